This design comes from an exercise in tuning for small area on the open sky130 flow, not from production work. RTL that was checked went through simulation tests only; none was proved equivalent to the original. Runs are listed by start time; runs that overlapped did not see each other's results, and the first one shown may already differ from the original design. The series may have gaps, and a smaller design here may also do less where the tests do not look. Function not checked in run 1: the RTL went through the layout flow alone. The flow treats the clock pin as an ideal source. Dropping or thinning the clock tree relies on that and would not hold on a real chip. Power figures rest on the tool's default switching activity, not on a simulated workload.

File: flow/config.mk
export PLATFORM = sky130hd
export DESIGN_NAME = DE1_SoC
export DESIGN_NICKNAME = DE1_SoC
export VERILOG_FILES = /design/flow/design.v
export SDC_FILE = /design/flow/constraint.sdc
export NUM_CORES = 4
export LEC_CHECK = 0
export CAP_MARGIN = 20
export CORE_MARGIN = 2
export CORE_UTILIZATION = 40
export PLACE_DENSITY = 0.6
export SLEW_MARGIN = 20
File: flow/constraint.sdc
create_clock -name core_clock -period 8.0 [get_ports {CLOCK_50}]
set_input_delay 1.6000 -clock core_clock [delete_from_list [all_inputs] [get_ports {CLOCK_50}]]
set_output_delay 1.6000 -clock core_clock [all_outputs]
set_load 0.01 [all_outputs]
File: flow/design.v
module seg7 (bcd, pattern);
	input logic [3:0] bcd;
	logic [6:0] leds;
	output logic [6:0] pattern;
	always_comb begin
		case (bcd)
			3'b000: leds = 7'b0111111;  
			3'b010: leds = 7'b0000110;  
			3'b100: leds = 7'b1011011;  
			3'b110: leds = 7'b1001111;  
			default: leds = 7'b0000000;
		endcase
	end
	assign pattern= ~leds;
endmodule
module User_Input(out, clk, reset, button);
	input logic button;
	logic button0, buttonF;
	input logic clk, reset;
	output logic out;
	enum{off, on} ps,ns;
		always_comb begin
			case(ps)
				on : if(buttonF)
					ns = on;
				 else
					ns = off;
				off: if (buttonF)
						ns = on;
					 else
						ns = off;
				default: ns = off;
			endcase
		end
		always_ff @(posedge clk) begin  
		 if (reset)  
			  ps <= off;  
		 else  
			  ps <= ns;  
	end
	always_ff @(posedge clk) begin 
		if(reset) begin
			buttonF<=0;
			button0<=0;
		end else begin
			buttonF<=button0;
			button0<=button;
			end
	end
	assign out = (ps==on & ns==off); 
endmodule
module CarController(clk, reset, difficulty, lane1, lane2, lane3, lane4, lane5, lane6, lane7, lane10, lane11, lane12, lane13, lane14, lane15);
	input  logic clk;
	input  logic reset;
	input  logic [1:0]  difficulty;
	output logic [15:0] lane1, lane2, lane3, lane4, lane5;
	output logic [15:0] lane6, lane7, lane10, lane11, lane12;
	output logic [15:0] lane13, lane14, lane15;
    logic [15:0] lane1_reg,  lane2_reg,  lane3_reg,  lane4_reg;
    logic [15:0] lane5_reg,  lane6_reg,  lane7_reg;
    logic [15:0] lane10_reg, lane11_reg, lane12_reg, lane13_reg, lane14_reg, lane15_reg;
	 logic [15:0] slowCount;
    logic [15:0] SHIFT_INTERVAL;
	 always_comb begin
         case (difficulty)
            2'b00: SHIFT_INTERVAL = 16'd1000;  
            2'b01: SHIFT_INTERVAL = 16'd500;   
            2'b10: SHIFT_INTERVAL = 16'd200;   
            2'b11: SHIFT_INTERVAL = 16'd100;
        endcase
    end
    always_ff @(posedge clk) begin
        if (reset) begin
            lane1_reg  <= 16'b0000_0000_0000_1000;
            lane2_reg  <= 16'b0000_0000_1000_0000;
            lane3_reg  <= 16'b1000_0000_0000_0000;
            lane4_reg  <= 16'b0000_0000_0000_0000;
            lane5_reg  <= 16'b0000_1000_0000_0000;
            lane6_reg  <= 16'b0001_0000_0001_0001;
            lane7_reg  <= 16'b1000_0000_0000_0001;
            lane10_reg <= 16'b0000_0000_0000_0000;
            lane11_reg <= 16'b0000_0000_0000_0001;
            lane12_reg <= 16'b1000_0000_0000_0001;
            lane13_reg <= 16'b1000_0000_0000_0001;
            lane14_reg <= 16'b1000_0000_0000_0001;
            lane15_reg <= 16'b0000_0000_0000_0000;
				slowCount <= 16'd0;
        end
        else begin
				slowCount <= slowCount + 1'b1;
				if (slowCount >= SHIFT_INTERVAL) begin
					slowCount <= 16'd0;
						lane1_reg  <= {lane1_reg [14:0],  lane1_reg [15]};
						lane2_reg  <= {lane2_reg [14:0],  lane2_reg [15]};
						lane3_reg  <= {lane3_reg [14:0],  lane3_reg [15]};
						lane4_reg  <= {lane4_reg [14:0],  lane4_reg [15]};
						lane5_reg  <= {lane5_reg [14:0],  lane5_reg [15]};
						lane6_reg  <= {lane6_reg [14:0],  lane6_reg [15]};
						lane7_reg  <= {lane7_reg [14:0],  lane7_reg [15]};
						lane10_reg <= {lane10_reg[14:0], lane10_reg[15]};
						lane11_reg <= {lane11_reg[14:0], lane11_reg[15]};
						lane12_reg <= {lane12_reg[14:0], lane12_reg[15]};
						lane13_reg <= {lane13_reg[14:0], lane13_reg[15]};
						lane14_reg <= {lane14_reg[14:0], lane14_reg[15]};
						lane15_reg <= {lane15_reg[14:0], lane15_reg[15]};
				end
        end
    end
    assign lane1  = lane1_reg;
    assign lane2  = lane2_reg;
    assign lane3  = lane3_reg;
    assign lane4  = lane4_reg;
    assign lane5  = lane5_reg;
    assign lane6  = lane6_reg;
    assign lane7  = lane7_reg;
    assign lane10 = lane10_reg;
    assign lane11 = lane11_reg;
    assign lane12 = lane12_reg;
    assign lane13 = lane13_reg;
    assign lane14 = lane14_reg;
    assign lane15 = lane15_reg;
endmodule
module VictoryCounter(clk, reset, frogAtBottom, Midreset, scoreSeg);
	input  logic clk;
	input  logic reset;
	input  logic frogAtBottom;
	output logic Midreset;
	output logic [6:0] scoreSeg;
   enum { ST_OFF, ST_WIN } ps, ns;
    logic [3:0] score;
    seg7 winR(.bcd(score), .pattern(scoreSeg));
    always_comb begin
        ns = ps;
        case (ps)
            ST_OFF: begin
                if (frogAtBottom)
                    ns = ST_WIN;
            end
            ST_WIN: begin
                ns = ST_OFF;
            end
        endcase
    end
    always_ff @(posedge clk) begin
        if (reset) begin
            ps <= ST_OFF;
            score <= 3'd0;
            Midreset <= 1'b0;
        end
        else if (Midreset) begin
            ps <= ST_OFF;
            Midreset <= 1'b0;
				score <= score;
        end
        else begin
            ps <= ns;
        end
        if (ps == ST_OFF && ns == ST_WIN) begin
            score <= score + 1;
        end
        if (ps == ST_WIN)
            Midreset <= 1'b1;
        else
            Midreset <= 1'b0;
    end
endmodule
module FroggerGame (clk, reset, moveUp, moveDown, moveLeft, moveRight, difficulty, RedPixels, GrnPixels, HEX0);	 
	 input  logic clk;
    input  logic reset;
    input  logic moveUp;
    input  logic moveDown;
    input  logic moveLeft;
    input  logic moveRight;
	 input  logic [1:0] difficulty;
    output logic [15:0][15:0] RedPixels;
    output logic [15:0][15:0] GrnPixels;
	 output logic [6:0] HEX0;
    logic [15:0] lane1, lane2, lane3, lane4;
    logic [15:0] lane5, lane6, lane7;
    logic [15:0] lane10, lane11, lane12, lane13, lane14, lane15_reg;
    CarController carGen(
        .clk     (clk),
        .reset   (reset),
		  .difficulty (difficulty),
        .lane1   (lane1),
        .lane2   (lane2),
        .lane3   (lane3),
        .lane4   (lane4),
        .lane5   (lane5),
        .lane6   (lane6),
        .lane7   (lane7),
        .lane10  (lane10),
        .lane11  (lane11),
        .lane12  (lane12),
        .lane13  (lane13),
        .lane14  (lane14),
        .lane15  (lane15_reg)
    );
    logic Midreset;
    logic frogAtBottom;
    VictoryCounter vmod (.clk , .reset, .frogAtBottom, .Midreset, .scoreSeg (HEX0));
    logic [3:0] frogRow, frogCol;
    always_ff @(posedge clk) begin
        if (reset) begin
            frogRow <= 4'd0;
            frogCol <= 4'd7;  
        end
        else if (Midreset) begin
            frogRow <= 4'd0;
            frogCol <= 4'd7;
        end
        else begin
            if (moveUp    && frogRow > 4'd0)   frogRow <= frogRow - 4'd1;
            if (moveDown  && frogRow < 4'd15)  frogRow <= frogRow + 4'd1;
            if (moveLeft  && frogCol > 4'd0)   frogCol <= frogCol - 4'd1;
            if (moveRight && frogCol < 4'd15)  frogCol <= frogCol + 4'd1;
            case (frogRow)
                4'd1 :  if (lane1[frogCol])  begin frogRow<=4'd0; frogCol<=4'd7; end
                4'd2 :  if (lane2[frogCol])  begin frogRow<=4'd0; frogCol<=4'd7; end
                4'd3 :  if (lane3[frogCol])  begin frogRow<=4'd0; frogCol<=4'd7; end
                4'd4 :  if (lane4[frogCol])  begin frogRow<=4'd0; frogCol<=4'd7; end
                4'd5 :  if (lane5[frogCol])  begin frogRow<=4'd0; frogCol<=4'd7; end
                4'd6 :  if (lane6[frogCol])  begin frogRow<=4'd0; frogCol<=4'd7; end
                4'd7 :  if (lane7[frogCol])  begin frogRow<=4'd0; frogCol<=4'd7; end
                4'd10: if (lane10[frogCol]) begin frogRow<=4'd0; frogCol<=4'd7; end
                4'd11: if (lane11[frogCol]) begin frogRow<=4'd0; frogCol<=4'd7; end
                4'd12: if (lane12[frogCol]) begin frogRow<=4'd0; frogCol<=4'd7; end
                4'd13: if (lane13[frogCol]) begin frogRow<=4'd0; frogCol<=4'd7; end
                4'd14: if (lane14[frogCol]) begin frogRow<=4'd0; frogCol<=4'd7; end
                4'd15: if (lane15_reg[frogCol]) begin frogRow<=4'd0; frogCol<=4'd7; end
            endcase
        end
    end
    assign frogAtBottom = (frogRow == 4'd15);
    always_comb begin
        RedPixels = '0;
        GrnPixels = '0;
        RedPixels[1]  = lane1;
        RedPixels[2]  = lane2;
        RedPixels[3]  = lane3;
        RedPixels[4]  = lane4;
        RedPixels[5]  = lane5;
        RedPixels[6]  = lane6;
        RedPixels[7]  = lane7;
        RedPixels[10] = lane10;
        RedPixels[11] = lane11;
        RedPixels[12] = lane12;
        RedPixels[13] = lane13;
        RedPixels[14] = lane14;
        RedPixels[15] = lane15_reg;
        GrnPixels[frogRow][frogCol] = 1'b1;
    end
endmodule
module LEDDriver #(parameter FREQDIV = 0) (GPIO_1, RedPixels, GrnPixels, EnableCount, CLK, RST);
    output logic [35:0] GPIO_1;
    input logic [15:0][15:0] RedPixels ;
    input logic [15:0][15:0] GrnPixels ;
    input logic EnableCount, CLK, RST;
    reg [(FREQDIV + 3):0] Counter;
    logic [3:0] RowSelect;
    assign RowSelect = Counter[(FREQDIV + 3):FREQDIV];
    always_ff @(posedge CLK)
    begin
        if(RST) Counter <= 'b0;
        else if(EnableCount) Counter <= Counter + 1'b1;
    end
    assign GPIO_1[35:32] = RowSelect;
    assign GPIO_1[31:16] = { GrnPixels[RowSelect][0], GrnPixels[RowSelect][1], GrnPixels[RowSelect][2], GrnPixels[RowSelect][3], GrnPixels[RowSelect][4], GrnPixels[RowSelect][5], GrnPixels[RowSelect][6], GrnPixels[RowSelect][7], GrnPixels[RowSelect][8], GrnPixels[RowSelect][9], GrnPixels[RowSelect][10], GrnPixels[RowSelect][11], GrnPixels[RowSelect][12], GrnPixels[RowSelect][13], GrnPixels[RowSelect][14], GrnPixels[RowSelect][15] };
    assign GPIO_1[15:0] = { RedPixels[RowSelect][0], RedPixels[RowSelect][1], RedPixels[RowSelect][2], RedPixels[RowSelect][3], RedPixels[RowSelect][4], RedPixels[RowSelect][5], RedPixels[RowSelect][6], RedPixels[RowSelect][7], RedPixels[RowSelect][8], RedPixels[RowSelect][9], RedPixels[RowSelect][10], RedPixels[RowSelect][11], RedPixels[RowSelect][12], RedPixels[RowSelect][13], RedPixels[RowSelect][14], RedPixels[RowSelect][15] };
endmodule
module DE1_SoC (CLOCK_50, reset, HEX0, KEY, SW, GPIO_1); 
	input logic CLOCK_50;
	input logic reset;
	output logic [6:0] HEX0;
	input logic [3:0] KEY;
	input logic [1:0] SW;
	output logic [35:0] GPIO_1;
    logic system_clk;
    assign system_clk = CLOCK_50;
	 logic [1:0] difficulty;
    assign difficulty = SW[1:0];
	 logic upPulse, downPulse, leftPulse, rightPulse;
    User_Input up_in (.clk(system_clk), .reset(reset), .button(~KEY[1]), .out(upPulse));
    User_Input down_in (.clk(system_clk), .reset(reset), .button(~KEY[2]), .out(downPulse));
    User_Input left_in (.clk(system_clk), .reset(reset), .button(~KEY[0]), .out(leftPulse));
    User_Input right_in (.clk(system_clk), .reset(reset), .button(~KEY[3]), .out(rightPulse));
    logic [15:0][15:0] RedPixels, GrnPixels;
    FroggerGame game_inst (
        .clk         (system_clk),
        .reset       (reset),
        .moveUp      (upPulse),
        .moveDown    (downPulse),
        .moveLeft    (leftPulse),
        .moveRight   (rightPulse),
		  .difficulty  (difficulty),
        .RedPixels   (RedPixels),
        .GrnPixels   (GrnPixels),
        .HEX0        (HEX0)
    );
	 LEDDriver #(.FREQDIV(0)) driver_inst (
        .CLK         (system_clk),
        .RST         (reset),
        .EnableCount (1'b1),
        .RedPixels   (RedPixels),
        .GrnPixels   (GrnPixels),
        .GPIO_1      (GPIO_1)
    );
endmodule
File: flow/run.sh
#!/bin/bash
# synth_recipe.tcl (not shown) runs the flow's synth.tcl, then flattens the netlist and writes it again
# the make line also repeats each setting of config.mk as NAME=value (left out here)
make -C /OpenROAD-flow-scripts/flow DESIGN_CONFIG=/design/flow/config.mk WORK_HOME=/design/flow/orfs CLKGATE_MAP_FILE= SYNTH_SCRIPT=/design/flow/synth_recipe.tcl finish
==> flow_metrics.py, run 1 <==
metrics = {
    "placement": {
        "finalWeightedCongestion": 0.870,
        "dpl.hpwl_mm": 26.7,
        "pre_cts_ws_ps": 2690,
        "port_buf_inserts": 50,
        "dp.cells": 2101,
        "placedInstanceArea_um2": 15400,
    },
    "clock_tree": {
        "cts_max_level": 2,
        "cts_max_path_buffers": 3,
        "cts.root.buffer_cell": "sky130_fd_sc_hd__clkbuf_16",
        "cts-buffers-inserted": 34,
        "clkLatencyLatePin_ps": 520,
        "clk_pin_slew_ps": 60,
        "post_cts_buffers": 0,
        "tritoncts": "done",
        "clock_sink_count": 285,
        "cts_resized": 0,
        "postCtsHoldBufs": 0,
    },
    "finish": {
        "fin_nets": 1698,
        "multi_input_comb_area_um2": 8340,
        "mostFrequentLayoutCells": "sky130_fd_sc_hd__nand2_1, sky130_fd_sc_hd__dfxtp_1, sky130_fd_sc_hd__a21oi_1, sky130_fd_sc_hd__nor2_1, sky130_fd_sc_hd__mux4_2",
        "final_layout_size_suffix_gt1_share_pct": 12.2,
        "final_common_cell": "sky130_fd_sc_hd__nand2_1",
        "postLayoutCellArea_um2": 16600,
        "area_growth_pct": 12.4,
        "stdcell_count": 2160,
        "fillerInstances": 3468,
        "diode_insertion_count_for_antenna_repair": 0,
        "reg_area_um2": 5760,
        "largest-register": "game_inst.vmod.ps",
        "largest_register_ffs": 32,
    },
    "floorplan": {
        "floorplan.die_area_um2": 38300,
        "rows": 70,
        "die_w_um": 196,
        "core-area_um2": 36400,
        "die_h_um": 196,
        "io_pins": 51,
        "initial_utilization_pct": 40.4,
    },
    "timing": {
        "timing.final.max_slew_violations": 0,
        "final.setup_skew_ps": 19.7,
        "timing.slew.headroom_pct": 33.0,
        "fmax_ghz": 0.170,
        "fin_crit_ps": 5890,
        "hold_violations": 0,
        "finalSetupViolCount": 0,
        "unrepaired_setup_endpoints_after_global_routing": "no",
        "timing.setup.tns_ps": 0,
        "final_critical_path_setup_slack_ps": 2110,
        "finalCritPeriodShare_pct": 73.6,
        "worst-slew-pin-transition_ps": 1010,
    },
    "routing": {
        "drcViolationCount": 0,
        "drt_iter0_drc": 1245,
        "detail-route-antenna-nets": 0,
        "route.detailed.wl_per_inst_um": 19.0,
        "mean_number_of_vias_per_cell": 5.67,
        "detailroute.via_count": 12300,
        "wirelength_mm": 41.0,
        "drtPass1Iterations": 5,
    },
    "power": {
        "ir_drop_mv": 0.123,
        "leakage_nw": 5.89,
        "cellPowerDensity_nw_per_um2": 207,
    },
    "worst_setup_path": {
        "startpoint_kind_of_the_worst_setup_timing_path": "register",
        "critical_path.reg2reg.startpoint": "game_inst.frogCol[1]$_SDFF_PP1_",
        "worst_ep_required_time_ps": 6400,
        "endpoint_kind": "output port",
        "arrival_time_at_the_worst_endpoint_ps": 4290,
        "cp-startpoint": "game_inst.frogCol[0]$_SDFF_PP1_",
        "worstSetupPathType": "register to output port",
        "critical_path.cell_chain": "buf_4, or4_4, nor2_4, nand2_1, nor2_1, ha_1, xor2_1, inv_1, a2111oi_0, nand4b_1, or3_1, nor2_1, clkdlybuf4s50_1",
        "crit_top_cell": "sky130_fd_sc_hd__nor2_1",
        "regToRegSetupSlack_ps": 4310,
        "timing.critical_path.fanout_max": 33,
        "rr_worst_depth": 8,
        "timing.critical_path.slowest_cell_delay_ps": 600,
        "worst_path_max_delay_cell": "sky130_fd_sc_hd__or4_4",
        "r2r-end": "game_inst.frogCol[1]$_SDFF_PP1_",
    },
    "global_routing": {
        "antenna_found_initial": 0,
        "global_route_wire_length_before_repair_mm": 65.0,
        "pin_count_of_the_biggest_net_entering_global_routing": 210,
        "grt_pass1_vias": 11400,
        "grt-ovfl-total": 0,
        "grt_usage_pct": 21.0,
    },
    "synthesis": {
        "syn_avg_cell_area_um2": 8.68,
        "synthesis.area_um2": 14700,
        "synth_edf_count": 4,
        "primary_ff_master_synth": "sky130_fd_sc_hd__dfxtp_1",
        "synthesis.instances": 1695,
        "postSynth.asyncResetShare_pct": 0,
        "synth.distinct_cells": 75,
        "yosys_warnings": 6,
        "sequential_share_of_the_synthesized_area_pct": 39.0,
        "ys_seq_elements": 285,
    },
    "min_path": {
        "hold_path.startpoint": "right_in.button0$_SDFF_PP0_",
        "hold_path_class": "register to register",
        "whs_path_depth": 1,
        "whs_endpoint": "right_in.buttonF$_SDFF_PP0_",
    },
    "job": {
        "maxCapViolations": 0,
    },
    "status": {
        "run_status": "finished clean",
    },
}
## worst max-delay path: cells and delay by family, from the launching register on
kind	cells	cell delay, ps
flip-flops	1	310
buffers and inverters	3	880
AND/OR/NAND/NOR	7	1690
AO/OA/AOI/OAI	1	380
XOR/XNOR	1	220
adder cells (fa/ha/maj)	1	300
## metal layers
metal / track usage [%] / share of wire (%)
met5: 0 / 0
met1: 30.6 / 46
met4: 6.00 / 2.5
met3: 2.51 / 6.0
met2: 32.9 / 46
## kinds of logic after synthesis
group,count (synthesis),synth area share [%]
XOR/XNOR,27,1.70
flip-flops,285,39.0
AO/OA/AOI/OAI,312,12.7
AND/OR/NAND/NOR,736,22.0
multiplexers,162,18.1
other,1,0.0255
adder cells (fa/ha/maj),21,1.79
buffers and inverters,151,4.59
## worst max-delay path by stage
stage                 end  slack [ps]
2_1_floorplan  GPIO_1[16]        3560
3_3_place_gp   GPIO_1[19]        2730
3_5_place_dp   GPIO_1[27]        2690
4_1_cts        GPIO_1[27]        2120
5_1_grt        GPIO_1[27]        1780
6_report       GPIO_1[27]        2110
## cells in the mapped netlist, types with 12 or more instances
cell type | count | area, um2
sky130_fd_sc_hd__a21oi_1 | 212 | 1060
sky130_fd_sc_hd__nor2_1 | 76 | 285
sky130_fd_sc_hd__nor4_1 | 12 | 75.1
sky130_fd_sc_hd__and2_1 | 41 | 257
sky130_fd_sc_hd__mux4_1 | 14 | 368
sky130_fd_sc_hd__mux2i_1 | 33 | 330
sky130_fd_sc_hd__o311ai_0 | 16 | 140
sky130_fd_sc_hd__nand3b_1 | 17 | 128
sky130_fd_sc_hd__buf_2 | 28 | 140
sky130_fd_sc_hd__mux4_2 | 60 | 1350
sky130_fd_sc_hd__nor3_1 | 15 | 75.1
sky130_fd_sc_hd__clkbuf_1 | 89 | 334
sky130_fd_sc_hd__nand3_1 | 16 | 80.1
sky130_fd_sc_hd__a22oi_1 | 27 | 203
sky130_fd_sc_hd__mux2_2 | 54 | 608
sky130_fd_sc_hd__dfxtp_1 | 281 | 5630
sky130_fd_sc_hd__inv_1 | 20 | 75.1
sky130_fd_sc_hd__ha_1 | 21 | 263
sky130_fd_sc_hd__nor2b_1 | 14 | 87.6
sky130_fd_sc_hd__xnor2_1 | 15 | 131
sky130_fd_sc_hd__nand2_1 | 488 | 1830
sky130_fd_sc_hd__nand2b_1 | 12 | 75.1
## metrics by stage
stage          utilization [%]  power (mW)  hold WS (ps)
2_1_floorplan                -        1.77           414
3_3_place_gp              42.3        1.85           434
3_5_place_dp              42.3        1.85           431
4_1_cts                   45.4        3.44           441
5_1_grt                   45.4        3.53           469
6_report                  45.4        3.42           438
## report_power, final
group / switching, mW / total, mW / internal, mW
registers: 0.0446 / 1.49 / 1.45
logic: 0.192 / 0.334 / 0.142
clock network: 0.611 / 1.59 / 0.980
## final cells by class
cell class / instances / share of cell area, %
repair buffers: 65 / 3.86
flip-flops and latches: 285 / 34.8
multi-input cells: 1263 / 50.4
clock inverters: 11 / 0.839
well taps: 468 / 3.54
inverters: 20 / 0.454
clock buffers: 48 / 6.13
==> inputs of run 2 (changes only) <==
==> flow/design.v (replaced) <==
module DE1_SoC (CLOCK_50, reset, HEX0, KEY, SW, GPIO_1);
	input  logic CLOCK_50;
	input  logic reset;
	output logic [6:0] HEX0;
	input  logic [3:0] KEY;
	input  logic [1:0] SW;
	output logic [35:0] GPIO_1;
	function automatic logic [3:0] lane_a(input logic [3:0] r);
		logic r6;
		r6 = (r == 4'd6);
		lane_a = {r6, 1'b0, r6, r6 | (r == 4'd7) | (r == 4'd11) | (r == 4'd12) | (r == 4'd13) | (r == 4'd14)};
	endfunction
	function automatic logic [3:0] lane_b(input logic [3:0] r);
		lane_b = {(r == 4'd3) | (r == 4'd7) | (r == 4'd12) | (r == 4'd13) | (r == 4'd14),
		          r == 4'd5, r == 4'd2, r == 4'd1};
	endfunction
	logic [3:0] b0, bF, bP;
	always_ff @(posedge CLOCK_50) begin
		if (reset) begin
			b0 <= 4'b0; bF <= 4'b0; bP <= 4'b0;
		end else begin
			b0 <= ~KEY; bF <= b0; bP <= bF;
		end
	end
	logic [3:0] pulse;
	assign pulse = bP & ~bF;    
	logic [9:0] cnt;
	logic [3:0] rot;
	logic shift;
	always_comb begin
		case (SW)
			2'd0: shift = &cnt[9:5] & cnt[3];                  
			2'd1: shift = cnt >= 10'd500;
			2'd2: shift = cnt >= 10'd200;
			default: shift = cnt >= 10'd100;
		endcase
	end
	always_ff @(posedge CLOCK_50) begin
		if (reset) begin
			cnt <= 10'd0; rot <= 4'd0;
		end else if (shift) begin
			cnt <= 10'd0; rot <= rot + 4'd1;
		end else begin
			cnt <= cnt + 10'd1;
		end
	end
	logic [3:0] frogRow, frogCol;
	logic hit, mid, vps;
	logic [3:0] fA, fB;
	logic [1:0] ra, rb, ra2;
	assign ra = rot[3:2];
	assign rb = rot[1:0];
	assign ra2 = ra + {1'b0, |rb};    
	assign fA = lane_a(frogRow);
	assign fB = lane_b(frogRow);
	assign hit = ((frogCol[1:0] == rb) & fA[frogCol[3:2] - ra])
	           | ((frogCol[1:0] + 2'd1 == rb) & fB[frogCol[3:2] - ra2]);
	always_ff @(posedge CLOCK_50) begin
		if (reset | mid | hit) begin
			frogRow <= 4'd0; frogCol <= 4'd7;
		end else begin
			if (pulse[2] && frogRow != 4'd15)      frogRow <= frogRow + 4'd1;
			else if (pulse[1] && frogRow != 4'd0)  frogRow <= frogRow - 4'd1;
			if (pulse[3] && frogCol != 4'd15)      frogCol <= frogCol + 4'd1;
			else if (pulse[0] && frogCol != 4'd0)  frogCol <= frogCol - 4'd1;
		end
	end
	logic atBottom, inc;
	logic [3:0] score;
	assign atBottom = (frogRow == 4'd15);
	assign inc = ~vps & atBottom;
	always_ff @(posedge CLOCK_50) begin
		mid <= vps;
		vps <= ~(reset | mid) & inc;
		if (inc) score <= score + 4'd1;
		else if (reset) score <= 4'd0;
	end
	always_comb begin
		case (score)
			4'd0: HEX0 = 7'b1000000;
			4'd2: HEX0 = 7'b1111001;
			4'd4: HEX0 = 7'b0100100;
			4'd6: HEX0 = 7'b0110000;
			default: HEX0 = 7'b1111111;
		endcase
	end
	logic [3:0] rs;
	always_ff @(posedge CLOCK_50) begin
		if (reset) rs <= 4'd0;
		else rs <= rs + 4'd1;
	end
	logic [15:0] red;
	logic [3:0] sA, sB, Ar, Br;
	assign sA = lane_a(rs);
	assign sB = lane_b(rs);
	always_comb begin
		for (int p = 0; p < 4; p++) begin
			Ar[p] = sA[2'(p - ra)];
			Br[p] = sB[2'(p - ra2)];
		end
		for (int p = 0; p < 4; p++)
			for (int q = 0; q < 4; q++)
				red[4*p+q] = ((2'(q) == rb) & Ar[p]) | ((2'(q+1) == rb) & Br[p]);
	end
	always_comb begin
		GPIO_1[35:32] = rs;
		for (int i = 0; i < 16; i++) begin
			GPIO_1[31-i] = (frogRow == rs) && (frogCol == i[3:0]);
			GPIO_1[15-i] = red[i];
		end
	end
endmodule
==> flow_metrics.py, run 2 <==
metrics = {
    "timing": {
        "hold_violations": 0,
        "finalCritPeriodShare_pct": 62.1,
        "worst-slew-pin-transition_ps": 870,
        "final.setup_skew_ps": 2.99,
        "fin_crit_ps": 4960,
        "timing.setup.tns_ps": 0,
        "unrepaired_setup_endpoints_after_global_routing": "no",
        "final_critical_path_setup_slack_ps": 3040,
        "timing.final.max_slew_violations": 0,
        "finalSetupViolCount": 0,
        "fmax_ghz": 0.201,
        "timing.slew.headroom_pct": 41.5,
    },
    "power": {
        "ir_drop_mv": 0.113,
        "leakage_nw": 1.38,
        "final_total_power_uw": 468,
        "cellPowerDensity_nw_per_um2": 132,
    },
    "placement": {
        "dpl.hpwl_mm": 4.48,
        "dp.cells": 483,
        "port_buf_inserts": 50,
        "finalWeightedCongestion": 0.817,
        "pre_cts_ws_ps": 3360,
    },
    "worst_setup_path": {
        "worst_ep_required_time_ps": 6400,
        "rr_worst_depth": 10,
        "critical_path.reg2reg.startpoint": "rot[0]$_SDFFE_PP0P_",
        "endpoint_kind": "output port",
        "r2r-end": "frogCol[0]$_SDFFE_PP1P_",
        "timing.critical_path.fanout_max": 10,
        "startpoint_kind_of_the_worst_setup_timing_path": "register",
        "cp-startpoint": "rot[0]$_SDFFE_PP0P_",
        "regToRegSetupSlack_ps": 4960,
        "arrival_time_at_the_worst_endpoint_ps": 3360,
        "worstSetupPathType": "register to output port",
    },
    "routing": {
        "detail-route-antenna-nets": 0,
        "wirelength_mm": 5.96,
        "drtPass1Iterations": 5,
        "drcViolationCount": 0,
        "mean_number_of_vias_per_cell": 4.96,
        "drt_iter0_drc": 102,
        "detailroute.via_count": 2435,
        "route.detailed.wl_per_inst_um": 12.1,
    },
    "clock_tree": {
        "clock_sink_count": 44,
        "post_cts_buffers": 0,
        "cts_resized": 0,
        "cts_max_path_buffers": 2,
        "cts.root.buffer_cell": "sky130_fd_sc_hd__clkbuf_8",
        "clk_pin_slew_ps": 80,
        "cts-buffers-inserted": 5,
        "postCtsHoldBufs": 0,
        "clkLatencyLatePin_ps": 290,
        "cts_max_level": 2,
        "tritoncts": "done",
    },
    "synthesis": {
        "syn_avg_cell_area_um2": 8.19,
        "synthesis.instances": 353,
        "yosys.area.top_type_share_pct": 27.7,
        "primary_ff_master_synth": "sky130_fd_sc_hd__dfxtp_1",
        "post_synth_main_area_contributors": "sky130_fd_sc_hd__dfxtp_1, sky130_fd_sc_hd__ha_1, sky130_fd_sc_hd__nor2_1, sky130_fd_sc_hd__xnor2_1, sky130_fd_sc_hd__a22o_1",
        "postSynth.asyncResetShare_pct": 0,
        "synth_xor_xnor_area_share_pct": 10.0,
        "ys_seq_elements": 44,
        "yosys.area_share.adder_pct": 10.8,
        "yosys_warnings": 1,
        "yosys-mux-area-fraction_pct": 1.38,
        "synth.distinct_cells": 51,
        "post-synth-top-area-cell": "sky130_fd_sc_hd__dfxtp_1",
        "netlist_top_cells_count": "sky130_fd_sc_hd__nor2_1, sky130_fd_sc_hd__dfxtp_1, sky130_fd_sc_hd__ha_1",
        "synthesis.area_um2": 2890,
        "synth_edf_count": 4,
        "synth_top_family_by_area": "simple AND/OR/NAND/NOR gates",
        "synth-compound-area-share_pct": 13.5,
        "synth_most_common_cell": "sky130_fd_sc_hd__nor2_1",
        "sequential_share_of_the_synthesized_area_pct": 31.8,
        "synth-simple-area-share_pct": 26.6,
    },
    "floorplan": {
        "core-area_um2": 7140,
        "die_h_um": 89.0,
        "rows": 31,
        "floorplan.die_area_um2": 7930,
        "io_pins": 51,
        "initial_utilization_pct": 40.5,
        "die_w_um": 89.0,
    },
    "min_path": {
        "hold_path.startpoint": "vps$_DFF_P_",
        "whs_endpoint": "mid$_DFF_P_",
        "hold_path_class": "register to register",
        "whs_path_depth": 0,
    },
    "global_routing": {
        "grt-ovfl-total": 0,
        "global_route_wire_length_before_repair_mm": 9.70,
        "antenna_found_initial": 0,
        "grt_usage_pct": 15.2,
        "grt_pass1_vias": 2109,
        "pin_count_of_the_biggest_net_entering_global_routing": 25,
    },
    "finish": {
        "largest_register_ffs": 10,
        "stdcell_count": 491,
        "final_layout_size_suffix_gt1_share_pct": 3.83,
        "postLayoutCoreUtil_pct": 49.6,
        "largest-register": "cnt",
        "mostFrequentLayoutCells": "sky130_fd_sc_hd__nor2_1, sky130_fd_sc_hd__clkdlybuf4s50_1, sky130_fd_sc_hd__dfxtp_1, sky130_fd_sc_hd__ha_1, sky130_fd_sc_hd__inv_1",
        "final_common_cell": "sky130_fd_sc_hd__nor2_1",
        "fin_nets": 424,
        "diode_insertion_count_for_antenna_repair": 0,
        "area_growth_pct": 22.3,
    },
    "status": {
        "run_status": "finished clean",
    },
    "job": {
        "maxCapViolations": 0,
    },
}
==> run 2: how the worst max path moves through the flow <==
stage | endpoint | slack, ps
global route | GPIO_1[7] | 2820
detailed placement | GPIO_1[13] | 3360
global placement | GPIO_1[15] | 3460
CTS | GPIO_1[13] | 3020
finish | GPIO_1[15] | 3040
floorplan | GPIO_1[4] | 3960
==> run 2: layer usage <==
metal	wire (um)	global-route usage, %	share of wire, %
met3	163	3.05	2.7
met1	2910	19.8	49
met5	0	0	0
met4	32	3.93	0.54
met2	2850	26.0	48
==> run 2: report_power, final <==
part	switching [mW]	internal (mW)	total [mW]
clock	0.0716	0.0926	0.164
combinational	0.0331	0.0325	0.0656
sequential	0.00906	0.229	0.238
==> run 2: stage by stage <==
step	instance area [um2]	hold slack [ps]
final	3540	352
after global routing	3540	369
after CTS	3540	353
after detailed placement	3430	339
after global placement	3430	330
after floorplan	2890	324
==> run 2: kinds of logic (layout without fill, tap and decap cells) <==
group,Yosys count,after routing
AOI/OAI and AO/OA,53,53
xor gates and xnor gates,31,31
adders and majority gates,25,25
buffers and inverters,41,80
DFF,44,44
muxes,4,4
and+or+nand+nor,155,155
==> run 2: cell type report <==
type                            instances  area [um2]
Multi-Input combinational cell        268        1800
Inverter                               22        82.6
Clock buffer                            6        72.6
Sequential cell                        44         921
Clock inverter                          2        35.0
Tap cell                               99         124
Timing Repair Buffer                   50         500
Fill cell                             698        3600
==> run 2: worst max-delay path, cell delays in order (launching register included) <==
cell and delay [ps]:
sky130_fd_sc_hd__dfxtp_1 360, sky130_fd_sc_hd__inv_1 130, sky130_fd_sc_hd__ha_1 380, sky130_fd_sc_hd__inv_1 80
sky130_fd_sc_hd__ha_1 410, sky130_fd_sc_hd__or3b_2 470, sky130_fd_sc_hd__a21oi_1 190, sky130_fd_sc_hd__nor3_1 80
sky130_fd_sc_hd__nor2_1 250, sky130_fd_sc_hd__a22o_1 200, sky130_fd_sc_hd__clkdlybuf4s50_1 530
==> inputs of run 3 (changes only) <==
--- a/flow/config.mk
+++ b/flow/config.mk
@@ -6,4 +6,5 @@
 export NUM_CORES = 4
 export LEC_CHECK = 0
+export ABC_AREA = 1
 export CAP_MARGIN = 20
 export CORE_MARGIN = 2
==> flow_metrics.py, run 3 <==
metrics = {
    "status": {
        "run_status": "finished clean",
    },
    "finish": {
        "area_growth_pct": 21.2,
        "final_layout_size_suffix_gt1_share_pct": 3.59,
        "mostFrequentLayoutCells": "sky130_fd_sc_hd__nand2_1, sky130_fd_sc_hd__nor2_1, sky130_fd_sc_hd__inv_1, sky130_fd_sc_hd__clkdlybuf4s50_1, sky130_fd_sc_hd__nand3_1",
        "postLayoutCoreUtil_pct": 50.6,
        "fin_nets": 533,
        "diode_insertion_count_for_antenna_repair": 0,
        "largest-register": "cnt",
        "final_common_cell": "sky130_fd_sc_hd__nand2_1",
        "largest_register_ffs": 10,
        "stdcell_count": 600,
        "postLayoutCellArea_um2": 3710,
    },
    "clock_tree": {
        "cts_max_level": 2,
        "cts_max_path_buffers": 2,
        "cts_resized": 0,
        "cts.root.buffer_cell": "sky130_fd_sc_hd__clkbuf_8",
        "clkLatencyLatePin_ps": 290,
        "clk_pin_slew_ps": 80,
        "postCtsHoldBufs": 0,
        "clock_sink_count": 44,
        "tritoncts": "done",
        "post_cts_buffers": 0,
        "cts-buffers-inserted": 5,
    },
    "min_path": {
        "hold_path_class": "register to register",
        "hold_path.startpoint": "vps$_DFF_P_",
    },
    "floorplan": {
        "core-area_um2": 7330,
        "die_h_um": 91.4,
        "io_pins": 51,
        "floorplan.die_area_um2": 8360,
        "rows": 31,
        "die_w_um": 91.4,
        "initial_utilization_pct": 41.7,
    },
    "placement": {
        "port_buf_inserts": 50,
        "finalWeightedCongestion": 0.870,
        "dpl.hpwl_mm": 5.33,
        "dp.cells": 592,
        "placedInstanceArea_um2": 3620,
        "pre_cts_ws_ps": 3800,
    },
    "routing": {
        "detailroute.via_count": 2815,
        "drtPass1Iterations": 4,
        "drcViolationCount": 0,
        "mean_number_of_vias_per_cell": 4.69,
        "drt_iter0_drc": 94,
        "wirelength_mm": 6.75,
        "route.detailed.wl_per_inst_um": 11.3,
        "detail-route-antenna-nets": 0,
    },
    "timing": {
        "timing.slew.headroom_pct": 44.8,
        "timing.final.max_slew_violations": 0,
        "hold_violations": 0,
        "unrepaired_setup_endpoints_after_global_routing": "no",
        "final.setup_skew_ps": 3.94,
        "fmax_ghz": 0.221,
        "finalSetupViolCount": 0,
        "final_critical_path_setup_slack_ps": 3480,
        "timing.setup.tns_ps": 0,
        "finalCritPeriodShare_pct": 56.5,
        "fin_crit_ps": 4520,
        "worst-slew-pin-transition_ps": 826,
    },
    "global_routing": {
        "grt_pass1_vias": 2640,
        "pin_count_of_the_biggest_net_entering_global_routing": 23,
        "grt_usage_pct": 17.0,
        "antenna_found_initial": 0,
        "global_route_wire_length_before_repair_mm": 11.8,
        "grt-ovfl-total": 0,
    },
    "power": {
        "leakage_nw": 1.69,
        "ir_drop_mv": 0.0816,
        "cellPowerDensity_nw_per_um2": 125,
    },
    "worst_setup_path": {
        "worstSetupPathType": "register to output port",
        "critical_path.reg2reg.startpoint": "rot[0]$_SDFFE_PP0P_",
        "startpoint_kind_of_the_worst_setup_timing_path": "register",
        "worst_ep_required_time_ps": 6400,
        "timing.critical_path.fanout_max": 9,
        "endpoint_kind": "output port",
        "cp-startpoint": "rot[0]$_SDFFE_PP0P_",
        "arrival_time_at_the_worst_endpoint_ps": 2920,
    },
    "synthesis": {
        "ys_seq_elements": 44,
        "synthesis.area_um2": 3060,
        "synthesis.instances": 456,
        "primary_ff_master_synth": "sky130_fd_sc_hd__dfxtp_1",
        "synth_most_common_cell": "sky130_fd_sc_hd__nand2_1",
        "post-synth-top-area-cell": "sky130_fd_sc_hd__dfxtp_1",
        "yosys.area.top_type_share_pct": 26.2,
        "synth_edf_count": 4,
        "synth.distinct_cells": 31,
        "netlist_top_cells_count": "sky130_fd_sc_hd__nand2_1, sky130_fd_sc_hd__nor2_1, sky130_fd_sc_hd__inv_1",
        "sequential_share_of_the_synthesized_area_pct": 30.1,
        "post_synth_main_area_contributors": "sky130_fd_sc_hd__dfxtp_1, sky130_fd_sc_hd__nand2_1, sky130_fd_sc_hd__ha_1, sky130_fd_sc_hd__nor2_1, sky130_fd_sc_hd__nand3_1",
        "postSynth.asyncResetShare_pct": 0,
        "yosys_warnings": 1,
        "syn_avg_cell_area_um2": 6.71,
    },
    "job": {
        "maxCapViolations": 0,
    },
}
-- run 3: logic make-up after synthesis --
group	count (synthesis)	synth area share (%)
and+or+nand+nor	246	34.6
AOI/OAI and AO/OA	45	8.47
adders and majority gates	25	10.2
xor gates and xnor gates	26	7.45
DFF	44	30.1
buffers and inverters	70	9.17
-- run 3: worst paths after layout --
kind,to,slack [ps],cells after the start
setup reg to reg,frogRow[2]$_SDFFE_PP0P_,5530,12
setup / recovery,GPIO_1[13],3480,10
hold reg to reg,mid$_DFF_P_,350,0
hold / removal,mid$_DFF_P_,350,0
-- run 3: critical path, stage by stage, from the launching register on --
cell and delay [ps]:
sky130_fd_sc_hd__dfxtp_1 380, sky130_fd_sc_hd__inv_1 130, sky130_fd_sc_hd__ha_1 360, sky130_fd_sc_hd__inv_1 80, sky130_fd_sc_hd__ha_1 420, sky130_fd_sc_hd__inv_1 150, sky130_fd_sc_hd__xor2_1 200, sky130_fd_sc_hd__o211ai_1 180
sky130_fd_sc_hd__nand3_1 110, sky130_fd_sc_hd__nand2_1 90, sky130_fd_sc_hd__clkdlybuf4s50_1 530
-- run 3: final cells by class --
class | instances | area, um2
clock buffer | 8 | 90.1
fill | 737 | 3620
inverter | 57 | 214
multi-input combinational | 342 | 1860
sequential | 44 | 921
tap | 99 | 124
timing repair buffer | 50 | 500
-- run 3: through the flow --
step | total power, mW | hold WS [ps]
detailed placement | 0.327 | 336
CTS | 0.472 | 354
global placement | 0.326 | 330
finish | 0.463 | 352
floorplan | 0.297 | 323
global route | 0.492 | 362
-- run 3: routing by layer --
layer | global-route usage, % | part of all wire (%) | routed length, um | vias up
li1 | - | - | - | 1526
met1 | 21.9 | 49 | 3340 | 1224
met2 | 28.9 | 46 | 3080 | 58
met3 | 3.07 | 4.0 | 271 | 7
met4 | 4.67 | 0.98 | 66 | 0
met5 | 0 | 0 | 0 | -
-- run 3: report_power, final --
group,total (mW),internal (mW),switching [mW]
combinational,0.0823,0.0363,0.0460
clock,0.142,0.0705,0.0712
sequential,0.239,0.230,0.00954
total,0.463,0.337,0.127
==> inputs of run 4 (changes only) <==
--- a/flow/design.v
+++ b/flow/design.v
@@ -15,14 +15,14 @@
 		          r == 4'd5, r == 4'd2, r == 4'd1};
 	endfunction
-	logic [3:0] b0, bF, bP;
+	logic [3:0] b0, b1n, b2;
+	logic [3:0] nrst;
+	assign nrst = {4{~reset}};
 	always_ff @(posedge CLOCK_50) begin
-		if (reset) begin
-			b0 <= 4'b0; bF <= 4'b0; bP <= 4'b0;
-		end else begin
-			b0 <= ~KEY; bF <= b0; bP <= bF;
-		end
+		b0  <= ~KEY & nrst;
+		b1n <= ~(b0 & nrst);
+		b2  <= ~b1n & nrst;
 	end
 	logic [3:0] pulse;
-	assign pulse = bP & ~bF;    
+	assign pulse = b2 & b1n;    
 	logic [9:0] cnt;
 	logic [3:0] rot;
@@ -37,11 +37,7 @@
 	end
 	always_ff @(posedge CLOCK_50) begin
-		if (reset) begin
-			cnt <= 10'd0; rot <= 4'd0;
-		end else if (shift) begin
-			cnt <= 10'd0; rot <= rot + 4'd1;
-		end else begin
-			cnt <= cnt + 10'd1;
-		end
+		if (reset | shift) cnt <= 10'd0;
+		else cnt <= cnt + 10'd1;
+		rot <= (rot + {3'b0, shift}) & {4{~reset}};
 	end
 	logic [3:0] frogRow, frogCol;
@@ -56,12 +52,24 @@
 	assign hit = ((frogCol[1:0] == rb) & fA[frogCol[3:2] - ra])
 	           | ((frogCol[1:0] + 2'd1 == rb) & fB[frogCol[3:2] - ra2]);
+	logic rInc, rDec, cInc, cDec;
+	logic [3:0] rt, ct;
+	assign rInc = pulse[2] & ~&frogRow;
+	assign rDec = pulse[1] & |frogRow & ~rInc;
+	assign cInc = pulse[3] & ~&frogCol;
+	assign cDec = pulse[0] & |frogCol & ~cInc;
+	always_comb begin
+		rt[0] = rInc | rDec;
+		ct[0] = cInc | cDec;
+		for (int i = 1; i < 4; i++) begin
+			rt[i] = rt[i-1] & (frogRow[i-1] ^ rDec);
+			ct[i] = ct[i-1] & (frogCol[i-1] ^ cDec);
+		end
+	end
 	always_ff @(posedge CLOCK_50) begin
 		if (reset | mid | hit) begin
 			frogRow <= 4'd0; frogCol <= 4'd7;
 		end else begin
-			if (pulse[2] && frogRow != 4'd15)      frogRow <= frogRow + 4'd1;
-			else if (pulse[1] && frogRow != 4'd0)  frogRow <= frogRow - 4'd1;
-			if (pulse[3] && frogCol != 4'd15)      frogCol <= frogCol + 4'd1;
-			else if (pulse[0] && frogCol != 4'd0)  frogCol <= frogCol - 4'd1;
+			frogRow <= frogRow ^ rt;
+			frogCol <= frogCol ^ ct;
 		end
 	end
@@ -73,6 +81,5 @@
 		mid <= vps;
 		vps <= ~(reset | mid) & inc;
-		if (inc) score <= score + 4'd1;
-		else if (reset) score <= 4'd0;
+		score <= (score + {3'b0, inc}) & {4{inc | ~reset}};
 	end
 	always_comb begin
--- a/flow/config.mk
+++ b/flow/config.mk
@@ -6,5 +6,4 @@
 export NUM_CORES = 4
 export LEC_CHECK = 0
-export ABC_AREA = 1
 export CAP_MARGIN = 20
 export CORE_MARGIN = 2
==> flow_metrics.py, run 4 <==
metrics = {
    "clock_tree": {
        "clock_sink_count": 44,
        "clk_pin_slew_ps": 90,
        "cts_resized": 0,
        "tritoncts": "done",
        "cts_max_path_buffers": 2,
        "cts-buffers-inserted": 5,
        "cts_max_level": 2,
        "clkLatencyLatePin_ps": 300,
        "postCtsHoldBufs": 0,
        "cts.root.buffer_cell": "sky130_fd_sc_hd__clkbuf_8",
        "post_cts_buffers": 0,
    },
    "placement": {
        "port_buf_inserts": 50,
        "placedInstanceArea_um2": 3430,
        "finalWeightedCongestion": 0.790,
        "dp.cells": 480,
        "dpl.hpwl_mm": 4.49,
    },
    "job": {
        "maxCapViolations": 0,
    },
    "synthesis": {
        "synth.distinct_cells": 63,
        "syn_avg_cell_area_um2": 8.39,
        "primary_ff_master_synth": "sky130_fd_sc_hd__dfxtp_1",
        "post_synth_main_area_contributors": "sky130_fd_sc_hd__dfxtp_1, sky130_fd_sc_hd__ha_1, sky130_fd_sc_hd__nor2_1, sky130_fd_sc_hd__nor3_2, sky130_fd_sc_hd__xor2_1",
        "post-synth-top-area-cell": "sky130_fd_sc_hd__dfxtp_1",
        "synth_edf_count": 0,
        "postSynth.asyncResetShare_pct": 0,
        "synthesis.instances": 354,
        "netlist_top_cells_count": "sky130_fd_sc_hd__nor2_1, sky130_fd_sc_hd__dfxtp_1, sky130_fd_sc_hd__nand2_1",
        "sequential_share_of_the_synthesized_area_pct": 29.6,
        "synthesis.area_um2": 2970,
        "yosys_warnings": 1,
        "ys_seq_elements": 44,
        "synth_most_common_cell": "sky130_fd_sc_hd__nor2_1",
        "yosys.area.top_type_share_pct": 29.6,
    },
    "routing": {
        "wirelength_mm": 6.10,
        "route.detailed.wl_per_inst_um": 12.5,
        "drtPass1Iterations": 4,
        "detailroute.via_count": 2548,
        "mean_number_of_vias_per_cell": 5.22,
        "drt_iter0_drc": 122,
        "detail-route-antenna-nets": 0,
        "drcViolationCount": 0,
    },
    "power": {
        "ir_drop_mv": 0.100,
        "cellPowerDensity_nw_per_um2": 131,
        "leakage_nw": 1.33,
        "final_total_power_uw": 465,
    },
    "global_routing": {
        "global_route_wire_length_before_repair_mm": 10.6,
        "antenna_found_initial": 0,
        "pin_count_of_the_biggest_net_entering_global_routing": 35,
        "grt_usage_pct": 15.2,
        "grt_pass1_vias": 2339,
        "grt-ovfl-total": 0,
    },
    "timing": {
        "unrepaired_setup_endpoints_after_global_routing": "no",
        "final.setup_skew_ps": 10.1,
        "finalCritPeriodShare_pct": 59.6,
        "timing.final.max_slew_violations": 0,
        "finalSetupViolCount": 0,
        "hold_slack_ps": 353,
        "timing.setup.tns_ps": 0,
        "fin_crit_ps": 4770,
        "fmax_ghz": 0.210,
        "timing.slew.headroom_pct": 43.0,
        "worst-slew-pin-transition_ps": 855,
        "hold_violations": 0,
    },
    "floorplan": {
        "initial_utilization_pct": 41.2,
        "rows": 31,
        "io_pins": 51,
        "core-area_um2": 7210,
        "floorplan.die_area_um2": 8130,
        "die_h_um": 90.2,
        "die_w_um": 90.2,
    },
    "finish": {
        "area_growth_pct": 19.2,
        "stdcell_count": 488,
        "fillerInstances": 712,
        "reg_area_um2": 881,
        "final_common_cell": "sky130_fd_sc_hd__clkdlybuf4s50_1",
        "diode_insertion_count_for_antenna_repair": 0,
        "final_layout_size_suffix_gt1_share_pct": 9.25,
        "largest-register": "cnt",
        "multi_input_comb_area_um2": 1870,
        "postLayoutCellArea_um2": 3540,
        "largest_register_ffs": 10,
        "fin_nets": 413,
        "mostFrequentLayoutCells": "sky130_fd_sc_hd__clkdlybuf4s50_1, sky130_fd_sc_hd__nor2_1, sky130_fd_sc_hd__dfxtp_1, sky130_fd_sc_hd__nand2_1, sky130_fd_sc_hd__ha_1",
    },
    "worst_setup_path": {
        "worstSetupPathType": "register to output port",
        "startpoint_kind_of_the_worst_setup_timing_path": "register",
        "worst_ep_required_time_ps": 6400,
        "critical_path.n_buffers_inverters": 1,
        "arrival_time_at_the_worst_endpoint_ps": 3170,
        "cp-startpoint": "rot[1]$_DFF_P_",
        "worst_path_max_delay_cell": "sky130_fd_sc_hd__ha_1",
        "endpoint_kind": "output port",
        "crit_top_cell": "sky130_fd_sc_hd__a21oi_1",
        "critical_path.cell_chain": "or2_2, ha_1, mux2_2, a21oi_1, a21oi_1, a21oi_2, o22ai_1, clkdlybuf4s50_1",
        "timing.critical_path.fanout_max": 12,
        "critical_path.reg2reg.startpoint": "rot[1]$_DFF_P_",
        "largest_delay_contributor_family_on_the_critical_path": "compound AO/OA/AOI/OAI gates",
        "timing.critical_path.slowest_cell_delay_ps": 500,
    },
    "status": {
        "run_status": "finished clean",
    },
    "min_path": {
        "hold_path.startpoint": "vps$_DFF_P_",
        "hold_path_class": "register to register",
    },
}
## run 4: cell types whose count changed after synthesis, moves of 10 or more
cell / before / now
sky130_fd_sc_hd__nor3_2: 0 / 14
sky130_fd_sc_hd__o211ai_1: 10 / 0
sky130_fd_sc_hd__nand2_1: 109 / 24
sky130_fd_sc_hd__nand3_1: 47 / 9
sky130_fd_sc_hd__nor2_1: 65 / 47
sky130_fd_sc_hd__inv_1: 55 / 13
sky130_fd_sc_hd__nand2b_1: 0 / 12
## run 4: per-stage QoR
| step | setup WS [ps] | utilization (%) |
|---|---|---|
| 2_1_floorplan | 4090 | - |
| 4_1_cts | 3240 | 49.1 |
| 6_report | 3230 | 49.1 |
| 3_3_place_gp | 3660 | 47.5 |
| 3_5_place_dp | 3590 | 47.5 |
| 5_1_grt | 3020 | 49.1 |
## run 4: area by class of cell
class,count,area share (%)
Inverter,13,1.38
Sequential cell,44,24.9
Multi-Input combinational cell,273,52.7
Clock buffer,5,1.94
Timing Repair Buffer,51,14.3
Clock inverter,3,1.31
Tap cell,99,3.50
## run 4: path summary, 6_finish.rpt
check                               end  depth (start not counted)  slack, ps
setup / recovery              GPIO_1[5]                          8       3230
hold / removal              mid$_DFF_P_                          0        350
setup reg to reg  frogRow[0]$_SDFF_PP0_                          8       5230
hold reg to reg             mid$_DFF_P_                          0        350
## run 4: worst register-to-register path: stages (launching register included)
cell and delay [ps]:
sky130_fd_sc_hd__dfxtp_1 430, sky130_fd_sc_hd__or2_2 410, sky130_fd_sc_hd__ha_1 500, sky130_fd_sc_hd__ha_1 370, sky130_fd_sc_hd__nor4bb_1 290, sky130_fd_sc_hd__a31oi_1 80
sky130_fd_sc_hd__a211o_1 350, sky130_fd_sc_hd__nand4b_4 160, sky130_fd_sc_hd__nor3_2 60
## run 4: per-layer routing
layer | vias to the layer above | GRT usage, % | share of wire [%]
li1 | 1307 | - | -
met1 | 1175 | 19.5 | 48
met2 | 55 | 25.9 | 46
met3 | 11 | 2.43 | 4.0
met4 | 0 | 5.51 | 1.7
met5 | - | 0 | 0
## run 4: cell families (layout without fill, tap and decap cells)
family / Yosys count / after routing / synth area share (%)
buffers and inverters: 37 / 72 / 7.58
multiplexers: 3 / 3 / 1.05
flip-flops: 44 / 44 / 29.6
adder cells (fa/ha/maj): 17 / 17 / 7.16
XOR/XNOR: 30 / 30 / 9.10
AND/OR/NAND/NOR: 158 / 158 / 30.3
AO/OA/AOI/OAI: 65 / 65 / 15.2
## run 4: report_power, final
part	total [mW]	internal (mW)	leakage, nW	switching [mW]
sequential	0.233	0.225	0.358	0.00794
combinational	0.0562	0.0274	0.920	0.0288
clock	0.176	0.0941	0.0548	0.0818
==> inputs of run 5 (changes only) <==
--- a/flow/config.mk
+++ b/flow/config.mk
@@ -9,4 +9,6 @@
 export CORE_MARGIN = 2
 export CORE_UTILIZATION = 40
+export CTS_CLUSTER_DIAMETER = 300
+export CTS_CLUSTER_SIZE = 50
 export PLACE_DENSITY = 0.6
 export SLEW_MARGIN = 20
==> flow_metrics.py, run 5 <==
metrics = {
    "status": {
        "run_status": "finished clean",
    },
    "power": {
        "pwr-share-clk_pct": 37.9,
        "net-switching-power_uw": 119,
        "final_total_power_uw": 465,
        "ir_drop_mv": 0.100,
        "cellPowerDensity_nw_per_um2": 131,
        "p_comb_share_pct": 12.1,
        "p_int_uw": 346,
        "leakage_nw": 1.33,
        "seq_power_share_pct": 50.1,
        "switching_share_pct": 25.5,
    },
    "worst_setup_path": {
        "worst_ep_required_time_ps": 6400,
        "worstSetupPathType": "register to output port",
        "endpoint_kind": "output port",
        "startpoint_kind_of_the_worst_setup_timing_path": "register",
        "arrival_time_at_the_worst_endpoint_ps": 3170,
        "timing.critical_path.fanout_max": 12,
        "critical_path.reg2reg.startpoint": "rot[1]$_DFF_P_",
        "regToRegSetupSlack_ps": 5230,
        "r2r-end": "frogRow[0]$_SDFF_PP0_",
        "rr_worst_depth": 8,
    },
    "timing": {
        "finalSetupViolCount": 0,
        "fin_crit_ps": 4770,
        "hold_slack_ps": 353,
        "timing.slew.headroom_pct": 43.0,
        "fmax_ghz": 0.210,
        "hold_violations": 0,
        "timing.setup.tns_ps": 0,
        "worst-slew-pin-transition_ps": 855,
        "unrepaired_setup_endpoints_after_global_routing": "no",
        "finalCritPeriodShare_pct": 59.6,
        "timing.final.max_slew_violations": 0,
        "final.setup_skew_ps": 10.1,
    },
    "floorplan": {
        "floorplan.die_area_um2": 8130,
        "die_w_um": 90.2,
        "rows": 31,
        "die_h_um": 90.2,
        "initial_utilization_pct": 41.2,
        "io_pins": 51,
        "core-area_um2": 7210,
    },
    "placement": {
        "port_buf_inserts": 50,
        "dpl.hpwl_mm": 4.49,
        "finalWeightedCongestion": 0.790,
        "dp.cells": 480,
    },
    "finish": {
        "final_layout_size_suffix_gt1_share_pct": 9.25,
        "area_growth_pct": 19.2,
        "fillerInstances": 712,
        "diode_insertion_count_for_antenna_repair": 0,
        "stdcell_count": 488,
        "fin_nets": 413,
        "postLayoutCoreUtil_pct": 49.1,
        "largest_register_ffs": 10,
        "mostFrequentLayoutCells": "sky130_fd_sc_hd__clkdlybuf4s50_1, sky130_fd_sc_hd__nor2_1, sky130_fd_sc_hd__dfxtp_1, sky130_fd_sc_hd__nand2_1, sky130_fd_sc_hd__ha_1",
        "largest-register": "cnt",
        "final_common_cell": "sky130_fd_sc_hd__clkdlybuf4s50_1",
    },
    "routing": {
        "wirelength_mm": 6.10,
        "met2WireLength_mm": 2.82,
        "drcViolationCount": 0,
        "mean_number_of_vias_per_cell": 5.22,
        "drtPass1Iterations": 4,
        "detail-route-antenna-nets": 0,
        "top_layer": "met4",
        "met3WireLength_um": 244,
        "drt_iter0_drc": 122,
        "route.detailed.wl_per_inst_um": 12.5,
        "detailroute.via_count": 2548,
        "wl_met1_mm": 2.93,
    },
    "clock_tree": {
        "cts.root.buffer_cell": "sky130_fd_sc_hd__clkbuf_8",
        "cts_max_path_buffers": 2,
        "clk_pin_slew_ps": 90,
        "clkLatencyLatePin_ps": 300,
        "cts_resized": 0,
        "post_cts_buffers": 0,
        "cts_max_level": 2,
        "postCtsHoldBufs": 0,
        "clock_sink_count": 44,
        "tritoncts": "done",
        "cts-buffers-inserted": 5,
    },
    "synthesis": {
        "yosys_warnings": 1,
        "syn_avg_cell_area_um2": 8.39,
        "netlist_top_cells_count": "sky130_fd_sc_hd__nor2_1, sky130_fd_sc_hd__dfxtp_1, sky130_fd_sc_hd__nand2_1",
        "synth_edf_count": 0,
        "post-synth-top-area-cell": "sky130_fd_sc_hd__dfxtp_1",
        "synth_most_common_cell": "sky130_fd_sc_hd__nor2_1",
        "ys_seq_elements": 44,
        "primary_ff_master_synth": "sky130_fd_sc_hd__dfxtp_1",
        "yosys.area.top_type_share_pct": 29.6,
        "sequential_share_of_the_synthesized_area_pct": 29.6,
        "postSynth.asyncResetShare_pct": 0,
        "synth.distinct_cells": 63,
        "post_synth_main_area_contributors": "sky130_fd_sc_hd__dfxtp_1, sky130_fd_sc_hd__ha_1, sky130_fd_sc_hd__nor2_1, sky130_fd_sc_hd__nor3_2, sky130_fd_sc_hd__xor2_1",
        "synthesis.area_um2": 2970,
        "synthesis.instances": 354,
    },
    "min_path": {
        "whs_endpoint": "mid$_DFF_P_",
        "hold_path_class": "register to register",
        "hold_path.startpoint": "vps$_DFF_P_",
        "whs_path_depth": 0,
    },
    "global_routing": {
        "grt_usage_pct": 15.2,
        "antenna_found_initial": 0,
        "grt-ovfl-total": 0,
        "grt_pass1_vias": 2339,
        "global_route_wire_length_before_repair_mm": 10.6,
        "pin_count_of_the_biggest_net_entering_global_routing": 35,
    },
    "job": {
        "maxCapViolations": 0,
    },
}
==> run 5: cell counts in the layout (fill, tap and decap cells not counted) <==
Identical to the previous run, type by type.
==> run 5: per-stage QoR <==
step	instance area, um2	setup WS (ps)
floorplan	2970	4090
global placement	3430	3660
detailed placement	3430	3590
CTS	3540	3240
global route	3540	3020
finish	3540	3230
==> run 5: layer usage <==
metal | vias to the layer above | global-route usage (%)
met3 | 11 | 2.43
met2 | 55 | 25.9
met5 | - | 0
li1 | 1307 | -
met1 | 1175 | 19.5
met4 | 0 | 5.51
==> run 5: worst max path at each step <==
stage                              start          to  slack, ps
final                     rot[1]$_DFF_P_   GPIO_1[5]       3230
after global routing      rot[1]$_DFF_P_  GPIO_1[12]       3020
after CTS                 rot[1]$_DFF_P_   GPIO_1[5]       3240
after detailed placement  rot[1]$_DFF_P_   GPIO_1[5]       3590
after global placement    rot[1]$_DFF_P_  GPIO_1[12]       3660
after floorplan           rot[1]$_DFF_P_  GPIO_1[12]       4090
==> run 5: cells by family after synthesis <==
kind of cell | after synthesis | share of synthesized area, %
AND/OR/NAND/NOR | 158 | 30.3
AO/OA/AOI/OAI | 65 | 15.2
flip-flops | 44 | 29.6
buffers and inverters | 37 | 7.58
XOR/XNOR | 30 | 9.10
adder cells (fa/ha/maj) | 17 | 7.16
multiplexers | 3 | 1.05
==> run 5: final cells by class <==
| type | count | area (um2) | area share (%) |
|---|---|---|---|
| Clock inverter | 3 | 46.3 | 1.31 |
| Clock buffer | 5 | 68.8 | 1.94 |
| Inverter | 13 | 48.8 | 1.38 |
| Multi-Input combinational cell | 273 | 1870 | 52.7 |
| Timing Repair Buffer | 51 | 508 | 14.3 |
| Sequential cell | 44 | 881 | 24.9 |
| Tap cell | 99 | 124 | 3.50 |
==> run 5: power groups by stage <==
stage / registers (mW) / logic, mW / clock network [mW]
finish: 0.233 / 0.0562 / 0.176
global route: 0.234 / 0.0629 / 0.191
CTS: 0.233 / 0.0568 / 0.182
detailed placement: 0.238 / 0.0565 / 0
global placement: 0.238 / 0.0558 / 0
floorplan: 0.235 / 0.0387 / 0
==> run 5: worst max-delay path, cell delays in order (launching register included) <==
cell	delay [ps]
sky130_fd_sc_hd__dfxtp_1	430
sky130_fd_sc_hd__or2_2	410
sky130_fd_sc_hd__ha_1	500
sky130_fd_sc_hd__mux2_2	390
sky130_fd_sc_hd__a21oi_1	190
sky130_fd_sc_hd__a21oi_1	80
sky130_fd_sc_hd__a21oi_2	240
sky130_fd_sc_hd__o22ai_1	120
sky130_fd_sc_hd__clkdlybuf4s50_1	500
==> inputs of run 6 (changes only) <==
==> flow/flow/run.sh (new file) <==
#!/bin/bash
# Layout flow: the standard ORFS flow (standard.sh) with three changes.
#  1. After the standard synthesis, the combinational logic is re-mapped for area with
#     ABC (flow/resyn.tcl); the registers are left as that synthesis made them. Several
#     ABC scripts are tried and the netlist with the smallest cell area is kept.
#  2. Port buffers use sky130_fd_sc_hd__buf_1 (every port still gets its buffer).
#  3. Clock tree synthesis inserts no dummy loads.
# Each tool's output goes to a log file of its own in the work folder.
set -euo pipefail
WORK=$PWD
export BUFFER_PORTS_ARGS="-buffer_cell sky130_fd_sc_hd__buf_1"
export CTS_ARGS="-sink_clustering_enable -repair_clock_nets -dont_use_dummy_load"

bash standard.sh synth > log_1_standard_synth.log 2>&1

RES=$WORK/orfs/results/$FLOW_PLATFORM/DE1_SoC/base
YOSYS=$FLOW_HOME/../tools/install/yosys/bin/yosys
[[ -x $YOSYS ]] || YOSYS=yosys
export RESYN_LIB=$FLOW_HOME/platforms/$FLOW_PLATFORM/lib/sky130_fd_sc_hd__tt_025C_1v80.lib
export RESYN_DONTUSE="$(tr '\n' ' ' < $WORK/flow/dont_use.txt)"
cp $RES/1_2_yosys.v $WORK/std_1_2_yosys.v
export RESYN_IN=$WORK/std_1_2_yosys.v

mkdir -p $WORK/resyn
best=""; bestarea=""
pids=()
for s in $WORK/flow/abc_*.script; do
  n=$(basename $s .script)
  ( RESYN_SCRIPT=$s RESYN_OUT=$WORK/resyn/$n.v timeout 900 $YOSYS -c $WORK/flow/resyn.tcl > $WORK/log_2_resyn_$n.log 2>&1 || true ) &
  pids+=($!)
done
wait "${pids[@]}"
for s in $WORK/flow/abc_*.script; do
  n=$(basename $s .script)
  [[ -f $WORK/resyn/$n.v.stat ]] || continue
  a=$(sed -n "s/.*Chip area for top module.*: *//p" $WORK/resyn/$n.v.stat)
  [[ -n $a ]] || continue
  echo "$n $a" >> $WORK/resyn/areas.txt
  if [[ -z $bestarea ]] || awk "BEGIN{exit !($a < $bestarea)}"; then best=$n; bestarea=$a; fi
done
if [[ -n $best ]]; then
  echo "using $best ($bestarea)" >> $WORK/resyn/areas.txt
  cp $WORK/resyn/$best.v $RES/1_2_yosys.v
  rm -f $RES/1_synth.odb $RES/1_synth.sdc
fi

bash standard.sh > log_3_standard_layout.log 2>&1
==> flow/flow/abc_a.script (new file) <==
&get -n
&deepsyn -T 30
&put
strash
dch -f
amap
topo
==> flow/flow/abc_b.script (new file) <==
&get -n
&deepsyn -T 30
&put
strash
dch -f
map -a
topo
==> flow/flow/abc_c.script (new file) <==
strash
dch -f
amap
topo
==> flow/flow/abc_d.script (new file) <==
strash
dc2
dc2
dch -f
map -a
strash
dch -f
map -a
topo
==> flow/flow/dont_use.txt (new file) <==
sky130_fd_sc_hd__probe_p_8
sky130_fd_sc_hd__probec_p_8
sky130_fd_sc_hd__lpflow_bleeder_1
sky130_fd_sc_hd__lpflow_clkbufkapwr_1
sky130_fd_sc_hd__lpflow_clkbufkapwr_16
sky130_fd_sc_hd__lpflow_clkbufkapwr_2
sky130_fd_sc_hd__lpflow_clkbufkapwr_4
sky130_fd_sc_hd__lpflow_clkbufkapwr_8
sky130_fd_sc_hd__lpflow_clkinvkapwr_1
sky130_fd_sc_hd__lpflow_clkinvkapwr_16
sky130_fd_sc_hd__lpflow_clkinvkapwr_2
sky130_fd_sc_hd__lpflow_clkinvkapwr_4
sky130_fd_sc_hd__lpflow_clkinvkapwr_8
sky130_fd_sc_hd__lpflow_decapkapwr_12
sky130_fd_sc_hd__lpflow_decapkapwr_3
sky130_fd_sc_hd__lpflow_decapkapwr_4
sky130_fd_sc_hd__lpflow_decapkapwr_6
sky130_fd_sc_hd__lpflow_decapkapwr_8
sky130_fd_sc_hd__lpflow_inputiso0n_1
sky130_fd_sc_hd__lpflow_inputiso0p_1
sky130_fd_sc_hd__lpflow_inputiso1n_1
sky130_fd_sc_hd__lpflow_inputiso1p_1
sky130_fd_sc_hd__lpflow_inputisolatch_1
sky130_fd_sc_hd__lpflow_isobufsrc_1
sky130_fd_sc_hd__lpflow_isobufsrc_16
sky130_fd_sc_hd__lpflow_isobufsrc_2
sky130_fd_sc_hd__lpflow_isobufsrc_4
sky130_fd_sc_hd__lpflow_isobufsrc_8
sky130_fd_sc_hd__lpflow_isobufsrckapwr_16
sky130_fd_sc_hd__lpflow_lsbuf_lh_hl_isowell_tap_1
sky130_fd_sc_hd__lpflow_lsbuf_lh_hl_isowell_tap_2
sky130_fd_sc_hd__lpflow_lsbuf_lh_hl_isowell_tap_4
sky130_fd_sc_hd__lpflow_lsbuf_lh_isowell_4
sky130_fd_sc_hd__lpflow_lsbuf_lh_isowell_tap_1
sky130_fd_sc_hd__lpflow_lsbuf_lh_isowell_tap_2
sky130_fd_sc_hd__lpflow_lsbuf_lh_isowell_tap_4
==> flow/flow/resyn.tcl (new file) <==
# Re-map the combinational logic of the standard synthesis netlist for area.
# Registers stay as they are: same instances, names and cell types.
# env: RESYN_IN, RESYN_OUT, RESYN_SCRIPT, RESYN_LIB, RESYN_DONTUSE
yosys -import
read_liberty -ignore_miss_func $::env(RESYN_LIB)
foreach m [list sky130_fd_sc_hd__dfxtp_1 sky130_fd_sc_hd__conb_1] {
  setattr -mod -set keep_hierarchy 1 $m
}
read_verilog $::env(RESYN_IN)
hierarchy -top $::env(FLOW_TOP)
flatten
opt_clean -purge
set du {}
foreach c $::env(RESYN_DONTUSE) { lappend du -dont_use $c }
abc -script $::env(RESYN_SCRIPT) -liberty $::env(RESYN_LIB) {*}$du
splitnets
opt_clean -purge
hilomap -singleton -hicell sky130_fd_sc_hd__conb_1 HI -locell sky130_fd_sc_hd__conb_1 LO
insbuf -buf sky130_fd_sc_hd__buf_1 A X
opt_clean -purge
check
tee -o $::env(RESYN_OUT).stat stat -liberty $::env(RESYN_LIB)
blackbox sky130_fd_sc_hd__dfxtp_1 sky130_fd_sc_hd__conb_1
write_verilog -noattr -nohex -nodec $::env(RESYN_OUT)
==> flow/standard.sh (new file) <==
#!/bin/bash
# synth_recipe.tcl (not shown) runs the flow's synth.tcl, then flattens the netlist and writes it again
# the make line also repeats each setting of config.mk as NAME=value (left out here)
make -C /OpenROAD-flow-scripts/flow DESIGN_CONFIG=/design/flow/config.mk WORK_HOME=/design/flow/orfs CLKGATE_MAP_FILE= SYNTH_SCRIPT=/design/flow/synth_recipe.tcl "${@:-finish}"
--- a/flow/config.mk
+++ b/flow/config.mk
@@ -9,6 +9,4 @@
 export CORE_MARGIN = 2
 export CORE_UTILIZATION = 40
-export CTS_CLUSTER_DIAMETER = 300
-export CTS_CLUSTER_SIZE = 50
 export PLACE_DENSITY = 0.6
 export SLEW_MARGIN = 20
removed: flow/run.sh
==> flow_metrics.py, run 6 <==
metrics = {
    "routing": {
        "drtPass1Iterations": 4,
        "wl_met1_mm": 2.53,
        "wirelength_mm": 5.13,
        "detailroute.via_count": 2328,
        "met2WireLength_mm": 2.27,
        "top_layer": "met4",
        "detail-route-antenna-nets": 0,
        "mean_number_of_vias_per_cell": 5.17,
        "drt_iter0_drc": 94,
        "met3WireLength_um": 251,
        "route.detailed.wl_per_inst_um": 11.4,
        "drcViolationCount": 0,
    },
    "power": {
        "leakage_nw": 0.858,
        "cellPowerDensity_nw_per_um2": 157,
        "ir_drop_mv": 0.103,
        "final_total_power_uw": 405,
    },
    "clock_tree": {
        "tritoncts": "done",
        "cts_max_level": 2,
        "clk_pin_slew_ps": 80,
        "clock_sink_count": 44,
        "cts_max_path_buffers": 2,
        "cts-buffers-inserted": 5,
        "postCtsHoldBufs": 0,
        "clkLatencyLatePin_ps": 290,
        "cts.root.buffer_cell": "sky130_fd_sc_hd__clkbuf_8",
        "cts_resized": 0,
        "post_cts_buffers": 0,
    },
    "timing": {
        "finalCritPeriodShare_pct": 51.9,
        "timing.setup.tns_ps": 0,
        "finalSetupViolCount": 0,
        "hold_slack_ps": 373,
        "hold_violations": 0,
        "fmax_ghz": 0.241,
        "final.setup_skew_ps": 9.01,
        "timing.final.max_slew_violations": 0,
        "worst-slew-pin-transition_ps": 623,
        "fin_crit_ps": 4150,
        "unrepaired_setup_endpoints_after_global_routing": "no",
        "timing.slew.headroom_pct": 58.1,
    },
    "worst_setup_path": {
        "critical_path.cell_chain": "nor2_1, clkinv_1, o32ai_1, nor2_1, a21oi_1, clkinv_1, or2_0, o22a_1, nor2_1, buf_1",
        "rr_worst_depth": 10,
        "arrival_time_at_the_worst_endpoint_ps": 2550,
        "regToRegSetupSlack_ps": 5170,
        "worst_path_max_delay_cell": "sky130_fd_sc_hd__dfxtp_1",
        "startpoint_kind_of_the_worst_setup_timing_path": "register",
        "timing.critical_path.fanout_max": 14,
        "endpoint_kind": "output port",
        "crit_top_cell": "sky130_fd_sc_hd__nor2_1",
        "worst_ep_required_time_ps": 6400,
        "timing.critical_path.slowest_cell_delay_ps": 450,
        "largest_delay_contributor_family_on_the_critical_path": "compound AO/OA/AOI/OAI gates",
        "cp-startpoint": "rot[0]$_DFF_P_",
        "r2r-end": "frogCol[3]$_SDFF_PP0_",
        "critical_path.n_buffers_inverters": 3,
        "critical_path.reg2reg.startpoint": "frogRow[0]$_SDFF_PP0_",
        "worstSetupPathType": "register to output port",
    },
    "finish": {
        "stdcell_count": 450,
        "area_growth_pct": 15.0,
        "final_common_cell": "sky130_fd_sc_hd__nor2_1",
        "diode_insertion_count_for_antenna_repair": 0,
        "multi_input_comb_area_um2": 1190,
        "fillerInstances": 601,
        "final_layout_size_suffix_gt1_share_pct": 1.59,
        "largest-register": "cnt",
        "reg_area_um2": 881,
        "fin_nets": 388,
        "largest_register_ffs": 10,
        "mostFrequentLayoutCells": "sky130_fd_sc_hd__nor2_1, sky130_fd_sc_hd__buf_1, sky130_fd_sc_hd__dfxtp_1, sky130_fd_sc_hd__clkinv_1, sky130_fd_sc_hd__nand2_1",
    },
    "placement": {
        "dp.cells": 445,
        "dpl.hpwl_mm": 4.00,
        "finalWeightedCongestion": 0.816,
        "port_buf_inserts": 50,
    },
    "floorplan": {
        "floorplan.die_area_um2": 6210,
        "core-area_um2": 5440,
        "io_pins": 51,
        "die_h_um": 78.8,
        "rows": 27,
        "die_w_um": 78.8,
        "initial_utilization_pct": 41.2,
    },
    "global_routing": {
        "grt_usage_pct": 17.3,
        "global_route_wire_length_before_repair_mm": 8.73,
        "antenna_found_initial": 0,
        "grt_pass1_vias": 1953,
        "grt-ovfl-total": 0,
        "pin_count_of_the_biggest_net_entering_global_routing": 19,
    },
    "synthesis": {
        "yosys_warnings": 1,
        "syn_avg_cell_area_um2": 6.85,
        "synthesis.area_um2": 2240,
        "synthesis.instances": 327,
    },
    "min_path": {
        "whs_path_depth": 1,
        "whs_endpoint": "b1n[0]$_DFF_P_",
        "hold_path_class": "register to register",
        "hold_path.startpoint": "b0[0]$_DFF_P_",
    },
    "status": {
        "run_status": "finished clean",
    },
    "job": {
        "maxCapViolations": 0,
    },
}
## run 6: area by class of cell
| type | instances | area share, % |
|---|---|---|
| Inverter | 39 | 5.69 |
| Multi-Input combinational cell | 239 | 46.3 |
| Timing Repair Buffer | 51 | 7.58 |
| Sequential cell | 44 | 34.2 |
| Clock buffer | 5 | 2.67 |
| Tap cell | 72 | 3.50 |
## run 6: stage by stage
step           util (%)  worst slack, ps  cell area [um2]
6_report           47.3             3850             2570
5_1_grt            47.3             3510             2570
4_1_cts            47.3             3840             2570
3_5_place_dp       46.1             4200             2500
3_3_place_gp       46.1             4180             2500
2_1_floorplan         -             4540             2240
## run 6: worst max-delay path by stage
stage | end | slack, ps | depth (start not counted)
finish | GPIO_1[13] | 3850 | 10
detailed placement | GPIO_1[13] | 4200 | 10
global route | GPIO_1[15] | 3510 | 10
global placement | GPIO_1[13] | 4180 | 10
floorplan | GPIO_1[13] | 4540 | 9
CTS | GPIO_1[13] | 3840 | 10
## run 6: power breakdown
group          internal [mW]  switching [mW]  total [mW]  leakage, nW
logic                 0.0190          0.0339      0.0529        0.464
registers              0.225         0.00509       0.230        0.359
clock network         0.0563          0.0657       0.122       0.0359
total                  0.301           0.105       0.405        0.858
## run 6: layer usage
layer	up-vias	GRT usage [%]
li1	1238	-
met5	-	0
met4	0	7.54
met2	51	27.7
met1	1033	23.0
met3	6	3.07
==> inputs of run 7 (changes only) <==
--- a/flow/flow/run.sh
+++ b/flow/flow/run.sh
@@ -10,5 +10,5 @@
 WORK=$PWD
 export BUFFER_PORTS_ARGS="-buffer_cell sky130_fd_sc_hd__buf_1"
-export CTS_ARGS="-sink_clustering_enable -repair_clock_nets -dont_use_dummy_load"
+export CTS_ARGS="-sink_clustering_enable -repair_clock_nets -dont_use_dummy_load -buf_list {sky130_fd_sc_hd__clkbuf_2 sky130_fd_sc_hd__clkbuf_4}"
 
 bash standard.sh synth > log_1_standard_synth.log 2>&1
==> flow_metrics.py, run 7 <==
metrics = {
    "power": {
        "net-switching-power_uw": 102,
        "cellPowerDensity_nw_per_um2": 148,
        "switching_share_pct": 27.1,
        "p_int_uw": 274,
        "seq_power_share_pct": 61.3,
        "ir_drop_mv": 0.0939,
        "pwr-share-clk_pct": 24.6,
        "leakage_nw": 0.845,
        "p_comb_share_pct": 14.1,
    },
    "routing": {
        "drt_iter0_drc": 85,
        "detailroute.via_count": 2336,
        "wirelength_mm": 5.12,
        "drtPass1Iterations": 4,
        "detail-route-antenna-nets": 0,
        "drcViolationCount": 0,
        "route.detailed.wl_per_inst_um": 11.4,
        "mean_number_of_vias_per_cell": 5.19,
    },
    "finish": {
        "area_growth_pct": 13.6,
        "largest-register": "cnt",
        "final_layout_size_suffix_gt1_share_pct": 1.59,
        "largest_register_ffs": 10,
        "diode_insertion_count_for_antenna_repair": 0,
        "final_common_cell": "sky130_fd_sc_hd__nor2_1",
        "fin_nets": 388,
        "mostFrequentLayoutCells": "sky130_fd_sc_hd__nor2_1, sky130_fd_sc_hd__buf_1, sky130_fd_sc_hd__dfxtp_1, sky130_fd_sc_hd__clkinv_1, sky130_fd_sc_hd__nand2_1",
        "postLayoutCellArea_um2": 2540,
    },
    "clock_tree": {
        "post_cts_buffers": 0,
        "clkLatencyLatePin_ps": 340,
        "cts_resized": 0,
        "cts_max_path_buffers": 2,
        "postCtsHoldBufs": 0,
        "cts_max_level": 2,
        "tritoncts": "done",
        "cts.root.buffer_cell": "sky130_fd_sc_hd__clkbuf_4",
        "cts-buffers-inserted": 5,
        "clk_pin_slew_ps": 110,
        "clock_sink_count": 44,
    },
    "global_routing": {
        "pin_count_of_the_biggest_net_entering_global_routing": 19,
        "grt_pass1_vias": 1953,
        "grt-ovfl-total": 0,
        "global_route_wire_length_before_repair_mm": 8.76,
        "antenna_found_initial": 0,
        "grt_usage_pct": 17.3,
    },
    "timing": {
        "final.setup_skew_ps": 12.1,
        "hold_violations": 0,
        "worst-slew-pin-transition_ps": 622,
        "timing.final.max_slew_violations": 0,
        "finalSetupViolCount": 0,
        "fmax_ghz": 0.236,
        "finalCritPeriodShare_pct": 52.9,
        "timing.slew.headroom_pct": 58.2,
        "fin_crit_ps": 4230,
        "unrepaired_setup_endpoints_after_global_routing": "no",
        "timing.setup.tns_ps": 0,
    },
    "floorplan": {
        "core-area_um2": 5440,
        "die_h_um": 78.8,
        "rows": 27,
        "initial_utilization_pct": 41.2,
        "die_w_um": 78.8,
        "floorplan.die_area_um2": 6210,
        "io_pins": 51,
    },
    "worst_setup_path": {
        "startpoint_kind_of_the_worst_setup_timing_path": "register",
        "critical_path.reg2reg.startpoint": "frogRow[0]$_SDFF_PP0_",
        "timing.critical_path.fanout_max": 14,
        "r2r-end": "frogCol[3]$_SDFF_PP0_",
        "regToRegSetupSlack_ps": 5180,
        "worstSetupPathType": "register to output port",
        "worst_ep_required_time_ps": 6400,
        "endpoint_kind": "output port",
        "rr_worst_depth": 10,
        "arrival_time_at_the_worst_endpoint_ps": 2630,
    },
    "placement": {
        "dpl.hpwl_mm": 4.00,
        "placedInstanceArea_um2": 2500,
        "port_buf_inserts": 50,
        "finalWeightedCongestion": 0.816,
    },
    "synthesis": {
        "syn_avg_cell_area_um2": 6.85,
        "synthesis.instances": 327,
        "yosys_warnings": 1,
        "synthesis.area_um2": 2240,
    },
    "min_path": {
        "hold_path_class": "register to register",
        "hold_path.startpoint": "b0[2]$_DFF_P_",
        "whs_path_depth": 1,
        "whs_endpoint": "b1n[2]$_DFF_P_",
    },
    "job": {
        "maxCapViolations": 0,
    },
    "status": {
        "run_status": "finished clean",
    },
}
## run 7: stage by stage
stage / setup WS, ps / cells / power (mW) / utilization [%] / hold WS (ps)
after floorplan: 4540 / 327 / 0.272 / - / 351
after global placement: 4180 / 445 / 0.288 / 46.1 / 354
after detailed placement: 4200 / 445 / 0.288 / 46.1 / 355
after CTS: 3770 / 450 / 0.381 / 46.7 / 380
after global routing: 3420 / 450 / 0.396 / 46.7 / 396
final: 3770 / 450 / 0.376 / 46.7 / 383
## run 7: critical path, stage by stage, from the launching register on
cell,delay (ps)
sky130_fd_sc_hd__dfxtp_1,460
sky130_fd_sc_hd__nor2_1,240
sky130_fd_sc_hd__clkinv_1,160
sky130_fd_sc_hd__o32ai_1,310
sky130_fd_sc_hd__nor2_1,70
sky130_fd_sc_hd__a21oi_1,250
sky130_fd_sc_hd__clkinv_1,130
sky130_fd_sc_hd__or2_0,240
sky130_fd_sc_hd__o22a_1,190
sky130_fd_sc_hd__nor2_1,90
sky130_fd_sc_hd__buf_1,160
## run 7: final cells by class
cell class / count / area [um2]
Multi-Input combinational cell: 239 / 1190
Tap cell: 72 / 90.1
Inverter: 39 / 146
Timing Repair Buffer: 51 / 195
Clock buffer: 5 / 37.5
Fill cell: 602 / 2900
Sequential cell: 44 / 881
## run 7: power by group through the flow
stage | clock network [mW] | registers, mW | logic (mW)
6_report | 0.0924 | 0.230 | 0.0529
5_1_grt | 0.104 | 0.232 | 0.0600
4_1_cts | 0.0974 | 0.230 | 0.0532
3_5_place_dp | 0 | 0.236 | 0.0529
3_3_place_gp | 0 | 0.235 | 0.0527
2_1_floorplan | 0 | 0.234 | 0.0380
## run 7: how the worst max path moves through the flow
stage            endpoint            from  cells past startpoint
6_report       GPIO_1[13]  rot[0]$_DFF_P_                     10
5_1_grt        GPIO_1[15]  rot[0]$_DFF_P_                     10
3_5_place_dp   GPIO_1[13]  rot[0]$_DFF_P_                     10
2_1_floorplan  GPIO_1[13]  rot[0]$_DFF_P_                      9
3_3_place_gp   GPIO_1[13]  rot[0]$_DFF_P_                     10
4_1_cts        GPIO_1[13]  rot[0]$_DFF_P_                     10
## run 7: metal layers
metal	global-route usage [%]	up-vias	routed length (um)
met5	0	-	0
met4	7.02	0	70
met3	3.41	6	271
met2	27.9	60	2260
met1	22.8	1024	2520
li1	-	1246	-
==> inputs of run 8 (changes only) <==
--- a/flow/flow/run.sh
+++ b/flow/flow/run.sh
@@ -10,5 +10,5 @@
 WORK=$PWD
 export BUFFER_PORTS_ARGS="-buffer_cell sky130_fd_sc_hd__buf_1"
-export CTS_ARGS="-sink_clustering_enable -repair_clock_nets -dont_use_dummy_load -buf_list {sky130_fd_sc_hd__clkbuf_2 sky130_fd_sc_hd__clkbuf_4}"
+export CTS_ARGS="-sink_clustering_enable -repair_clock_nets -dont_use_dummy_load -sink_clustering_size 50 -sink_clustering_max_diameter 500"
 
 bash standard.sh synth > log_1_standard_synth.log 2>&1
==> flow_metrics.py, run 8 <==
metrics = {
    "finish": {
        "area_growth_pct": 15.0,
        "final_layout_size_suffix_gt1_share_pct": 1.59,
        "fillerInstances": 601,
        "largest-register": "cnt",
        "mostFrequentLayoutCells": "sky130_fd_sc_hd__nor2_1, sky130_fd_sc_hd__buf_1, sky130_fd_sc_hd__dfxtp_1, sky130_fd_sc_hd__clkinv_1, sky130_fd_sc_hd__nand2_1",
        "diode_insertion_count_for_antenna_repair": 0,
        "fin_nets": 388,
        "final_common_cell": "sky130_fd_sc_hd__nor2_1",
        "largest_register_ffs": 10,
    },
    "global_routing": {
        "global_route_wire_length_before_repair_mm": 8.73,
        "pin_count_of_the_biggest_net_entering_global_routing": 19,
        "grt-ovfl-total": 0,
        "grt_usage_pct": 17.3,
        "antenna_found_initial": 0,
        "grt_pass1_vias": 1953,
    },
    "clock_tree": {
        "cts.root.buffer_cell": "sky130_fd_sc_hd__clkbuf_8",
        "clk_pin_slew_ps": 80,
        "tritoncts": "done",
        "cts_max_path_buffers": 2,
        "cts-buffers-inserted": 5,
        "postCtsHoldBufs": 0,
        "cts_max_level": 2,
        "clock_sink_count": 44,
        "clkLatencyLatePin_ps": 290,
        "post_cts_buffers": 0,
        "cts_resized": 0,
    },
    "routing": {
        "route.detailed.wl_per_inst_um": 11.4,
        "drt_iter0_drc": 94,
        "mean_number_of_vias_per_cell": 5.17,
        "drtPass1Iterations": 4,
        "detail-route-antenna-nets": 0,
        "wirelength_mm": 5.13,
        "drcViolationCount": 0,
        "detailroute.via_count": 2328,
    },
    "min_path": {
        "hold_path_class": "register to register",
    },
    "worst_setup_path": {
        "timing.critical_path.slowest_cell_delay_ps": 450,
        "arrival_time_at_the_worst_endpoint_ps": 2550,
        "critical_path.endpoint": "GPIO_1[13]",
        "critical_path.cell_chain": "nor2_1, clkinv_1, o32ai_1, nor2_1, a21oi_1, clkinv_1, or2_0, o22a_1, nor2_1, buf_1",
        "cp-startpoint": "rot[0]$_DFF_P_",
        "regToRegSetupSlack_ps": 5170,
        "worst_path_max_delay_cell": "sky130_fd_sc_hd__dfxtp_1",
        "startpoint_kind_of_the_worst_setup_timing_path": "register",
        "cp.depth": 10,
        "timing.critical_path.fanout_max": 14,
        "largest_delay_contributor_family_on_the_critical_path": "compound AO/OA/AOI/OAI gates",
        "critical_path.n_buffers_inverters": 3,
        "endpoint_kind": "output port",
        "r2r-end": "frogCol[3]$_SDFF_PP0_",
        "worst_ep_required_time_ps": 6400,
        "worstSetupPathType": "register to output port",
        "rr_worst_depth": 10,
        "crit_top_cell": "sky130_fd_sc_hd__nor2_1",
        "critical_path.reg2reg.startpoint": "frogRow[0]$_SDFF_PP0_",
    },
    "floorplan": {
        "core-area_um2": 5440,
        "initial_utilization_pct": 41.2,
        "floorplan.die_area_um2": 6210,
        "rows": 27,
        "die_w_um": 78.8,
        "die_h_um": 78.8,
        "io_pins": 51,
    },
    "timing": {
        "worst-slew-pin-transition_ps": 623,
        "hold_violations": 0,
        "finalSetupViolCount": 0,
        "fmax_ghz": 0.241,
        "final.setup_skew_ps": 9.01,
        "finalCritPeriodShare_pct": 51.9,
        "timing.final.max_slew_violations": 0,
        "timing.slew.headroom_pct": 58.1,
        "timing.setup.tns_ps": 0,
        "hold_slack_ps": 373,
        "unrepaired_setup_endpoints_after_global_routing": "no",
        "fin_crit_ps": 4150,
    },
    "job": {
        "maxCapViolations": 0,
    },
    "synthesis": {
        "yosys_warnings": 1,
        "synthesis.instances": 327,
        "syn_avg_cell_area_um2": 6.85,
        "synthesis.area_um2": 2240,
    },
    "power": {
        "final_total_power_uw": 405,
        "ir_drop_mv": 0.103,
        "switching_share_pct": 25.8,
        "net-switching-power_uw": 105,
        "p_comb_share_pct": 13.1,
        "cellPowerDensity_nw_per_um2": 157,
        "seq_power_share_pct": 56.8,
        "pwr-share-clk_pct": 30.1,
        "leakage_nw": 0.858,
        "p_int_uw": 301,
    },
    "placement": {
        "dpl.hpwl_mm": 4.00,
        "port_buf_inserts": 50,
        "finalWeightedCongestion": 0.816,
    },
    "status": {
        "run_status": "finished clean",
    },
}
-- run 8: changes by cell type in the layout (fill, tap and decap cells not counted) --
cell                       before  now
sky130_fd_sc_hd__clkbuf_4       5    0
sky130_fd_sc_hd__clkbuf_8       0    5
-- run 8: area by class of cell --
cell class / count / area (um2) / share of cell area, %
Timing Repair Buffer: 51 / 195 / 7.58
Sequential cell: 44 / 881 / 34.2
Multi-Input combinational cell: 239 / 1190 / 46.3
Inverter: 39 / 146 / 5.69
Clock buffer: 5 / 68.8 / 2.67
Tap cell: 72 / 90.1 / 3.50
-- run 8: routing by layer --
layer | wire, um | up-vias | GRT usage [%]
met5 | 0 | - | 0
li1 | - | 1238 | -
met3 | 251 | 6 | 3.07
met2 | 2270 | 51 | 27.7
met4 | 76 | 0 | 7.54
met1 | 2530 | 1033 | 23.0
-- run 8: how the worst min path moves through the flow --
stage             startpoint        endpoint  slack (ps)  depth (start not counted)
6_report       b0[0]$_DFF_P_  b1n[0]$_DFF_P_         370                          1
3_3_place_gp   b0[1]$_DFF_P_  b1n[1]$_DFF_P_         350                          1
4_1_cts        b0[2]$_DFF_P_  b1n[2]$_DFF_P_         370                          1
2_1_floorplan    vps$_DFF_P_     mid$_DFF_P_         350                          0
5_1_grt        b0[2]$_DFF_P_  b1n[2]$_DFF_P_         390                          1
3_5_place_dp   b0[0]$_DFF_P_  b1n[0]$_DFF_P_         350                          1
-- run 8: power groups by stage --
stage | clock (mW) | combinational, mW | sequential, mW
2_1_floorplan | 0 | 0.0380 | 0.234
3_3_place_gp | 0 | 0.0527 | 0.235
3_5_place_dp | 0 | 0.0529 | 0.236
4_1_cts | 0.128 | 0.0532 | 0.230
5_1_grt | 0.134 | 0.0600 | 0.231
6_report | 0.122 | 0.0529 | 0.230
-- run 8: per-stage QoR --
stage	setup slack (ps)	instance area (um2)	instances	utilization, %
final	3850	2570	450	47.3
after global routing	3510	2570	450	47.3
after CTS	3840	2570	450	47.3
after detailed placement	4200	2500	445	46.1
after global placement	4180	2500	445	46.1
after floorplan	4540	2240	327	-
==> inputs of run 9 (changes only) <==
--- a/flow/flow/run.sh
+++ b/flow/flow/run.sh
@@ -10,5 +10,5 @@
 WORK=$PWD
 export BUFFER_PORTS_ARGS="-buffer_cell sky130_fd_sc_hd__buf_1"
-export CTS_ARGS="-sink_clustering_enable -repair_clock_nets -dont_use_dummy_load -sink_clustering_size 50 -sink_clustering_max_diameter 500"
+export CTS_ARGS="-sink_clustering_enable -repair_clock_nets -dont_use_dummy_load -buf_list sky130_fd_sc_hd__clkbuf_4 -root_buf sky130_fd_sc_hd__clkbuf_4"
 
 bash standard.sh synth > log_1_standard_synth.log 2>&1
==> flow_metrics.py, run 9 <==
metrics = {
    "power": {
        "ir_drop_mv": 0.0939,
        "final_total_power_uw": 376,
        "cellPowerDensity_nw_per_um2": 148,
        "leakage_nw": 0.845,
    },
    "floorplan": {
        "rows": 27,
        "die_h_um": 78.8,
        "initial_utilization_pct": 41.2,
        "io_pins": 51,
        "core-area_um2": 5440,
        "die_w_um": 78.8,
        "floorplan.die_area_um2": 6210,
    },
    "timing": {
        "timing.slew.headroom_pct": 58.2,
        "hold_slack_ps": 383,
        "fin_crit_ps": 4230,
        "unrepaired_setup_endpoints_after_global_routing": "no",
        "final.setup_skew_ps": 12.1,
        "finalCritPeriodShare_pct": 52.9,
        "fmax_ghz": 0.236,
        "hold_violations": 0,
        "timing.setup.tns_ps": 0,
        "finalSetupViolCount": 0,
        "timing.final.max_slew_violations": 0,
        "worst-slew-pin-transition_ps": 622,
    },
    "worst_setup_path": {
        "worstSetupPathType": "register to output port",
        "endpoint_kind": "output port",
        "arrival_time_at_the_worst_endpoint_ps": 2630,
        "timing.critical_path.fanout_max": 14,
        "startpoint_kind_of_the_worst_setup_timing_path": "register",
        "worst_ep_required_time_ps": 6400,
    },
    "placement": {
        "finalWeightedCongestion": 0.816,
        "dpl.hpwl_mm": 4.00,
        "port_buf_inserts": 50,
    },
    "routing": {
        "drtPass1Iterations": 4,
        "detailroute.via_count": 2336,
        "wirelength_mm": 5.12,
        "detail-route-antenna-nets": 0,
        "drt_iter0_drc": 85,
        "mean_number_of_vias_per_cell": 5.19,
        "drcViolationCount": 0,
        "route.detailed.wl_per_inst_um": 11.4,
    },
    "clock_tree": {
        "cts_max_level": 2,
        "cts_max_path_buffers": 2,
        "clock_sink_count": 44,
        "clkLatencyLatePin_ps": 340,
        "tritoncts": "done",
        "cts.root.buffer_cell": "sky130_fd_sc_hd__clkbuf_4",
        "post_cts_buffers": 0,
        "cts_resized": 0,
        "cts-buffers-inserted": 5,
        "clk_pin_slew_ps": 110,
        "postCtsHoldBufs": 0,
    },
    "synthesis": {
        "syn_avg_cell_area_um2": 6.85,
        "synthesis.instances": 327,
        "synthesis.area_um2": 2240,
        "yosys_warnings": 1,
    },
    "finish": {
        "largest_register_ffs": 10,
        "mostFrequentLayoutCells": "sky130_fd_sc_hd__nor2_1, sky130_fd_sc_hd__buf_1, sky130_fd_sc_hd__dfxtp_1, sky130_fd_sc_hd__clkinv_1, sky130_fd_sc_hd__nand2_1",
        "largest-register": "cnt",
        "area_growth_pct": 13.6,
        "final_common_cell": "sky130_fd_sc_hd__nor2_1",
        "diode_insertion_count_for_antenna_repair": 0,
        "final_layout_size_suffix_gt1_share_pct": 1.59,
        "fin_nets": 388,
    },
    "global_routing": {
        "global_route_wire_length_before_repair_mm": 8.76,
        "grt_pass1_vias": 1953,
        "antenna_found_initial": 0,
        "grt_usage_pct": 17.3,
        "pin_count_of_the_biggest_net_entering_global_routing": 19,
        "grt-ovfl-total": 0,
    },
    "job": {
        "maxCapViolations": 0,
    },
    "min_path": {
        "hold_path_class": "register to register",
    },
    "status": {
        "run_status": "finished clean",
    },
}
-- run 9: metal layers --
metal  global-route usage [%]  routed length (um)
met1                     22.8                2520
met2                     27.9                2260
met3                     3.41                 271
met4                     7.02                  70
met5                        0                   0
-- run 9: worst paths after layout --
| kind | from | to | slack, ps | depth (start not counted) |
|---|---|---|---|---|
| setup / recovery | rot[0]$_DFF_P_ | GPIO_1[13] | 3770 | 10 |
| hold / removal | b0[2]$_DFF_P_ | b1n[2]$_DFF_P_ | 380 | 1 |
| setup reg to reg | frogRow[0]$_SDFF_PP0_ | frogCol[3]$_SDFF_PP0_ | 5180 | 10 |
| hold reg to reg | b0[2]$_DFF_P_ | b1n[2]$_DFF_P_ | 380 | 1 |
-- run 9: per-stage QoR --
| step | instances | cell area, um2 | setup WS (ps) | utilization (%) |
|---|---|---|---|---|
| 2_1_floorplan | 327 | 2240 | 4540 | - |
| 3_3_place_gp | 445 | 2500 | 4180 | 46.1 |
| 3_5_place_dp | 445 | 2500 | 4200 | 46.1 |
| 4_1_cts | 450 | 2540 | 3770 | 46.7 |
| 5_1_grt | 450 | 2540 | 3420 | 46.7 |
| 6_report | 450 | 2540 | 3770 | 46.7 |
-- run 9: final cells by class --
type	count	area [um2]
multi-input combinational	239	1190
timing repair buffer	51	195
tap	72	90.1
inverter	39	146
clock buffer	5	37.5
sequential	44	881
fill	602	2900
-- run 9: critical path, stage by stage, from the launching register on --
cell                       delay, ps
sky130_fd_sc_hd__dfxtp_1         460
sky130_fd_sc_hd__nor2_1          240
sky130_fd_sc_hd__clkinv_1        160
sky130_fd_sc_hd__o32ai_1         310
sky130_fd_sc_hd__nor2_1           70
sky130_fd_sc_hd__a21oi_1         250
sky130_fd_sc_hd__clkinv_1        130
sky130_fd_sc_hd__or2_0           240
sky130_fd_sc_hd__o22a_1          190
sky130_fd_sc_hd__nor2_1           90
sky130_fd_sc_hd__buf_1           160
-- run 9: power by group --
part / switching, mW / leakage, nW / internal (mW)
Clock: 0.0629 / 0.0230 / 0.0295
Combinational: 0.0339 / 0.464 / 0.0190
Sequential: 0.00511 / 0.359 / 0.225
Total: 0.102 / 0.845 / 0.274
==> inputs of run 10 (changes only) <==
==> flow/flow/run.sh (replaced) <==
#!/bin/bash
# Layout flow: the standard ORFS flow (standard.sh) with three changes.
#  1. After the standard synthesis, the combinational logic is re-mapped for area with
#     ABC (flow/resyn.tcl, driven by flow/resyn_loop.sh); the registers are left as that
#     synthesis made them. Several ABC runs are tried and the smallest netlist is kept.
#  2. Port buffers use sky130_fd_sc_hd__buf_1 (every port still gets its buffer).
#  3. Clock tree synthesis is replaced by one clock buffer at the centre of the registers
#     (flow/pre_cts.tcl); every register's clock goes through it.
# Each tool's output goes to a log file of its own in the work folder.
set -euo pipefail
WORK=$PWD
export BUFFER_PORTS_ARGS="-buffer_cell sky130_fd_sc_hd__buf_1"
export PRE_CTS_TCL=$WORK/flow/pre_cts.tcl

bash standard.sh synth > log_1_standard_synth.log 2>&1

RES=$WORK/orfs/results/$FLOW_PLATFORM/DE1_SoC/base
export YOSYS=$FLOW_HOME/../tools/install/yosys/bin/yosys
[[ -x $YOSYS ]] || YOSYS=yosys
export RESYN_LIB=$FLOW_HOME/platforms/$FLOW_PLATFORM/lib/sky130_fd_sc_hd__tt_025C_1v80.lib
export RESYN_DONTUSE="$(tr '\n' ' ' < $WORK/flow/dont_use.txt)"
cp $RES/1_2_yosys.v $WORK/std_1_2_yosys.v
bash $WORK/flow/resyn_loop.sh $WORK/std_1_2_yosys.v $WORK/resyn_1_2_yosys.v $WORK/resyn 2 ${NUM_CORES:-4} 30 > log_2_resyn.log 2>&1
if [[ -s $WORK/resyn_1_2_yosys.v ]] && grep -q "^final [0-9]" $WORK/resyn/areas.txt; then
  cp $WORK/resyn_1_2_yosys.v $RES/1_2_yosys.v
  rm -f $RES/1_synth.odb $RES/1_synth.sdc
fi

bash standard.sh > log_3_standard_layout.log 2>&1
==> flow/flow/pre_cts.tcl (new file) <==
# Runs before clock tree synthesis (PRE_CTS_TCL). The design has few registers, so one
# clock buffer at the centre of the registers drives them all, in place of a clock tree:
# every register's clock arrives through the same buffer. clock_tree_synthesis is then
# skipped; the rest of the CTS step (placement legalisation, timing repair) runs as usual.
set block [ord::get_db_block]
set dbu [$block getDbUnitsPerMicron]
set sx 0.0; set sy 0.0; set n 0
foreach inst [$block getInsts] {
  if {[[$inst getMaster] isSequential]} {
    set bb [$inst getBBox]
    set sx [expr {$sx + ([$bb xMin] + [$bb xMax]) / 2.0}]
    set sy [expr {$sy + ([$bb yMin] + [$bb yMax]) / 2.0}]
    incr n
  }
}
set x [expr {$sx / $n / $dbu}]
set y [expr {$sy / $n / $dbu}]
puts "pre_cts: $n registers, clock buffer at $x $y"
insert_buffer -buffer_cell sky130_fd_sc_hd__clkbuf_8 -net CLOCK_50 -location [list $x $y] \
  -buffer_name clkbuf_root -net_name clknet_root
[$block findNet clknet_root] setSigType CLOCK
[$block findNet CLOCK_50] setSigType CLOCK
set_propagated_clock [all_clocks]
proc clock_tree_synthesis {args} { puts "clock_tree_synthesis skipped: one clock buffer drives all registers" }
--- a/flow/flow/resyn.tcl
+++ b/flow/flow/resyn.tcl
@@ -10,4 +10,5 @@
 hierarchy -top $::env(FLOW_TOP)
 flatten
+yosys rename -hide w:*.*
 opt_clean -purge
 set du {}
==> flow/flow/resyn_loop.sh (new file) <==
#!/bin/bash
# resyn_loop.sh IN OUT WORKDIR ROUNDS JOBS SECONDS
# Iterated area re-mapping: each round runs JOBS ABC jobs (different seeds of &deepsyn,
# SECONDS each) on the best netlist so far, and keeps the smallest result.
set -u
IN=$1; OUT=$2; D=$3; ROUNDS=$4; JOBS=$5; SECS=$6
HERE=$(cd "$(dirname "$0")" && pwd)
mkdir -p $D
cp $IN $D/best.v
best=1000000000
seed=1
for r in $(seq 1 $ROUNDS); do
  pids=()
  for j in $(seq 1 $JOBS); do
    n=r${r}_j${j}
    if [[ $r -eq 1 && $j -eq 1 ]]; then
      printf 'strash\ndch -f\nmap -a\namap\ntopo\n' > $D/$n.script
    else
      printf '&get -n\n&deepsyn -T %s -S %s\n&put\nstrash\ndch -f\nmap -a\namap\ntopo\n' $SECS $seed > $D/$n.script
    fi
    seed=$((seed+1))
    ( RESYN_IN=$D/best.v RESYN_SCRIPT=$D/$n.script RESYN_OUT=$D/$n.v timeout $((SECS*4+300)) ${YOSYS:-yosys} -c $HERE/resyn.tcl > $D/$n.log 2>&1 ) &
    pids+=($!)
  done
  wait "${pids[@]}"
  for j in $(seq 1 $JOBS); do
    n=r${r}_j${j}
    a=$(sed -n 's/.*Chip area for top module.*: *//p' $D/$n.v.stat 2>/dev/null)
    [[ -n $a ]] || continue
    echo "$n $a" >> $D/areas.txt
    if awk "BEGIN{exit !($a < $best)}"; then best=$a; cp $D/$n.v $D/best.v; echo "best $n $a" >> $D/areas.txt; fi
  done
done
cp $D/best.v $OUT
echo "final $best" >> $D/areas.txt
removed: flow/flow/abc_a.script
removed: flow/flow/abc_b.script
removed: flow/flow/abc_c.script
removed: flow/flow/abc_d.script
==> flow_metrics.py, run 10 <==
metrics = {
    "status": {
        "run_status": "did not finish",
        "haltStage": "clock tree synthesis",
        "first-error": "Error: cts.tcl, 6 invalid command name \"NULL\"",
    },
    "placement": {
        "placedInstanceArea_um2": 2450,
        "port_buf_inserts": 50,
        "dp.cells": 424,
        "dpl.hpwl_mm": 3.91,
        "finalWeightedCongestion": 0.862,
        "pre_cts_ws_ps": 4330,
    },
    "floorplan": {
        "io_pins": 51,
        "initial_utilization_pct": 42.2,
        "die_h_um": 77.9,
        "rows": 26,
        "die_w_um": 77.9,
    },
    "synthesis": {
        "synthesis.area_um2": 2180,
        "synthesis.instances": 306,
        "yosys_warnings": 1,
        "syn_avg_cell_area_um2": 7.13,
    },
}
## run 10: worst max path at each step
stage / from / slack (ps) / end / cells after the start
after floorplan: rs[0]$_SDFF_PP0_ / 4520 / GPIO_1[13] / 9
after global placement: rs[0]$_SDFF_PP0_ / 4410 / GPIO_1[15] / 10
after detailed placement: rs[0]$_SDFF_PP0_ / 4330 / GPIO_1[15] / 10
## run 10: stage by stage
| step | power, mW | utilization [%] | hold WS, ps |
|---|---|---|---|
| floorplan | 0.264 | - | 351 |
| global placement | 0.278 | 47.4 | 355 |
| detailed placement | 0.279 | 47.4 | 358 |
## run 10: power groups by stage
stage               logic, mW  registers, mW  clock network [mW]
detailed placement     0.0434          0.236                   0
floorplan              0.0296          0.235                   0
global placement       0.0431          0.235                   0
==> inputs of run 11 (changes only) <==
--- a/flow/flow/run.sh
+++ b/flow/flow/run.sh
@@ -5,11 +5,11 @@
 #     synthesis made them. Several ABC runs are tried and the smallest netlist is kept.
 #  2. Port buffers use sky130_fd_sc_hd__buf_1 (every port still gets its buffer).
-#  3. Clock tree synthesis is replaced by one clock buffer at the centre of the registers
-#     (flow/pre_cts.tcl); every register's clock goes through it.
+#  3. Clock tree synthesis builds its tree from sky130_fd_sc_hd__clkbuf_4 and inserts no
+#     dummy loads.
 # Each tool's output goes to a log file of its own in the work folder.
 set -euo pipefail
 WORK=$PWD
 export BUFFER_PORTS_ARGS="-buffer_cell sky130_fd_sc_hd__buf_1"
-export PRE_CTS_TCL=$WORK/flow/pre_cts.tcl
+export CTS_ARGS="-sink_clustering_enable -repair_clock_nets -dont_use_dummy_load -buf_list sky130_fd_sc_hd__clkbuf_4 -root_buf sky130_fd_sc_hd__clkbuf_4"
 
 bash standard.sh synth > log_1_standard_synth.log 2>&1
removed: flow/flow/pre_cts.tcl
==> flow_metrics.py, run 11 <==
metrics = {
    "status": {
        "run_status": "finished clean",
    },
    "worst_setup_path": {
        "timing.critical_path.slowest_cell_delay_ps": 470,
        "worstSetupPathType": "register to output port",
        "largest_delay_contributor_family_on_the_critical_path": "compound AO/OA/AOI/OAI gates",
        "critical_path.endpoint": "GPIO_1[13]",
        "critical_path.cell_chain": "clkinv_1, nor2_1, clkinv_1, nor2_1, a21oi_1, o22ai_1, nor2_1, o21ai_0, o22ai_1, buf_1",
        "critical_path.n_buffers_inverters": 3,
        "r2r-end": "frogRow[1]$_SDFF_PP0_",
        "regToRegSetupSlack_ps": 5140,
        "cp.depth": 10,
        "crit_top_cell": "sky130_fd_sc_hd__nor2_1",
        "critical_path.reg2reg.startpoint": "rot[2]$_DFF_P_",
        "arrival_time_at_the_worst_endpoint_ps": 2550,
        "startpoint_kind_of_the_worst_setup_timing_path": "register",
        "rr_worst_depth": 11,
        "endpoint_kind": "output port",
        "timing.critical_path.fanout_max": 7,
        "worst_path_max_delay_cell": "sky130_fd_sc_hd__dfxtp_1",
        "cp-startpoint": "rs[0]$_SDFF_PP0_",
        "worst_ep_required_time_ps": 6400,
    },
    "power": {
        "net-switching-power_uw": 107,
        "seq_power_share_pct": 61.0,
        "ir_drop_mv": 0.118,
        "switching_share_pct": 28.1,
        "leakage_nw": 0.813,
        "pwr-share-clk_pct": 24.7,
        "cellPowerDensity_nw_per_um2": 153,
        "p_comb_share_pct": 14.3,
        "final_total_power_uw": 381,
        "p_int_uw": 274,
    },
    "routing": {
        "route.detailed.wl_per_inst_um": 12.5,
        "detail-route-antenna-nets": 0,
        "wirelength_mm": 5.39,
        "drcViolationCount": 0,
        "drtPass1Iterations": 4,
        "mean_number_of_vias_per_cell": 5.36,
        "drt_iter0_drc": 120,
        "detailroute.via_count": 2312,
    },
    "clock_tree": {
        "clock_sink_count": 44,
        "clk_pin_slew_ps": 120,
        "cts_max_level": 2,
        "post_cts_buffers": 0,
        "clkLatencyLatePin_ps": 350,
        "cts.root.buffer_cell": "sky130_fd_sc_hd__clkbuf_4",
        "cts_resized": 0,
        "tritoncts": "done",
        "cts-buffers-inserted": 5,
        "cts_max_path_buffers": 2,
        "postCtsHoldBufs": 0,
    },
    "floorplan": {
        "rows": 26,
        "die_w_um": 78.0,
        "io_pins": 51,
        "core-area_um2": 5200,
        "floorplan.die_area_um2": 6080,
        "die_h_um": 78.0,
        "initial_utilization_pct": 42.1,
    },
    "synthesis": {
        "syn_avg_cell_area_um2": 7.09,
        "yosys_warnings": 1,
        "synthesis.instances": 309,
        "synthesis.area_um2": 2190,
    },
    "global_routing": {
        "global_route_wire_length_before_repair_mm": 8.98,
        "antenna_found_initial": 0,
        "grt_pass1_vias": 1989,
        "grt_usage_pct": 18.2,
        "grt-ovfl-total": 0,
        "pin_count_of_the_biggest_net_entering_global_routing": 19,
    },
    "finish": {
        "largest_register_ffs": 10,
        "fin_nets": 371,
        "area_growth_pct": 13.8,
        "mostFrequentLayoutCells": "sky130_fd_sc_hd__nor2_1, sky130_fd_sc_hd__buf_1, sky130_fd_sc_hd__clkinv_1, sky130_fd_sc_hd__dfxtp_1, sky130_fd_sc_hd__o22ai_1",
        "diode_insertion_count_for_antenna_repair": 0,
        "largest-register": "cnt",
        "final_layout_size_suffix_gt1_share_pct": 1.39,
        "final_common_cell": "sky130_fd_sc_hd__nor2_1",
    },
    "min_path": {
        "hold_path_class": "register to register",
        "whs_path_depth": 1,
    },
    "timing": {
        "finalCritPeriodShare_pct": 51.9,
        "fmax_ghz": 0.241,
        "final.setup_skew_ps": 19.2,
        "hold_violations": 0,
        "timing.final.max_slew_violations": 0,
        "timing.setup.tns_ps": 0,
        "hold_slack_ps": 377,
        "worst-slew-pin-transition_ps": 896,
        "timing.slew.headroom_pct": 40.3,
        "finalSetupViolCount": 0,
        "fin_crit_ps": 4150,
        "unrepaired_setup_endpoints_after_global_routing": "no",
    },
    "placement": {
        "port_buf_inserts": 50,
        "dpl.hpwl_mm": 4.08,
        "finalWeightedCongestion": 0.863,
    },
    "job": {
        "maxCapViolations": 0,
    },
}
## run 11: cell type report
type | instances | area (um2)
multi-input combinational | 217 | 1130
sequential | 44 | 881
fill | 557 | 2710
clock buffer | 5 | 37.5
inverter | 45 | 169
tap | 70 | 87.6
timing repair buffer | 50 | 188
## run 11: power groups by stage
stage	clock, mW	sequential [mW]	combinational (mW)
2_1_floorplan	0	0.236	0.0381
3_3_place_gp	0	0.237	0.0540
3_5_place_dp	0	0.237	0.0543
4_1_cts	0.0972	0.232	0.0546
5_1_grt	0.107	0.234	0.0618
6_report	0.0940	0.232	0.0544
## run 11: metrics by stage
stage	cell area, um2	utilization (%)	worst slack (ps)	instances
floorplan	2190	-	4600	309
global placement	2450	47.2	4390	426
detailed placement	2450	47.2	4300	426
CTS	2490	47.9	3890	431
global route	2490	47.9	3490	431
finish	2490	47.9	3850	431
## run 11: metal layers
metal | GRT usage, % | vias up | routed length [um]
li1 | - | 1199 | -
met1 | 23.4 | 1026 | 2690
met2 | 30.3 | 76 | 2310
met3 | 3.60 | 11 | 287
met4 | 6.67 | 0 | 101
met5 | 0 | - | 0
## run 11: worst min-delay path by stage
| stage | from | end | slack, ps |
|---|---|---|---|
| after floorplan | b0[0]$_DFF_P_ | b1n[0]$_DFF_P_ | 340 |
| after global placement | b0[1]$_DFF_P_ | b1n[1]$_DFF_P_ | 350 |
| after detailed placement | b0[2]$_DFF_P_ | b1n[2]$_DFF_P_ | 350 |
| after CTS | vps$_DFF_P_ | mid$_DFF_P_ | 380 |
| after global routing | vps$_DFF_P_ | mid$_DFF_P_ | 390 |
| final | b0[2]$_DFF_P_ | b1n[2]$_DFF_P_ | 380 |
## run 11: worst reg2reg max path, stage by stage (launching register included)
cell                       delay, ps
sky130_fd_sc_hd__dfxtp_1         490
sky130_fd_sc_hd__clkinv_1        300
sky130_fd_sc_hd__o22ai_1         360
sky130_fd_sc_hd__clkinv_1        140
sky130_fd_sc_hd__o22ai_1         250
sky130_fd_sc_hd__o21a_1          170
sky130_fd_sc_hd__nor2_1           40
sky130_fd_sc_hd__a21oi_1         120
sky130_fd_sc_hd__o32ai_1          90
sky130_fd_sc_hd__a31oi_1         340
sky130_fd_sc_hd__clkinv_1        280
sky130_fd_sc_hd__a211oi_1        220
==> inputs of run 12 (changes only) <==
--- a/flow/design.v
+++ b/flow/design.v
@@ -15,14 +15,10 @@
 		          r == 4'd5, r == 4'd2, r == 4'd1};
 	endfunction
-	logic [3:0] b0, b1n, b2;
-	logic [3:0] nrst;
-	assign nrst = {4{~reset}};
+	logic [3:0] b0, b1n, pulse;
 	always_ff @(posedge CLOCK_50) begin
-		b0  <= ~KEY & nrst;
-		b1n <= ~(b0 & nrst);
-		b2  <= ~b1n & nrst;
+		b0    <= ~KEY & {4{~reset}};
+		b1n   <= ~(b0 & {4{~reset}});
+		pulse <= ~b1n & ~b0 & {4{~reset}};
 	end
-	logic [3:0] pulse;
-	assign pulse = b2 & b1n;    
 	logic [9:0] cnt;
 	logic [3:0] rot;
@@ -43,13 +39,22 @@
 	logic [3:0] frogRow, frogCol;
 	logic hit, mid, vps;
-	logic [3:0] fA, fB;
 	logic [1:0] ra, rb, ra2;
 	assign ra = rot[3:2];
 	assign rb = rot[1:0];
 	assign ra2 = ra + {1'b0, |rb};    
-	assign fA = lane_a(frogRow);
-	assign fB = lane_b(frogRow);
-	assign hit = ((frogCol[1:0] == rb) & fA[frogCol[3:2] - ra])
-	           | ((frogCol[1:0] + 2'd1 == rb) & fB[frogCol[3:2] - ra2]);
+	logic [3:0] d;
+	assign d = frogCol - rot;
+	always_comb begin
+		case (frogRow)
+			4'd1: hit = d == 4'd3;
+			4'd2: hit = d == 4'd7;
+			4'd3: hit = d == 4'd15;
+			4'd5: hit = d == 4'd11;
+			4'd6: hit = d == 4'd0 || d == 4'd4 || d == 4'd12;
+			4'd7, 4'd12, 4'd13, 4'd14: hit = d == 4'd0 || d == 4'd15;
+			4'd11: hit = d == 4'd0;
+			default: hit = 1'b0;
+		endcase
+	end
 	logic rInc, rDec, cInc, cDec;
 	logic [3:0] rt, ct;
==> flow/flow/run.sh (replaced) <==
#!/bin/bash
set -euo pipefail
WORK=$PWD
export BUFFER_PORTS_ARGS="-buffer_cell sky130_fd_sc_hd__buf_1"
export CTS_ARGS="-sink_clustering_enable -repair_clock_nets -dont_use_dummy_load -buf_list sky130_fd_sc_hd__clkbuf_4 -root_buf sky130_fd_sc_hd__clkbuf_4"
export POST_CTS_TCL=$WORK/flow/post_cts.tcl
RES=$WORK/orfs/results/$FLOW_PLATFORM/DE1_SoC/base

# S: the standard synthesis.
bash standard.sh synth > log_1_standard_synth.log 2>&1
cp $RES/1_2_yosys.v $WORK/synth_S.v

# A: the same synthesis with an area ABC script, in a work folder of its own.
ALT=$WORK/orfs_alt
rm -rf $WORK/alt_scripts
cp -r $FLOW_HOME/scripts $WORK/alt_scripts
cp $WORK/flow/abc_area_map.script $WORK/alt_scripts/abc_speed.script
cp $WORK/flow/abc_area_map.script $WORK/alt_scripts/abc_area.script
if bash standard.sh WORK_HOME=$ALT SCRIPTS_DIR=$WORK/alt_scripts ADDER_MAP_FILE= \
     $ALT/results/$FLOW_PLATFORM/DE1_SoC/base/1_2_yosys.v > log_1_alt_synth.log 2>&1; then
  cp $ALT/results/$FLOW_PLATFORM/DE1_SoC/base/1_2_yosys.v $WORK/synth_A.v
fi

# Re-map each for area; keep the smallest.
export YOSYS=$FLOW_HOME/../tools/install/yosys/bin/yosys
[[ -x $YOSYS ]] || YOSYS=yosys
export RESYN_LIB=$FLOW_HOME/platforms/$FLOW_PLATFORM/lib/sky130_fd_sc_hd__tt_025C_1v80.lib
export RESYN_DONTUSE="$(tr '\n' ' ' < $WORK/flow/dont_use.txt)"
best=""; bestarea=1000000000
for s in S A; do
  [[ -s $WORK/synth_$s.v ]] || continue
  bash $WORK/flow/resyn_loop.sh $WORK/synth_$s.v $WORK/resyn_$s.v $WORK/resyn_$s 2 ${NUM_CORES:-4} 30 > log_2_resyn_$s.log 2>&1 || true
  a=$(sed -n 's/^final //p' $WORK/resyn_$s/areas.txt 2>/dev/null || true)
  echo "$s ${a:-none}" >> $WORK/resyn_choice.txt
  if [[ -n $a && -s $WORK/resyn_$s.v ]] && awk "BEGIN{exit !($a < $bestarea)}"; then best=$s; bestarea=$a; fi
done
if [[ -n $best ]]; then
  echo "using $best ($bestarea)" >> $WORK/resyn_choice.txt
  cp $WORK/resyn_$best.v $RES/1_2_yosys.v
  rm -f $RES/1_synth.odb $RES/1_synth.sdc
fi
rm -rf $WORK/alt_scripts

bash standard.sh > log_3_standard_layout.log 2>&1
==> flow/flow/abc_area_map.script (new file) <==
strash
dc2
dch -f
map -a
amap
topo
==> flow/flow/post_cts.tcl (new file) <==
set block [ord::get_db_block]
set root [$block findInst clkbuf_0_CLOCK_50]
if {$root ne "NULL"} {
  set out [$root findITerm X]
  set loads [expr {[llength [[$out getNet] getITerms]] - 1}]
  set port_loads [expr {[llength [[$block findNet CLOCK_50] getITerms]]}]
  if {$loads <= 4 && $port_loads == 1} {
    remove_buffers [list clkbuf_0_CLOCK_50]
    puts "post_cts: removed root clock buffer; the clock port drives $loads leaf buffers"
  }
}
--- a/flow/config.mk
+++ b/flow/config.mk
@@ -9,4 +9,5 @@
 export CORE_MARGIN = 2
 export CORE_UTILIZATION = 40
+export GPL_TIMING_DRIVEN = 0
 export PLACE_DENSITY = 0.6
 export SLEW_MARGIN = 20
==> flow_metrics.py, run 12 <==
metrics = {
    "status": {
        "run_status": "finished clean",
    },
    "floorplan": {
        "core-area_um2": 5170,
        "rows": 26,
        "initial_utilization_pct": 42.2,
        "floorplan.die_area_um2": 6070,
        "die_w_um": 77.9,
        "io_pins": 51,
        "die_h_um": 77.9,
    },
    "routing": {
        "drtPass1Iterations": 5,
        "mean_number_of_vias_per_cell": 5.30,
        "detailroute.via_count": 2320,
        "drt_iter0_drc": 136,
        "wirelength_mm": 5.09,
        "detail-route-antenna-nets": 0,
        "drcViolationCount": 0,
        "route.detailed.wl_per_inst_um": 11.6,
    },
    "timing": {
        "timing.final.max_slew_violations": 0,
        "final.setup_skew_ps": 18.3,
        "hold_slack_ps": 379,
        "fmax_ghz": 0.239,
        "timing.setup.tns_ps": 0,
        "worst-slew-pin-transition_ps": 821,
        "timing.slew.headroom_pct": 45.3,
        "finalCritPeriodShare_pct": 52.4,
        "unrepaired_setup_endpoints_after_global_routing": "no",
        "finalSetupViolCount": 0,
        "hold_violations": 0,
        "fin_crit_ps": 4190,
    },
    "global_routing": {
        "grt_usage_pct": 17.9,
        "global_route_wire_length_before_repair_mm": 9.11,
        "antenna_found_initial": 0,
        "pin_count_of_the_biggest_net_entering_global_routing": 19,
        "grt_pass1_vias": 2049,
        "grt-ovfl-total": 0,
    },
    "finish": {
        "largest-register": "cnt",
        "mostFrequentLayoutCells": "sky130_fd_sc_hd__nor2_1, sky130_fd_sc_hd__buf_1, sky130_fd_sc_hd__clkinv_1, sky130_fd_sc_hd__dfxtp_1, sky130_fd_sc_hd__nand2_1",
        "multi_input_comb_area_um2": 1110,
        "area_growth_pct": 14.0,
        "reg_area_um2": 881,
        "fin_nets": 378,
        "final_layout_size_suffix_gt1_share_pct": 1.09,
        "diode_insertion_count_for_antenna_repair": 0,
        "stdcell_count": 438,
        "largest_register_ffs": 10,
        "fillerInstances": 560,
        "final_common_cell": "sky130_fd_sc_hd__nor2_1",
    },
    "worst_setup_path": {
        "endpoint_kind": "output port",
        "startpoint_kind_of_the_worst_setup_timing_path": "register",
        "timing.critical_path.fanout_max": 5,
        "worst_ep_required_time_ps": 6400,
        "arrival_time_at_the_worst_endpoint_ps": 2590,
        "worstSetupPathType": "register to output port",
    },
    "power": {
        "p_comb_share_pct": 16.6,
        "pwr-share-clk_pct": 20.3,
        "net-switching-power_uw": 98.9,
        "leakage_nw": 0.825,
        "seq_power_share_pct": 63.1,
        "final_total_power_uw": 370,
        "cellPowerDensity_nw_per_um2": 149,
        "ir_drop_mv": 0.120,
        "p_int_uw": 271,
        "switching_share_pct": 26.7,
    },
    "synthesis": {
        "synthesis.area_um2": 2180,
        "yosys_warnings": 1,
        "syn_avg_cell_area_um2": 6.95,
        "synthesis.instances": 314,
    },
    "clock_tree": {
        "clk_pin_slew_ps": 120,
        "clkLatencyLatePin_ps": 180,
        "clock_sink_count": 44,
    },
    "placement": {
        "port_buf_inserts": 50,
        "finalWeightedCongestion": 0.848,
        "dpl.hpwl_mm": 4.01,
        "dp.cells": 434,
    },
    "min_path": {
        "hold_path_class": "register to register",
    },
    "job": {
        "maxCapViolations": 0,
    },
}
-- run 12: per-stage QoR --
| step | setup WS [ps] | instance area, um2 | utilization, % |
|---|---|---|---|
| 2_1_floorplan | 4410 | 2180 | - |
| 3_3_place_gp | 4100 | 2460 | 47.5 |
| 3_5_place_dp | 4080 | 2460 | 47.5 |
| 5_1_grt | 3470 | 2490 | 48.1 |
| 6_report | 3810 | 2490 | 48.1 |
-- run 12: final cells by class --
class                           instances  share of cell area [%]
Clock buffer                            4                    1.21
Sequential cell                        44                    35.4
Buffer                                  1                   0.151
Tap cell                               70                    3.52
Inverter                               49                    7.39
Multi-Input combinational cell        220                    44.8
Timing Repair Buffer                   50                    7.54
-- run 12: metal layers --
layer  part of all wire (%)  up-vias  track usage [%]  routed length (um)
li1                       -     1222                -                   -
met1                     51     1032             25.0                2600
met2                     43       62             29.1                2160
met3                    5.5        4             2.91                 278
met4                   0.87        0             3.75                  44
met5                      0        -                0                   0
-- run 12: final timing paths --
kind	from	to	slack, ps	cells after the start
worst max-delay path	rs[0]$_SDFF_PP0_	GPIO_1[12]	3810	13
worst min-delay path	vps$_DFF_P_	mid$_DFF_P_	380	0
worst max register to register	rot[2]$_DFF_P_	frogRow[2]$_SDFF_PP0_	5200	11
worst min register to register	vps$_DFF_P_	mid$_DFF_P_	380	0
-- run 12: power by group through the flow --
stage / clock network (mW) / logic, mW / registers [mW]
floorplan: 0 / 0.0433 / 0.237
finish: 0.0752 / 0.0614 / 0.233
global route: 0.0892 / 0.0706 / 0.235
detailed placement: 0 / 0.0609 / 0.238
global placement: 0 / 0.0603 / 0.238
-- run 12: worst max-delay path: stages, from the launching register on --
cell,delay [ps]
sky130_fd_sc_hd__dfxtp_1,440
sky130_fd_sc_hd__clkinv_1,140
sky130_fd_sc_hd__nor2_1,160
sky130_fd_sc_hd__clkinv_1,130
sky130_fd_sc_hd__nor2_1,180
sky130_fd_sc_hd__nor2_1,60
sky130_fd_sc_hd__a21oi_1,150
sky130_fd_sc_hd__nor2_1,50
sky130_fd_sc_hd__a21oi_1,230
sky130_fd_sc_hd__nand2_1,100
sky130_fd_sc_hd__o21ai_0,270
sky130_fd_sc_hd__clkinv_1,140
sky130_fd_sc_hd__o22ai_1,170
sky130_fd_sc_hd__buf_1,180
==> inputs of run 13 (changes only) <==
==> flow/flow/run.sh (replaced) <==
#!/bin/bash
set -euo pipefail
WORK=$PWD
export BUFFER_PORTS_ARGS="-buffer_cell sky130_fd_sc_hd__buf_1"
export CTS_ARGS="-sink_clustering_enable -repair_clock_nets -dont_use_dummy_load -buf_list sky130_fd_sc_hd__clkbuf_4 -root_buf sky130_fd_sc_hd__clkbuf_4"
export POST_CTS_TCL=$WORK/flow/post_cts.tcl
RES=$WORK/orfs/results/$FLOW_PLATFORM/DE1_SoC/base
JOBS=${NUM_CORES:-4}

# S: the standard synthesis.
bash standard.sh synth > log_1_standard_synth.log 2>&1
cp $RES/1_2_yosys.v $WORK/synth_S.v

export YOSYS=$FLOW_HOME/../tools/install/yosys/bin/yosys
[[ -x $YOSYS ]] || YOSYS=yosys
export RESYN_LIB=$FLOW_HOME/platforms/$FLOW_PLATFORM/lib/sky130_fd_sc_hd__tt_025C_1v80.lib
export RESYN_DONTUSE="$(tr '\n' ' ' < $WORK/flow/dont_use.txt)"
CAND=$WORK/candidates
mkdir -p $CAND

# S, re-mapped.
bash $WORK/flow/resyn_loop.sh $WORK/synth_S.v $CAND/S.v $WORK/resyn_S 1 $JOBS 30 > log_2_resyn_S.log 2>&1 || true
a=$(sed -n 's/^final //p' $WORK/resyn_S/areas.txt 2>/dev/null || true)
[[ -n $a && -s $CAND/S.v ]] && echo "S $a" >> $CAND/areas.txt

# P, one run per seed.
seed=1
for round in 1 2 3; do
  pids=()
  for j in $(seq 1 $JOBS); do
    n=P$seed
    printf '&get -n\n&deepsyn -T 30 -S %s\n&put\nstrash\ndch -f\nmap -a\namap\ntopo\n' $seed > $CAND/$n.script
    ( P_DESIGN=$FLOW_DESIGN P_SCRIPT=$CAND/$n.script P_OUT=$CAND/$n.raw.v timeout 600 $YOSYS -c $WORK/flow/synth_p.tcl > log_2_synth_$n.log 2>&1 \
      && python3 $WORK/flow/rename_regs.py $WORK/synth_S.v $CAND/$n.raw.v $CAND/$n.v >> log_2_synth_$n.log 2>&1 \
      && echo "$n $(sed -n 's/.*Chip area for module.*: *//p' $CAND/$n.raw.v.stat | tail -1)" >> $CAND/areas.txt ) &
    pids+=($!)
    seed=$((seed+1))
  done
  wait "${pids[@]}" || true
done

best=$(sort -k2 -g $CAND/areas.txt 2>/dev/null | head -1 | cut -d' ' -f1 || true)
if [[ -n $best && -s $CAND/$best.v ]]; then
  echo "using $best" >> $CAND/areas.txt
  cp $CAND/$best.v $RES/1_2_yosys.v
  rm -f $RES/1_synth.odb $RES/1_synth.sdc
fi

bash standard.sh > log_3_standard_layout.log 2>&1
==> flow/flow/rename_regs.py (new file) <==
# rename_regs.py STD.v IN.v OUT.v : give IN's flip-flops the instance names that STD's
# flip-flops driving the same net have. Fails unless every flip-flop pairs up, same cell type.
import re, sys
cell_re = re.compile(r'^\s*(sky130_fd_sc_hd__\w+)\s+(\\\S+|\S+)\s*\((.*?)\);', re.M | re.S)
def norm(n):
    n = n.strip()
    if n.startswith('\\'): n = n[1:]
    return n.replace(' ', '')
def flops(text):
    d = {}
    for m in cell_re.finditer(text):
        t, inst, body = m.group(1), m.group(2), m.group(3)
        if not re.search(r'__(df|ed|sdf)', t): continue
        q = re.search(r'\.Q\(\s*(.*?)\s*\)\s*(,|$)', body, re.S)
        d[norm(q.group(1))] = (t, inst, m.start(2), m.end(2))
    return d
std = open(sys.argv[1]).read(); txt = open(sys.argv[2]).read()
ports = lambda t: sorted(l.strip() for l in t.splitlines() if re.match(r'\s*(input|output|inout)\b', l))
if ports(std) != ports(txt) or not ports(std):
    sys.exit('ports differ')
fs, fi = flops(std), flops(txt)
if set(fs) != set(fi) or len(fs) == 0:
    sys.exit('register nets differ: %s' % sorted(set(fs) ^ set(fi))[:10])
for q in fs:
    if fs[q][0] != fi[q][0]: sys.exit('cell type differs for %s' % q)
out = txt
for q, (t, inst, a, b) in sorted(fi.items(), key=lambda x: -x[1][2]):
    out = out[:a] + fs[q][1] + out[b:]
open(sys.argv[3], 'w').write(out)
print('renamed %d registers' % len(fs))
==> flow/flow/synth_p.tcl (new file) <==
# Plain Yosys synthesis of the design, flattened, registers mapped to the library's flops,
# logic mapped for area by ABC. Registers are renamed afterwards to the standard names.
yosys -import
read_verilog -sv $::env(P_DESIGN)
synth -top $::env(FLOW_TOP) -flatten -nofsm -noshare
set du {}
foreach c $::env(RESYN_DONTUSE) { lappend du -dont_use $c }
dfflibmap -liberty $::env(RESYN_LIB) {*}$du
opt
abc -script $::env(P_SCRIPT) -liberty $::env(RESYN_LIB) {*}$du
splitnets
opt_clean -purge
hilomap -singleton -hicell sky130_fd_sc_hd__conb_1 HI -locell sky130_fd_sc_hd__conb_1 LO
insbuf -buf sky130_fd_sc_hd__buf_1 A X
opt_clean -purge
tee -o $::env(P_OUT).stat stat -liberty $::env(RESYN_LIB)
write_verilog -noattr -nohex -nodec $::env(P_OUT)
removed: flow/flow/abc_area_map.script
==> flow_metrics.py, run 13 <==
metrics = {
    "status": {
        "run_status": "finished clean",
    },
    "finish": {
        "final_layout_size_suffix_gt1_share_pct": 1.43,
        "mostFrequentLayoutCells": "sky130_fd_sc_hd__nor2_1, sky130_fd_sc_hd__buf_1, sky130_fd_sc_hd__dfxtp_1, sky130_fd_sc_hd__clkinv_1, sky130_fd_sc_hd__o22ai_1",
        "stdcell_count": 420,
        "area_growth_pct": 14.2,
        "diode_insertion_count_for_antenna_repair": 0,
        "postLayoutCoreUtil_pct": 47.9,
        "fillerInstances": 538,
        "largest_register_ffs": 10,
        "reg_area_um2": 881,
        "final_common_cell": "sky130_fd_sc_hd__nor2_1",
        "multi_input_comb_area_um2": 1120,
        "postLayoutCellArea_um2": 2460,
        "largest-register": "cnt",
        "fin_nets": 360,
    },
    "floorplan": {
        "io_pins": 51,
        "initial_utilization_pct": 42.0,
        "die_w_um": 77.4,
        "die_h_um": 77.4,
        "rows": 26,
        "core-area_um2": 5140,
        "floorplan.die_area_um2": 6000,
    },
    "timing": {
        "timing.setup.tns_ps": 0,
        "finalCritPeriodShare_pct": 48.5,
        "final_critical_path_setup_slack_ps": 4120,
        "finalSetupViolCount": 0,
        "worst-slew-pin-transition_ps": 737,
        "timing.final.max_slew_violations": 0,
        "hold_violations": 0,
        "final.setup_skew_ps": 26.1,
        "unrepaired_setup_endpoints_after_global_routing": "no",
        "timing.slew.headroom_pct": 50.5,
        "hold_slack_ps": 378,
        "fin_crit_ps": 3880,
        "fmax_ghz": 0.258,
    },
    "synthesis": {
        "yosys_warnings": 1,
        "synthesis.instances": 296,
        "synthesis.area_um2": 2160,
        "syn_avg_cell_area_um2": 7.29,
    },
    "global_routing": {
        "global_route_wire_length_before_repair_mm": 8.67,
        "antenna_found_initial": 0,
        "grt-ovfl-total": 0,
        "grt_pass1_vias": 1993,
        "pin_count_of_the_biggest_net_entering_global_routing": 29,
        "grt_usage_pct": 17.1,
    },
    "routing": {
        "route.detailed.wl_per_inst_um": 11.6,
        "drt_iter0_drc": 84,
        "drcViolationCount": 0,
        "wirelength_mm": 4.89,
        "drtPass1Iterations": 4,
        "mean_number_of_vias_per_cell": 5.31,
        "detailroute.via_count": 2231,
        "detail-route-antenna-nets": 0,
    },
    "worst_setup_path": {
        "critical_path.cell_chain": "clkinv_1, nor2_1, clkinv_1, a21oi_1, a22o_1, nor2_1, o22ai_1, o22ai_1, buf_1",
        "worst_ep_required_time_ps": 6400,
        "worstSetupPathType": "register to output port",
        "startpoint_kind_of_the_worst_setup_timing_path": "register",
        "timing.critical_path.fanout_max": 8,
        "worst_path_max_delay_cell": "sky130_fd_sc_hd__dfxtp_1",
        "timing.critical_path.slowest_cell_delay_ps": 510,
        "critical_path.n_buffers_inverters": 3,
        "endpoint_kind": "output port",
        "arrival_time_at_the_worst_endpoint_ps": 2280,
        "largest_delay_contributor_family_on_the_critical_path": "compound AO/OA/AOI/OAI gates",
    },
    "placement": {
        "placedInstanceArea_um2": 2430,
        "dp.cells": 416,
        "dpl.hpwl_mm": 3.68,
        "pre_cts_ws_ps": 4210,
        "finalWeightedCongestion": 0.850,
        "port_buf_inserts": 50,
    },
    "power": {
        "cellPowerDensity_nw_per_um2": 141,
        "ir_drop_mv": 0.0906,
        "leakage_nw": 0.755,
        "final_total_power_uw": 349,
    },
    "job": {
        "maxCapViolations": 0,
    },
    "min_path": {
        "hold_path_class": "register to register",
    },
    "clock_tree": {
        "clkLatencyLatePin_ps": 180,
        "clk_pin_slew_ps": 120,
        "clock_sink_count": 44,
    },
}
-- run 13: path summary, 6_finish.rpt --
check,start,to,slack (ps),cells after the start
worst min register to register,b1n[1]$_DFF_P_,pulse[1]$_DFF_P_,380,1
worst max-delay path,rs[0]$_SDFF_PP0_,GPIO_1[12],4120,9
worst min-delay path,b1n[1]$_DFF_P_,pulse[1]$_DFF_P_,380,1
worst max register to register,frogRow[1]$_SDFF_PP0_,frogRow[0]$_SDFF_PP0_,5380,8
-- run 13: worst reg2reg max path: stages, from the launching register on --
cell	delay, ps
sky130_fd_sc_hd__dfxtp_1	440
sky130_fd_sc_hd__clkinv_1	180
sky130_fd_sc_hd__nor2_1	280
sky130_fd_sc_hd__o22ai_1	130
sky130_fd_sc_hd__or2_0	290
sky130_fd_sc_hd__a311o_1	300
sky130_fd_sc_hd__a31oi_1	320
sky130_fd_sc_hd__clkinv_1	260
sky130_fd_sc_hd__a2111oi_0	300
-- run 13: metal layers --
metal / share of wire (%) / vias up / track usage, %
li1: - / 1191 / -
met1: 49 / 990 / 21.6
met2: 46 / 46 / 30.2
met3: 4.3 / 4 / 3.02
met4: 0.90 / 0 / 4.11
met5: 0 / - / 0
-- run 13: where the power goes --
part           switching, mW  total [mW]  internal (mW)
registers            0.00552       0.231          0.225
clock network         0.0541      0.0781         0.0241
logic                 0.0260      0.0399         0.0140
-- run 13: layout make-up --
cell class | count | share of cell area (%)
timing repair buffer | 50 | 7.67
sequential | 44 | 35.8
tap | 70 | 3.56
multi-input combinational | 211 | 45.6
buffer | 1 | 0.152
clock buffer | 4 | 1.22
inverter | 40 | 6.09
==> inputs of run 14 (changes only) <==
--- a/flow/config.mk
+++ b/flow/config.mk
@@ -8,6 +8,6 @@
 export CAP_MARGIN = 20
 export CORE_MARGIN = 2
-export CORE_UTILIZATION = 40
+export CORE_UTILIZATION = 60
 export GPL_TIMING_DRIVEN = 0
-export PLACE_DENSITY = 0.6
+export PLACE_DENSITY = 0.8
 export SLEW_MARGIN = 20
==> flow_metrics.py, run 14 <==
metrics = {
    "status": {
        "run_status": "finished clean",
    },
    "floorplan": {
        "initial_utilization_pct": 63.6,
        "rows": 21,
        "die_h_um": 64.0,
        "die_w_um": 64.0,
        "floorplan.die_area_um2": 4090,
        "io_pins": 51,
        "core-area_um2": 3390,
    },
    "clock_tree": {
        "clkLatencyLatePin_ps": 180,
        "clock_sink_count": 44,
        "clk_pin_slew_ps": 120,
    },
    "global_routing": {
        "global_route_wire_length_before_repair_mm": 8.24,
        "grt_usage_pct": 24.4,
        "grt_use_met3_pct": 3.87,
        "antenna_found_initial": 0,
        "pin_count_of_the_biggest_net_entering_global_routing": 19,
        "grt-ovfl-total": 0,
        "grt_pass1_vias": 1941,
        "grt.busiest_layer": "met2",
        "grt.met1_usage_pct": 32.0,
        "met2_usage_pct": 41.8,
    },
    "timing": {
        "timing.final.max_slew_violations": 0,
        "worst-slew-pin-transition_ps": 764,
        "fmax_ghz": 0.255,
        "timing.setup.tns_ps": 0,
        "unrepaired_setup_endpoints_after_global_routing": "no",
        "finalSetupViolCount": 0,
        "finalCritPeriodShare_pct": 49.0,
        "hold_slack_ps": 375,
        "fin_crit_ps": 3920,
        "timing.slew.headroom_pct": 48.7,
        "hold_violations": 0,
        "final.setup_skew_ps": 21.5,
    },
    "routing": {
        "mean_number_of_vias_per_cell": 5.72,
        "drcViolationCount": 0,
        "detailroute.via_count": 2269,
        "drtPass1Iterations": 4,
        "drt_iter0_drc": 109,
        "wirelength_mm": 4.61,
        "route.detailed.wl_per_inst_um": 11.6,
        "detail-route-antenna-nets": 0,
    },
    "finish": {
        "stdcell_count": 397,
        "fin_nets": 361,
        "diode_insertion_count_for_antenna_repair": 0,
        "postLayoutCellArea_um2": 2450,
        "largest-register": "cnt",
        "area_growth_pct": 13.5,
        "largest_register_ffs": 10,
        "final_common_cell": "sky130_fd_sc_hd__nor2_1",
        "mostFrequentLayoutCells": "sky130_fd_sc_hd__nor2_1, sky130_fd_sc_hd__buf_1, sky130_fd_sc_hd__dfxtp_1, sky130_fd_sc_hd__clkinv_1, sky130_fd_sc_hd__o22ai_1",
        "fillerInstances": 298,
        "final_layout_size_suffix_gt1_share_pct": 1.42,
    },
    "placement": {
        "dpl.hpwl_mm": 3.46,
        "finalWeightedCongestion": 0.816,
        "port_buf_inserts": 50,
        "placedInstanceArea_um2": 2420,
        "dp.cells": 393,
    },
    "synthesis": {
        "syn_avg_cell_area_um2": 7.29,
        "synthesis.instances": 296,
        "yosys_warnings": 1,
        "synthesis.area_um2": 2160,
    },
    "worst_setup_path": {
        "worstSetupPathType": "register to output port",
        "startpoint_kind_of_the_worst_setup_timing_path": "register",
        "arrival_time_at_the_worst_endpoint_ps": 2320,
        "endpoint_kind": "output port",
        "worst_ep_required_time_ps": 6400,
        "timing.critical_path.fanout_max": 8,
    },
    "job": {
        "maxCapViolations": 0,
    },
    "power": {
        "leakage_nw": 0.760,
        "ir_drop_mv": 0.135,
        "cellPowerDensity_nw_per_um2": 142,
        "final_total_power_uw": 347,
    },
    "min_path": {
        "hold_path_class": "register to register",
    },
}
## run 14: through the flow
stage	util [%]	setup WS (ps)
2_1_floorplan	-	4650
3_3_place_gp	70.9	4020
3_5_place_dp	71.3	3970
5_1_grt	72.2	3750
6_report	72.2	4080
## run 14: power by group
group,switching [mW],internal (mW)
sequential,0.00573,0.225
combinational,0.0260,0.0146
clock,0.0521,0.0240
## run 14: area by class of cell
class / instances / area [um2] / area share [%]
plain buffers: 1 / 3.75 / 0.153
clock buffers: 4 / 30.0 / 1.23
inverters: 40 / 150 / 6.13
multi-input cells: 211 / 1120 / 45.9
flip-flops and latches: 44 / 881 / 36.0
well taps: 46 / 57.6 / 2.35
repair buffers: 51 / 203 / 8.28
## run 14: final timing paths
path	from	end	slack, ps	cells past startpoint
max reg2reg	frogRow[1]$_SDFF_PP0_	frogRow[0]$_SDFF_PP0_	5430	8
min reg2reg	vps$_DFF_P_	mid$_DFF_P_	380	0
min	vps$_DFF_P_	mid$_DFF_P_	380	0
max	rs[0]$_SDFF_PP0_	GPIO_1[0]	4080	7
## run 14: routing by layer
| metal | share of wire [%] | routed length, um |
|---|---|---|
| met1 | 48 | 2220 |
| met5 | 0 | 0 |
| met2 | 45 | 2050 |
| met4 | 0.93 | 43 |
| met3 | 6.3 | 289 |
## run 14: worst max-delay path, stage by stage (launching register included)
cell	delay, ps
sky130_fd_sc_hd__dfxtp_1	510
sky130_fd_sc_hd__clkinv_1	180
sky130_fd_sc_hd__nor2_1	260
sky130_fd_sc_hd__a21oi_1	140
sky130_fd_sc_hd__o21ai_0	420
sky130_fd_sc_hd__a31oi_1	260
sky130_fd_sc_hd__o22ai_1	230
sky130_fd_sc_hd__buf_1	170
==> inputs of run 15 (changes only) <==
--- a/flow/flow/run.sh
+++ b/flow/flow/run.sh
@@ -24,19 +24,19 @@
 [[ -n $a && -s $CAND/S.v ]] && echo "S $a" >> $CAND/areas.txt
 
-# P, one run per seed.
-seed=1
-for round in 1 2 3; do
-  pids=()
-  for j in $(seq 1 $JOBS); do
-    n=P$seed
-    printf '&get -n\n&deepsyn -T 30 -S %s\n&put\nstrash\ndch -f\nmap -a\namap\ntopo\n' $seed > $CAND/$n.script
-    ( P_DESIGN=$FLOW_DESIGN P_SCRIPT=$CAND/$n.script P_OUT=$CAND/$n.raw.v timeout 600 $YOSYS -c $WORK/flow/synth_p.tcl > log_2_synth_$n.log 2>&1 \
-      && python3 $WORK/flow/rename_regs.py $WORK/synth_S.v $CAND/$n.raw.v $CAND/$n.v >> log_2_synth_$n.log 2>&1 \
-      && echo "$n $(sed -n 's/.*Chip area for module.*: *//p' $CAND/$n.raw.v.stat | tail -1)" >> $CAND/areas.txt ) &
-    pids+=($!)
-    seed=$((seed+1))
-  done
-  wait "${pids[@]}" || true
+# P, one run per deepsyn seed and mapping.
+for seed in 1 2 3 4 5 6 7 8; do
+  printf '&get -n\n&deepsyn -T 30 -S %s\n&put\nstrash\ndch -f\nmap -a\namap\ntopo\n' $seed > $CAND/P${seed}a.script
+  printf '&get -n\n&deepsyn -T 30 -S %s\n&put\nstrash\ndch -f\namap\ntopo\n' $seed > $CAND/P${seed}b.script
+  printf '&get -n\n&deepsyn -T 30 -S %s\n&dch -f\n&nf -a -R 1000\n&put\ntopo\n' $seed > $CAND/P${seed}c.script
 done
+run_p() {
+  n=$1
+  P_DESIGN=$FLOW_DESIGN P_SCRIPT=$CAND/$n.script P_OUT=$CAND/$n.raw.v timeout 600 $YOSYS -c $WORK/flow/synth_p.tcl > $WORK/log_2_synth_$n.log 2>&1 \
+    && python3 $WORK/flow/rename_regs.py $WORK/synth_S.v $CAND/$n.raw.v $CAND/$n.v >> $WORK/log_2_synth_$n.log 2>&1 \
+    && echo "$n $(sed -n 's/.*Chip area for module.*: *//p' $CAND/$n.raw.v.stat | tail -1)" >> $CAND/areas.txt
+}
+export -f run_p
+export WORK CAND
+ls $CAND/*.script | xargs -n1 basename | sed 's/\.script$//' | xargs -P $JOBS -I{} bash -c 'run_p {}' || true
 
 best=$(sort -k2 -g $CAND/areas.txt 2>/dev/null | head -1 | cut -d' ' -f1 || true)
--- a/flow/config.mk
+++ b/flow/config.mk
@@ -8,6 +8,6 @@
 export CAP_MARGIN = 20
 export CORE_MARGIN = 2
-export CORE_UTILIZATION = 60
+export CORE_UTILIZATION = 40
 export GPL_TIMING_DRIVEN = 0
-export PLACE_DENSITY = 0.8
+export PLACE_DENSITY = 0.6
 export SLEW_MARGIN = 20
==> flow_metrics.py, run 15 <==
metrics = {
    "status": {
        "run_status": "finished clean",
    },
    "timing": {
        "timing.setup.tns_ps": 0,
        "finalSetupViolCount": 0,
        "unrepaired_setup_endpoints_after_global_routing": "no",
        "worst-slew-pin-transition_ps": 862,
        "final_critical_path_setup_slack_ps": 4010,
        "timing.final.max_slew_violations": 0,
        "final.setup_skew_ps": 21.6,
        "fin_crit_ps": 3990,
        "timing.slew.headroom_pct": 42.5,
        "hold_slack_ps": 334,
        "hold_violations": 0,
        "finalCritPeriodShare_pct": 49.8,
        "fmax_ghz": 0.251,
    },
    "clock_tree": {
        "clk_pin_slew_ps": 120,
        "clock_sink_count": 44,
        "clkLatencyLatePin_ps": 170,
    },
    "global_routing": {
        "grt_pass1_vias": 2016,
        "grt-ovfl-total": 0,
        "global_route_wire_length_before_repair_mm": 8.79,
        "grt_usage_pct": 17.5,
        "pin_count_of_the_biggest_net_entering_global_routing": 19,
        "antenna_found_initial": 0,
    },
    "floorplan": {
        "io_pins": 51,
        "rows": 26,
        "floorplan.die_area_um2": 5970,
        "die_h_um": 77.2,
        "initial_utilization_pct": 41.7,
        "core-area_um2": 5140,
        "die_w_um": 77.2,
    },
    "routing": {
        "drtPass1Iterations": 4,
        "drcViolationCount": 0,
        "detail-route-antenna-nets": 0,
        "route.detailed.wl_per_inst_um": 11.8,
        "mean_number_of_vias_per_cell": 5.27,
        "detailroute.via_count": 2234,
        "drt_iter0_drc": 99,
        "wirelength_mm": 5.00,
    },
    "worst_setup_path": {
        "regToRegSetupSlack_ps": 5010,
        "endpoint_kind": "output port",
        "critical_path.reg2reg.startpoint": "rot[2]$_DFF_P_",
        "worstSetupPathType": "register to output port",
        "startpoint_kind_of_the_worst_setup_timing_path": "register",
        "timing.critical_path.fanout_max": 8,
        "rr_worst_depth": 9,
        "r2r-end": "frogRow[0]$_SDFF_PP0_",
        "worst_ep_required_time_ps": 6400,
        "arrival_time_at_the_worst_endpoint_ps": 2390,
    },
    "min_path": {
        "whs_endpoint": "mid$_DFF_P_",
        "hold_path_class": "register to register",
        "whs_path_depth": 0,
        "hold_path.startpoint": "vps$_DFF_P_",
    },
    "power": {
        "final_total_power_uw": 349,
        "leakage_nw": 0.763,
        "cellPowerDensity_nw_per_um2": 142,
        "pwr-share-clk_pct": 22.3,
        "net-switching-power_uw": 86.0,
        "ir_drop_mv": 0.0921,
        "switching_share_pct": 24.6,
        "p_comb_share_pct": 11.5,
        "p_int_uw": 263,
        "seq_power_share_pct": 66.2,
    },
    "synthesis": {
        "syn_avg_cell_area_um2": 7.15,
        "synthesis.instances": 300,
        "yosys_warnings": 1,
        "synthesis.area_um2": 2150,
    },
    "placement": {
        "finalWeightedCongestion": 0.853,
        "placedInstanceArea_um2": 2420,
        "port_buf_inserts": 50,
        "dp.cells": 420,
        "dpl.hpwl_mm": 3.80,
        "pre_cts_ws_ps": 4280,
    },
    "finish": {
        "final_layout_size_suffix_gt1_share_pct": 1.13,
        "stdcell_count": 424,
        "fin_nets": 364,
        "final_common_cell": "sky130_fd_sc_hd__nor2_1",
        "largest-register": "cnt",
        "largest_register_ffs": 10,
        "diode_insertion_count_for_antenna_repair": 0,
        "mostFrequentLayoutCells": "sky130_fd_sc_hd__nor2_1, sky130_fd_sc_hd__buf_1, sky130_fd_sc_hd__dfxtp_1, sky130_fd_sc_hd__clkinv_1, sky130_fd_sc_hd__nand2_1",
        "postLayoutCoreUtil_pct": 47.7,
        "postLayoutCellArea_um2": 2450,
        "area_growth_pct": 14.2,
    },
    "job": {
        "maxCapViolations": 0,
    },
}
-- run 15: layout make-up --
class / instances / area, um2
Tap cell: 70 / 87.6
Clock buffer: 4 / 30.0
Sequential cell: 44 / 881
Buffer: 1 / 3.75
Fill cell: 554 / 2690
Timing Repair Buffer: 50 / 188
Multi-Input combinational cell: 223 / 1140
Inverter: 32 / 120
-- run 15: worst max-delay path by stage --
stage | start | end | slack, ps | cells after the start
after floorplan | rs[0]$_SDFF_PP0_ | GPIO_1[12] | 4610 | 9
after global placement | rs[0]$_SDFF_PP0_ | GPIO_1[2] | 4300 | 8
after detailed placement | rs[0]$_SDFF_PP0_ | GPIO_1[9] | 4280 | 8
after global routing | rs[0]$_SDFF_PP0_ | GPIO_1[2] | 3720 | 8
final | rs[0]$_SDFF_PP0_ | GPIO_1[12] | 4010 | 10
-- run 15: metal layers --
metal	up-vias	part of all wire, %	track usage, %
met5	-	0	0
met3	5	4.3	3.29
met4	0	0.98	5.54
met2	54	45	30.1
li1	1178	-	-
met1	997	50	22.1
-- run 15: power groups by stage --
stage | clock network [mW] | logic, mW | registers (mW)
global route | 0.0908 | 0.0461 | 0.232
floorplan | 0 | 0.0276 | 0.235
detailed placement | 0 | 0.0400 | 0.236
finish | 0.0778 | 0.0401 | 0.231
global placement | 0 | 0.0398 | 0.236
-- run 15: worst max-delay path: stages, from the launching register on --
cell	delay (ps)
sky130_fd_sc_hd__dfxtp_1	490
sky130_fd_sc_hd__clkinv_1	210
sky130_fd_sc_hd__nor2_1	320
sky130_fd_sc_hd__nor2_1	90
sky130_fd_sc_hd__nor2_1	100
sky130_fd_sc_hd__nor2_1	60
sky130_fd_sc_hd__o22ai_1	220
sky130_fd_sc_hd__o21a_1	190
sky130_fd_sc_hd__o22ai_1	140
sky130_fd_sc_hd__o22ai_1	200
sky130_fd_sc_hd__buf_1	170

-- what the ideal ports hide --
No port has a modelled driver above. Below, the same layouts with a new extraction and two added sets of constraints.
Step 1 (the two cells are an assumption about what drives the block):
set clk [get_ports {CLOCK_50}]
set_driving_cell -lib_cell sky130_fd_sc_hd__clkbuf_16 $clk
set_driving_cell -lib_cell sky130_fd_sc_hd__buf_2 [delete_from_list [all_inputs] $clk]
Step 2 adds t to the input delays and takes it off the output delays; t is the mean of the earliest and latest rising clock arrival at the registers after step 1. Input paths then give back, and output paths get back, about the clock's delay inside the block.
Three values: no drivers, after step 1, after step 2; two values: the first two.
run	shift t [ns]	slack for setup (ns)	hold slack, ns	worst setup path at the end	latest minus earliest clock arrival (ns)
run 1	0.564	2.111 / 2.055 / 2.619	0.438 / 0.438 / 0.438	register to output	0.021 / 0.020
run 2	0.314	3.036 / 3.009 / 3.322	0.352 / 0.352 / 0.352	register to output	0.003 / 0.003
run 3	0.317	3.482 / 3.455 / 3.772	0.352 / 0.352 / 0.352	register to output	0.004 / 0.004
run 4	0.326	3.233 / 3.205 / 3.531	0.353 / 0.353 / 0.353	register to output	0.010 / 0.011
run 5	0.326	3.233 / 3.205 / 3.531	0.353 / 0.353 / 0.353	register to output	0.010 / 0.011
run 6	0.310	3.851 / 3.823 / 4.134	0.373 / 0.373 / 0.373	register to output	0.009 / 0.009
run 7	0.362	3.766 / 3.741 / 4.103	0.383 / 0.383 / 0.383	register to output	0.012 / 0.012
run 8	0.310	3.851 / 3.823 / 4.134	0.373 / 0.373 / 0.373	register to output	0.009 / 0.009
run 9	0.362	3.766 / 3.741 / 4.103	0.383 / 0.383 / 0.383	register to output	0.012 / 0.012
run 11	0.363	3.850 / 3.823 / 4.187	0.377 / 0.377 / 0.377	register to output	0.019 / 0.019
run 12	0.209	3.811 / 3.769 / 3.978	0.379 / 0.379 / 0.379	register to output	0.019 / 0.019
run 13	0.207	4.121 / 4.079 / 4.267	0.378 / 0.378 / 0.378	input to register	0.026 / 0.026
run 14	0.208	4.081 / 4.039 / 4.228	0.375 / 0.375 / 0.375	input to register	0.022 / 0.022
run 15	0.207	4.013 / 3.970 / 4.176	0.334 / 0.334 / 0.334	register to output	0.021 / 0.021
After both steps setup and hold are still met in every run listed.
